Source: an optimization exercise on an open RTL-to-GDS flow (aim: small area, a short achievable clock period and few clock cycles per item). Production flows keep margins and buffers that such runs may drop.
RTL that was checked went through simulation tests only; none was proved equivalent to the original.
Runs are listed by start time; runs that overlapped did not see each other's results, and the first one shown may already differ from the original design.
Some runs may be left out. An edit can pass the tests and still lose a function that they never use.
No functional check of the RTL was part of runs 2, 6 to 14, 16 to 20 and 22.
Power is estimated from default activity; no workload was simulated.

==> design.v <==
`timescale 1ns/100ps
module cache_controller(
    input [31:0] current_instruction,
    input clock,
    input reset,
    input [127:0] inst_readdata,
    input inst_BUSY,
    output reg inst_read,
    output [31:0] output_instr,
    output reg [5:0] inst_address,
    output reg BUSY
);
    reg cache_VALID [7:0];
    reg [2:0] cache_TAG [7:0];
    reg [127:0] cache_DATA [7:0];
    wire [9:0] address;
    wire VALID;
    wire [2:0] TAG;
    reg [127:0] DATA;
    wire compare;
    wire HIT;
    integer i;
    assign address = current_instruction[9:0];
    always @ (*) begin
        DATA = cache_DATA[address[6:4]];
    end
    assign VALID = cache_VALID[address[6:4]];
    assign TAG = cache_TAG[address[6:4]];
    assign compare = (TAG == address[9:7]) ? 1 : 0;
    assign HIT = compare && VALID;
    always @(posedge clock) begin  
        if ( (current_instruction == 32'd0) || (HIT) ) begin
            BUSY <= 1'b0;
        end 
        else begin
            BUSY <= 1'b1;
        end
    end
    assign output_instr = ((address[3:2] == 2'b01) && HIT) ? DATA[63:32] :
                          ((address[3:2] == 2'b10) && HIT) ? DATA[95:64] :
                          ((address[3:2] == 2'b11) && HIT) ? DATA[127:96] : DATA[31:0];
    parameter IDLE = 2'b00, MEM_READ = 2'b01, CACHE_UPDATE = 2'b10;
    reg [1:0] state, next_state;
    always @(*) begin
        case (state)
            IDLE:
                if ((current_instruction != 32'd0) && !HIT)
                    next_state = MEM_READ;
                else
                    next_state = IDLE;
            MEM_READ:
                if (inst_BUSY)
                    next_state = MEM_READ;
                else
                    next_state = CACHE_UPDATE;
            CACHE_UPDATE:
                next_state = IDLE;
            default:
                next_state = IDLE;
        endcase
    end
    always @(*) begin
        case(state)
            MEM_READ: begin
                inst_read = 1;
                inst_address = {address[9:4]};
            end
            default: begin
                inst_read = 0;
                inst_address = 6'd0;
            end
        endcase
    end
    always @(posedge clock or posedge reset) begin
        if (reset) begin
            for(i = 0; i < 8; i = i + 1) begin
                cache_VALID[i] <= 1'd0;
            end
        end
        else if (state == MEM_READ && !inst_BUSY) begin
            cache_VALID[address[6:4]] <= 1'b1;
        end
    end
    always @(posedge clock) begin
        if (state == MEM_READ && !inst_BUSY) begin
            cache_DATA[address[6:4]] <= inst_readdata;
            cache_TAG[address[6:4]] <= address[9:7];
        end
    end
always @(posedge clock or posedge reset) begin
    if (reset)
        state <= IDLE;
    else
        state <= next_state;
end
endmodule
==> run.sh <==
#!/bin/bash
# synth_recipe.tcl (not shown) runs the flow's synth.tcl, then flattens the netlist and writes it again
# the make line also repeats each setting of config.mk as NAME=value (left out here)
make -C /OpenROAD-flow-scripts/flow DESIGN_CONFIG=/design/flow/config.mk WORK_HOME=/design/flow/orfs CLKGATE_MAP_FILE= SYNTH_SCRIPT=/design/flow/synth_recipe.tcl finish
==> config.mk <==
export PLATFORM = sky130hd
export DESIGN_NAME = cache_controller
export DESIGN_NICKNAME = cache_controller
export VERILOG_FILES = /design/flow/design.v
export SDC_FILE = /design/flow/constraint.sdc
export NUM_CORES = 4
export LEC_CHECK = 0
export CAP_MARGIN = 20
export CORE_MARGIN = 2
export CORE_UTILIZATION = 40
export PLACE_DENSITY = 0.6
export SLEW_MARGIN = 20
==> constraint.sdc <==
create_clock -name core_clock -period 6.5 [get_ports {clock}]
set_input_delay 1.3000 -clock core_clock [delete_from_list [all_inputs] [get_ports {clock}]]
set_output_delay 1.3000 -clock core_clock [all_outputs]
set_load 0.01 [all_outputs]
==> impl_metrics.tcl, run 1 <==
set metrics [dict create \
    seq_area_mm2 0.0317 \
    fillerInstances 8353 \
    synth_top_cell_by_area "edfxtp_1" \
    slowest_delay_ns 0.64 \
    clk_latency_ns 0.68 \
    antenna_found_initial 23 \
    start_util_pct 40.4 \
    regToRegStartpoint "state[0]" \
    ys_types 60 \
    cts_made_buffers 102 \
    place_inst 3710 \
    place_worst_setup_slack_ns 0.334 \
    grt_max_degree 133 \
    syn_nets 2368 \
    synth-xor-area-share_pct 0.0647 \
    ctsHtreeMaxLevel 3 \
    ir_drop_mv 0.196 \
    fin_cells 3897 \
    hold_path_class "reg -> reg" \
    fin_crit_sh_pct 94.5 \
    critical_path_class "in -> out" \
    status "finished clean" \
    r2r_cells 5 \
    hold_depth 1 \
    postSynthAreaPerCell_um2 18.4 \
    overflow 0 \
    fp.dieH_um 323 \
    grt_pass1_wl_mm 168 \
    synth-simple-area-share_pct 2.82 \
    wirelength_mm 117 \
    drt-initial-drc-count 2590 \
    cp_slowest_cell "clkdlybuf4s50_1" \
    die_x_um 323 \
    cts_max_path_buffers 3 \
    post_cts_buffers 0 \
    p_per_area_mw_per_mm2 313 \
    die_area_mm2 0.104 \
    design_area_mm2 0.0481 \
    fmax_mhz 163 \
    num_io_pins 203 \
    crit_chain "buf_8, mux4_2, mux2i_1, xnor2_1, a2111oi_4, nand2_1, mux2_2, a21oi_1, clkdlybuf4s50_1" \
    ys_async_sr_fraction_pct 0.944 \
    fin_util_pct 47.9 \
    gp_congestion 0.782 \
    yosysWarnings 2 \
    nets 2620 \
    cts_tree "yes" \
    finClkSkew_ns 0.0294 \
    drv_slew 0 \
    core_area_mm2 0.100 \
    synth_top_family_by_area "compound AO/OA/AOI/OAI gates" \
    io_buffers 202 \
    critPathCaptureType "output port" \
    routedWlPerCell_um 30.1 \
    synth-compound-area-share_pct 8.71 \
    seq_area_frac_synth_pct 78.1 \
    reg2reg_to "cache_DATA[6][43]" \
    synth_edf_count 1048 \
    syn_inst 2205 \
    fin_ws_ns 0.356 \
    dr_total_vias 22900 \
    postCtsResizedCells 0 \
    area_delta_synth_final_pct 18.5 \
    grt_util_all_layers_pct 22.5 \
    holdPathEnd "state[0]" \
    vias_per_cell 5.88 \
    ys_seq_elements 1059 \
    crit_path_max_fanout 30 \
    synthMuxAreaShare_pct 8.62 \
    drt_first_pass_iters 5 \
    cap_violations 0 \
    synth_ff_type "edfxtp_1" \
    yosysTopAreaCellShare_pct 77.5 \
    timing.hold.ws_ns 0.439 \
    ctsRootBufferMaster "clkbuf_16" \
    rows 116 \
    hold_viol_final 0 \
    multi_input_area_mm2 0.00834 \
    setup_viol 0 \
    cts.sinks 1059 \
    start_kind "input pin" \
    crit_arrival_ns 4.84 \
    tightest_slew_ns 1.01 \
    synthTopCellsByArea "edfxtp_1, mux4_2, mux2i_1, a221oi_1, mux2_2" \
    placed_cell_area_mm2 0.0447 \
    hpwlAfterDp_mm 66.8 \
    drc 0 \
    power.leakage_uw 0.0154 \
    rsz0062_at_grt "no" \
    ant_nets 0 \
    drive_above_1_share_pct 16.7 \
    min_from "state[1]" \
    yosys.area_share.adder_pct 0 \
    cp.required_ns 5.20 \
    path_clk_slew_ns 0.06 \
    cts.hold.buffers_added 0 \
    synth_area_mm2 0.0406 \
    min_period_ns 6.14 \
    grt_pass1_vias 22636 \
    slew_headroom_pct 32.4 \
    rrSetupSlack_ns 2.49 \
]
[synthesized netlist by cell type, types with 17 or more instances]
library cell / count
mux2i_1: 118
nor2_1: 93
buf_2: 54
a22o_1: 32
o21ai_0: 45
a221oi_1: 122
mux2_2: 76
nor3_1: 19
nand2_1: 77
edfxtp_1: 1048
clkbuf_1: 76
mux4_2: 65
a221o_1: 39
o22ai_1: 17
a21oi_1: 102
a22oi_1: 63
[kinds of logic (layout without fill, tap and decap cells)]
group / Yosys count / count (layout)
AOI/OAI and AO/OA: 479 / 479
xor gates and xnor gates: 3 / 3
buffers and inverters: 153 / 485
DFF: 1059 / 1059
muxes: 259 / 259
other: 0 / 3
and+or+nand+nor: 252 / 252
[stage by stage]
stage / setup TNS (ns) / power, uW
4_1_cts: 0 / 15200
5_1_grt: 0 / 15500
2_1_floorplan: -1342.16 / 8560
6_report: 0 / 15100
3_3_place_gp: 0 / 9180
3_5_place_dp: 0 / 9210
[cell type report]
cell class | instances | share of cell area (%)
Tap cell | 1357 | 3.53
Inverter | 6 | 0.0468
Multi-Input combinational cell | 993 | 17.3
Sequential cell | 1059 | 66.0
Antenna cell | 3 | 0.0156
Clock inverter | 63 | 1.44
Clock buffer | 121 | 5.61
Timing Repair Buffer | 295 | 6.08
[sequential cells by signal (all words and copies together) (netlist names)]
name	count
cache_TAG	24
BUSY	1
state	2
cache_DATA	1024
cache_VALID	8
[worst max-delay path, delay by kind of cell]
kind | cells | cell delay (ns)
simple gates | 1 | 0.45
mux | 3 | 1.13
buf+inv | 2 | 0.87
xor+xnor | 1 | 0.14
compound gates | 2 | 0.94
[placed cells by master (no fill, tap or decap), types with 4 or more instances in the layout]
cell type and instances:
edfxtp_1 1048, clkdlybuf4s50_1 198, a221oi_1 122, mux2i_1 118, clkbuf_16 105, a21oi_1 102, nor2_1 89, nand2_1 77
buf_4 77, mux2_2 76, mux4_2 65, a22oi_1 63, o21ai_0 45, a221o_1 39, a22o_1 32, clkinv_1 21
clkinv_2 21, o22ai_1 17, buf_12 16, clkbuf_1 15, bufinv_16 15, a31oi_1 14, nor3_1 12, a211oi_1 11
or2_2 10, and2_1 10, dfrtp_1 10, o211ai_1 7, nand3_1 6, nor3_4 6, nor4_1 6, o221ai_1 5
nand4_1 5, nor2b_2 4, o22a_1 4, inv_1 4
[per-layer routing]
metal  up-vias  wire length [um]  share of wire, %  GRT usage [%]
met5         -               253              0.22              0
met4        38              2220               1.9           5.43
met3       188             10400               8.8           5.20
met2      1009             56500                48           36.1
met1     12059             48200                41           31.3
li1       9606                 -                 -              -
[worst max path at each step]
stage | slack (ns) | end | startpoint
finish | 0.36 | output_instr[12] | current_instruction[5]
global route | 0.30 | output_instr[12] | current_instruction[4]
CTS | 0.36 | output_instr[3] | current_instruction[4]
detailed placement | 0.33 | output_instr[3] | current_instruction[4]
global placement | 0.39 | output_instr[3] | current_instruction[4]
floorplan | -1.81 | cache_VALID[0] | current_instruction[6]
[power by group]
part | leakage [uW] | total [uW] | switching, uW | internal (uW)
Combinational | 0.00418 | 1240 | 781 | 461
Sequential | 0.00957 | 7820 | 54.6 | 7760
Clock | 0.00167 | 6030 | 2480 | 3540
Testbench counts, summed over its fixed seeds: cycles 18,253, requests 6,400.
==> run 2: changes to the inputs <==
==> design.v (replaced) <==
`timescale 1ns/100ps
module cache_controller(
    input [31:0] current_instruction,
    input clock,
    input reset,
    input [127:0] inst_readdata,
    input inst_BUSY,
    output reg inst_read,
    output [31:0] output_instr,
    output reg [5:0] inst_address,
    output reg BUSY
);
    reg         cache_VALID [7:0];
    reg [2:0]   cache_TAG   [7:0];
    reg [127:0] cache_DATA  [7:0];
    reg         done;
    reg [31:0]  out_q;
    wire [9:0] address = current_instruction[9:0];
    wire       fetch   = |current_instruction;
    wire       HIT     = cache_VALID[address[6:4]] && (cache_TAG[address[6:4]] == address[9:7]);
    wire       ready   = !inst_read && !done;
    reg [31:0] out_d;
    integer l, w;
    always @(*) begin
        out_d = 32'd0;
        for (l = 0; l < 8; l = l + 1)
            for (w = 0; w < 4; w = w + 1)
                out_d = out_d | ({32{!inst_read && address[6:4] == l && address[3:2] == w}}
                                 & cache_DATA[l][32*w +: 32]);
        for (w = 0; w < 4; w = w + 1)
            out_d = out_d | ({32{inst_read && address[3:2] == w}} & inst_readdata[32*w +: 32]);
    end
    wire read_d = inst_read ? inst_BUSY : (ready && fetch && !HIT);
    wire done_d = inst_read ? !inst_BUSY : (ready && fetch && HIT);
    always @(posedge clock or posedge reset) begin
        if (reset) begin
            inst_read <= 1'b0;
            done      <= 1'b0;
        end else begin
            inst_read <= read_d;
            done      <= done_d;
        end
    end
    always @(posedge clock) begin
        BUSY         <= !done_d;
        inst_address <= address[9:4];
        out_q        <= out_d;
    end
    assign output_instr = out_q;
    integer i;
    always @(posedge clock or posedge reset) begin
        if (reset) begin
            for (i = 0; i < 8; i = i + 1)
                cache_VALID[i] <= 1'b0;
        end else if (inst_read) begin
            cache_VALID[inst_address[2:0]] <= 1'b1;
        end
    end
    always @(posedge clock) begin
        if (inst_read) begin
            cache_DATA[inst_address[2:0]] <= inst_readdata;
            cache_TAG[inst_address[2:0]]  <= inst_address[5:3];
        end
    end
endmodule
--- a/config.mk
+++ b/config.mk
@@ -9,4 +9,5 @@
 export CORE_MARGIN = 2
 export CORE_UTILIZATION = 40
 export PLACE_DENSITY = 0.6
+export SETUP_SLACK_MARGIN = 3.8
 export SLEW_MARGIN = 20
==> run 2 against run 1 <==
Via count up 5.5%; sequential power increased by 8.6%; critical path depth down 7; utilization is 1.5 points higher; sequential cell count up 38; critical path type is now reg -> out; global-route usage increased by 2.5 points.
==> impl_metrics.tcl, run 2 <==
set metrics [dict create \
    status "finished clean" \
    area_delta_synth_final_pct 22.3 \
    cts_made_buffers 106 \
    regToRegStartpoint "inst_read" \
    rsz0062_at_grt "yes" \
    critPathCaptureType "output port" \
    fin_tns_setup_ns 0 \
    die_x_um 319 \
    path_clk_slew_ns 0.06 \
    antenna_found_initial 16 \
    ir_drop_mv 0.214 \
    ctsRootBufferMaster "clkbuf_16" \
    slew_headroom_pct 28.9 \
    finClkSkew_ns 0.0177 \
    synthTopCellsByArea "edfxtp_1, a22oi_1, mux4_2, dfxtp_1, nand4_1" \
    ys_types 41 \
    path_buf_inv 2 \
    syn_nets 2300 \
    crit_path_start "inst_read" \
    overflow 0 \
    grt_util_all_layers_pct 25.1 \
    dr_total_vias 24165 \
    largest_reg_flops 1024 \
    fin_cells 3877 \
    rrSetupSlack_ns 3.91 \
    power.leakage_uw 0.0157 \
    design_area_mm2 0.0486 \
    synth_area_mm2 0.0398 \
    wirelength_mm 130 \
    drv_slew 0 \
    grt_use_met3_pct 5.02 \
    routedWlPerCell_um 33.5 \
    seq_area_frac_synth_pct 81.7 \
    synth_ff_type "edfxtp_1" \
    grt_use_met2_pct 40.5 \
    crit_arrival_ns 1.44 \
    start_util_pct 40.4 \
    gr-max-usage-layer "met2" \
    crit_chain "buf_16, buf_6" \
    ys_seq_elements 1097 \
    cts.hold.buffers_added 0 \
    drt_first_pass_iters 7 \
    ys_top_cells_by_count "edfxtp_1, a22oi_1, nand2_1, nand4_1, buf_2" \
    nets 2654 \
    cp.required_ns 5.20 \
    cap_violations 0 \
    p_per_area_mw_per_mm2 332 \
    num_io_pins 203 \
    ys_async_sr_fraction_pct 0.912 \
    slowest_delay_ns 0.51 \
    cp_slowest_cell "dfrtp_4" \
    ctsHtreeMaxLevel 3 \
    min_period_ns 2.74 \
    use_met1_pct 33.7 \
    clk_latency_ns 0.67 \
    syn_inst 2137 \
    fp.dieH_um 319 \
    start_kind "flip-flop" \
    cts_max_path_buffers 3 \
    drt-initial-drc-count 3357 \
    cts_tree "yes" \
    yosysMostFrequentCell "edfxtp_1" \
    final_common_cell "edfxtp_1" \
    io_buffers 202 \
    synth_edf_count 1048 \
    critical_path_class "reg -> out" \
    crit_path_max_fanout 3 \
    grt_pass1_vias 23919 \
    tightest_slew_ns 1.07 \
    place_inst 3582 \
    hold_viol_final 0 \
    drive_above_1_share_pct 17.4 \
    synth_top_cell_by_area "edfxtp_1" \
    setup_viol 0 \
    placed_cell_area_mm2 0.0438 \
    yosysTopAreaCellShare_pct 79.1 \
    cts.sinks 1097 \
    layout_common_cells "edfxtp_1, a22oi_1, clkdlybuf4s50_1" \
    vias_per_cell 6.23 \
    core_area_mm2 0.0984 \
    place_worst_setup_slack_ns 1.61 \
    drc 0 \
    fmax_mhz 366 \
    rows 115 \
    min_from "cache_VALID[7]" \
    grt_max_degree 133 \
    hpwlAfterDp_mm 68.3 \
    ant_nets 0 \
    postSynthAreaPerCell_um2 18.6 \
    critPathTopFamily "flip-flops" \
    fin_ws_ns 3.76 \
    fin_crit_sh_pct 42.1 \
    yosysWarnings 2 \
    hold_path_class "reg -> reg" \
    gp_congestion 0.797 \
    die_area_mm2 0.102 \
    grt_pass1_wl_mm 182 \
]
-- run 2: cell types whose count changed after synthesis, moves of 42 or more --
cell | previous run | this run
a21oi_1 | 102 | 0
a221oi_1 | 122 | 0
a22oi_1 | 63 | 480
mux2_2 | 76 | 2
mux2i_1 | 118 | 4
nand4_1 | 5 | 93
o21ai_0 | 45 | 3
-- run 2: path summary, 6_finish.rpt --
kind                                endpoint  cells after the start
min in group asynchronous     cache_VALID[0]                      2
setup / recovery                   inst_read                      2
setup reg to reg           cache_DATA[5][19]                      6
max in group asynchronous          inst_read                      2
hold reg to reg               cache_VALID[7]                      1
hold / removal                cache_VALID[7]                      1
-- run 2: layer usage --
metal  routed length (um)  up-vias
met5                  105        -
met4                 4680       16
met2                61800     1659
li1                     -     9710
met1                48900    12476
met3                14200      304
-- run 2: cells by family after synthesis --
family | share of synthesized area, %
flip-flops | 81.7
AND/OR/NAND/NOR | 4.57
multiplexers | 2.20
AO/OA/AOI/OAI | 10.1
XOR/XNOR | 0.0441
buffers and inverters | 1.38
-- run 2: final cells by class --
cell class,count,area (um2)
multi-input cells,921,7110
clock buffers,158,3030
inverters,3,11.3
diodes,6,15.0
clock inverters,43,429
well taps,1287,1610
flip-flops and latches,1097,32500
fillers,7976,49800
repair buffers,362,3890
-- run 2: worst register-to-register path, delay by kind of cell (launching register included) --
family	cells	cell delay, ns
buffers and inverters	4	1.48
flip-flops	1	0.45
AND/OR/NAND/NOR	2	0.24
-- run 2: power by group --
part | internal [uW] | total [uW] | switching [uW] | leakage, uW
combinational | 542 | 1550 | 1010 | 0.00408
clock | 3510 | 6100 | 2590 | 0.00171
sequential | 8310 | 8490 | 175 | 0.00995
-- run 2: metrics by stage --
stage | util, % | hold slack, ns | total power [uW]
global route | 49.4 | 0.477 | 16500
floorplan | - | 0.428 | 9170
global placement | 44.4 | 0.443 | 10000
finish | 49.4 | 0.466 | 16100
detailed placement | 44.5 | 0.441 | 10100
CTS | 49.3 | 0.465 | 16200
-- run 2: timing repair --
action,4_1_cts,5_1_grt
cloned,5,0
setup endpoints to repair,1121,38
buffers inserted,83,0
gates resized for setup,142,19
pin swaps,32,13
==> run 3: changes to the inputs <==
==> design.v (replaced) <==
`timescale 1ns/100ps
module cache_controller(
    input [31:0] current_instruction,
    input clock,
    input reset,
    input [127:0] inst_readdata,
    input inst_BUSY,
    output reg inst_read,
    output [31:0] output_instr,
    output reg [5:0] inst_address,
    output reg BUSY
);
    reg         cache_VALID [7:0];
    reg [2:0]   cache_TAG   [7:0];
    reg [127:0] cache_DATA  [7:0];
    reg         idle_rd;         
    reg         done;            
    reg [7:0]   line_we;         
    reg [3:0]   word_rd;         
    reg [31:0]  out_q;
    wire [9:0] address = current_instruction[9:0];
    wire       fetch   = |current_instruction;
    wire       HIT     = cache_VALID[address[6:4]] && (cache_TAG[address[6:4]] == address[9:7]);
    wire       ready   = idle_rd && !done;
    wire read_d = idle_rd ? (ready && fetch && !HIT) : inst_BUSY;
    wire done_d = idle_rd ? (ready && fetch && HIT) : !inst_BUSY;
    reg [31:0] out_d;
    integer l, w;
    always @(*) begin
        out_d = 32'd0;
        for (l = 0; l < 8; l = l + 1)
            for (w = 0; w < 4; w = w + 1)
                out_d = out_d | ({32{idle_rd && address[6:4] == l && address[3:2] == w}}
                                 & cache_DATA[l][32*w +: 32]);
        for (w = 0; w < 4; w = w + 1)
            out_d = out_d | ({32{word_rd[w]}} & inst_readdata[32*w +: 32]);
    end
    integer i;
    always @(posedge clock or posedge reset) begin
        if (reset) begin
            idle_rd   <= 1'b1;
            done      <= 1'b0;
            inst_read <= 1'b0;
            line_we   <= 8'd0;
        end else begin
            idle_rd   <= !read_d;
            done      <= done_d;
            inst_read <= read_d;
            for (i = 0; i < 8; i = i + 1)
                line_we[i] <= read_d && address[6:4] == i;
        end
    end
    always @(posedge clock) begin
        for (i = 0; i < 4; i = i + 1)
            word_rd[i] <= read_d && address[3:2] == i;
        BUSY         <= !done_d;
        inst_address <= address[9:4];
        out_q        <= out_d;
    end
    assign output_instr = out_q;
    always @(posedge clock or posedge reset) begin
        if (reset) begin
            for (i = 0; i < 8; i = i + 1)
                cache_VALID[i] <= 1'b0;
        end else begin
            for (i = 0; i < 8; i = i + 1)
                if (line_we[i]) cache_VALID[i] <= 1'b1;
        end
    end
    always @(posedge clock) begin
        for (i = 0; i < 8; i = i + 1)
            if (line_we[i]) begin
                cache_DATA[i] <= inst_readdata;
                cache_TAG[i]  <= address[9:7];
            end
    end
endmodule
==> flow/run.sh (new file) <==
#!/bin/bash
# The standard layout, with plain buffers on the ports instead of the
# delay cells buffer_ports picks by default. make's output goes to
# make_finish.log; each ORFS step logs under orfs/logs/.
set -euo pipefail
bash standard.sh \
    BUFFER_PORTS_ARGS="-buffer_cell sky130_fd_sc_hd__buf_2" \
    finish > make_finish.log 2>&1
==> standard.sh (new file) <==
#!/bin/bash
# synth_recipe.tcl (not shown) runs the flow's synth.tcl, then flattens the netlist and writes it again
# the make line also repeats each setting of config.mk as NAME=value (left out here)
make -C /OpenROAD-flow-scripts/flow DESIGN_CONFIG=/design/flow/config.mk WORK_HOME=/design/flow/orfs CLKGATE_MAP_FILE= SYNTH_SCRIPT=/design/flow/synth_recipe.tcl "${@:-finish}"
--- a/config.mk
+++ b/config.mk
@@ -9,5 +9,5 @@
 export CORE_MARGIN = 2
 export CORE_UTILIZATION = 40
 export PLACE_DENSITY = 0.6
-export SETUP_SLACK_MARGIN = 3.8
+export SETUP_SLACK_MARGIN = 4.0
 export SLEW_MARGIN = 20
removed: run.sh
==> run 3 against run 2 <==
Still clean; critical path depth increased by 7; routed wire length rose by 5.2%; count of clock-buffer cells in the layout fell by 12; utilization is 0.54 points lower; cell count increased by 0.39%; synthesized cell count is 0.28% higher; setup slack better by 0.12 ns; register-to-register slack improved by 0.09 ns; via count increased by 3.6%.
==> impl_metrics.tcl, run 3 <==
set metrics [dict create \
    cpMostUsedCell "buf_4" \
    crit_path_max_fanout 12 \
    hold_viol_final 0 \
    drv_slew 0 \
    yosysTopAreaCellShare_pct 79.1 \
    yosysWarnings 4 \
    hold_depth 1 \
    hold_path_class "reg -> reg" \
    cp_slowest_cell "nor2_4" \
    crit_arrival_ns 3.23 \
    cts_max_path_buffers 3 \
    die_area_mm2 0.102 \
    min_period_ns 2.62 \
    tightest_slew_ns 1.16 \
    timing.hold.ws_ns 0.468 \
    clk_latency_ns 0.69 \
    gp_congestion 0.836 \
    synth_ff_type "edfxtp_1" \
    power_uw 16600 \
    reg2reg_to "out_q[5]" \
    largest_reg_flops 1024 \
    rows 115 \
    ctsRootBufferMaster "clkbuf_16" \
    nets 2669 \
    die_x_um 319 \
    fin_ws_ns 3.88 \
    rrSetupSlack_ns 4.00 \
    area_delta_synth_final_pct 21.0 \
    synth_edf_count 1048 \
    overflow 0 \
    slew_headroom_pct 22.5 \
    vias_per_cell 6.44 \
    core_area_mm2 0.0986 \
    critPathCaptureType "flip-flop" \
    wirelength_mm 136 \
    yosysMostFrequentCell "edfxtp_1" \
    fin_tns_setup_ns 0 \
    path_clk_slew_ns 0.06 \
    dr_total_vias 25046 \
    ys_types 51 \
    final_common_cell "edfxtp_1" \
    place_worst_setup_slack_ns 2.19 \
    slowest_delay_ns 0.64 \
    holdPathEnd "cache_VALID[6]" \
    crit_chain "buf_16, nand2b_4, buf_4, buf_4, nor2_4, a22oi_1, nand4_1, nor4_2, nand2_1" \
    ys_async_sr_fraction_pct 1.71 \
    drt_first_pass_iters 6 \
    min_from "cache_VALID[6]" \
    seq_area_frac_synth_pct 82.4 \
    layout_common_cells "edfxtp_1, a22oi_1, buf_2" \
    finClkSkew_ns 0.0371 \
    antenna_found_initial 23 \
    start_kind "input pin" \
    fmax_mhz 382 \
    p_per_area_mw_per_mm2 344 \
    r2r_cells 8 \
    cp.required_ns 7.11 \
    routedWlPerCell_um 35.1 \
    synth_top_cell_by_area "edfxtp_1" \
    fin_util_pct 48.9 \
    grt_pass1_vias 24835 \
    postSynthAreaPerCell_um2 18.6 \
    fp.dieH_um 319 \
    cap_violations 0 \
    grt_util_all_layers_pct 26.2 \
    drc 0 \
    status "finished clean" \
    ant_nets 0 \
    ctsHtreeMaxLevel 3 \
    synth_area_mm2 0.0398 \
    ys_top_cells_by_count "edfxtp_1, a22oi_1, nand4_1, nand2_1, clkbuf_1" \
    cts_tree "yes" \
    power.leakage_uw 0.0155 \
    drive_above_1_share_pct 26.3 \
    ys_seq_elements 1110 \
    setup_viol 0 \
    hpwlAfterDp_mm 70.6 \
    critical_path_class "in -> reg" \
    fin_crit_sh_pct 40.2 \
    syn_nets 2306 \
    syn_inst 2143 \
    num_io_pins 203 \
    synthTopCellsByArea "edfxtp_1, a22oi_1, dfxtp_1, nand4_1, dfrtp_1" \
    io_buffers 202 \
    rsz0062_at_grt "yes" \
    regToRegStartpoint "idle_rd" \
    ir_drop_mv 0.212 \
    grt_max_degree 88 \
    cts_made_buffers 110 \
    grt_pass1_wl_mm 190 \
    cts.hold.buffers_added 0 \
    cts.sinks 1110 \
    start_util_pct 40.4 \
    drt-initial-drc-count 3867 \
]
run 3: changes by cell type after synthesis, sizes merged, moves of 22 or more:
cell,before,now
mux4,36,0
nor3,30,5
a221oi,0,50
clkbuf,47,69
nand2,115,76
nor4,13,41
nor2,73,41
a22o,0,50
a22oi,480,404
nand3,0,28
run 3: stage by stage:
step	std cells	instance area [um2]
6_report	3892	48200
5_1_grt	3891	48200
4_1_cts	3867	47600
3_5_place_dp	3573	42700
3_3_place_gp	3570	42600
2_1_floorplan	2143	40100
run 3: power by group:
group | internal [uW] | switching [uW] | total, uW | leakage, uW
Clock | 3510 | 2720 | 6230 | 0.00172
Combinational | 526 | 981 | 1510 | 0.00372
Sequential | 8480 | 357 | 8830 | 0.0101
run 3: area by class of cell:
class,count,area (um2)
clock inverter,62,571
inverter,4,15.0
clock buffer,146,2980
antenna,3,7.51
fill,7946,50400
tap,1287,1610
multi-input combinational,912,7150
timing repair buffer,368,2960
sequential,1110,32900
run 3: cell families after synthesis:
family,Yosys count,share of synthesized area (%)
buf+inv,128,1.51
simple gates,330,4.47
flops,1110,82.4
xor+xnor,2,0.0629
compound gates,564,11.3
mux,9,0.226
run 3: critical path, delay by kind of cell:
kind            cells  cell delay, ns
simple gates        5            1.22
buf+inv             3            0.48
compound gates      1            0.18
run 3: worst max-delay path by stage:
stage | from | endpoint | slack (ns) | cells past startpoint
after floorplan | current_instruction[4] | line_we[2] | 3.56 | 10
after global placement | current_instruction[5] | out_q[7] | 2.23 | 9
after detailed placement | current_instruction[5] | out_q[17] | 2.19 | 8
after CTS | out_q[2] | output_instr[2] | 3.97 | 1
after global routing | current_instruction[5] | out_q[5] | 3.90 | 11
final | current_instruction[6] | out_q[5] | 3.88 | 9
run 3: repair_timing:
item	in CTS	in global routing
resized for setup	125	76
setup buffers	77	21
endpoints found under the setup margin	66	52
pin swaps	35	20
gates cloned	9	1
run 3: metal layers:
metal / vias to the layer above / part of all wire [%] / GRT usage (%)
li1: 9860 / - / -
met1: 12815 / 36 / 34.7
met2: 1978 / 47 / 41.7
met3: 369 / 12 / 6.64
met4: 24 / 3.9 / 9.87
met5: - / 0.11 / 0
Testbench counts for the RTL of run 3, summed over its fixed seeds: cycles 16,611, requests 6,400.
==> run 4: changes to the inputs <==
--- a/config.mk
+++ b/config.mk
@@ -7,7 +7,9 @@
 export LEC_CHECK = 0
 export CAP_MARGIN = 20
 export CORE_MARGIN = 2
-export CORE_UTILIZATION = 40
-export PLACE_DENSITY = 0.6
-export SETUP_SLACK_MARGIN = 4.0
+export CORE_UTILIZATION = 55
+export CTS_CLUSTER_DIAMETER = 80
+export CTS_CLUSTER_SIZE = 25
+export PLACE_DENSITY = 0.7
+export SETUP_SLACK_MARGIN = 4.4
 export SLEW_MARGIN = 20
==> run 4 against run 3 <==
Largest cell class unchanged; combinational power grew 19%; sequential cell count unchanged; hold slack improved by 0.0077 ns; cell count down 8.4%; clock power is 39% lower; critical path type unchanged; routed wire length increased by 2.9%; global-route usage up 11 points.
==> impl_metrics.tcl, run 4 <==
set metrics [dict create \
    status "finished clean" \
    cts_max_path_buffers 3 \
    cts_made_buffers 52 \
    layout_common_cells "edfxtp_1, a22oi_1, buf_2" \
    crit_path_max_fanout 5 \
    die_x_um 273 \
    synth_edf_count 1048 \
    fin_crit_sh_pct 39.7 \
    ir_drop_mv 0.244 \
    final_common_cell "edfxtp_1" \
    area_delta_synth_final_pct 22.9 \
    path_clk_slew_ns 0.11 \
    grt_util_all_layers_pct 36.9 \
    p_per_area_mw_per_mm2 295 \
    yosysMostFrequentCell "edfxtp_1" \
    slew_headroom_pct 26.5 \
    ys_async_sr_fraction_pct 1.71 \
    start_util_pct 55.6 \
    largest_reg_flops 1024 \
    cts.hold.buffers_added 0 \
    hold_path_class "reg -> reg" \
    drt_first_pass_iters 10 \
    multi_input_area_mm2 0.00789 \
    syn_nets 2306 \
    fp.dieH_um 273 \
    synth_area_mm2 0.0398 \
    yosysWarnings 4 \
    postSynthAreaPerCell_um2 18.6 \
    cts_tree "yes" \
    synthTopCellsByArea "edfxtp_1, a22oi_1, dfxtp_1, nand4_1, dfrtp_1" \
    wirelength_mm 140 \
    fin_ws_ns 3.92 \
    routedWlPerCell_um 39.4 \
    antenna_found_initial 20 \
    io_buffers 202 \
    gp_congestion 0.834 \
    fin_tns_setup_ns 0 \
    finClkSkew_ns 0.0314 \
    fmax_mhz 388 \
    die_area_mm2 0.0745 \
    drive_above_1_share_pct 32.5 \
    seq_area_frac_synth_pct 82.4 \
    core_area_mm2 0.0716 \
    fin_util_pct 68.3 \
    fillerInstances 4384 \
    min_period_ns 2.58 \
    grt_pass1_vias 25282 \
    grt_pass1_wl_mm 192 \
    yosysTopAreaCellShare_pct 79.1 \
    syn_inst 2143 \
    ant_nets 0 \
    setup_viol 0 \
    rows 98 \
    critical_path_class "in -> reg" \
    start_kind "input pin" \
    ctsRootBufferMaster "clkbuf_16" \
    cap_violations 0 \
    num_io_pins 203 \
    ys_top_cells_by_count "edfxtp_1, a22oi_1, nand4_1, nand2_1, clkbuf_1" \
    drv_slew 0 \
    cts.sinks 1110 \
    drt-initial-drc-count 4957 \
    critPathCaptureType "flip-flop" \
    vias_per_cell 7.39 \
    seq_area_mm2 0.0329 \
    ys_seq_elements 1110 \
    dr_total_vias 26354 \
    rsz0062_at_grt "yes" \
    clk_latency_ns 0.67 \
    ys_types 51 \
    hpwlAfterDp_mm 63.6 \
    drc 0 \
    synth_top_cell_by_area "edfxtp_1" \
    power.leakage_uw 0.0158 \
    nets 2723 \
    tightest_slew_ns 1.10 \
    hold_viol_final 0 \
    synth_ff_type "edfxtp_1" \
    crit_arrival_ns 3.10 \
    grt_max_degree 109 \
    place_worst_setup_slack_ns 1.98 \
    overflow 0 \
    ctsHtreeMaxLevel 2 \
    cp.required_ns 7.02 \
]
==> run 4: what timing repair did <==
item / CTS / global route
cloned: 34 / 4
buffers inserted: 174 / 19
gates resized for setup: 339 / 138
setup endpoints to repair: 354 / 88
pin swaps: 147 / 92
==> run 4: worst paths after layout <==
path                                       end  slack [ns]  cells past startpoint              startpoint
min in group asynchronous                 done        0.74                      2                   reset
max in group asynchronous           line_we[7]        5.22                      2                   reset
worst max register to register        out_q[7]        4.00                      9                 idle_rd
worst min-delay path            cache_VALID[3]        0.48                      1          cache_VALID[3]
worst min register to register  cache_VALID[3]        0.48                      1          cache_VALID[3]
worst max-delay path                  out_q[7]        3.92                     11  current_instruction[6]
==> run 4: cell type report <==
type	count	area share, %
clock buffers	84	2.99
diodes	13	0.0665
inverters	4	0.0358
well taps	950	2.43
flip-flops and latches	1110	67.3
multi-input cells	911	16.1
clock inverters	12	0.243
repair buffers	481	10.8
==> run 4: per-layer routing <==
metal	vias to the layer above	global-route usage [%]	part of all wire, %
li1	9925	-	-
met1	13107	49.3	32
met2	2661	55.8	45
met3	641	11.1	16
met4	20	18.3	6.7
met5	-	0	0.11
==> run 4: worst max-delay path, cell delays in order <==
cell and delay (ns):
buf_16 0.12, buf_12 0.13, nand2b_4 0.09, nor2_4 0.05
buf_12 0.15, buf_12 0.15, a22oi_2 0.20, nand4_1 0.14
a221o_1 0.31, nor4_2 0.26, nand2_1 0.16
==> run 4: logic make-up (layout without fill, tap and decap cells) <==
| group | count (synthesis) | in the layout | synth area share (%) |
|---|---|---|---|
| compound gates | 564 | 564 | 11.3 |
| other cells | 0 | 13 | 0 |
| buf+inv | 128 | 581 | 1.51 |
| flops | 1110 | 1110 | 82.4 |
| simple gates | 330 | 336 | 4.47 |
| xor+xnor | 2 | 2 | 0.0629 |
| mux | 9 | 9 | 0.226 |
==> run 4: metrics by stage <==
stage | cells | cell area, um2 | total power, uW | hold slack (ns)
floorplan | 2143 | 40300 | 9410 | 0.431
global placement | 3222 | 42200 | 10100 | 0.441
detailed placement | 3225 | 42300 | 10200 | 0.452
CTS | 3529 | 47900 | 14200 | 0.476
global route | 3555 | 48900 | 14700 | 0.497
finish | 3565 | 48900 | 14400 | 0.475
==> run 4: power breakdown <==
group	switching (uW)	internal, uW	total, uW
sequential	331	8470	8800
clock	2230	1590	3820
combinational	1090	703	1790
total	3650	10800	14400
==> run 5: changes to the inputs <==
--- a/config.mk
+++ b/config.mk
@@ -11,5 +11,5 @@
 export CTS_CLUSTER_DIAMETER = 80
 export CTS_CLUSTER_SIZE = 25
 export PLACE_DENSITY = 0.7
-export SETUP_SLACK_MARGIN = 4.4
+export SETUP_SLACK_MARGIN = 4.0
 export SLEW_MARGIN = 20
==> run 5 against run 4 <==
Still clean on timing, DRC and antenna; via count is 5.7% lower; sequential share of layout area increased by 3.6 points; clock skew is 0.0072 ns lower; first-iteration DRC count is 15% lower; global-route usage decreased by 3.3 points; hold slack worse by 0.0053 ns; setup slack gained 0.034 ns; sequential power shrank 0.7%; synthesized cell count unchanged; clock power is 5.8% lower; critical path type unchanged.
==> impl_metrics.tcl, run 5 <==
set metrics [dict create \
    status "finished clean" \
    drive_above_1_share_pct 24.8 \
    fin_cells 3483 \
    min_period_ns 2.55 \
    hpwlAfterDp_mm 64.4 \
    drc 0 \
    path_clk_slew_ns 0.10 \
    slew_headroom_pct 25.4 \
    cts.sinks 1110 \
    grt_util_all_layers_pct 33.7 \
    ys_types 51 \
    overflow 0 \
    area_delta_synth_final_pct 16.5 \
    synthTopCellsByArea "edfxtp_1, a22oi_1, dfxtp_1, nand4_1, dfrtp_1" \
    cap_violations 0 \
    crit_path_max_fanout 15 \
    start_util_pct 55.6 \
    postSynthAreaPerCell_um2 18.6 \
    grt_pass1_wl_mm 177 \
    yosysWarnings 4 \
    cts_tree "yes" \
    fmax_mhz 393 \
    ir_drop_mv 0.203 \
    yosysMostFrequentCell "edfxtp_1" \
    tightest_slew_ns 1.12 \
    ys_seq_elements 1110 \
    grt_pass1_vias 23887 \
    synth_edf_count 1048 \
    cts.hold.buffers_added 0 \
    crit_arrival_ns 3.13 \
    hold_path_class "reg -> reg" \
    drt-initial-drc-count 4197 \
    cp.required_ns 7.08 \
    critical_path_class "in -> reg" \
    ant_nets 0 \
    rrSetupSlack_ns 4.01 \
    cts_max_path_buffers 3 \
    rsz0062_at_grt "yes" \
    syn_inst 2143 \
    fin_crit_sh_pct 39.2 \
    die_area_mm2 0.0745 \
    wirelength_mm 129 \
    fp.dieH_um 273 \
    gp_congestion 0.824 \
    vias_per_cell 7.14 \
    cts_made_buffers 50 \
    start_kind "input pin" \
    num_io_pins 203 \
    power.leakage_uw 0.0149 \
    synth_area_mm2 0.0398 \
    clk_latency_ns 0.65 \
    place_inst 3231 \
    seq_area_frac_synth_pct 82.4 \
    grt_max_degree 67 \
    ctsHtreeMaxLevel 2 \
    layout_common_cells "edfxtp_1, a22oi_1, buf_2" \
    ys_top_cells_by_count "edfxtp_1, a22oi_1, nand4_1, nand2_1, clkbuf_1" \
    largest_reg_flops 1024 \
    routedWlPerCell_um 37.0 \
    ctsRootBufferMaster "clkbuf_16" \
    final_common_cell "edfxtp_1" \
    drt_first_pass_iters 8 \
    die_x_um 273 \
    rows 98 \
    fin_tns_setup_ns 0 \
    hold_viol_final 0 \
    critPathCaptureType "flip-flop" \
    drv_slew 0 \
    yosysTopAreaCellShare_pct 79.1 \
    syn_nets 2306 \
    p_per_area_mw_per_mm2 299 \
    ys_async_sr_fraction_pct 1.71 \
    setup_viol 0 \
    dr_total_vias 24864 \
    synth_ff_type "edfxtp_1" \
    core_area_mm2 0.0716 \
    synth_top_cell_by_area "edfxtp_1" \
    nets 2651 \
    io_buffers 202 \
    antenna_found_initial 19 \
    finClkSkew_ns 0.0241 \
]
-- run 5: cell counts after synthesis --
Identical to the previous run, type by type.
-- run 5: per-stage QoR --
step	utilization [%]	hold slack (ns)	setup WS [ns]	power (uW)	area, um2
global placement	58.9	0.451	2.24	10100	42200
floorplan	-	0.431	3.56	9420	40100
detailed placement	59.0	0.448	2.16	10100	42300
global route	64.7	0.493	3.94	14200	46400
CTS	63.2	0.469	4.00	13700	45200
finish	64.8	0.470	3.95	13900	46400
-- run 5: critical path, cell delays in order --
cell       delay (ns)
buf_16           0.13
or4b_4           0.63
nor2_4           0.30
clkbuf_16        0.34
a22oi_1          0.12
nand4_1          0.15
nor4_2           0.06
nand2_1          0.05
-- run 5: path summary, 6_finish.rpt --
kind / start / endpoint / cells after the start
setup / recovery: current_instruction[4] / out_q[10] / 8
hold / removal: cache_DATA[0][86] / out_q[22] / 2
setup reg to reg: idle_rd / out_q[10] / 7
hold reg to reg: cache_DATA[0][86] / out_q[22] / 2
max in group asynchronous: reset / line_we[0] / 2
min in group asynchronous: reset / inst_read / 2
-- run 5: cells by family (layout without fill, tap and decap cells) --
kind of cell / after synthesis / in the layout / share of synthesized area, %
DFF: 1110 / 1110 / 82.4
muxes: 9 / 9 / 0.226
and+or+nand+nor: 330 / 336 / 4.47
AOI/OAI and AO/OA: 564 / 564 / 11.3
xor gates and xnor gates: 2 / 2 / 0.0629
buffers and inverters: 128 / 499 / 1.51
other: 0 / 13 / 0
-- run 5: per-layer routing --
metal	vias to the layer above	wire [um]	GRT usage (%)	part of all wire [%]
li1	9750	-	-	-
met4	14	7680	18.1	6.0
met1	12381	42700	45.5	33
met2	2295	60200	52.4	47
met5	-	92	0	0.071
met3	424	18100	6.40	14
-- run 5: timing repair --
| item | 4_1_cts | 5_1_grt |
|---|---|---|
| gates cloned | 8 | 7 |
| setup endpoints to repair | 58 | 88 |
| pin swaps | 47 | 47 |
| gates resized for setup | 100 | 111 |
| setup buffers | 101 | 38 |
-- run 5: power by group --
| part | internal, uW | leakage [uW] | switching (uW) | total, uW |
|---|---|---|---|---|
| Combinational | 511 | 0.00408 | 1000 | 1510 |
| Clock | 1490 | 0.000683 | 2110 | 3600 |
| Sequential | 8450 | 0.0101 | 293 | 8740 |
| Total | 10400 | 0.0149 | 3400 | 13900 |
-- run 5: area by class of cell --
class,count,area (um2)
fillers,4753,25200
multi-input cells,911,7220
diodes,13,32.5
clock buffers,81,1400
clock inverters,3,22.5
inverters,4,15.0
flip-flops and latches,1110,32900
well taps,950,1190
repair buffers,411,3640
==> run 6: changes to the inputs <==
--- a/design.v
+++ b/design.v
@@ -24,16 +24,30 @@
     wire       ready   = idle_rd && !done;
     wire read_d = idle_rd ? (ready && fetch && !HIT) : inst_BUSY;
     wire done_d = idle_rd ? (ready && fetch && HIT) : !inst_BUSY;
+    wire [7:0] line_sel;
+    wire [3:0] word_sel;
+    genvar g;
+    generate
+        for (g = 0; g < 8; g = g + 1) begin : g_line
+            assign line_sel[g] = address[6:4] == g;
+        end
+        for (g = 0; g < 4; g = g + 1) begin : g_word
+            assign word_sel[g] = idle_rd && address[3:2] == g;
+        end
+    endgenerate
+    reg [31:0] pos_word [3:0];
     reg [31:0] out_d;
     integer l, w;
     always @(*) begin
+        for (w = 0; w < 4; w = w + 1) begin
+            pos_word[w] = 32'd0;
+            for (l = 0; l < 8; l = l + 1)
+                pos_word[w] = pos_word[w] | ({32{line_sel[l]}} & cache_DATA[l][32*w +: 32]);
+        end
         out_d = 32'd0;
-        for (l = 0; l < 8; l = l + 1)
-            for (w = 0; w < 4; w = w + 1)
-                out_d = out_d | ({32{idle_rd && address[6:4] == l && address[3:2] == w}}
-                                 & cache_DATA[l][32*w +: 32]);
         for (w = 0; w < 4; w = w + 1)
-            out_d = out_d | ({32{word_rd[w]}} & inst_readdata[32*w +: 32]);
+            out_d = out_d | ({32{word_sel[w]}} & pos_word[w])
+                          | ({32{word_rd[w]}} & inst_readdata[32*w +: 32]);
     end
     integer i;
     always @(posedge clock or posedge reset) begin
==> run 6 against run 5 <==
Still clean on timing, DRC and antenna; total power barely moved; critical path depth did not move; sequential power barely moved; via count down 3.9%; register-to-register slack improved by 0.13 ns; synthesized cell count fell by 0.56%; fmax shrank 7.6%; count of clock-buffer cells in the layout grew 4; highest routed layer unchanged.
==> impl_metrics.tcl, run 6 <==
set metrics [dict create \
    area_delta_synth_final_pct 14.0 \
    postSynthAreaPerCell_um2 18.8 \
    placed_cell_area_mm2 0.0422 \
    ctsHtreeMaxLevel 2 \
    place_worst_setup_slack_ns 2.44 \
    critical_path_class "in -> reg" \
    antenna_found_initial 25 \
    vias_per_cell 7.07 \
    io_buffers 202 \
    crit_arrival_ns 3.24 \
    synth_edf_count 1048 \
    slew_headroom_pct 27.1 \
    hold_path_class "reg -> reg" \
    ir_drop_mv 0.204 \
    fin_tns_setup_ns 0 \
    dr_total_vias 23887 \
    hpwlAfterDp_mm 49.6 \
    ant_nets 0 \
    start_util_pct 55.3 \
    fin_crit_sh_pct 42.4 \
    p_int_uw 10400 \
    yosysMostFrequentCell "edfxtp_1" \
    crit_chain "clkbuf_16, and3_4, buf_4, a22o_1, a221oi_2, a31oi_2, nor4_4, nand3_1" \
    ys_types 52 \
    synth_area_mm2 0.0401 \
    core_area_mm2 0.0726 \
    min_from "cache_VALID[2]" \
    critPathCaptureType "flip-flop" \
    design_area_mm2 0.0457 \
    reg2reg_to "cache_DATA[7][126]" \
    tightest_slew_ns 1.09 \
    cts_tree "yes" \
    power.leakage_uw 0.0142 \
    cp_slowest_cell "nor4_4" \
    die_x_um 274 \
    drt-initial-drc-count 3805 \
    netSwitchingPower_uw 3420 \
    slowest_delay_ns 0.46 \
    p_sw_share_pct 24.7 \
    die_area_mm2 0.0751 \
    path_clk_slew_ns 0.09 \
    regToRegStartpoint "line_we[7]" \
    ys_seq_elements 1110 \
    synth_ff_type "edfxtp_1" \
    holdPathEnd "cache_VALID[2]" \
    cap_violations 0 \
    pwr-share-clk_pct 25.9 \
    rsz0062_at_grt "yes" \
    start_kind "input pin" \
    power_frac_seq_pct 63.2 \
    overflow 0 \
    gp_congestion 0.819 \
    crit_path_max_fanout 7 \
    grt_pass1_wl_mm 161 \
    ys_top_cells_by_count "edfxtp_1, a22oi_1, a31oi_1, a22o_1, a221oi_1" \
    grt_pass1_vias 22826 \
    cts.hold.buffers_added 0 \
    clk_latency_ns 0.65 \
    ctsRootBufferMaster "clkbuf_16" \
    routedWlPerCell_um 35.1 \
    nets 2533 \
    num_io_pins 203 \
    rows 99 \
    min_period_ns 2.76 \
    largest_reg_flops 1024 \
    cp.required_ns 6.99 \
    r2r_cells 1 \
    rrSetupSlack_ns 4.14 \
    wirelength_mm 119 \
    seq_area_frac_synth_pct 81.8 \
    syn_inst 2131 \
    hold_viol_final 0 \
    cts.sinks 1110 \
    fin_ws_ns 3.74 \
    final_common_cell "edfxtp_1" \
    drt_first_pass_iters 5 \
    fmax_mhz 363 \
    p_per_area_mw_per_mm2 303 \
    finClkSkew_ns 0.0326 \
    yosysWarnings 5 \
    combinationalPowerShare_pct 10.9 \
    layout_common_cells "edfxtp_1, a22oi_1, buf_2" \
    cts_made_buffers 50 \
    ys_async_sr_fraction_pct 1.71 \
    synth_top_cell_by_area "edfxtp_1" \
    yosysTopAreaCellShare_pct 78.5 \
    drive_above_1_share_pct 20.9 \
    synthTopCellsByArea "edfxtp_1, a22oi_1, dfxtp_1, a22o_1, a221oi_1" \
    drc 0 \
    grt_max_degree 119 \
    setup_viol 0 \
    grt_util_all_layers_pct 30.1 \
    drv_slew 0 \
    fp.dieH_um 274 \
    syn_nets 2294 \
    cts_max_path_buffers 3 \
    status "finished clean" \
    hold_depth 1 \
]
-- run 6: cell types whose count changed after synthesis, moves of 7 or more --
cell,delta
nand4_1,-105
buf_1,+27
nor2_1,-28
nand2_1,-68
nand3_1,+7
a221oi_1,+31
a22o_1,+39
buf_2,+9
a31oi_1,+91
a41oi_1,+40
a221oi_2,+8
a221o_1,-8
clkbuf_1,-15
a222oi_1,-32
-- run 6: logic make-up after synthesis --
logic type | synth area share (%)
and+or+nand+nor | 1.83
buffers and inverters | 1.74
AOI/OAI and AO/OA | 14.5
muxes | 0.156
DFF | 81.8
-- run 6: worst max-delay path: cells and delay by family --
kind | cells | cell delay [ns]
AO/OA/AOI/OAI | 3 | 0.68
AND/OR/NAND/NOR | 3 | 0.90
buffers and inverters | 2 | 0.34
-- run 6: worst max-delay path by stage --
| stage | start | endpoint |
|---|---|---|
| finish | current_instruction[4] | out_q[13] |
| global route | current_instruction[5] | out_q[13] |
| CTS | current_instruction[6] | out_q[2] |
| detailed placement | current_instruction[4] | line_we[6] |
| global placement | current_instruction[4] | line_we[6] |
| floorplan | current_instruction[4] | line_we[0] |
-- run 6: per-stage QoR --
stage	hold slack [ns]	std cells	total power (uW)	util (%)
after floorplan	0.430	2131	9420	-
after global placement	0.451	3184	10100	58.2
after detailed placement	0.452	3184	10200	58.2
after CTS	0.474	3322	13700	61.7
after global routing	0.487	3372	14200	63.0
final	0.470	3380	13800	63.0
-- run 6: metal layers --
metal  vias up  share of wire [%]  track usage, %
li1       9621                  -               -
met3       272                 13            7.90
met5         -               0.14               0
met1     12198                 36            40.4
met4        26                3.5            10.2
met2      1770                 47            48.4
-- run 6: cell type report --
class | instances | area (um2)
tap | 959 | 1200
multi-input combinational | 879 | 7100
clock buffer | 85 | 1400
inverter | 3 | 23.8
sequential | 1110 | 32900
fill | 4951 | 26900
clock inverter | 4 | 30.0
timing repair buffer | 326 | 3080
antenna | 14 | 35.0
-- run 6: power by group through the flow --
| stage | clock network [uW] | registers, uW | logic (uW) |
|---|---|---|---|
| after floorplan | 0 | 8910 | 508 |
| after global placement | 0 | 8870 | 1240 |
| after detailed placement | 0 | 8890 | 1260 |
| after CTS | 3580 | 8740 | 1380 |
| after global routing | 3830 | 8790 | 1570 |
| final | 3580 | 8750 | 1510 |
-- run 6: repair_timing --
action | in CTS | in global routing
buffers inserted | 26 | 31
gates cloned | 23 | 13
pin swaps | 34 | 51
gates resized for setup | 72 | 65
setup endpoints to repair | 57 | 47
hold endpoints to repair | 0 | 0
==> run 7: changes to the inputs <==
==> design.v (replaced) <==
`timescale 1ns/100ps
module cache_controller(
    input [31:0] current_instruction,
    input clock,
    input reset,
    input [127:0] inst_readdata,
    input inst_BUSY,
    output reg inst_read,
    output [31:0] output_instr,
    output reg [5:0] inst_address,
    output reg BUSY
);
    reg         cache_VALID [7:0];
    reg [2:0]   cache_TAG   [7:0];
    reg [127:0] ring        [7:0];
    reg  [2:0]  ptr;             
    reg         pend;            
    reg  [2:0]  pend_line;       
    reg         idle_rd;         
    reg         done;            
    reg         waiting;         
    reg [3:0]   word_rd;         
    reg [31:0]  out_q;
    wire [9:0] address = current_instruction[9:0];
    wire [2:0] index   = address[6:4];
    wire       fetch   = |current_instruction;
    wire       HIT     = cache_VALID[index] && (cache_TAG[index] == address[9:7]);
    wire       ready   = idle_rd && !done && !waiting;
    wire       enter0 = pend && (pend_line == 3'd7 - ptr);
    wire       enter4 = pend && (pend_line == 3'd3 - ptr);
    wire       enter   = enter0 || enter4;
    wire       go      = !pend || enter || (pend_line == index);
    wire miss   = ready && fetch && !HIT;
    wire read_d = idle_rd ? ((miss || waiting) && go) : inst_BUSY;
    wire wait_d = (miss || waiting) && !go;
    wire done_d = idle_rd ? (ready && fetch && HIT) : !inst_BUSY;
    wire last   = !idle_rd && !inst_BUSY;    
    wire pend_d = last || (pend && !enter && !read_d);
    wire       pend_hit = pend && (pend_line == index);
    reg [31:0] out_d;
    integer s, w;
    always @(*) begin
        out_d = 32'd0;
        for (s = 0; s < 8; s = s + 1)
            for (w = 0; w < 4; w = w + 1)
                out_d = out_d | ({32{idle_rd && !(pend && pend_line == s[2:0] - ptr)
                                     && index == s[2:0] - ptr && address[3:2] == w}}
                                 & ring[s][32*w +: 32]);
        for (w = 0; w < 4; w = w + 1)
            out_d = out_d | ({32{word_rd[w] || (idle_rd && pend_hit && address[3:2] == w)}}
                             & inst_readdata[32*w +: 32]);
    end
    integer i;
    always @(posedge clock or posedge reset) begin
        if (reset) begin
            idle_rd   <= 1'b1;
            done      <= 1'b0;
            waiting   <= 1'b0;
            inst_read <= 1'b0;
            ptr       <= 3'd0;
            pend      <= 1'b0;
        end else begin
            idle_rd   <= !read_d;
            done      <= done_d;
            waiting   <= wait_d;
            inst_read <= read_d;
            ptr       <= ptr + 3'd1;
            pend      <= pend_d;
        end
    end
    always @(posedge clock) begin
        for (i = 0; i < 4; i = i + 1)
            word_rd[i] <= read_d && address[3:2] == i;
        BUSY         <= !done_d;
        inst_address <= address[9:4];
        out_q        <= out_d;
        if (last)
            pend_line <= index;
    end
    assign output_instr = out_q;
    always @(posedge clock or posedge reset) begin
        if (reset) begin
            for (i = 0; i < 8; i = i + 1)
                cache_VALID[i] <= 1'b0;
        end else if (last) begin
            cache_VALID[index] <= 1'b1;
        end
    end
    always @(posedge clock) begin
        if (last)
            cache_TAG[index] <= address[9:7];
    end
    always @(posedge clock) begin
        ring[0] <= enter0 ? inst_readdata : ring[7];
        ring[4] <= enter4 ? inst_readdata : ring[3];
        for (i = 1; i < 8; i = i + 1)
            if (i != 4) ring[i] <= ring[i-1];
    end
endmodule
==> run 7 against run 6 <==
Via count is 29% higher; non-clock buffer count is 283 higher; synthesized cell count grew 49%; total power increased by 33%; sequential power grew 33%; largest power group unchanged.
==> impl_metrics.tcl, run 7 <==
set metrics [dict create \
    status "finished clean" \
    ant_nets 0 \
    critPathCaptureType "flip-flop" \
    cts_max_path_buffers 3 \
    die_x_um 254 \
    crit_chain "buf_8, ha_4, xor3_2, o41ai_2, buf_4, or3_4, buf_4, nor2_4, a22oi_1, o2111ai_2, or4_1" \
    rows 91 \
    cp_slowest_cell "nor2_4" \
    tightest_slew_ns 1.06 \
    overflow 0 \
    crit_arrival_ns 3.98 \
    syn_nets 3334 \
    hpwlAfterDp_mm 78.2 \
    yosysTopAreaCellShare_pct 62.2 \
    placed_cell_area_mm2 0.0370 \
    cts.hold.buffers_added 0 \
    fp.dieH_um 254 \
    p_per_area_mw_per_mm2 418 \
    drc 0 \
    synth_top_cell_by_area "dfxtp_1" \
    grt_pass1_vias 29409 \
    nets 3805 \
    dr_total_vias 30766 \
    vias_per_cell 6.85 \
    hold_depth 0 \
    fin_tns_setup_ns 0 \
    synth_ff_type "dfxtp_1" \
    ys_seq_elements 1110 \
    yosysMostFrequentCell "dfxtp_1" \
    ys_top_cells_by_count "dfxtp_1, nand2_1, a22oi_1, clkbuf_1, a22o_1" \
    grt_util_all_layers_pct 43.8 \
    regToRegStartpoint "ptr[1]" \
    cpMostUsedCell "buf_4" \
    ys_async_sr_fraction_pct 1.44 \
    critPathTopFamily "simple AND/OR/NAND/NOR gates" \
    start_kind "flip-flop" \
    clk_latency_ns 0.69 \
    rsz0062_at_grt "yes" \
    r2r_cells 11 \
    postSynthAreaPerCell_um2 10.8 \
    hold_path_class "reg -> reg" \
    min_period_ns 3.35 \
    hold_viol_final 0 \
    largest_reg_flops 1024 \
    path_clk_slew_ns 0.11 \
    ctsRootBufferMaster "clkbuf_16" \
    fmax_mhz 298 \
    path_buf_inv 3 \
    routedWlPerCell_um 33.5 \
    grt_pass1_wl_mm 202 \
    synth_edf_count 27 \
    reg2reg_to "out_q[18]" \
    die_area_mm2 0.0644 \
    critical_path_class "reg -> reg" \
    gp_congestion 0.952 \
    synth_area_mm2 0.0343 \
    antenna_found_initial 8 \
    ctsHtreeMaxLevel 2 \
    drt_first_pass_iters 8 \
    io_buffers 202 \
    cap_violations 0 \
    final_common_cell "dfxtp_1" \
    setup_viol 0 \
    slew_headroom_pct 29.5 \
    wirelength_mm 150 \
    synthTopCellsByArea "dfxtp_1, nand2_1, a22oi_1, edfxtp_1, a22o_1" \
    crit_path_max_fanout 7 \
    seq_area_frac_synth_pct 65.8 \
    start_util_pct 55.6 \
    cts_tree "yes" \
    drive_above_1_share_pct 26.0 \
    finClkSkew_ns 0.0411 \
    grt_max_degree 69 \
    min_from "ring[6][69]" \
    cts.sinks 1110 \
    power.leakage_uw 0.0186 \
    layout_common_cells "dfxtp_1, nand2_1, a22oi_1" \
    fin_crit_sh_pct 51.5 \
    syn_inst 3169 \
    ys_types 79 \
    cp.required_ns 7.13 \
    slowest_delay_ns 0.49 \
    drt-initial-drc-count 5274 \
    cts_made_buffers 51 \
    yosysWarnings 3 \
    area_delta_synth_final_pct 28.3 \
    holdPathEnd "ring[7][69]" \
    num_io_pins 203 \
    rrSetupSlack_ns 3.15 \
    ir_drop_mv 0.295 \
    fillerInstances 4176 \
    core_area_mm2 0.0617 \
    design_area_mm2 0.0440 \
    drv_slew 0 \
]
run 7: layout make-up:
| class | instances | area [um2] | share of cell area, % |
|---|---|---|---|
| repair buffers | 609 | 6200 | 14.1 |
| clock inverters | 6 | 66.3 | 0.151 |
| inverters | 14 | 78.8 | 0.179 |
| diodes | 1 | 2.50 | 0.00568 |
| multi-input cells | 1853 | 12700 | 28.7 |
| clock buffers | 59 | 1370 | 3.11 |
| repair inverters | 1 | 16.3 | 0.0369 |
| flip-flops and latches | 1110 | 22600 | 51.3 |
| well taps | 837 | 1050 | 2.38 |
run 7: repair_timing:
action                                  in CTS  in global routing
endpoints found under the setup margin     252                170
gates resized for setup                    347                152
pin swaps                                  137                116
buffers inserted                           227                 72
gates cloned                                19                  5
run 7: worst max-delay path by stage:
stage	start	endpoint	depth (start not counted)
CTS	current_instruction[6]	out_q[21]	11
global placement	current_instruction[3]	out_q[10]	9
floorplan	current_instruction[5]	out_q[22]	9
finish	ptr[1]	out_q[18]	11
detailed placement	current_instruction[3]	out_q[10]	9
global route	ptr[1]	out_q[18]	11
run 7: through the flow:
step                      cells  utilization (%)  setup WS, ns  hold slack (ns)  power (uW)
after floorplan            3169                -          3.13            0.323       12200
after global placement     4099             59.9          1.48            0.330       13600
after detailed placement   4101             59.9          1.36            0.335       13700
after CTS                  4412             69.0          3.51            0.343       17700
after global routing       4489             71.3          3.19            0.352       18800
final                      4490             71.3          3.15            0.346       18400
run 7: routing by layer:
metal	track usage [%]	part of all wire [%]	wire length, um	up-vias
met5	0.618	0.10	152	-
met4	30.1	9.1	13700	16
met2	63.8	41	62000	2964
met3	16.1	16	23300	966
met1	54.0	34	51000	14621
li1	-	-	-	12199
run 7: report_power, final:
group          switching, uW  leakage [uW]  internal (uW)  total, uW
logic                   1780       0.00848           1320       3100
registers               1940       0.00939           9660      11600
clock network           2180      0.000702           1510       3700
run 7: cell families (layout without fill, tap and decap cells):
group / count (synthesis) / count (layout) / synth area share (%)
xor gates and xnor gates: 23 / 23 / 0.879
muxes: 60 / 60 / 1.99
AOI/OAI and AO/OA: 596 / 596 / 13.9
other: 0 / 1 / 0
buffers and inverters: 206 / 689 / 2.35
DFF: 1110 / 1110 / 65.8
and+or+nand+nor: 1172 / 1172 / 15.1
adders and majority gates: 2 / 2 / 0.0729
==> run 8: changes to the inputs <==
--- a/design.v
+++ b/design.v
@@ -13,7 +13,7 @@
     reg         cache_VALID [7:0];
     reg [2:0]   cache_TAG   [7:0];
     reg [127:0] ring        [7:0];
-    reg  [2:0]  ptr;             
+    reg  [2:0]  label       [7:0];   
     reg         pend;            
     reg  [2:0]  pend_line;       
     reg         idle_rd;         
@@ -26,8 +26,8 @@
     wire       fetch   = |current_instruction;
     wire       HIT     = cache_VALID[index] && (cache_TAG[index] == address[9:7]);
     wire       ready   = idle_rd && !done && !waiting;
-    wire       enter0 = pend && (pend_line == 3'd7 - ptr);
-    wire       enter4 = pend && (pend_line == 3'd3 - ptr);
+    wire       enter0 = pend && (pend_line == label[7]);
+    wire       enter4 = pend && (pend_line == label[3]);
     wire       enter   = enter0 || enter4;
     wire       go      = !pend || enter || (pend_line == index);
     wire miss   = ready && fetch && !HIT;
@@ -43,8 +43,8 @@
         out_d = 32'd0;
         for (s = 0; s < 8; s = s + 1)
             for (w = 0; w < 4; w = w + 1)
-                out_d = out_d | ({32{idle_rd && !(pend && pend_line == s[2:0] - ptr)
-                                     && index == s[2:0] - ptr && address[3:2] == w}}
+                out_d = out_d | ({32{idle_rd && !(pend && pend_line == label[s])
+                                     && index == label[s] && address[3:2] == w}}
                                  & ring[s][32*w +: 32]);
         for (w = 0; w < 4; w = w + 1)
             out_d = out_d | ({32{word_rd[w] || (idle_rd && pend_hit && address[3:2] == w)}}
@@ -57,14 +57,17 @@
             done      <= 1'b0;
             waiting   <= 1'b0;
             inst_read <= 1'b0;
-            ptr       <= 3'd0;
+            for (i = 0; i < 8; i = i + 1)
+                label[i] <= i;
             pend      <= 1'b0;
         end else begin
             idle_rd   <= !read_d;
             done      <= done_d;
             waiting   <= wait_d;
             inst_read <= read_d;
-            ptr       <= ptr + 3'd1;
+            label[0]  <= label[7];
+            for (i = 1; i < 8; i = i + 1)
+                label[i] <= label[i-1];
             pend      <= pend_d;
         end
     end
==> run 8 against run 7 <==
Critical endpoint is now out_q[0]; via count fell by 14%; fmax rose by 4.8%; register-to-register slack improved by 0.21 ns; still clean; largest cell class unchanged; design area fell by 9.0%; highest routed layer is now met4; clock power fell by 3%.
==> impl_metrics.tcl, run 8 <==
set metrics [dict create \
    num_io_pins 203 \
    final_common_cell "dfxtp_1" \
    postSynthAreaPerCell_um2 12.2 \
    design_area_mm2 0.0401 \
    yosysTopAreaCellShare_pct 63.6 \
    hold_viol_final 0 \
    status "finished clean" \
    fmax_mhz 313 \
    fin_ws_ns 3.30 \
    slew_headroom_pct 27.5 \
    netSwitchingPower_uw 5060 \
    dr_total_vias 26434 \
    tightest_slew_ns 1.09 \
    ant_nets 0 \
    p_sw_share_pct 29.4 \
    gp_congestion 0.928 \
    layout_common_cells "dfxtp_1, nand2_1, a22oi_1" \
    combinationalPowerShare_pct 12.2 \
    vias_per_cell 6.83 \
    ir_drop_mv 0.256 \
    power_frac_seq_pct 66.8 \
    die_x_um 251 \
    min_period_ns 3.20 \
    ys_top_cells_by_count "dfxtp_1, nand2_1, a22oi_1, mux2_2, clkbuf_1" \
    area_delta_synth_final_pct 19.3 \
    drc 0 \
    overflow 0 \
    syn_inst 2751 \
    yosysWarnings 4 \
    hpwlAfterDp_mm 67.2 \
    crit_path_max_fanout 11 \
    drt-initial-drc-count 4397 \
    place_inst 3642 \
    die_area_mm2 0.0631 \
    drv_slew 0 \
    place_worst_setup_slack_ns 1.89 \
    synth_top_cell_by_area "dfxtp_1" \
    cts.hold.buffers_added 0 \
    syn_nets 2914 \
    wirelength_mm 123 \
    fin_tns_setup_ns 0 \
    grt_pass1_vias 26109 \
    setup_viol 0 \
    start_util_pct 55.7 \
    io_buffers 202 \
    fin_util_pct 66.4 \
    antenna_found_initial 3 \
    cts_max_path_buffers 3 \
    synthTopCellsByArea "dfxtp_1, a22oi_1, nand2_1, mux2_2, a221oi_1" \
    clk_latency_ns 0.66 \
    nets 3241 \
    crit_arrival_ns 3.72 \
    cp.required_ns 7.02 \
    p_per_area_mw_per_mm2 429 \
    finClkSkew_ns 0.0210 \
    power.leakage_uw 0.0166 \
    cts_tree "yes" \
    rsz0062_at_grt "yes" \
    seq_area_frac_synth_pct 68.8 \
    grt_util_all_layers_pct 37.6 \
    critPathCaptureType "flip-flop" \
    path_clk_slew_ns 0.10 \
    critical_path_class "in -> reg" \
    synth_edf_count 27 \
    cap_violations 0 \
    cts.sinks 1131 \
    ys_types 50 \
    synth_area_mm2 0.0336 \
    grt_max_degree 74 \
    pwr-share-clk_pct 20.9 \
    rows 90 \
    p_int_uw 12200 \
    grt_pass1_wl_mm 174 \
    fp.dieH_um 251 \
    ys_seq_elements 1131 \
    start_kind "input pin" \
    core_area_mm2 0.0604 \
    fillerInstances 4332 \
    ctsHtreeMaxLevel 2 \
    synth_ff_type "dfxtp_1" \
    ys_async_sr_fraction_pct 3.27 \
    routedWlPerCell_um 31.7 \
    fin_crit_sh_pct 49.2 \
    fin_cells 3871 \
    ctsRootBufferMaster "clkbuf_16" \
    hold_path_class "reg -> reg" \
    cts_made_buffers 51 \
    largest_reg_flops 1024 \
    placed_cell_area_mm2 0.0358 \
    drt_first_pass_iters 7 \
    yosysMostFrequentCell "dfxtp_1" \
    drive_above_1_share_pct 25.8 \
]
## run 8: cell types whose count changed in the layout (fill, tap and decap cells not counted), sizes merged, moves of 25 or more
cell    before  now
a21oi       29    4
xnor2        8   39
mux2        25  135
nor2        55   21
buf        592  426
nand2      848  426
a221oi      65  114
nand4       48   75
mux2i       31    4
nor4        38    9
## run 8: final cells by class
class | instances | area [um2] | share of cell area, %
clock buffers | 57 | 1320 | 3.29
flip-flops and latches | 1131 | 23100 | 57.7
repair buffers | 437 | 3790 | 9.46
multi-input cells | 1450 | 10800 | 26.9
diodes | 2 | 5.00 | 0.0125
inverters | 7 | 26.3 | 0.0656
clock inverters | 5 | 53.8 | 0.134
well taps | 782 | 978 | 2.44
## run 8: logic make-up after synthesis
family	count (synthesis)	synth area share, %
flops	1131	68.8
simple gates	699	9.51
xor+xnor	42	1.09
buf+inv	174	2.06
mux	139	4.64
compound gates	566	13.9
## run 8: path summary, 6_finish.rpt
path,end,cells past startpoint,slack (ns),startpoint
min in group asynchronous,label[0][1],3,0.73,reset
hold / removal,ring[2][2],0,0.35,ring[1][2]
hold reg to reg,ring[2][2],0,0.35,ring[1][2]
setup reg to reg,out_q[0],13,3.36,pend_line[2]
max in group asynchronous,label[3][0],3,5.40,reset
setup / recovery,out_q[0],13,3.30,current_instruction[4]
## run 8: per-stage QoR
stage | hold WS [ns] | total power (uW)
global route | 0.347 | 17700
detailed placement | 0.336 | 13200
CTS | 0.351 | 16900
global placement | 0.333 | 13100
floorplan | 0.327 | 11900
finish | 0.346 | 17200
## run 8: timing repair
action	in CTS	in global routing
cloned	24	1
endpoints found under the setup margin	224	173
pin swaps	77	32
buffers inserted	120	20
gates resized for setup	212	56
## run 8: power groups by stage
stage	sequential, uW	combinational, uW	clock (uW)
after floorplan	10800	1140	0
after global placement	11300	1720	0
after detailed placement	11400	1770	0
after CTS	11300	1990	3580
after global routing	11700	2220	3820
final	11500	2110	3600
## run 8: per-layer routing
layer  vias to the layer above  share of wire (%)  track usage [%]
met5                         -                  0                0
met4                         0                6.7             21.3
met3                       537                 14             9.96
met2                      2349                 43             56.0
met1                     12810                 37             49.9
li1                      10738                  -                -
## run 8: worst max-delay path: stages
cell and delay, ns:
buf_16 0.13, xor2_4 0.16, nor4b_4 0.38, buf_4 0.18
buf_4 0.10, buf_6 0.12, buf_4 0.12, nor2_4 0.05
buf_12 0.17, a22oi_1 0.20, and3_1 0.22, nand4_1 0.11
or4_1 0.46
==> run 9: changes to the inputs <==
--- a/design.v
+++ b/design.v
@@ -13,7 +13,7 @@
     reg         cache_VALID [7:0];
     reg [2:0]   cache_TAG   [7:0];
     reg [127:0] ring        [7:0];
-    reg  [2:0]  label       [7:0];   
+    reg [2:0]   label       [7:0];   
     reg         pend;            
     reg  [2:0]  pend_line;       
     reg         idle_rd;         
@@ -26,8 +26,8 @@
     wire       fetch   = |current_instruction;
     wire       HIT     = cache_VALID[index] && (cache_TAG[index] == address[9:7]);
     wire       ready   = idle_rd && !done && !waiting;
-    wire       enter0 = pend && (pend_line == label[7]);
-    wire       enter4 = pend && (pend_line == label[3]);
+    wire       enter0  = pend && (pend_line == label[7]);
+    wire       enter4  = pend && (pend_line == label[3]);
     wire       enter   = enter0 || enter4;
     wire       go      = !pend || enter || (pend_line == index);
     wire miss   = ready && fetch && !HIT;
@@ -36,19 +36,33 @@
     wire done_d = idle_rd ? (ready && fetch && HIT) : !inst_BUSY;
     wire last   = !idle_rd && !inst_BUSY;    
     wire pend_d = last || (pend && !enter && !read_d);
-    wire       pend_hit = pend && (pend_line == index);
+    wire [23:0] labels;
+    wire [8:0]  slot_ok;
+    wire [31:0] sel;
+    wire [3:0]  fsel;
+    genvar g;
+    generate
+        for (g = 0; g < 8; g = g + 1) begin : g_slot
+            assign labels[3*g +: 3] = label[g];
+            assign slot_ok[g] = idle_rd && !(pend && pend_line == label[g]);
+        end
+    endgenerate
+    assign slot_ok[8] = idle_rd && pend;
+    cache_word_select u_select (
+        .index(index), .word(address[3:2]),
+        .labels({pend_line, labels}), .slot_ok(slot_ok),
+        .sel({fsel, sel})
+    );
+    wire [3:0] rsel = word_rd | fsel;
     reg [31:0] out_d;
     integer s, w;
     always @(*) begin
         out_d = 32'd0;
         for (s = 0; s < 8; s = s + 1)
             for (w = 0; w < 4; w = w + 1)
-                out_d = out_d | ({32{idle_rd && !(pend && pend_line == label[s])
-                                     && index == label[s] && address[3:2] == w}}
-                                 & ring[s][32*w +: 32]);
+                out_d = out_d | ({32{sel[4*s+w]}} & ring[s][32*w +: 32]);
         for (w = 0; w < 4; w = w + 1)
-            out_d = out_d | ({32{word_rd[w] || (idle_rd && pend_hit && address[3:2] == w)}}
-                             & inst_readdata[32*w +: 32]);
+            out_d = out_d | ({32{rsel[w]}} & inst_readdata[32*w +: 32]);
     end
     integer i;
     always @(posedge clock or posedge reset) begin
@@ -57,18 +71,18 @@
             done      <= 1'b0;
             waiting   <= 1'b0;
             inst_read <= 1'b0;
+            pend      <= 1'b0;
             for (i = 0; i < 8; i = i + 1)
                 label[i] <= i;
-            pend      <= 1'b0;
         end else begin
             idle_rd   <= !read_d;
             done      <= done_d;
             waiting   <= wait_d;
             inst_read <= read_d;
+            pend      <= pend_d;
             label[0]  <= label[7];
             for (i = 1; i < 8; i = i + 1)
                 label[i] <= label[i-1];
-            pend      <= pend_d;
         end
     end
     always @(posedge clock) begin
@@ -100,3 +114,20 @@
             if (i != 4) ring[i] <= ring[i-1];
     end
 endmodule
+module cache_word_select (
+    input  [2:0]  index,
+    input  [1:0]  word,
+    input  [26:0] labels,
+    input  [8:0]  slot_ok,
+    output [35:0] sel
+);
+    genvar s, w;
+    generate
+        for (s = 0; s < 9; s = s + 1) begin : g_s
+            wire hit = slot_ok[s] && index == labels[3*s +: 3];
+            for (w = 0; w < 4; w = w + 1) begin : g_w
+                assign sel[4*s+w] = hit && word == w;
+            end
+        end
+    endgenerate
+endmodule
--- a/config.mk
+++ b/config.mk
@@ -13,3 +13,5 @@
 export PLACE_DENSITY = 0.7
 export SETUP_SLACK_MARGIN = 4.0
 export SLEW_MARGIN = 20
+export SYNTH_HIERARCHICAL = 1
+export SYNTH_MINIMUM_KEEP_SIZE = 0
==> run 9 against run 8 <==
Total power down 0.27%; die area up 1.1%; global-route usage down 0.50 points; clock skew down 0.0020 ns; critical path type is now reg -> reg; utilization up 0.98 points; critical endpoint is now out_q[1]; cell count down 5.8%; fmax up 12%; setup slack better by 0.34 ns; clock power up 3%.
==> impl_metrics.tcl, run 9 <==
set metrics [dict create \
    power.leakage_uw 0.0159 \
    cts.sinks 1131 \
    area_delta_synth_final_pct 21.6 \
    cts_made_buffers 52 \
    seq_area_mm2 0.0231 \
    nets 3003 \
    die_area_mm2 0.0638 \
    multi_input_area_mm2 0.0122 \
    p_per_area_mw_per_mm2 415 \
    postSynthAreaPerCell_um2 13.3 \
    power_frac_seq_pct 65.3 \
    start_util_pct 55.4 \
    wirelength_mm 123 \
    syn_inst 2559 \
    die_x_um 253 \
    cp.required_ns 7.02 \
    synth_top_cell_by_area "dfxtp_1" \
    path_clk_slew_ns 0.10 \
    placed_cell_area_mm2 0.0369 \
    fin_cells 3646 \
    core_area_mm2 0.0614 \
    cts_tree "yes" \
    hpwlAfterDp_mm 59.2 \
    drt-initial-drc-count 3556 \
    fp.dieH_um 253 \
    grt_pass1_vias 24778 \
    slew_headroom_pct 47.0 \
    grt_util_all_layers_pct 37.1 \
    gp_congestion 0.870 \
    pwr-share-clk_pct 21.5 \
    p_int_uw 12200 \
    synth_area_mm2 0.0340 \
    critical_path_class "reg -> reg" \
    yosysMostFrequentCell "dfxtp_1" \
    ant_nets 0 \
    io_buffers 202 \
    p_sw_share_pct 28.8 \
    ys_seq_elements 1131 \
    synthTopCellsByArea "dfxtp_1, a22oi_1, mux2_2, nand4_1, edfxtp_1" \
    ctsRootBufferMaster "clkbuf_16" \
    hold_viol_final 0 \
    hold_path_class "reg -> reg" \
    num_io_pins 203 \
    place_inst 3440 \
    start_kind "flip-flop" \
    antenna_found_initial 10 \
    finClkSkew_ns 0.0190 \
    syn_nets 2722 \
    synth_edf_count 27 \
    cap_violations 0 \
    fin_tns_setup_ns 0 \
    vias_per_cell 6.84 \
    drv_slew 0 \
    status "finished clean" \
    ctsHtreeMaxLevel 2 \
    combinationalPowerShare_pct 13.2 \
    cts.hold.buffers_added 0 \
    dr_total_vias 24952 \
    design_area_mm2 0.0414 \
    grt_max_degree 83 \
    ys_top_cells_by_count "dfxtp_1, a22oi_1, mux2_2, nand4_1, clkbuf_1" \
    drive_above_1_share_pct 34.2 \
    rows 91 \
    fillerInstances 4174 \
    yosysTopAreaCellShare_pct 62.8 \
    seq_area_frac_synth_pct 68.0 \
    min_period_ns 2.85 \
    clk_latency_ns 0.65 \
    netSwitchingPower_uw 4950 \
    crit_arrival_ns 3.37 \
    crit_path_max_fanout 16 \
    rsz0062_at_grt "yes" \
    drt_first_pass_iters 8 \
    drc 0 \
    grt_pass1_wl_mm 171 \
    fin_crit_sh_pct 43.9 \
    critPathCaptureType "flip-flop" \
    yosysWarnings 10 \
    fmax_mhz 350 \
    ys_async_sr_fraction_pct 3.27 \
    routedWlPerCell_um 33.6 \
    overflow 0 \
    ir_drop_mv 0.270 \
    ys_types 48 \
    layout_common_cells "dfxtp_1, a22oi_1, mux2_2" \
    largest_reg_flops 1024 \
    synth_ff_type "dfxtp_1" \
    setup_viol 0 \
    cts_max_path_buffers 3 \
    final_common_cell "dfxtp_1" \
    tightest_slew_ns 0.789 \
]
## run 9: layer usage
layer | GRT usage, % | share of wire, % | up-vias
met5 | 0 | 0.073 | -
met4 | 19.1 | 5.9 | 14
met3 | 10.4 | 12 | 470
met2 | 56.4 | 44 | 1820
met1 | 48.5 | 38 | 12410
li1 | - | - | 10238
## run 9: critical path, stage by stage (launching register included)
cell	delay (ns)
edfxtp_1	0.44
buf_4	0.17
buf_6	0.14
xnor2_1	0.20
a41oi_2	0.18
or3b_2	0.26
nor4_4	0.04
buf_4	0.19
buf_16	0.20
a22oi_1	0.22
nand4_1	0.21
nor4_2	0.36
nand3_1	0.13
## run 9: metrics by stage
| stage | worst slack [ns] | hold slack [ns] | power (uW) | utilization (%) |
|---|---|---|---|---|
| CTS | 3.89 | 0.347 | 16900 | 66.4 |
| finish | 3.65 | 0.347 | 17200 | 67.4 |
| global placement | 2.30 | 0.334 | 12900 | 60.1 |
| global route | 3.59 | 0.354 | 17600 | 67.4 |
| detailed placement | 2.31 | 0.336 | 13000 | 60.1 |
| floorplan | 3.66 | 0.331 | 11800 | - |
## run 9: layout make-up
| cell class | instances | area share [%] |
|---|---|---|
| Multi-Input combinational cell | 1268 | 29.4 |
| Clock buffer | 57 | 3.24 |
| Sequential cell | 1131 | 55.9 |
| Antenna cell | 7 | 0.0424 |
| Tap cell | 790 | 2.39 |
| Timing Repair Buffer | 382 | 8.71 |
| Clock inverter | 6 | 0.233 |
| Inverter | 5 | 0.0454 |
## run 9: path summary, 6_finish.rpt
kind	slack (ns)	to	startpoint	depth (start not counted)
worst max-delay path	3.65	out_q[1]	pend_line[2]	12
worst min-delay path	0.35	ring[3][64]	ring[2][64]	0
worst max register to register	3.65	out_q[1]	pend_line[2]	12
worst min register to register	0.35	ring[3][64]	ring[2][64]	0
max in group asynchronous	5.37	label[5][0]	reset	3
min in group asynchronous	0.76	inst_read	reset	3
## run 9: cells by family after synthesis
| family | after synthesis | synth area share [%] |
|---|---|---|
| simple gates | 330 | 6.05 |
| compound gates | 608 | 13.5 |
| buf+inv | 164 | 2.09 |
| xor+xnor | 57 | 1.47 |
| mux | 269 | 8.91 |
| flops | 1131 | 68.0 |
## run 9: what timing repair did
| action | 4_1_cts | 5_1_grt |
|---|---|---|
| setup endpoints to repair | 332 | 125 |
| gates resized for setup | 235 | 60 |
| pin swaps | 83 | 28 |
| cloned | 30 | 4 |
| buffers inserted | 77 | 25 |
## run 9: modules after synthesis (local to each module, per instance)
module | cells inside | flops+latches
cache_controller | 2451 | 1131
cache_word_select | 108 | 0
## run 9: power groups by stage
| stage | clock [uW] | sequential, uW | combinational [uW] |
|---|---|---|---|
| 2_1_floorplan | 0 | 10600 | 1230 |
| 3_3_place_gp | 0 | 11100 | 1790 |
| 3_5_place_dp | 0 | 11100 | 1830 |
| 4_1_cts | 3670 | 11100 | 2140 |
| 5_1_grt | 3910 | 11400 | 2370 |
| 6_report | 3690 | 11200 | 2270 |
==> run 10: changes to the inputs <==
==> design.v (replaced) <==
`timescale 1ns/100ps
module cache_controller(
    input [31:0] current_instruction,
    input clock,
    input reset,
    input [127:0] inst_readdata,
    input inst_BUSY,
    output reg inst_read,
    output [31:0] output_instr,
    output reg [5:0] inst_address,
    output reg BUSY
);
    reg         cache_VALID [7:0];
    reg [2:0]   cache_TAG   [7:0];
    reg [127:0] cache_DATA  [7:0];
    reg         idle_rd;         
    reg         done;            
    reg [7:0]   line_we;         
    reg [3:0]   word_rd;         
    reg [31:0]  out_q;
    wire [9:0] address = current_instruction[9:0];
    wire       fetch   = |current_instruction;
    wire       HIT     = cache_VALID[address[6:4]] && (cache_TAG[address[6:4]] == address[9:7]);
    wire       ready   = idle_rd && !done;
    wire read_d = idle_rd ? (ready && fetch && !HIT) : inst_BUSY;
    wire done_d = idle_rd ? (ready && fetch && HIT) : !inst_BUSY;
    wire [31:0] sel;
    cache_word_select u_select (
        .index(address[6:4]), .word(address[3:2]), .enable(idle_rd),
        .sel(sel)
    );
    reg [31:0] out_d;
    integer l, w;
    always @(*) begin
        out_d = 32'd0;
        for (l = 0; l < 8; l = l + 1)
            for (w = 0; w < 4; w = w + 1)
                out_d = out_d | ({32{sel[4*l+w]}} & cache_DATA[l][32*w +: 32]);
        for (w = 0; w < 4; w = w + 1)
            out_d = out_d | ({32{word_rd[w]}} & inst_readdata[32*w +: 32]);
    end
    integer i;
    always @(posedge clock or posedge reset) begin
        if (reset) begin
            idle_rd   <= 1'b1;
            done      <= 1'b0;
            inst_read <= 1'b0;
            line_we   <= 8'd0;
        end else begin
            idle_rd   <= !read_d;
            done      <= done_d;
            inst_read <= read_d;
            for (i = 0; i < 8; i = i + 1)
                line_we[i] <= read_d && address[6:4] == i;
        end
    end
    always @(posedge clock) begin
        for (i = 0; i < 4; i = i + 1)
            word_rd[i] <= read_d && address[3:2] == i;
        BUSY         <= !done_d;
        inst_address <= address[9:4];
        out_q        <= out_d;
    end
    assign output_instr = out_q;
    always @(posedge clock or posedge reset) begin
        if (reset) begin
            for (i = 0; i < 8; i = i + 1)
                cache_VALID[i] <= 1'b0;
        end else begin
            for (i = 0; i < 8; i = i + 1)
                if (line_we[i]) cache_VALID[i] <= 1'b1;
        end
    end
    always @(posedge clock) begin
        for (i = 0; i < 8; i = i + 1)
            if (line_we[i]) begin
                cache_DATA[i] <= inst_readdata;
                cache_TAG[i]  <= address[9:7];
            end
    end
endmodule
module cache_word_select (
    input  [2:0]  index,
    input  [1:0]  word,
    input         enable,
    output [31:0] sel
);
    genvar l, w;
    generate
        for (l = 0; l < 8; l = l + 1) begin : g_l
            for (w = 0; w < 4; w = w + 1) begin : g_w
                assign sel[4*l+w] = enable && index == l && word == w;
            end
        end
    endgenerate
endmodule
==> run 10 against run 9 <==
Non-clock buffer count grew 8; via count grew 0.41%; clock power is 3% higher; setup slack better by 0.34 ns; count of clock-buffer cells in the layout grew 30; clock skew increased by 0.0081 ns; synthesized cell count fell by 18%; cell count fell by 5.6%; highest routed layer unchanged; die area rose by 17%; critical endpoint is now out_q[3]; design area grew 12%; total power fell by 18%; fmax up 14%; still clean.
==> impl_metrics.tcl, run 10 <==
set metrics [dict create \
    yosysMostFrequentCell "edfxtp_1" \
    grt_util_all_layers_pct 34.1 \
    dr_total_vias 25054 \
    crit_arrival_ns 3.10 \
    clk_latency_ns 0.68 \
    p_sw_share_pct 24.9 \
    routedWlPerCell_um 37.4 \
    status "finished clean" \
    ant_nets 0 \
    synth_area_mm2 0.0397 \
    hold_path_class "reg -> reg" \
    hpwlAfterDp_mm 66.0 \
    tightest_slew_ns 1.15 \
    fp.dieH_um 273 \
    grt_pass1_vias 24347 \
    ys_seq_elements 1110 \
    drt_first_pass_iters 6 \
    cts.sinks 1110 \
    postSynthAreaPerCell_um2 18.8 \
    drv_slew 0 \
    finClkSkew_ns 0.0270 \
    syn_nets 2272 \
    fin_crit_sh_pct 38.6 \
    ys_types 50 \
    cts_made_buffers 52 \
    regToRegStartpoint "line_we[4]" \
    largest_reg_flops 1024 \
    p_int_uw 10500 \
    netSwitchingPower_uw 3500 \
    area_delta_synth_final_pct 16.7 \
    yosysWarnings 10 \
    hold_viol_final 0 \
    drive_above_1_share_pct 26.5 \
    io_buffers 202 \
    start_util_pct 55.6 \
    synth_top_cell_by_area "edfxtp_1" \
    num_io_pins 203 \
    drc 0 \
    ys_async_sr_fraction_pct 1.71 \
    critPathCaptureType "flip-flop" \
    core_area_mm2 0.0715 \
    pwr-share-clk_pct 27.1 \
    antenna_found_initial 9 \
    cts_tree "yes" \
    cap_violations 0 \
    wirelength_mm 129 \
    yosysTopAreaCellShare_pct 79.2 \
    cts_max_path_buffers 3 \
    setup_viol 0 \
    fmax_mhz 398 \
    combinationalPowerShare_pct 10.3 \
    ir_drop_mv 0.230 \
    synth_edf_count 1048 \
    crit_path_start "current_instruction[6]" \
    grt_pass1_wl_mm 179 \
    vias_per_cell 7.28 \
    ys_top_cells_by_count "edfxtp_1, a22oi_1, nand4_1, clkbuf_1, a221oi_1" \
    final_common_cell "edfxtp_1" \
    rows 98 \
    min_from "cache_VALID[1]" \
    power_frac_seq_pct 62.6 \
    die_area_mm2 0.0744 \
    rsz0062_at_grt "yes" \
    start_kind "input pin" \
    synth_ff_type "edfxtp_1" \
    fin_tns_setup_ns 0 \
    ctsRootBufferMaster "clkbuf_16" \
    grt_max_degree 92 \
    p_per_area_mw_per_mm2 303 \
    syn_inst 2109 \
    critical_path_class "in -> reg" \
    ctsHtreeMaxLevel 2 \
    slew_headroom_pct 23.6 \
    cts.hold.buffers_added 0 \
    crit_path_max_fanout 17 \
    nets 2605 \
    drt-initial-drc-count 4130 \
    min_period_ns 2.51 \
    synthTopCellsByArea "edfxtp_1, a22oi_1, dfxtp_1, a221oi_1, a22o_1" \
    cp.required_ns 7.09 \
    gp_congestion 0.841 \
    fin_util_pct 64.9 \
    die_x_um 273 \
    overflow 0 \
    seq_area_frac_synth_pct 82.5 \
    power.leakage_uw 0.0146 \
    layout_common_cells "edfxtp_1, a22oi_1, buf_2" \
    path_clk_slew_ns 0.09 \
]
run 10: final cells by class:
| cell class | count | area, um2 |
|---|---|---|
| inverters | 4 | 15.0 |
| repair buffers | 390 | 3230 |
| clock inverters | 8 | 150 |
| clock buffers | 87 | 1430 |
| flip-flops and latches | 1110 | 32900 |
| multi-input cells | 884 | 7470 |
| well taps | 950 | 1190 |
| fillers | 4705 | 25100 |
| diodes | 9 | 22.5 |
run 10: power groups by stage:
stage          Sequential, uW  Clock (uW)  Combinational (uW)
2_1_floorplan            8940           0                 470
4_1_cts                  8780        3790                1340
5_1_grt                  8810        4030                1500
3_3_place_gp             8900           0                1200
6_report                 8780        3800                1450
3_5_place_dp             8920           0                1230
run 10: logic make-up after synthesis:
| family | synth area share [%] |
|---|---|
| AO/OA/AOI/OAI | 12.3 |
| buffers and inverters | 1.23 |
| flip-flops | 82.5 |
| multiplexers | 0.186 |
| AND/OR/NAND/NOR | 3.70 |
run 10: layer usage:
metal  routed length [um]  track usage (%)  vias to the layer above
met3                18200             8.19                      414
li1                     -                -                     9716
met2                60000             52.6                     2298
met4                 6970             16.4                        2
met1                43500             46.3                    12624
met5                   13                0                        -
run 10: path summary, 6_finish.rpt:
check                                    end  slack (ns)  depth (start not counted)
max                                 out_q[3]        3.99                          8
min                           cache_VALID[1]        0.48                          1
max reg2reg                cache_DATA[4][52]        3.99                          1
min reg2reg                   cache_VALID[1]        0.48                          1
max in group asynchronous         line_we[4]        5.09                          2
min in group asynchronous         line_we[0]        0.80                          2
run 10: repair_timing:
| action | in CTS | in global routing |
|---|---|---|
| setup buffers | 90 | 32 |
| hold endpoints to repair | 0 | 0 |
| pin swaps | 40 | 29 |
| gates resized for setup | 105 | 69 |
| cloned | 9 | 3 |
| endpoints found under the setup margin | 61 | 52 |
run 10: through the flow:
step / hold slack (ns) / area (um2) / worst slack (ns) / total power, uW / std cells
after floorplan: 0.439 / 40900 / 3.61 / 9410 / 2109
after global placement: 0.452 / 42600 / 2.07 / 10100 / 3200
after detailed placement: 0.454 / 42600 / 2.11 / 10100 / 3203
after CTS: 0.478 / 45600 / 3.95 / 13900 / 3397
after global routing: 0.508 / 46400 / 3.96 / 14400 / 3440
final: 0.476 / 46400 / 3.99 / 14000 / 3442
run 10: worst max-delay path, stage by stage:
cell and delay (ns):
buf_16 0.13, or4b_4 0.64, nor2_4 0.26, buf_8 0.29, a22oi_1 0.13, nand4_1 0.17
nor3_2 0.07, nand4_1 0.09
run 10: modules after synthesis (local to each module, per instance):
module / area (um2) / flip-flops and latches
cache_controller: 39500 / 1110
cache_word_select: 234 / 0
==> run 11: changes to the inputs <==
--- a/design.v
+++ b/design.v
@@ -85,12 +85,26 @@
     input         enable,
     output [31:0] sel
 );
+    wire [3:0] pa, pq;
+    wire [1:0] pb;
+    sel_dec2 u_pa (.a(index[1:0]), .y(pa));
+    sel_dec2 u_pq (.a(word), .y(pq));
+    sel_dec1 u_pb (.a(index[2]), .en(enable), .y(pb));
     genvar l, w;
     generate
         for (l = 0; l < 8; l = l + 1) begin : g_l
             for (w = 0; w < 4; w = w + 1) begin : g_w
-                assign sel[4*l+w] = enable && index == l && word == w;
+                sel_and3 u_and (.a(pa[l % 4]), .b(pb[l / 4]), .c(pq[w]), .y(sel[4*l+w]));
             end
         end
     endgenerate
 endmodule
+module sel_dec2 (input [1:0] a, output [3:0] y);
+    assign y = {a[1] & a[0], a[1] & !a[0], !a[1] & a[0], !a[1] & !a[0]};
+endmodule
+module sel_dec1 (input a, input en, output [1:0] y);
+    assign y = {en & a, en & !a};
+endmodule
+module sel_and3 (input a, input b, input c, output y);
+    assign y = a & b & c;
+endmodule
==> run 11 against run 10 <==
Synthesized cell count decreased by 0.24%; count of clock-buffer cells in the layout decreased by 1; highest routed layer unchanged; cell count increased by 1.1%; combinational power increased by 9.7%; sequential share of layout area decreased by 0.87 points; still clean; utilization increased by 0.65 points; routed wire length increased by 8.8%.
==> impl_metrics.tcl, run 11 <==
set metrics [dict create \
    rrSetupSlack_ns 4.12 \
    fin_tns_setup_ns 0 \
    yosysMostFrequentCell "edfxtp_1" \
    grt_pass1_wl_mm 188 \
    drt_first_pass_iters 8 \
    layout_common_cells "edfxtp_1, a22oi_1, buf_2" \
    grt_pass1_vias 24428 \
    hpwlAfterDp_mm 56.1 \
    combinationalPowerShare_pct 11.3 \
    synth_ff_type "edfxtp_1" \
    syn_nets 2267 \
    dr.max_layer_used "met5" \
    rows 98 \
    largest_reg_flops 1024 \
    fillerInstances 4728 \
    crit_chain "buf_12, nor2_4, and3_4, a22oi_1, nand4_1, nor3_2, nand4_1" \
    p_sw_share_pct 25.0 \
    cp.required_ns 7.08 \
    r2r_cells 6 \
    nets 2650 \
    power_frac_seq_pct 62.1 \
    wirelength_mm 140 \
    grt_util_all_layers_pct 36.5 \
    fin_crit_sh_pct 40.5 \
    cts_made_buffers 51 \
    drt-initial-drc-count 5002 \
    drv_slew 0 \
    seq_area_frac_synth_pct 82.5 \
    ctsHtreeMaxLevel 2 \
    clk_latency_ns 0.65 \
    cp.depth 7 \
    cts.sinks 1110 \
    ys_top_cells_by_count "edfxtp_1, a22oi_1, nand4_1, a221oi_1, clkbuf_1" \
    min_period_ns 2.63 \
    cap_violations 0 \
    cp_slowest_cell "and3_4" \
    slew_headroom_pct 24.7 \
    critPathCaptureType "flip-flop" \
    grt_max_degree 108 \
    start_util_pct 55.6 \
    core_area_mm2 0.0716 \
    ys_seq_elements 1110 \
    antenna_found_initial 15 \
    synth_top_cell_by_area "edfxtp_1" \
    cpMostUsedCell "nand4_1" \
    syn_inst 2104 \
    drc 0 \
    wl_met3_mm 23.8 \
    fin_util_pct 65.5 \
    critPathTopFamily "simple AND/OR/NAND/NOR gates" \
    routedWlPerCell_um 40.2 \
    overflow 0 \
    drive_above_1_share_pct 28.6 \
    regToRegStartpoint "idle_rd" \
    path_clk_slew_ns 0.10 \
    setup_viol 0 \
    yosysWarnings 10 \
    pwr-share-clk_pct 26.6 \
    finClkSkew_ns 0.0217 \
    holdPathEnd "cache_VALID[1]" \
    wl_met1_mm 45.2 \
    crit_path_max_fanout 23 \
    p_int_uw 10500 \
    postSynthAreaPerCell_um2 18.9 \
    ctsRootBufferMaster "clkbuf_16" \
    num_io_pins 203 \
    ys_async_sr_fraction_pct 1.71 \
    die_area_mm2 0.0745 \
    netSwitchingPower_uw 3510 \
    reg2reg_to "out_q[7]" \
    ir_drop_mv 0.214 \
    met2_length_mm 61.9 \
    hold_depth 1 \
    cts_max_path_buffers 3 \
    hold_viol_final 0 \
    dr_total_vias 26097 \
    path_buf_inv 1 \
    vias_per_cell 7.50 \
    tightest_slew_ns 1.13 \
    ys_types 48 \
    synth_edf_count 1048 \
    min_from "cache_VALID[1]" \
    gp_congestion 0.808 \
    synthTopCellsByArea "edfxtp_1, a22oi_1, dfxtp_1, a221oi_1, a22o_1" \
    die_x_um 273 \
    power.leakage_uw 0.0150 \
    crit_arrival_ns 3.21 \
    io_buffers 202 \
    synth_area_mm2 0.0398 \
    fmax_mhz 380 \
    rsz0062_at_grt "yes" \
    final_common_cell "edfxtp_1" \
    cts_tree "yes" \
    p_per_area_mw_per_mm2 300 \
    fp.dieH_um 273 \
    area_delta_synth_final_pct 17.9 \
    start_kind "input pin" \
    status "finished clean" \
    critical_path_class "in -> reg" \
    slowest_delay_ns 0.67 \
    yosysTopAreaCellShare_pct 79.1 \
    hold_path_class "reg -> reg" \
    ant_nets 0 \
]
-- run 11: area by class of cell --
class                      instances  area, um2  area share, %
clock buffer                      86       1450           3.09
inverter                           4       15.0         0.0320
tap                              950       1190           2.53
multi-input combinational        914       7840           16.7
timing repair buffer             406       3490           7.44
sequential                      1110      32900           70.0
clock inverter                     5       70.1          0.149
antenna                            5       12.5         0.0267
-- run 11: how the worst max path moves through the flow --
stage	slack (ns)	to	from
after floorplan	3.59	line_we[1]	current_instruction[4]
after global routing	3.93	out_q[7]	current_instruction[6]
after CTS	3.94	out_q[12]	current_instruction[4]
final	3.87	out_q[7]	current_instruction[4]
after detailed placement	2.59	out_q[14]	current_instruction[6]
after global placement	2.56	out_q[14]	current_instruction[6]
-- run 11: power by group through the flow --
stage	sequential (uW)	combinational (uW)	clock, uW
after floorplan	8930	486	0
after global placement	8840	1230	0
after detailed placement	8860	1250	0
after CTS	8710	1420	3710
after global routing	8760	1630	3950
final	8720	1590	3740
-- run 11: routing by layer --
layer,vias up,GRT usage (%)
met5,-,0
met4,22,17.9
met3,560,12.2
met2,2618,54.4
met1,13037,48.6
li1,9860,-
-- run 11: modules after synthesis, one instance, submodules excluded, excerpt --
module | cells | area [um2] | copies in the design | flops+latches
sel_and3 | 1 | 6.26 | 32 | 0
sel_dec1 | 2 | 16.3 | 1 | 0
cache_controller | 2062 | 39500 | 1 | 1110
sel_dec2 | 4 | 26.3 | 2 | 0
-- run 11: logic make-up after synthesis --
logic type             after synthesis  synth area share [%]
flip-flops                        1110                  82.5
AO/OA/AOI/OAI                      618                  12.3
buffers and inverters              119                  1.20
AND/OR/NAND/NOR                    250                  3.81
multiplexers                         7                 0.186
-- run 11: through the flow --
step | total power, uW | hold WS [ns] | worst slack [ns] | cells | cell area (um2)
2_1_floorplan | 9420 | 0.439 | 3.59 | 2104 | 40900
3_3_place_gp | 10100 | 0.449 | 2.56 | 3166 | 42400
3_5_place_dp | 10100 | 0.454 | 2.59 | 3166 | 42400
4_1_cts | 13800 | 0.485 | 3.94 | 3410 | 45900
5_1_grt | 14300 | 0.503 | 3.93 | 3477 | 46900
6_report | 14100 | 0.481 | 3.87 | 3480 | 46900
-- run 11: repair_timing --
| action | CTS | global route |
|---|---|---|
| hold endpoints to repair | 0 | 0 |
| hold buffers | 0 | 0 |
| cloned | 37 | 9 |
| resized for setup | 82 | 64 |
| setup buffers | 116 | 56 |
| endpoints found under the setup margin | 53 | 48 |
| pin swaps | 12 | 37 |
==> run 12: changes to the inputs <==
==> design.v (replaced) <==
`timescale 1ns/100ps
module cache_controller(
    input [31:0] current_instruction,
    input clock,
    input reset,
    input [127:0] inst_readdata,
    input inst_BUSY,
    output reg inst_read,
    output [31:0] output_instr,
    output reg [5:0] inst_address,
    output reg BUSY
);
    reg         cache_VALID [7:0];
    reg [2:0]   cache_TAG   [7:0];
    reg [127:0] ring        [7:0];
    reg [2:0]   label       [7:0];   
    reg         pend;            
    reg  [2:0]  pend_line;       
    reg         idle_rd;         
    reg         done;            
    reg         waiting;         
    reg [3:0]   word_rd;         
    reg [31:0]  out_q;
    wire [9:0] address = current_instruction[9:0];
    wire [2:0] index   = address[6:4];
    wire       fetch   = |current_instruction;
    wire       HIT     = cache_VALID[index] && (cache_TAG[index] == address[9:7]);
    wire       ready   = idle_rd && !done && !waiting;
    wire       enter0  = pend && (pend_line == label[7]);
    wire       enter4  = pend && (pend_line == label[3]);
    wire       enter   = enter0 || enter4;
    wire       go      = !pend || enter || (pend_line == index);
    wire miss   = ready && fetch && !HIT;
    wire read_d = idle_rd ? ((miss || waiting) && go) : inst_BUSY;
    wire wait_d = (miss || waiting) && !go;
    wire done_d = idle_rd ? (ready && fetch && HIT) : !inst_BUSY;
    wire last   = !idle_rd && !inst_BUSY;    
    wire pend_d = last || (pend && !enter && !read_d);
    wire [23:0] labels;
    wire [8:0]  slot_ok;
    genvar g;
    generate
        for (g = 0; g < 8; g = g + 1) begin : g_slot
            assign labels[3*g +: 3] = label[g];
            assign slot_ok[g] = idle_rd && !(pend && pend_line == label[g]);
        end
    endgenerate
    assign slot_ok[8] = idle_rd && pend;
    wire [35:0] sel_g [3:0];
    genvar q;
    generate
        for (q = 0; q < 4; q = q + 1) begin : g_sel
            cache_word_select u_select (
                .index(index), .word(address[3:2]),
                .labels({pend_line, labels}), .slot_ok(slot_ok),
                .sel(sel_g[q])
            );
        end
    endgenerate
    reg [31:0] out_d;
    integer s, w, b;
    always @(*) begin
        out_d = 32'd0;
        for (b = 0; b < 32; b = b + 1) begin
            for (s = 0; s < 8; s = s + 1)
                for (w = 0; w < 4; w = w + 1)
                    out_d[b] = out_d[b] | (sel_g[b/8][4*s+w] & ring[s][32*w+b]);
            for (w = 0; w < 4; w = w + 1)
                out_d[b] = out_d[b] | ((word_rd[w] | sel_g[b/8][32+w]) & inst_readdata[32*w+b]);
        end
    end
    integer i;
    always @(posedge clock or posedge reset) begin
        if (reset) begin
            idle_rd   <= 1'b1;
            done      <= 1'b0;
            waiting   <= 1'b0;
            inst_read <= 1'b0;
            pend      <= 1'b0;
            for (i = 0; i < 8; i = i + 1)
                label[i] <= i;
        end else begin
            idle_rd   <= !read_d;
            done      <= done_d;
            waiting   <= wait_d;
            inst_read <= read_d;
            pend      <= pend_d;
            label[0]  <= label[7];
            for (i = 1; i < 8; i = i + 1)
                label[i] <= label[i-1];
        end
    end
    always @(posedge clock) begin
        for (i = 0; i < 4; i = i + 1)
            word_rd[i] <= read_d && address[3:2] == i;
        BUSY         <= !done_d;
        inst_address <= address[9:4];
        out_q        <= out_d;
        if (last)
            pend_line <= index;
    end
    assign output_instr = out_q;
    always @(posedge clock or posedge reset) begin
        if (reset) begin
            for (i = 0; i < 8; i = i + 1)
                cache_VALID[i] <= 1'b0;
        end else if (last) begin
            cache_VALID[index] <= 1'b1;
        end
    end
    always @(posedge clock) begin
        if (last)
            cache_TAG[index] <= address[9:7];
    end
    always @(posedge clock) begin
        ring[0] <= enter0 ? inst_readdata : ring[7];
        ring[4] <= enter4 ? inst_readdata : ring[3];
        for (i = 1; i < 8; i = i + 1)
            if (i != 4) ring[i] <= ring[i-1];
    end
endmodule
module cache_word_select (
    input  [2:0]  index,
    input  [1:0]  word,
    input  [26:0] labels,
    input  [8:0]  slot_ok,
    output [35:0] sel
);
    wire [3:0] pq;
    wire [8:0] hit;
    sel_dec2 u_pq (.a(word), .y(pq));
    genvar s, w;
    generate
        for (s = 0; s < 9; s = s + 1) begin : g_s
            sel_match u_match (.a(index), .b(labels[3*s +: 3]), .en(slot_ok[s]), .y(hit[s]));
            for (w = 0; w < 4; w = w + 1) begin : g_w
                sel_and2 u_and (.a(hit[s]), .b(pq[w]), .y(sel[4*s+w]));
            end
        end
    endgenerate
endmodule
module sel_dec2 (input [1:0] a, output [3:0] y);
    assign y = {a[1] & a[0], a[1] & !a[0], !a[1] & a[0], !a[1] & !a[0]};
endmodule
module sel_match (input [2:0] a, input [2:0] b, input en, output y);
    assign y = en && a == b;
endmodule
module sel_and2 (input a, input b, output y);
    assign y = a & b;
endmodule
==> run 12 against run 11 <==
Critical endpoint is now out_q[20]; critical path depth up 3; via count down 4.2%; largest power group unchanged; cell count up 9.7%; synthesized cell count up 33%; sequential cell count up 21; still clean on timing, DRC and antenna; total power up 23%; count of clock-buffer cells in the layout down 24; sequential power up 31%; sequential share of layout area down 14 points; largest cell class unchanged.
==> impl_metrics.tcl, run 12 <==
set metrics [dict create \
    design_area_mm2 0.0416 \
    synth-xor-area-share_pct 3.37 \
    syn_nets 2966 \
    finClkSkew_ns 0.0202 \
    fin_crit_sh_pct 41.7 \
    yosys.area_share.adder_pct 0 \
    synth-compound-area-share_pct 12.8 \
    slew_headroom_pct 56.0 \
    cts_max_path_buffers 3 \
    drt_first_pass_iters 6 \
    critPathCaptureType "flip-flop" \
    min_from "ring[6][11]" \
    ctsRootBufferMaster "clkbuf_16" \
    wl_met3_mm 10.2 \
    combinationalPowerShare_pct 12.8 \
    ir_drop_mv 0.273 \
    grt_util_all_layers_pct 33.0 \
    dr_total_vias 24991 \
    hold_path_class "reg -> reg" \
    cts.sinks 1131 \
    clk_latency_ns 0.64 \
    drv_slew 0 \
    die_area_mm2 0.0668 \
    met2_length_mm 53.0 \
    cts_made_buffers 52 \
    drt-initial-drc-count 2368 \
    hpwlAfterDp_mm 70.9 \
    rsz0062_at_grt "yes" \
    routedWlPerCell_um 29.8 \
    synthMuxAreaShare_pct 8.45 \
    crit_path_start "pend_line[0]" \
    p_sw_share_pct 29.0 \
    crit_path_max_fanout 8 \
    synth_ff_type "dfxtp_1" \
    seq_area_frac_synth_pct 64.9 \
    path_clk_slew_ns 0.10 \
    synth_edf_count 27 \
    ctsHtreeMaxLevel 2 \
    yosysTopAreaCellShare_pct 60.0 \
    synth-simple-area-share_pct 8.34 \
    io_buffers 202 \
    hold_viol_final 0 \
    slowest_delay_ns 0.48 \
    ys_types 48 \
    place_inst 3686 \
    path_buf_inv 2 \
    gp_congestion 0.957 \
    die_x_um 258 \
    wl_met1_mm 45.3 \
    final_common_cell "dfxtp_1" \
    rows 93 \
    critical_path_class "reg -> reg" \
    placed_cell_area_mm2 0.0381 \
    vias_per_cell 6.54 \
    min_period_ns 2.71 \
    power_frac_seq_pct 66.0 \
    postSynthAreaPerCell_um2 12.7 \
    area_delta_synth_final_pct 16.8 \
    power.leakage_uw 0.0159 \
    grt_pass1_wl_mm 165 \
    core_area_mm2 0.0642 \
    status "finished clean" \
    fmax_mhz 369 \
    yosysWarnings 13 \
    cts_tree "yes" \
    start_kind "flip-flop" \
    setup_viol 0 \
    drive_above_1_share_pct 37.9 \
    netSwitchingPower_uw 5010 \
    nets 3112 \
    yosysMostFrequentCell "dfxtp_1" \
    num_io_pins 203 \
    grt_pass1_vias 25663 \
    ys_async_sr_fraction_pct 3.27 \
    tightest_slew_ns 0.658 \
    start_util_pct 55.4 \
    pwr-share-clk_pct 21.2 \
    grt_max_degree 54 \
    ys_seq_elements 1131 \
    synth_top_family_by_area "compound AO/OA/AOI/OAI gates" \
    synth_top_cell_by_area "dfxtp_1" \
    power_uw 17300 \
    overflow 0 \
    synth_area_mm2 0.0356 \
    ant_nets 0 \
    largest_reg_flops 1024 \
    cap_violations 0 \
    wirelength_mm 114 \
    p_int_uw 12300 \
    fillerInstances 4857 \
    critPathTopFamily "simple AND/OR/NAND/NOR gates" \
    rrSetupSlack_ns 3.79 \
    syn_inst 2803 \
    ys_top_cells_by_count "dfxtp_1, a22oi_1, mux2_2, and2_1, clkbuf_1" \
    crit_arrival_ns 3.22 \
    fin_tns_setup_ns 0 \
    fin_cells 3819 \
    drc 0 \
    regToRegStartpoint "pend_line[0]" \
    dr.max_layer_used "met4" \
    p_per_area_mw_per_mm2 416 \
    cp.required_ns 7.01 \
    layout_common_cells "dfxtp_1, a22oi_1, mux2_2" \
    crit_chain "buf_6, buf_12, xnor2_2, a41oi_4, and4_4, and2_4, a22oi_1, nand4_1, nor4_2, nand3_1" \
    fp.dieH_um 258 \
    antenna_found_initial 0 \
    cp_slowest_cell "edfxtp_1" \
    synthTopCellsByArea "dfxtp_1, a22oi_1, mux2_2, xnor2_1, and2_1" \
]
-- run 12: changes by cell type in the layout (fill, tap and decap cells not counted), sizes merged, moves of 26 or more --
cell    delta
dfxtp   +1024
edfxtp  -1021
mux2     +254
a22oi    +196
and2     +145
buf      -131
xnor2    +128
a221oi    -97
a22o      -96
and3      -66
and4      +36
nand3     +34
nor4      +33
clkbuf    -26
-- run 12: path summary, 6_finish.rpt --
| kind | to | cells after the start |
|---|---|---|
| min in group asynchronous | cache_VALID[2] | 3 |
| max reg2reg | out_q[20] | 10 |
| max | out_q[20] | 10 |
| max in group asynchronous | pend | 3 |
| min reg2reg | ring[7][11] | 0 |
| min | ring[7][11] | 0 |
-- run 12: power by group through the flow --
stage	clock (uW)	combinational, uW	sequential [uW]
after floorplan	0	1260	10800
after global placement	0	1790	11400
after detailed placement	0	1840	11400
after CTS	3710	2050	11300
after global routing	3960	2330	11600
final	3670	2210	11400
-- run 12: what timing repair did --
| action | 4_1_cts | 5_1_grt |
|---|---|---|
| resized for setup | 400 | 72 |
| setup endpoints to repair | 325 | 210 |
| pin swaps | 45 | 65 |
| hold buffers | 0 | 0 |
| cloned | 4 | 2 |
| buffers inserted | 29 | 29 |
-- run 12: Yosys stat by module, one instance, submodules excluded, excerpt --
module            flip-flops and latches  area [um2]  times used  cells
cache_controller                    1131       33300           1   2499
sel_match                              0        35.0          36      4
sel_dec2                               0        26.3           4      4
sel_and2                               0        6.26         144      1
-- run 12: final cells by class --
class	instances	area (um2)	area share [%]
Antenna cell	1	2.50	0.00602
Inverter	6	26.3	0.0632
Clock buffer	62	1380	3.32
Timing Repair Buffer	273	1930	4.64
Clock inverter	6	77.6	0.187
Multi-Input combinational cell	1485	14000	33.6
Sequential cell	1131	23100	55.6
Tap cell	855	1070	2.57
-- run 12: kinds of logic after synthesis --
family                 Yosys count
AO/OA/AOI/OAI                  606
XOR/XNOR                       137
buffers and inverters          188
flip-flops                    1131
multiplexers                   268
AND/OR/NAND/NOR                473
-- run 12: per-layer routing --
metal	track usage, %	vias to the layer above
met3	6.64	392
met1	43.0	12465
li1	-	10635
met2	52.9	1499
met4	16.0	0
met5	0.712	-
-- run 12: metrics by stage --
step | utilization, % | worst slack (ns) | hold WS, ns
2_1_floorplan | - | 3.71 | 0.331
3_3_place_gp | 59.3 | 2.08 | 0.333
3_5_place_dp | 59.3 | 2.05 | 0.337
4_1_cts | 63.7 | 3.85 | 0.343
5_1_grt | 64.7 | 3.73 | 0.357
6_report | 64.7 | 3.79 | 0.349
==> run 13: changes to the inputs <==
--- a/design.v
+++ b/design.v
@@ -20,6 +20,7 @@
     reg         done;            
     reg         waiting;         
     reg [3:0]   word_rd;         
+    reg [8:0]   slot_ok;         
     reg [31:0]  out_q;
     wire [9:0] address = current_instruction[9:0];
     wire [2:0] index   = address[6:4];
@@ -36,38 +37,32 @@
     wire done_d = idle_rd ? (ready && fetch && HIT) : !inst_BUSY;
     wire last   = !idle_rd && !inst_BUSY;    
     wire pend_d = last || (pend && !enter && !read_d);
+    wire       pend_x    = last || (pend && !enter);
+    wire [2:0] pend_next = last ? index : pend_line;
     wire [23:0] labels;
-    wire [8:0]  slot_ok;
+    wire [31:0] sel;
+    wire [3:0]  fsel;
     genvar g;
     generate
         for (g = 0; g < 8; g = g + 1) begin : g_slot
             assign labels[3*g +: 3] = label[g];
-            assign slot_ok[g] = idle_rd && !(pend && pend_line == label[g]);
         end
     endgenerate
-    assign slot_ok[8] = idle_rd && pend;
-    wire [35:0] sel_g [3:0];
-    genvar q;
-    generate
-        for (q = 0; q < 4; q = q + 1) begin : g_sel
-            cache_word_select u_select (
-                .index(index), .word(address[3:2]),
-                .labels({pend_line, labels}), .slot_ok(slot_ok),
-                .sel(sel_g[q])
-            );
-        end
-    endgenerate
+    cache_word_select u_select (
+        .index(index), .word(address[3:2]), .enable(idle_rd),
+        .labels({pend_line, labels}), .slot_ok(slot_ok),
+        .sel({fsel, sel})
+    );
+    wire [3:0] rsel = word_rd | fsel;
     reg [31:0] out_d;
-    integer s, w, b;
+    integer s, w;
     always @(*) begin
         out_d = 32'd0;
-        for (b = 0; b < 32; b = b + 1) begin
-            for (s = 0; s < 8; s = s + 1)
-                for (w = 0; w < 4; w = w + 1)
-                    out_d[b] = out_d[b] | (sel_g[b/8][4*s+w] & ring[s][32*w+b]);
+        for (s = 0; s < 8; s = s + 1)
             for (w = 0; w < 4; w = w + 1)
-                out_d[b] = out_d[b] | ((word_rd[w] | sel_g[b/8][32+w]) & inst_readdata[32*w+b]);
-        end
+                out_d = out_d | ({32{sel[4*s+w]}} & ring[s][32*w +: 32]);
+        for (w = 0; w < 4; w = w + 1)
+            out_d = out_d | ({32{rsel[w]}} & inst_readdata[32*w +: 32]);
     end
     integer i;
     always @(posedge clock or posedge reset) begin
@@ -77,6 +72,7 @@
             waiting   <= 1'b0;
             inst_read <= 1'b0;
             pend      <= 1'b0;
+            slot_ok   <= 9'h0ff;
             for (i = 0; i < 8; i = i + 1)
                 label[i] <= i;
         end else begin
@@ -85,6 +81,10 @@
             waiting   <= wait_d;
             inst_read <= read_d;
             pend      <= pend_d;
+            slot_ok[0] <= !(pend_x && pend_next == label[7]);
+            for (i = 1; i < 8; i = i + 1)
+                slot_ok[i] <= !(pend_x && pend_next == label[i-1]);
+            slot_ok[8] <= pend_x;
             label[0]  <= label[7];
             for (i = 1; i < 8; i = i + 1)
                 label[i] <= label[i-1];
@@ -122,13 +122,14 @@
 module cache_word_select (
     input  [2:0]  index,
     input  [1:0]  word,
+    input         enable,
     input  [26:0] labels,
     input  [8:0]  slot_ok,
     output [35:0] sel
 );
     wire [3:0] pq;
     wire [8:0] hit;
-    sel_dec2 u_pq (.a(word), .y(pq));
+    sel_dec2 u_pq (.a(word), .en(enable), .y(pq));
     genvar s, w;
     generate
         for (s = 0; s < 9; s = s + 1) begin : g_s
@@ -139,8 +140,8 @@
         end
     endgenerate
 endmodule
-module sel_dec2 (input [1:0] a, output [3:0] y);
-    assign y = {a[1] & a[0], a[1] & !a[0], !a[1] & a[0], !a[1] & !a[0]};
+module sel_dec2 (input [1:0] a, input en, output [3:0] y);
+    assign y = {4{en}} & {a[1] & a[0], a[1] & !a[0], !a[1] & a[0], !a[1] & !a[0]};
 endmodule
 module sel_match (input [2:0] a, input [2:0] b, input en, output y);
     assign y = en && a == b;
==> run 13 against run 12 <==
Still clean on timing, DRC and antenna; register-to-register slack worse by 0.11 ns; combinational power about the same; die area fell by 4.7%; clock skew increased by 0.0048 ns; routed wire length shrank 4.7%; count of clock-buffer cells in the layout down 5; clock power decreased by 3%; critical path type is now in -> reg; critical endpoint is now out_q[0]; largest power group unchanged.
==> impl_metrics.tcl, run 13 <==
set metrics [dict create \
    hold_viol_final 0 \
    status "finished clean" \
    ir_drop_mv 0.263 \
    ant_nets 0 \
    drive_above_1_share_pct 30.7 \
    grt_max_degree 117 \
    netSwitchingPower_uw 5360 \
    rows 91 \
    final_common_cell "dfxtp_1" \
    ctsRootBufferMaster "clkbuf_16" \
    yosysMostFrequentCell "dfxtp_1" \
    yosysWarnings 10 \
    seq_area_frac_synth_pct 68.8 \
    crit_arrival_ns 3.59 \
    ys_seq_elements 1140 \
    critPathCaptureType "flip-flop" \
    hold_path_class "reg -> reg" \
    drc 0 \
    grt_pass1_vias 23526 \
    grt_util_all_layers_pct 33.5 \
    p_sw_share_pct 29.4 \
    slowest_delay_ns 0.86 \
    wl_met1_mm 43.7 \
    ys_types 53 \
    cap_violations 0 \
    drv_slew 0 \
    met2_length_mm 47.7 \
    setup_viol 0 \
    start_kind "input pin" \
    gp_congestion 0.880 \
    tightest_slew_ns 0.978 \
    core_area_mm2 0.0614 \
    largest_reg_flops 1024 \
    die_area_mm2 0.0637 \
    cts_made_buffers 51 \
    wirelength_mm 109 \
    yosysTopAreaCellShare_pct 63.2 \
    drt_first_pass_iters 6 \
    rsz0062_at_grt "yes" \
    ys_async_sr_fraction_pct 4.04 \
    nets 2833 \
    synth_area_mm2 0.0339 \
    dr.max_layer_used "met4" \
    p_int_uw 12900 \
    combinationalPowerShare_pct 12.1 \
    synth_edf_count 24 \
    start_util_pct 55.2 \
    critical_path_class "in -> reg" \
    min_period_ns 3.03 \
    p_per_area_mw_per_mm2 475 \
    wl_met3_mm 12.0 \
    slew_headroom_pct 34.8 \
    synthTopCellsByArea "dfxtp_1, a22oi_1, mux2_2, nand4_1, edfxtp_1" \
    syn_inst 2531 \
    syn_nets 2694 \
    ys_top_cells_by_count "dfxtp_1, a22oi_1, mux2_2, clkbuf_1, nand4_1" \
    fin_tns_setup_ns 0 \
    cp.required_ns 7.07 \
    fin_crit_sh_pct 46.5 \
    area_delta_synth_final_pct 13.2 \
    crit_chain "buf_2, and3b_1, and2_4, a22oi_1, nand4_1, nor4_1, nand3_1" \
    grt_pass1_wl_mm 156 \
    rrSetupSlack_ns 3.68 \
    routedWlPerCell_um 31.3 \
    ctsHtreeMaxLevel 2 \
    crit_path_max_fanout 32 \
    cts_tree "yes" \
    fmax_mhz 331 \
    drt-initial-drc-count 2733 \
    die_x_um 252 \
    critPathTopFamily "simple AND/OR/NAND/NOR gates" \
    layout_common_cells "dfxtp_1, a22oi_1, mux2_2" \
    dr_total_vias 22828 \
    postSynthAreaPerCell_um2 13.4 \
    path_buf_inv 1 \
    finClkSkew_ns 0.0251 \
    cts.sinks 1140 \
    antenna_found_initial 2 \
    hpwlAfterDp_mm 57.0 \
    cts_max_path_buffers 3 \
    fp.dieH_um 252 \
    overflow 0 \
    synth_ff_type "dfxtp_1" \
    fillerInstances 4651 \
    num_io_pins 203 \
    io_buffers 202 \
    pwr-share-clk_pct 19.5 \
    power_frac_seq_pct 68.4 \
    vias_per_cell 6.58 \
    path_clk_slew_ns 0.10 \
    clk_latency_ns 0.65 \
    power.leakage_uw 0.0148 \
    synth_top_cell_by_area "dfxtp_1" \
    fin_util_pct 62.5 \
    cp_slowest_cell "and2_4" \
]
run 13: cell count changes in the layout (fill, tap and decap cells not counted), sizes merged, moves of 12 or more:
cell	previous run	this run
and2	152	43
and4	36	10
buf	269	222
or2	27	15
xnor2	128	28
xor2	9	34
run 13: per-module statistics from Yosys, one instance, submodules excluded, a selection:
module            flip-flops and latches  copies in the design  cells inside  area (um2)
sel_and2                               0                    36             1        6.26
sel_match                              0                     9             4        35.0
cache_controller                    1140                     1          2455       33300
sel_dec2                               0                     1             4        37.5
run 13: power groups by stage:
stage,Sequential [uW],Combinational (uW),Clock [uW]
floorplan,11700,1490,0
global placement,12400,2010,0
detailed placement,12500,2060,0
CTS,12400,2180,3570
global route,12700,2350,3820
finish,12500,2210,3550
run 13: worst paths after layout:
path,startpoint,to,cells after the start
max in group asynchronous,reset,slot_ok[0],3
min in group asynchronous,reset,slot_ok[8],3
setup reg to reg,idle_rd,out_q[0],6
setup / recovery,current_instruction[2],out_q[0],7
hold / removal,ring[4][32],ring[5][32],0
hold reg to reg,ring[4][32],ring[5][32],0
run 13: kinds of logic after synthesis:
| group | synth area share (%) |
|---|---|
| AO/OA/AOI/OAI | 13.3 |
| flip-flops | 68.8 |
| buffers and inverters | 1.74 |
| XOR/XNOR | 1.60 |
| AND/OR/NAND/NOR | 5.60 |
| multiplexers | 9.01 |
run 13: through the flow:
stage	std cells	hold slack [ns]	total power, uW	worst slack, ns	area (um2)
after floorplan	2531	0.331	13200	3.57	36400
after global placement	3382	0.332	14500	2.73	36600
after detailed placement	3382	0.336	14500	2.60	36600
after CTS	3460	0.345	18100	3.63	38200
after global routing	3470	0.354	18900	3.50	38400
final	3470	0.335	18200	3.47	38400
run 13: repair_timing:
action	4_1_cts	5_1_grt
setup buffers	7	8
cloned	9	1
pin swaps	8	5
hold buffers	0	0
resized for setup	25	18
setup endpoints to repair	127	154
run 13: final cells by class:
cell class | instances | area [um2] | share of cell area [%]
antenna | 1 | 2.50 | 0.00652
clock buffer | 57 | 1300 | 3.38
clock inverter | 5 | 40.0 | 0.104
inverter | 7 | 26.3 | 0.0685
multi-input combinational | 1247 | 11400 | 29.6
sequential | 1140 | 23300 | 60.8
tap | 790 | 988 | 2.58
timing repair buffer | 223 | 1330 | 3.46
run 13: per-layer routing:
layer / track usage [%] / vias to the layer above
li1: - / 9762
met1: 45.4 / 11226
met2: 51.8 / 1493
met3: 7.64 / 347
met4: 14.3 / 0
met5: 0 / -
==> run 14: changes to the inputs <==
--- a/design.v
+++ b/design.v
@@ -40,30 +40,43 @@
     wire       pend_x    = last || (pend && !enter);
     wire [2:0] pend_next = last ? index : pend_line;
     wire [23:0] labels;
-    wire [31:0] sel;
-    wire [3:0]  fsel;
     genvar g;
     generate
         for (g = 0; g < 8; g = g + 1) begin : g_slot
             assign labels[3*g +: 3] = label[g];
         end
     endgenerate
-    cache_word_select u_select (
-        .index(index), .word(address[3:2]), .enable(idle_rd),
-        .labels({pend_line, labels}), .slot_ok(slot_ok),
-        .sel({fsel, sel})
-    );
-    wire [3:0] rsel = word_rd | fsel;
-    reg [31:0] out_d;
-    integer s, w;
-    always @(*) begin
-        out_d = 32'd0;
-        for (s = 0; s < 8; s = s + 1)
-            for (w = 0; w < 4; w = w + 1)
-                out_d = out_d | ({32{sel[4*s+w]}} & ring[s][32*w +: 32]);
-        for (w = 0; w < 4; w = w + 1)
-            out_d = out_d | ({32{rsel[w]}} & inst_readdata[32*w +: 32]);
-    end
+    wire [35:0] sel_g [3:0];
+    genvar q;
+    generate
+        for (q = 0; q < 4; q = q + 1) begin : g_sel
+            cache_word_select u_select (
+                .index(index), .word(address[3:2]), .enable(idle_rd),
+                .labels({pend_line, labels}), .slot_ok(slot_ok),
+                .sel(sel_g[q])
+            );
+        end
+    endgenerate
+    wire [31:0] out_d;
+    genvar b, k;
+    generate
+        for (b = 0; b < 32; b = b + 1) begin : g_bit
+            wire [35:0] term_s, term_d;
+            wire [8:0]  grp;
+            for (k = 0; k < 32; k = k + 1) begin : g_k
+                assign term_s[k] = sel_g[b/8][k];
+                assign term_d[k] = ring[k/4][32*(k%4)+b];
+            end
+            for (k = 0; k < 4; k = k + 1) begin : g_r
+                assign term_s[32+k] = word_rd[k] | sel_g[b/8][32+k];
+                assign term_d[32+k] = inst_readdata[32*k+b];
+            end
+            for (k = 0; k < 9; k = k + 1) begin : g_grp
+                sel_ao4 u_ao (.s(term_s[4*k +: 4]), .d(term_d[4*k +: 4]), .y(grp[k]));
+            end
+            sel_or9 u_or (.a(grp), .y(out_d[b]));
+        end
+    endgenerate
     integer i;
     always @(posedge clock or posedge reset) begin
         if (reset) begin
@@ -149,3 +162,19 @@
 module sel_and2 (input a, input b, output y);
     assign y = a & b;
 endmodule
+module sel_ao4 (input [3:0] s, input [3:0] d, output y);
+    assign y = |(s & d);
+endmodule
+module sel_or9 (input [8:0] a, output y);
+    wire [2:0] n;
+    sel_nor3 u_n0 (.a(a[2:0]), .y(n[0]));
+    sel_nor3 u_n1 (.a(a[5:3]), .y(n[1]));
+    sel_nor3 u_n2 (.a(a[8:6]), .y(n[2]));
+    sel_nand3 u_o (.a(n), .y(y));
+endmodule
+module sel_nor3 (input [2:0] a, output y);
+    assign y = !(|a);
+endmodule
+module sel_nand3 (input [2:0] a, output y);
+    assign y = !(&a);
+endmodule
==> run 14 against run 13 <==
Setup slack improved by 0.40 ns; via count increased by 7.7%; synthesized area increased by 7.1%; sequential share of layout area decreased by 3.9 points; sequential power decreased by 7%.
==> impl_metrics.tcl, run 14 <==
set metrics [dict create \
    fp.dieH_um 261 \
    timing.hold.ws_ns 0.344 \
    vias_per_cell 6.12 \
    synth_area_mm2 0.0363 \
    grt_pass1_wl_mm 153 \
    cts_max_path_buffers 3 \
    cpMostUsedCell "buf_16" \
    setup_viol 0 \
    ys_top_cells_by_count "dfxtp_1, a22oi_1, nand2_1, mux2_2, and2_1" \
    place_inst 3921 \
    layout_common_cells "dfxtp_1, a22oi_1, nand2_1" \
    tightest_slew_ns 0.791 \
    ir_drop_mv 0.277 \
    fin_crit_sh_pct 40.3 \
    rows 94 \
    synth_top_cell_by_area "dfxtp_1" \
    power_uw 17700 \
    critPathTopFamily "simple AND/OR/NAND/NOR gates" \
    overflow 0 \
    nets 3303 \
    crit_path_max_fanout 6 \
    ys_async_sr_fraction_pct 4.04 \
    r2r_cells 5 \
    cp_slowest_cell "or2_4" \
    largest_reg_flops 1024 \
    wirelength_mm 106 \
    crit_path_start "current_instruction[6]" \
    cts_tree "yes" \
    fmax_mhz 382 \
    synthTopCellsByArea "dfxtp_1, a22oi_1, mux2_2, nand2_1, nor3_2" \
    critPathCaptureType "flip-flop" \
    seq_area_frac_synth_pct 64.2 \
    syn_nets 3043 \
    io_buffers 202 \
    fin_cells 4017 \
    hold_path_class "reg -> reg" \
    antenna_found_initial 0 \
    grt_util_all_layers_pct 30.3 \
    min_from "ring[1][5]" \
    netSwitchingPower_uw 4980 \
    power_frac_seq_pct 65.2 \
    num_io_pins 203 \
    die_x_um 261 \
    design_area_mm2 0.0410 \
    slowest_delay_ns 0.28 \
    cts_made_buffers 51 \
    fin_tns_setup_ns 0 \
    ant_nets 0 \
    clk_latency_ns 0.64 \
    antenna_cells 0 \
    yosysTopAreaCellShare_pct 59.0 \
    status "finished clean" \
    postSynthAreaPerCell_um2 12.6 \
    grt_max_degree 71 \
    finClkSkew_ns 0.0151 \
    pwr-share-clk_pct 20.3 \
    slew_headroom_pct 46.3 \
    dr_total_vias 24578 \
    synth_ff_type "dfxtp_1" \
    placed_cell_area_mm2 0.0384 \
    drive_above_1_share_pct 29.2 \
    grt_pass1_vias 24937 \
    start_util_pct 55.4 \
    combinationalPowerShare_pct 14.5 \
    hpwlAfterDp_mm 67.7 \
    p_sw_share_pct 28.1 \
    path_clk_slew_ns 0.10 \
    yosysMostFrequentCell "dfxtp_1" \
    crit_chain "buf_16, buf_16, xnor2_1, and4_1, and2_1, or2_4, buf_12, a22oi_1, nand2_1, nor3_2, nand3_1" \
    critical_path_class "in -> reg" \
    drv_slew 0 \
    crit_arrival_ns 3.13 \
    start_kind "input pin" \
    ctsHtreeMaxLevel 2 \
    ys_types 43 \
    min_period_ns 2.62 \
    drt-initial-drc-count 2256 \
    core_area_mm2 0.0655 \
    regToRegStartpoint "pend_line[1]" \
    p_per_area_mw_per_mm2 432 \
    die_area_mm2 0.0681 \
    synth_edf_count 24 \
    cts.sinks 1140 \
    hold_depth 0 \
    rsz0062_at_grt "yes" \
    ys_seq_elements 1140 \
    rrSetupSlack_ns 3.97 \
    cap_violations 0 \
    power.leakage_uw 0.0172 \
    holdPathEnd "ring[2][5]" \
    path_buf_inv 3 \
    final_common_cell "dfxtp_1" \
    drc 0 \
    syn_inst 2880 \
    hold_viol_final 0 \
    ctsRootBufferMaster "clkbuf_16" \
    routedWlPerCell_um 26.3 \
    reg2reg_to "ring[0][119]" \
    yosysWarnings 13 \
    drt_first_pass_iters 6 \
    gp_congestion 0.884 \
    cp.required_ns 7.01 \
    area_delta_synth_final_pct 13.0 \
    p_int_uw 12800 \
]
[run 14: kinds of logic (layout without fill, tap and decap cells)]
kind of cell / Yosys count / after routing / synth area share, %
AOI/OAI and AO/OA: 591 / 591 / 12.3
xor gates and xnor gates: 144 / 144 / 3.47
buffers and inverters: 41 / 312 / 0.479
DFF: 1140 / 1140 / 64.2
muxes: 269 / 269 / 8.46
and+or+nand+nor: 695 / 697 / 11.1
[run 14: worst max-delay path by stage]
stage / slack [ns] / cells after the start / end
2_1_floorplan: 3.60 / 7 / pend
3_3_place_gp: 2.56 / 9 / out_q[12]
3_5_place_dp: 2.48 / 9 / out_q[20]
4_1_cts: 3.95 / 9 / out_q[25]
5_1_grt: 3.85 / 8 / pend
6_report: 3.88 / 11 / out_q[21]
[run 14: stage by stage]
stage	setup slack (ns)	utilization, %
2_1_floorplan	3.60	-
3_3_place_gp	2.56	58.6
3_5_place_dp	2.48	58.6
4_1_cts	3.95	61.8
5_1_grt	3.85	62.7
6_report	3.88	62.7
[run 14: layout make-up]
| cell class | count | area [um2] |
|---|---|---|
| Clock inverter | 1 | 5.00 |
| Clock buffer | 65 | 1400 |
| Fill cell | 5103 | 24500 |
| Timing Repair Buffer | 238 | 1690 |
| Inverter | 8 | 30.0 |
| Tap cell | 864 | 1080 |
| Sequential cell | 1140 | 23300 |
| Multi-Input combinational cell | 1701 | 13500 |
[run 14: Yosys stat by module (local to each module, per instance), a selection]
| module | cells inside | copies in the design |
|---|---|---|
| cache_controller | 1584 | 1 |
| sel_dec2 | 4 | 4 |
| sel_match | 4 | 36 |
| sel_ao4 | 3 | 288 |
| sel_nor3 | 1 | 96 |
| sel_and2 | 1 | 144 |
| sel_nand3 | 1 | 32 |
[run 14: power by group through the flow]
stage	registers [uW]	logic (uW)	clock network [uW]
final	11600	2580	3590
after detailed placement	11600	2300	0
after CTS	11500	2440	3640
after global placement	11500	2250	0
after global routing	11800	2750	3880
after floorplan	11000	1590	0
[run 14: repair_timing]
| item | CTS | global route |
|---|---|---|
| hold buffers | 0 | 0 |
| cloned | 8 | 2 |
| setup endpoints to repair | 305 | 107 |
| setup buffers | 9 | 11 |
| resized for setup | 185 | 132 |
| pin swaps | 11 | 19 |
[run 14: layer usage]
metal | track usage, % | part of all wire, % | up-vias
li1 | - | - | 11026
met1 | 39.3 | 40 | 12123
met2 | 50.2 | 48 | 1139
met3 | 4.48 | 7.9 | 290
met4 | 13.9 | 4.6 | 0
met5 | 0 | 0 | -
==> run 15: changes to the inputs <==
--- a/design.v
+++ b/design.v
@@ -57,26 +57,18 @@
             );
         end
     endgenerate
-    wire [31:0] out_d;
-    genvar b, k;
-    generate
-        for (b = 0; b < 32; b = b + 1) begin : g_bit
-            wire [35:0] term_s, term_d;
-            wire [8:0]  grp;
-            for (k = 0; k < 32; k = k + 1) begin : g_k
-                assign term_s[k] = sel_g[b/8][k];
-                assign term_d[k] = ring[k/4][32*(k%4)+b];
-            end
-            for (k = 0; k < 4; k = k + 1) begin : g_r
-                assign term_s[32+k] = word_rd[k] | sel_g[b/8][32+k];
-                assign term_d[32+k] = inst_readdata[32*k+b];
-            end
-            for (k = 0; k < 9; k = k + 1) begin : g_grp
-                sel_ao4 u_ao (.s(term_s[4*k +: 4]), .d(term_d[4*k +: 4]), .y(grp[k]));
-            end
-            sel_or9 u_or (.a(grp), .y(out_d[b]));
+    reg [31:0] out_d;
+    integer s, w, b;
+    always @(*) begin
+        out_d = 32'd0;
+        for (b = 0; b < 32; b = b + 1) begin
+            for (s = 0; s < 8; s = s + 1)
+                for (w = 0; w < 4; w = w + 1)
+                    out_d[b] = out_d[b] | (sel_g[b/8][4*s+w] & ring[s][32*w+b]);
+            for (w = 0; w < 4; w = w + 1)
+                out_d[b] = out_d[b] | ((word_rd[w] | sel_g[b/8][32+w]) & inst_readdata[32*w+b]);
         end
-    endgenerate
+    end
     integer i;
     always @(posedge clock or posedge reset) begin
         if (reset) begin
@@ -162,19 +154,3 @@
 module sel_and2 (input a, input b, output y);
     assign y = a & b;
 endmodule
-module sel_ao4 (input [3:0] s, input [3:0] d, output y);
-    assign y = |(s & d);
-endmodule
-module sel_or9 (input [8:0] a, output y);
-    wire [2:0] n;
-    sel_nor3 u_n0 (.a(a[2:0]), .y(n[0]));
-    sel_nor3 u_n1 (.a(a[5:3]), .y(n[1]));
-    sel_nor3 u_n2 (.a(a[8:6]), .y(n[2]));
-    sel_nand3 u_o (.a(n), .y(y));
-endmodule
-module sel_nor3 (input [2:0] a, output y);
-    assign y = !(|a);
-endmodule
-module sel_nand3 (input [2:0] a, output y);
-    assign y = !(&a);
-endmodule
==> run 15 against run 14 <==
Routed wire length grew 7.1%; sequential cell count is the same; first-iteration DRC count grew 11%; synthesized cell count shrank 2.8%; via count grew 1.1%; sequential power grew 4%; clock skew grew 0.0021 ns; clock power grew 1%; sequential share of layout area shrank 0.71 points; critical endpoint unchanged.
==> impl_metrics.tcl, run 15 <==
set metrics [dict create \
    status "finished clean" \
    io_buffers 202 \
    layout_common_cells "dfxtp_1, a22oi_1, a22oi_2" \
    crit_path_max_fanout 8 \
    ctsHtreeMaxLevel 2 \
    grt_pass1_wl_mm 164 \
    die_area_mm2 0.0672 \
    path_clk_slew_ns 0.10 \
    postSynthAreaPerCell_um2 12.8 \
    ys_top_cells_by_count "dfxtp_1, a22oi_1, mux2_2, and2_1, clkbuf_1" \
    overflow 0 \
    largest_reg_flops 1024 \
    power.leakage_uw 0.0160 \
    yosysMostFrequentCell "dfxtp_1" \
    seq_area_frac_synth_pct 65.1 \
    grt_pass1_vias 25321 \
    finClkSkew_ns 0.0173 \
    synthTopCellsByArea "dfxtp_1, a22oi_1, mux2_2, xnor2_1, and2_1" \
    ys_async_sr_fraction_pct 4.04 \
    synth_top_cell_by_area "dfxtp_1" \
    dr_total_vias 24858 \
    cp.required_ns 7.01 \
    syn_nets 2963 \
    tightest_slew_ns 0.782 \
    cts_tree "yes" \
    r2r_cells 5 \
    fmax_mhz 388 \
    hpwlAfterDp_mm 72.0 \
    wirelength_mm 113 \
    yosysWarnings 13 \
    num_io_pins 203 \
    final_common_cell "dfxtp_1" \
    antenna_found_initial 0 \
    reg2reg_to "ring[0][113]" \
    ant_nets 0 \
    cts.sinks 1140 \
    grt_util_all_layers_pct 32.6 \
    core_area_mm2 0.0645 \
    nets 3098 \
    drc 0 \
    crit_end "out_q[21]" \
    synth_edf_count 24 \
    ir_drop_mv 0.268 \
    synth_ff_type "dfxtp_1" \
    ys_types 43 \
    rows 93 \
    ctsRootBufferMaster "clkbuf_16" \
    vias_per_cell 6.54 \
    cts.hold.buffers_added 0 \
    cap_violations 0 \
    grt_max_degree 62 \
    drv_slew 0 \
    fin_tns_setup_ns 0 \
    cts_made_buffers 52 \
    start_kind "input pin" \
    drive_above_1_share_pct 37.9 \
    design_area_mm2 0.0416 \
    drt_first_pass_iters 9 \
    min_period_ns 2.58 \
    crit_arrival_ns 3.08 \
    rrSetupSlack_ns 4.07 \
    hold_viol_final 0 \
    routedWlPerCell_um 29.8 \
    fp.dieH_um 259 \
    syn_inst 2800 \
    crit_path_start "current_instruction[4]" \
    multi_input_area_mm2 0.0138 \
    drt-initial-drc-count 2495 \
    ys_seq_elements 1140 \
    p_per_area_mw_per_mm2 437 \
    synth_area_mm2 0.0358 \
    fillerInstances 4827 \
    cts_max_path_buffers 3 \
    slew_headroom_pct 47.9 \
    yosysTopAreaCellShare_pct 59.8 \
    antenna_cells 0 \
    rsz0062_at_grt "yes" \
    gp_congestion 0.976 \
    clk_latency_ns 0.65 \
    placed_cell_area_mm2 0.0384 \
    seq_area_mm2 0.0233 \
    fin_crit_sh_pct 39.6 \
    start_util_pct 55.6 \
    regToRegStartpoint "label[7][1]" \
    power_uw 18100 \
    die_x_um 259 \
    setup_viol 0 \
    hold_path_class "reg -> reg" \
    critPathCaptureType "flip-flop" \
    critical_path_class "in -> reg" \
    area_delta_synth_final_pct 16.0 \
]
-- run 15: layer usage --
metal | GRT usage, % | vias to the layer above | part of all wire (%)
li1 | - | 10610 | -
met4 | 13.9 | 0 | 4.8
met1 | 43.1 | 12195 | 40
met3 | 8.42 | 424 | 10
met5 | 0.285 | - | 0
met2 | 51.0 | 1629 | 45
-- run 15: cell families after synthesis --
| group | share of synthesized area [%] |
|---|---|
| flip-flops | 65.1 |
| multiplexers | 8.57 |
| XOR/XNOR | 3.52 |
| buffers and inverters | 2.01 |
| AO/OA/AOI/OAI | 12.5 |
| AND/OR/NAND/NOR | 8.34 |
-- run 15: what timing repair did --
action | in CTS | in global routing
endpoints found under the hold margin | 0 | 0
pin swaps | 28 | 63
endpoints found under the setup margin | 296 | 128
cloned | 7 | 2
resized for setup | 340 | 124
buffers inserted | 14 | 24
-- run 15: worst max-delay path: stages --
cell and delay, ns:
buf_16 0.12, buf_12 0.12, buf_12 0.14, buf_6 0.12, xnor2_1 0.12, and4_4 0.17, and2_4 0.21, a22oi_2 0.18
nand4_1 0.12, nor4_2 0.36, nand3_1 0.12
-- run 15: modules after synthesis, one instance, submodules excluded, a selection --
module / flip-flops and latches / cells
cache_controller: 1140 / 2496
sel_and2: 0 / 1
sel_dec2: 0 / 4
sel_match: 0 / 4
-- run 15: worst min path at each step --
stage	from	endpoint	cells after the start
final	ring[1][65]	ring[2][65]	0
after global routing	ring[2][33]	ring[3][33]	0
after CTS	ring[2][61]	ring[3][61]	0
after detailed placement	ring[5][31]	ring[6][31]	0
after global placement	ring[5][70]	ring[6][70]	0
after floorplan	ring[0][0]	ring[1][0]	0
-- run 15: cell type report --
cell class / instances / share of cell area (%)
sequential: 1140 / 56.1
multi-input combinational: 1475 / 33.3
timing repair buffer: 258 / 4.53
clock buffer: 61 / 3.31
tap: 855 / 2.57
clock inverter: 5 / 0.0933
inverter: 8 / 0.0783
-- run 15: power by group --
| group | internal [uW] | total [uW] | switching, uW |
|---|---|---|---|
| logic | 1250 | 2430 | 1180 |
| registers | 9930 | 12100 | 2150 |
| clock network | 1510 | 3640 | 2130 |
| total | 12700 | 18100 | 5460 |
-- run 15: metrics by stage --
step	worst slack (ns)	util, %	hold slack (ns)	cells
2_1_floorplan	3.60	-	0.331	2800
3_3_place_gp	2.25	59.6	0.334	3689
3_5_place_dp	2.21	59.6	0.336	3689
4_1_cts	3.95	63.4	0.351	3776
5_1_grt	3.86	64.5	0.356	3802
6_report	3.92	64.5	0.349	3802
Testbench counts for the RTL of run 15, summed over its fixed seeds: cycles 16,889, requests 6,400.
==> run 16: changes to the inputs <==
--- a/design.v
+++ b/design.v
@@ -46,13 +46,17 @@
             assign labels[3*g +: 3] = label[g];
         end
     endgenerate
+    wire [8:0]  hit;
     wire [35:0] sel_g [3:0];
+    cache_slot_match u_match (
+        .index(index), .labels({pend_line, labels}), .slot_ok(slot_ok),
+        .hit(hit)
+    );
     genvar q;
     generate
         for (q = 0; q < 4; q = q + 1) begin : g_sel
             cache_word_select u_select (
-                .index(index), .word(address[3:2]), .enable(idle_rd),
-                .labels({pend_line, labels}), .slot_ok(slot_ok),
+                .hit(hit), .word(address[3:2]), .enable(idle_rd),
                 .sel(sel_g[q])
             );
         end
@@ -75,7 +79,6 @@
             idle_rd   <= 1'b1;
             done      <= 1'b0;
             waiting   <= 1'b0;
-            inst_read <= 1'b0;
             pend      <= 1'b0;
             slot_ok   <= 9'h0ff;
             for (i = 0; i < 8; i = i + 1)
@@ -84,7 +87,6 @@
             idle_rd   <= !read_d;
             done      <= done_d;
             waiting   <= wait_d;
-            inst_read <= read_d;
             pend      <= pend_d;
             slot_ok[0] <= !(pend_x && pend_next == label[7]);
             for (i = 1; i < 8; i = i + 1)
@@ -96,6 +98,7 @@
         end
     end
     always @(posedge clock) begin
+        inst_read    <= read_d;
         for (i = 0; i < 4; i = i + 1)
             word_rd[i] <= read_d && address[3:2] == i;
         BUSY         <= !done_d;
@@ -124,21 +127,30 @@
             if (i != 4) ring[i] <= ring[i-1];
     end
 endmodule
+module cache_slot_match (
+    input  [2:0]  index,
+    input  [26:0] labels,
+    input  [8:0]  slot_ok,
+    output [8:0]  hit
+);
+    genvar s;
+    generate
+        for (s = 0; s < 9; s = s + 1) begin : g_s
+            sel_match u_match (.a(index), .b(labels[3*s +: 3]), .en(slot_ok[s]), .y(hit[s]));
+        end
+    endgenerate
+endmodule
 module cache_word_select (
-    input  [2:0]  index,
+    input  [8:0]  hit,
     input  [1:0]  word,
     input         enable,
-    input  [26:0] labels,
-    input  [8:0]  slot_ok,
     output [35:0] sel
 );
     wire [3:0] pq;
-    wire [8:0] hit;
     sel_dec2 u_pq (.a(word), .en(enable), .y(pq));
     genvar s, w;
     generate
         for (s = 0; s < 9; s = s + 1) begin : g_s
-            sel_match u_match (.a(index), .b(labels[3*s +: 3]), .en(slot_ok[s]), .y(hit[s]));
             for (w = 0; w < 4; w = w + 1) begin : g_w
                 sel_and2 u_and (.a(hit[s]), .b(pq[w]), .y(sel[4*s+w]));
             end
--- a/config.mk
+++ b/config.mk
@@ -11,7 +11,7 @@
 export CTS_CLUSTER_DIAMETER = 80
 export CTS_CLUSTER_SIZE = 25
 export PLACE_DENSITY = 0.7
-export SETUP_SLACK_MARGIN = 4.0
+export SETUP_SLACK_MARGIN = 4.15
 export SLEW_MARGIN = 20
 export SYNTH_HIERARCHICAL = 1
 export SYNTH_MINIMUM_KEEP_SIZE = 0
==> run 16 against run 15 <==
Die area is 2.6% lower; clock power hardly changed; via count is 3.9% lower; largest power group unchanged.
==> impl_metrics.tcl, run 16 <==
set metrics [dict create \
    holdPathEnd "ring[2][101]" \
    area_delta_synth_final_pct 18.6 \
    p_per_area_mw_per_mm2 438 \
    cts_tree "yes" \
    hold_depth 0 \
    yosysWarnings 13 \
    wl_met3_mm 9.84 \
    die_x_um 256 \
    largest_reg_flops 1024 \
    hold_path_class "reg -> reg" \
    fin_cells 3706 \
    drc 0 \
    cts_max_path_buffers 3 \
    core_area_mm2 0.0629 \
    gp_congestion 0.935 \
    critical_path_class "in -> reg" \
    syn_nets 2855 \
    io_buffers 202 \
    slowest_delay_ns 0.42 \
    synth_area_mm2 0.0349 \
    cts_made_buffers 51 \
    fmax_mhz 397 \
    start_util_pct 55.5 \
    antenna_found_initial 1 \
    layout_common_cells "dfxtp_1, a22oi_2, a22oi_1" \
    grt_max_degree 71 \
    setup_viol 0 \
    cp_slowest_cell "and4_4" \
    critPathCaptureType "flip-flop" \
    cap_violations 0 \
    synth_edf_count 24 \
    tightest_slew_ns 0.616 \
    yosysTopAreaCellShare_pct 61.5 \
    ctsRootBufferMaster "clkbuf_16" \
    routedWlPerCell_um 30.0 \
    ys_top_cells_by_count "dfxtp_1, a22oi_1, mux2_2, and2_1, clkbuf_1" \
    ys_types 43 \
    drt_first_pass_iters 5 \
    grt_pass1_wl_mm 160 \
    nets 3011 \
    grt_util_all_layers_pct 32.7 \
    cp.required_ns 7.08 \
    crit_chain "buf_12, xnor2_1, and4_4, and2_4, buf_6, buf_4, a22oi_2, nand4_1, nor4_2, nand3_1" \
    slew_headroom_pct 58.8 \
    syn_inst 2692 \
    antenna_cells 0 \
    path_clk_slew_ns 0.10 \
    status "finished clean" \
    die_area_mm2 0.0654 \
    reg2reg_to "out_q[6]" \
    vias_per_cell 6.45 \
    ir_drop_mv 0.337 \
    min_period_ns 2.52 \
    rows 92 \
    wirelength_mm 111 \
    cts.hold.buffers_added 0 \
    wl_met1_mm 45.8 \
    ctsHtreeMaxLevel 2 \
    postSynthAreaPerCell_um2 13.0 \
    overflow 0 \
    place_inst 3568 \
    min_from "ring[1][101]" \
    fin_crit_sh_pct 38.8 \
    crit_arrival_ns 3.10 \
    rrSetupSlack_ns 4.12 \
    finClkSkew_ns 0.0204 \
    dr_total_vias 23895 \
    fp.dieH_um 256 \
    num_io_pins 203 \
    fin_tns_setup_ns 0 \
    r2r_cells 5 \
    final_common_cell "dfxtp_1" \
    ant_nets 0 \
    dr.max_layer_used "met5" \
    met2_length_mm 50.5 \
    ys_seq_elements 1140 \
    clk_latency_ns 0.64 \
    placed_cell_area_mm2 0.0377 \
    drive_above_1_share_pct 42.2 \
    design_area_mm2 0.0414 \
    cts.sinks 1140 \
    synth_top_cell_by_area "dfxtp_1" \
    hpwlAfterDp_mm 67.3 \
    power.leakage_uw 0.0159 \
    start_kind "input pin" \
    crit_path_max_fanout 21 \
    drt-initial-drc-count 2303 \
    hold_viol_final 0 \
    regToRegStartpoint "idle_rd" \
    drv_slew 0 \
    ys_async_sr_fraction_pct 3.95 \
    synthTopCellsByArea "dfxtp_1, a22oi_1, mux2_2, and2_1, nand4_1" \
    seq_area_frac_synth_pct 66.9 \
    rsz0062_at_grt "yes" \
    grt_pass1_vias 24384 \
    yosysMostFrequentCell "dfxtp_1" \
    synth_ff_type "dfxtp_1" \
]
run 16: power breakdown:
part	internal, uW	total [uW]	switching [uW]
Combinational	1300	2520	1220
Sequential	9940	11900	1990
Clock	1560	3670	2110
run 16: Yosys stat by module (local to each module, per instance), excerpt:
module	flops+latches	copies in the design
sel_and2	0	144
cache_controller	1140	1
sel_dec2	0	4
sel_match	0	9
run 16: kinds of logic after synthesis:
kind of cell           Yosys count  share of synthesized area (%)
buffers and inverters          185                           2.06
AND/OR/NAND/NOR                444                           7.89
multiplexers                   269                           8.81
flip-flops                    1140                           66.9
XOR/XNOR                        63                           1.58
AO/OA/AOI/OAI                  591                           12.8
run 16: worst max-delay path by stage:
stage                                 from          to  slack [ns]
CTS                 current_instruction[5]  word_rd[0]        4.02
global route        current_instruction[5]    out_q[5]        3.97
global placement    current_instruction[5]    out_q[2]        2.79
finish              current_instruction[6]    out_q[0]        3.98
detailed placement  current_instruction[5]   out_q[30]        2.75
floorplan           current_instruction[5]        pend        3.60
run 16: layer usage:
metal / track usage [%] / vias up
met3: 7.09 / 336
met2: 51.6 / 1383
met4: 14.4 / 2
li1: - / 10282
met5: 0 / -
met1: 43.6 / 11892
run 16: cell type report:
| type | count | area, um2 |
|---|---|---|
| Clock inverter | 1 | 30.0 |
| Multi-Input combinational cell | 1375 | 13400 |
| Timing Repair Buffer | 272 | 2060 |
| Clock buffer | 64 | 1400 |
| Sequential cell | 1140 | 23300 |
| Fill cell | 4643 | 21500 |
| Tap cell | 846 | 1060 |
| Inverter | 8 | 30.0 |
run 16: timing repair:
item / CTS / global route
pin swaps: 68 / 96
endpoints found under the setup margin: 324 / 258
gates cloned: 10 / 3
setup buffers: 17 / 43
resized for setup: 254 / 99
run 16: metrics by stage:
stage          power [uW]  setup slack (ns)  utilization [%]  hold WS [ns]
3_5_place_dp        14000              2.75             60.0         0.337
5_1_grt             18700              3.97             65.8         0.353
3_3_place_gp        13900              2.79             60.0         0.332
2_1_floorplan       12700              3.60                -         0.331
6_report            18100              3.98             65.8         0.344
4_1_cts             17900              4.02             64.2         0.349
run 16: worst max-delay path: cells and delay by family:
family / cells / cell delay [ns]
simple gates: 5 / 0.90
xor+xnor: 1 / 0.37
compound gates: 1 / 0.06
buf+inv: 3 / 0.44
==> run 17: changes to the inputs <==
--- a/config.mk
+++ b/config.mk
@@ -7,10 +7,10 @@
 export LEC_CHECK = 0
 export CAP_MARGIN = 20
 export CORE_MARGIN = 2
-export CORE_UTILIZATION = 55
+export CORE_UTILIZATION = 65
 export CTS_CLUSTER_DIAMETER = 80
 export CTS_CLUSTER_SIZE = 25
-export PLACE_DENSITY = 0.7
+export PLACE_DENSITY = 0.78
 export SETUP_SLACK_MARGIN = 4.15
 export SLEW_MARGIN = 20
 export SYNTH_HIERARCHICAL = 1
==> run 17 against run 16 <==
Combinational power about the same; via count increased by 2.0%; critical path type unchanged; synthesized area is the same; hold slack gained 0.00091 ns.
==> impl_metrics.tcl, run 17 <==
set metrics [dict create \
    status "finished clean" \
    grt_pass1_vias 24973 \
    hpwlAfterDp_mm 66.1 \
    finClkSkew_ns 0.0257 \
    fp.dieH_um 236 \
    critPathCaptureType "flip-flop" \
    start_util_pct 66.1 \
    seq_area_frac_synth_pct 66.9 \
    ys_seq_elements 1140 \
    layout_common_cells "dfxtp_1, a22oi_2, a22oi_1" \
    core_area_mm2 0.0528 \
    cts_made_buffers 51 \
    ctsHtreeMaxLevel 2 \
    fin_ws_ns 3.92 \
    die_area_mm2 0.0555 \
    crit_arrival_ns 3.09 \
    fin_crit_sh_pct 39.7 \
    drt-initial-drc-count 2630 \
    io_buffers 202 \
    synth_edf_count 24 \
    min_period_ns 2.58 \
    critical_path_class "in -> reg" \
    cts_max_path_buffers 3 \
    nets 3005 \
    fin_cells 3541 \
    drc 0 \
    yosysMostFrequentCell "dfxtp_1" \
    crit_path_max_fanout 22 \
    grt_use_met2_pct 60.2 \
    grt_max_degree 59 \
    postSynthAreaPerCell_um2 13.0 \
    grt_pass1_wl_mm 160 \
    cts.sinks 1140 \
    drv_slew 0 \
    fin_tns_setup_ns 0 \
    clk_latency_ns 0.65 \
    fmax_mhz 387 \
    gp_congestion 0.970 \
    yosysTopAreaCellShare_pct 61.5 \
    num_io_pins 203 \
    slew_headroom_pct 34.6 \
    area_delta_synth_final_pct 17.0 \
    antenna_cells 0 \
    cts_tree "yes" \
    synth_area_mm2 0.0349 \
    ir_drop_mv 0.311 \
    largest_reg_flops 1024 \
    drive_above_1_share_pct 40.7 \
    cp.required_ns 7.01 \
    synthTopCellsByArea "dfxtp_1, a22oi_1, mux2_2, and2_1, nand4_1" \
    grt_use_met3_pct 8.61 \
    place_worst_setup_slack_ns 2.61 \
    ys_async_sr_fraction_pct 3.95 \
    dr_total_vias 24380 \
    cap_violations 0 \
    place_inst 3411 \
    power.leakage_uw 0.0158 \
    yosysWarnings 13 \
    start_kind "input pin" \
    die_x_um 236 \
    path_clk_slew_ns 0.09 \
    timing.hold.ws_ns 0.344 \
    overflow 0 \
    ctsRootBufferMaster "clkbuf_16" \
    rsz0062_at_grt "yes" \
    ys_top_cells_by_count "dfxtp_1, a22oi_1, mux2_2, and2_1, clkbuf_1" \
    synth_top_cell_by_area "dfxtp_1" \
    drt_first_pass_iters 5 \
    gr-max-usage-layer "met2" \
    ant_nets 0 \
    hold_path_class "reg -> reg" \
    grt_util_all_layers_pct 38.4 \
    use_met1_pct 49.8 \
    p_per_area_mw_per_mm2 442 \
    tightest_slew_ns 0.981 \
    ys_types 43 \
    synth_ff_type "dfxtp_1" \
    final_common_cell "dfxtp_1" \
    hold_viol_final 0 \
    syn_inst 2692 \
    vias_per_cell 6.89 \
    syn_nets 2855 \
    routedWlPerCell_um 30.9 \
    setup_viol 0 \
    wirelength_mm 109 \
    antenna_found_initial 0 \
    rows 84 \
]
## run 17: cell types whose count changed in the layout (fill, tap and decap cells not counted), sizes merged
| cell | delta |
|---|---|
| buf | -2 |
| clkinv | -1 |
| clkbuf | -4 |
| and4 | -1 |
| bufinv | -1 |
| inv | +2 |
## run 17: per-module statistics from Yosys, one instance, submodules excluded, a selection
module            cells inside  flip-flops and latches
cache_controller          2496                    1140
sel_match                    4                       0
sel_dec2                     4                       0
sel_and2                     1                       0
## run 17: logic make-up after synthesis
family | Yosys count | synth area share [%]
flops | 1140 | 66.9
mux | 269 | 8.81
buf+inv | 185 | 2.06
simple gates | 444 | 7.89
xor+xnor | 63 | 1.58
compound gates | 591 | 12.8
## run 17: path summary, 6_finish.rpt
check	to	cells past startpoint	slack, ns	start
max in group asynchronous	label[5][1]	2	4.98	reset
min in group asynchronous	cache_VALID[7]	2	0.89	reset
min reg2reg	ring[2][68]	0	0.34	ring[1][68]
max reg2reg	out_q[2]	9	4.20	label[7][1]
min	ring[2][68]	0	0.34	ring[1][68]
max	out_q[1]	9	3.92	current_instruction[4]
## run 17: area by class of cell
class | count | area [um2]
Multi-Input combinational cell | 1374 | 13200
Timing Repair Buffer | 267 | 1960
Inverter | 8 | 30.0
Sequential cell | 1140 | 23300
Tap cell | 688 | 861
Fill cell | 3272 | 12000
Clock inverter | 1 | 11.3
Clock buffer | 63 | 1360
## run 17: per-stage QoR
step / instance area [um2] / total power, uW / util [%]
floorplan: 37300 / 12700 / -
global placement: 37500 / 13800 / 71.1
detailed placement: 37500 / 14000 / 71.1
CTS: 40200 / 17800 / 76.2
global route: 40800 / 18600 / 77.3
finish: 40800 / 18000 / 77.3
## run 17: routing by layer
layer | wire [um] | part of all wire [%]
met1 | 42900 | 39
met2 | 49900 | 46
met3 | 10700 | 9.8
met4 | 5790 | 5.3
met5 | 0 | 0
## run 17: what timing repair did
item | CTS | global route
pin swaps | 68 | 50
gates cloned | 11 | 1
setup buffers | 20 | 34
gates resized for setup | 256 | 63
hold buffers | 0 | 0
endpoints found under the setup margin | 319 | 270
## run 17: power by group
part	leakage, uW	internal (uW)	switching [uW]
clock network	0.000671	1480	2110
registers	0.00968	9940	2000
logic	0.00547	1290	1200
## run 17: worst max-delay path: stages
cell and delay (ns):
buf_12 0.14, xnor2_1 0.18, and4_4 0.25, and2_4 0.22
buf_6 0.13, a22oi_2 0.18, nand4_1 0.14, nor4_2 0.35
nand3_1 0.14
==> run 18: changes to the inputs <==
--- a/design.v
+++ b/design.v
@@ -13,7 +13,8 @@
     reg         cache_VALID [7:0];
     reg [2:0]   cache_TAG   [7:0];
     reg [127:0] ring        [7:0];
-    reg [2:0]   label       [7:0];   
+    reg [2:0]   ptr;
+    wire [2:0]  label       [7:0];   
     reg         pend;            
     reg  [2:0]  pend_line;       
     reg         idle_rd;         
@@ -43,6 +44,7 @@
     genvar g;
     generate
         for (g = 0; g < 8; g = g + 1) begin : g_slot
+            assign label[g] = g - ptr;
             assign labels[3*g +: 3] = label[g];
         end
     endgenerate
@@ -81,8 +83,7 @@
             waiting   <= 1'b0;
             pend      <= 1'b0;
             slot_ok   <= 9'h0ff;
-            for (i = 0; i < 8; i = i + 1)
-                label[i] <= i;
+            ptr       <= 3'd0;
         end else begin
             idle_rd   <= !read_d;
             done      <= done_d;
@@ -92,9 +93,7 @@
             for (i = 1; i < 8; i = i + 1)
                 slot_ok[i] <= !(pend_x && pend_next == label[i-1]);
             slot_ok[8] <= pend_x;
-            label[0]  <= label[7];
-            for (i = 1; i < 8; i = i + 1)
-                label[i] <= label[i-1];
+            ptr       <= ptr + 3'd1;
         end
     end
     always @(posedge clock) begin
--- a/flow/run.sh
+++ b/flow/run.sh
@@ -4,5 +4,5 @@
 # make_finish.log; each ORFS step logs under orfs/logs/.
 set -euo pipefail
 bash standard.sh \
-    BUFFER_PORTS_ARGS="-buffer_cell sky130_fd_sc_hd__buf_2" \
+    BUFFER_PORTS_ARGS="-buffer_cell sky130_fd_sc_hd__buf_1" \
     finish > make_finish.log 2>&1
--- a/config.mk
+++ b/config.mk
@@ -7,10 +7,10 @@
 export LEC_CHECK = 0
 export CAP_MARGIN = 20
 export CORE_MARGIN = 2
-export CORE_UTILIZATION = 65
+export CORE_UTILIZATION = 55
 export CTS_CLUSTER_DIAMETER = 80
 export CTS_CLUSTER_SIZE = 25
-export PLACE_DENSITY = 0.78
+export PLACE_DENSITY = 0.7
 export SETUP_SLACK_MARGIN = 4.15
 export SLEW_MARGIN = 20
 export SYNTH_HIERARCHICAL = 1
==> run 18 against run 17 <==
Register-to-register slack got worse by 0.33 ns; critical path depth up 2; largest power group unchanged; still clean; clock skew fell by 0.0059 ns; first-iteration DRC count increased by 0.76%; critical endpoint is now out_q[11]; routed wire length up 2.0%.
==> impl_metrics.tcl, run 18 <==
set metrics [dict create \
    status "finished clean" \
    ir_drop_mv 0.254 \
    cap_violations 0 \
    fillerInstances 4497 \
    die_area_mm2 0.0644 \
    path_clk_slew_ns 0.10 \
    fmax_mhz 373 \
    postSynthAreaPerCell_um2 12.8 \
    pwr-share-clk_pct 20.4 \
    ant_nets 0 \
    cts_max_path_buffers 3 \
    core_area_mm2 0.0617 \
    gp_congestion 0.926 \
    cts_tree "yes" \
    fin_tns_setup_ns 0 \
    ctsHtreeMaxLevel 2 \
    num_io_pins 203 \
    antenna_found_initial 2 \
    crit_arrival_ns 3.20 \
    area_delta_synth_final_pct 19.8 \
    grt_util_all_layers_pct 33.6 \
    cts.hold.buffers_added 0 \
    min_period_ns 2.68 \
    power_frac_seq_pct 66.2 \
    layout_common_cells "dfxtp_1, a22oi_2, a22oi_1" \
    drive_above_1_share_pct 37.7 \
    seq_area_frac_synth_pct 66.4 \
    tightest_slew_ns 0.976 \
    combinationalPowerShare_pct 13.5 \
    p_int_uw 12400 \
    clk_latency_ns 0.65 \
    final_common_cell "dfxtp_1" \
    setup_viol 0 \
    ys_top_cells_by_count "dfxtp_1, a22oi_1, mux2_2, and2_1, clkbuf_1" \
    synth_top_cell_by_area "dfxtp_1" \
    grt_pass1_vias 24782 \
    drv_slew 0 \
    die_x_um 254 \
    routedWlPerCell_um 29.7 \
    synth_edf_count 24 \
    io_buffers 202 \
    grt_pass1_wl_mm 160 \
    p_per_area_mw_per_mm2 424 \
    cp.required_ns 7.02 \
    cts_made_buffers 50 \
    wirelength_mm 111 \
    critical_path_class "in -> reg" \
    vias_per_cell 6.50 \
    largest_reg_flops 1024 \
    start_util_pct 55.6 \
    grt_max_degree 57 \
    hold_path_class "reg -> reg" \
    synth_ff_type "dfxtp_1" \
    synthTopCellsByArea "dfxtp_1, a22oi_1, mux2_2, and2_1, nand4_1" \
    yosysMostFrequentCell "dfxtp_1" \
    hpwlAfterDp_mm 65.6 \
    drt_first_pass_iters 6 \
    overflow 0 \
    fin_crit_sh_pct 41.2 \
    yosysTopAreaCellShare_pct 62.5 \
    ys_async_sr_fraction_pct 2.14 \
    p_sw_share_pct 29.0 \
    rsz0062_at_grt "yes" \
    ys_seq_elements 1119 \
    drc 0 \
    crit_path_max_fanout 8 \
    finClkSkew_ns 0.0198 \
    yosysWarnings 11 \
    power.leakage_uw 0.0155 \
    fp.dieH_um 254 \
    dr_total_vias 24384 \
    cts.sinks 1119 \
    nets 3068 \
    slew_headroom_pct 34.5 \
    netSwitchingPower_uw 5060 \
    syn_nets 2848 \
    ys_types 54 \
    ctsRootBufferMaster "clkbuf_16" \
    rows 91 \
    start_kind "input pin" \
    critPathCaptureType "flip-flop" \
    syn_inst 2683 \
    hold_viol_final 0 \
    synth_area_mm2 0.0343 \
    power_uw 17400 \
    drt-initial-drc-count 2650 \
]
==> run 18: final timing paths <==
kind	slack, ns	cells after the start	from	to
min in group asynchronous	0.72	2	reset	cache_VALID[7]
max in group asynchronous	5.25	2	reset	ptr[2]
hold reg to reg	0.35	0	ring[0][15]	ring[1][15]
hold / removal	0.35	0	ring[0][15]	ring[1][15]
setup reg to reg	3.87	12	ptr[0]	out_q[11]
setup / recovery	3.82	11	current_instruction[4]	out_q[11]
==> run 18: timing repair <==
| action | 4_1_cts | 5_1_grt |
|---|---|---|
| buffers inserted | 57 | 65 |
| gates cloned | 11 | 4 |
| endpoints found under the setup margin | 304 | 118 |
| gates resized for setup | 324 | 90 |
| pin swaps | 110 | 98 |
==> run 18: area by class of cell <==
cell class                      count  area (um2)  share of cell area (%)
Multi-Input combinational cell   1379       13400                    32.5
Clock buffer                       62        1360                    3.31
Antenna cell                        2        5.00                  0.0122
Clock inverter                      1        7.51                  0.0183
Inverter                           14        60.1                   0.146
Timing Repair Buffer              339        2440                    5.95
Sequential cell                  1119       22800                    55.5
Tap cell                          837        1050                    2.55
==> run 18: critical path, stage by stage <==
cell and delay, ns:
buf_8 0.10, buf_12 0.14, buf_6 0.13, xnor2_2 0.13, and4_4 0.25, and2_4 0.24
buf_4 0.16, a22oi_2 0.15, nand4_1 0.14, nor4_2 0.35, nand3_1 0.10
==> run 18: power by group through the flow <==
| stage | Clock [uW] | Combinational [uW] | Sequential, uW |
|---|---|---|---|
| global placement | 0 | 1900 | 11400 |
| global route | 3810 | 2480 | 11800 |
| CTS | 3570 | 2220 | 11400 |
| floorplan | 0 | 1400 | 10900 |
| finish | 3550 | 2350 | 11500 |
| detailed placement | 0 | 1950 | 11500 |
==> run 18: through the flow <==
stage | utilization (%) | setup WS, ns | instance area [um2] | hold slack (ns) | instances
after floorplan | - | 3.52 | 36900 | 0.331 | 2683
after global placement | 59.8 | 2.63 | 36900 | 0.334 | 3551
after detailed placement | 59.8 | 2.58 | 36900 | 0.336 | 3551
after CTS | 64.9 | 3.91 | 40100 | 0.349 | 3682
after global routing | 66.6 | 3.80 | 41100 | 0.357 | 3753
final | 66.6 | 3.82 | 41100 | 0.350 | 3753
==> run 18: metal layers <==
| layer | GRT usage (%) | up-vias | part of all wire, % |
|---|---|---|---|
| met5 | 0 | - | 0 |
| met4 | 16.2 | 0 | 4.8 |
| met3 | 8.95 | 381 | 10 |
| met2 | 50.7 | 1537 | 44 |
| met1 | 44.9 | 12101 | 41 |
| li1 | - | 10365 | - |
==> run 18: kinds of logic (layout without fill, tap and decap cells) <==
group / after synthesis / after routing / synth area share [%]
flip-flops: 1119 / 1119 / 66.4
AO/OA/AOI/OAI: 601 / 601 / 13.1
AND/OR/NAND/NOR: 453 / 461 / 8.13
multiplexers: 268 / 268 / 8.93
buffers and inverters: 193 / 416 / 2.21
XOR/XNOR: 47 / 47 / 1.20
adder cells (fa/ha/maj): 2 / 2 / 0.0729
other: 0 / 2 / 0
==> run 18: Yosys stat by module (local to each module, per instance), excerpt <==
module	times used	area, um2
sel_and2	144	6.26
sel_dec2	4	37.5
cache_controller	1	32900
sel_match	9	35.0
==> run 19: changes to the inputs <==
--- a/flow/run.sh
+++ b/flow/run.sh
@@ -4,5 +4,5 @@
 # make_finish.log; each ORFS step logs under orfs/logs/.
 set -euo pipefail
 bash standard.sh \
-    BUFFER_PORTS_ARGS="-buffer_cell sky130_fd_sc_hd__buf_1" \
+    BUFFER_PORTS_ARGS="-buffer_cell sky130_fd_sc_hd__buf_2" \
     finish > make_finish.log 2>&1
==> run 19 against run 18 <==
Critical path depth grew 1; count of clock-buffer cells in the layout grew 2; cell count shrank 1.5%; first-iteration DRC count shrank 8.4%; die area is the same; critical endpoint is now out_q[4]; largest cell class unchanged; largest power group unchanged.
==> impl_metrics.tcl, run 19 <==
set metrics [dict create \
    fin_util_pct 65.7 \
    cap_violations 0 \
    fin_tns_setup_ns 0 \
    seq_area_frac_synth_pct 66.4 \
    fp.dieH_um 254 \
    ys_async_sr_fraction_pct 2.14 \
    ys_types 54 \
    critical_path_class "reg -> reg" \
    power.leakage_uw 0.0156 \
    tightest_slew_ns 0.960 \
    routedWlPerCell_um 29.6 \
    cts.sinks 1119 \
    dr_total_vias 23757 \
    finClkSkew_ns 0.0288 \
    drive_above_1_share_pct 40.7 \
    syn_inst 2683 \
    drt-initial-drc-count 2427 \
    ctsRootBufferMaster "clkbuf_16" \
    ant_nets 0 \
    fmax_mhz 383 \
    synth_top_cell_by_area "dfxtp_1" \
    min_from "ring[2][1]" \
    min_period_ns 2.61 \
    nets 3010 \
    grt_pass1_vias 24291 \
    synth_area_mm2 0.0343 \
    vias_per_cell 6.43 \
    ys_seq_elements 1119 \
    slew_headroom_pct 35.6 \
    fin_crit_sh_pct 40.1 \
    setup_viol 0 \
    grt_util_all_layers_pct 33.3 \
    rsz0062_at_grt "yes" \
    design_area_mm2 0.0405 \
    yosysMostFrequentCell "dfxtp_1" \
    num_io_pins 203 \
    antenna_found_initial 1 \
    final_common_cell "dfxtp_1" \
    gp_congestion 0.913 \
    synth_ff_type "dfxtp_1" \
    yosysWarnings 11 \
    cts_max_path_buffers 3 \
    wirelength_mm 109 \
    crit_path_start "ptr[1]" \
    start_kind "flip-flop" \
    ir_drop_mv 0.256 \
    clk_latency_ns 0.64 \
    cts_tree "yes" \
    start_util_pct 55.6 \
    grt_max_degree 43 \
    hpwlAfterDp_mm 65.3 \
    ys_top_cells_by_count "dfxtp_1, a22oi_1, mux2_2, and2_1, clkbuf_1" \
    hold_path_class "reg -> reg" \
    overflow 0 \
    status "finished clean" \
    layout_common_cells "dfxtp_1, a22oi_2, a22oi_1" \
    critPathCaptureType "flip-flop" \
    drt_first_pass_iters 5 \
    synthTopCellsByArea "dfxtp_1, a22oi_1, mux2_2, and2_1, nand4_1" \
    die_x_um 254 \
    synth_edf_count 24 \
    crit_arrival_ns 3.12 \
    regToRegStartpoint "ptr[1]" \
    p_per_area_mw_per_mm2 429 \
    io_buffers 202 \
    drv_slew 0 \
    cp.required_ns 7.01 \
    drc 0 \
    cts.hold.buffers_added 0 \
    yosysTopAreaCellShare_pct 62.5 \
    area_delta_synth_final_pct 18.1 \
    core_area_mm2 0.0617 \
    cts_made_buffers 50 \
    rows 91 \
    placed_cell_area_mm2 0.0372 \
    largest_reg_flops 1024 \
    hold_viol_final 0 \
    ctsHtreeMaxLevel 2 \
    path_clk_slew_ns 0.10 \
    fillerInstances 4548 \
    syn_nets 2848 \
    grt_pass1_wl_mm 158 \
    crit_path_max_fanout 8 \
    postSynthAreaPerCell_um2 12.8 \
    die_area_mm2 0.0644 \
]
## run 19: cell counts after synthesis
No cell type changed its count.
## run 19: path summary, 6_finish.rpt
check	endpoint	slack, ns	cells after the start
setup / recovery	out_q[4]	3.89	12
hold / removal	ring[3][1]	0.34	0
setup reg to reg	out_q[4]	3.89	12
hold reg to reg	ring[3][1]	0.34	0
max in group asynchronous	ptr[0]	5.26	2
min in group asynchronous	cache_VALID[4]	0.74	2
## run 19: cell type report
| class | instances | area, um2 | area share, % |
|---|---|---|---|
| inverter | 14 | 57.6 | 0.142 |
| antenna | 1 | 2.50 | 0.00617 |
| multi-input combinational | 1376 | 13100 | 32.4 |
| tap | 837 | 1050 | 2.58 |
| sequential | 1119 | 22800 | 56.3 |
| clock buffer | 64 | 1400 | 3.45 |
| timing repair buffer | 284 | 2100 | 5.18 |
## run 19: cells by family (layout without fill, tap and decap cells)
| logic type | Yosys count | after routing | synth area share [%] |
|---|---|---|---|
| flops | 1119 | 1119 | 66.4 |
| compound gates | 601 | 601 | 13.1 |
| simple gates | 453 | 458 | 8.13 |
| mux | 268 | 268 | 8.93 |
| buf+inv | 193 | 362 | 2.21 |
| xor+xnor | 47 | 47 | 1.20 |
| fa+ha+maj | 2 | 2 | 0.0729 |
| other cells | 0 | 1 | 0 |
## run 19: through the flow
step | hold slack (ns) | total power [uW] | instances | worst slack [ns]
2_1_floorplan | 0.331 | 12300 | 2683 | 3.52
3_3_place_gp | 0.335 | 13300 | 3549 | 2.70
3_5_place_dp | 0.337 | 13400 | 3549 | 2.64
4_1_cts | 0.342 | 17200 | 3644 | 3.93
5_1_grt | 0.356 | 18000 | 3695 | 3.80
6_report | 0.343 | 17400 | 3695 | 3.89
## run 19: per-layer routing
| metal | GRT usage [%] | routed length, um | part of all wire, % | vias up |
|---|---|---|---|---|
| met5 | 0 | 0 | 0 | - |
| met4 | 14.8 | 4970 | 4.6 | 0 |
| met3 | 7.94 | 10700 | 9.8 | 347 |
| met2 | 50.4 | 48500 | 44 | 1442 |
| met1 | 45.4 | 45000 | 41 | 11711 |
| li1 | - | - | - | 10257 |
## run 19: critical path, stage by stage (launching register included)
cell	delay, ns
dfrtp_2	0.49
buf_6	0.15
ha_4	0.17
xor2_4	0.14
inv_2	0.07
xnor2_2	0.15
and4_4	0.26
and2_4	0.22
buf_12	0.14
a22oi_1	0.16
nand4_1	0.13
nor4_2	0.29
nand3_1	0.10
## run 19: report_power, final
| group | switching (uW) | internal (uW) |
|---|---|---|
| registers | 1850 | 9650 |
| clock network | 2070 | 1510 |
| logic | 1090 | 1220 |
| total | 5000 | 12400 |
## run 19: what timing repair did
action,4_1_cts,5_1_grt
gates cloned,9,1
gates resized for setup,191,115
buffers inserted,22,49
setup endpoints to repair,305,159
pin swaps,31,137
## run 19: modules after synthesis, one instance, submodules excluded, a selection
module / copies in the design / cells inside
sel_match: 9 / 4
cache_controller: 1 / 2487
sel_dec2: 4 / 4
sel_and2: 144 / 1
==> run 20: changes to the inputs <==
--- a/design.v
+++ b/design.v
@@ -13,8 +13,7 @@
     reg         cache_VALID [7:0];
     reg [2:0]   cache_TAG   [7:0];
     reg [127:0] ring        [7:0];
-    reg [2:0]   ptr;
-    wire [2:0]  label       [7:0];   
+    reg [2:0]   label       [7:0];   
     reg         pend;            
     reg  [2:0]  pend_line;       
     reg         idle_rd;         
@@ -28,23 +27,25 @@
     wire       fetch   = |current_instruction;
     wire       HIT     = cache_VALID[index] && (cache_TAG[index] == address[9:7]);
     wire       ready   = idle_rd && !done && !waiting;
-    wire       enter0  = pend && (pend_line == label[7]);
-    wire       enter4  = pend && (pend_line == label[3]);
+    wire       last    = !idle_rd && !inst_BUSY;
+    wire       pend_e  = pend || last;
+    wire [2:0] pline_e = last ? index : pend_line;
+    wire       enter0, enter4;
+    sel_match u_enter0 (.a(pline_e), .b(label[7]), .en(pend_e), .y(enter0));
+    sel_match u_enter4 (.a(pline_e), .b(label[3]), .en(pend_e), .y(enter4));
     wire       enter   = enter0 || enter4;
     wire       go      = !pend || enter || (pend_line == index);
     wire miss   = ready && fetch && !HIT;
     wire read_d = idle_rd ? ((miss || waiting) && go) : inst_BUSY;
     wire wait_d = (miss || waiting) && !go;
     wire done_d = idle_rd ? (ready && fetch && HIT) : !inst_BUSY;
-    wire last   = !idle_rd && !inst_BUSY;    
-    wire pend_d = last || (pend && !enter && !read_d);
-    wire       pend_x    = last || (pend && !enter);
-    wire [2:0] pend_next = last ? index : pend_line;
+    wire pend_d = pend_e && !enter && !read_d;
+    wire       pend_x    = pend_e && !enter;
+    wire [2:0] pend_next = pline_e;
     wire [23:0] labels;
     genvar g;
     generate
         for (g = 0; g < 8; g = g + 1) begin : g_slot
-            assign label[g] = g - ptr;
             assign labels[3*g +: 3] = label[g];
         end
     endgenerate
@@ -81,23 +82,27 @@
             idle_rd   <= 1'b1;
             done      <= 1'b0;
             waiting   <= 1'b0;
+            inst_read <= 1'b0;
             pend      <= 1'b0;
             slot_ok   <= 9'h0ff;
-            ptr       <= 3'd0;
+            for (i = 0; i < 8; i = i + 1)
+                label[i] <= i;
         end else begin
             idle_rd   <= !read_d;
             done      <= done_d;
             waiting   <= wait_d;
+            inst_read <= read_d;
             pend      <= pend_d;
             slot_ok[0] <= !(pend_x && pend_next == label[7]);
             for (i = 1; i < 8; i = i + 1)
                 slot_ok[i] <= !(pend_x && pend_next == label[i-1]);
             slot_ok[8] <= pend_x;
-            ptr       <= ptr + 3'd1;
+            label[0]  <= label[7];
+            for (i = 1; i < 8; i = i + 1)
+                label[i] <= label[i-1];
         end
     end
     always @(posedge clock) begin
-        inst_read    <= read_d;
         for (i = 0; i < 4; i = i + 1)
             word_rd[i] <= read_d && address[3:2] == i;
         BUSY         <= !done_d;
==> run 20 against run 19 <==
Clock power is 3% higher; design area grew 4.9%; via count up 3.4%; synthesized cell count increased by 0.26%; fmax is 6.3% lower; first-iteration DRC count up 1.2%; global-route usage increased by 1.8 points; critical path depth fell by 1; non-clock buffer count is 21 higher; critical endpoint is now ring[0][33]; largest cell class unchanged; highest routed layer is now met5.
==> impl_metrics.tcl, run 20 <==
set metrics [dict create \
    min_period_ns 2.79 \
    ir_drop_mv 0.285 \
    placed_cell_area_mm2 0.0378 \
    ys_top_cells_by_count "dfxtp_1, a22oi_1, mux2_2, clkbuf_1, and2_1" \
    seq_area_frac_synth_pct 66.9 \
    yosysMostFrequentCell "dfxtp_1" \
    cp.required_ns 7.04 \
    area_delta_synth_final_pct 22.0 \
    antenna_found_initial 4 \
    tightest_slew_ns 0.987 \
    place_inst 3565 \
    path_clk_slew_ns 0.10 \
    dr_total_vias 24569 \
    slew_headroom_pct 34.0 \
    crit_path_start "inst_BUSY" \
    yosysWarnings 13 \
    largest_reg_flops 1024 \
    drt_first_pass_iters 5 \
    cts_max_path_buffers 3 \
    wl_met1_mm 47.8 \
    rsz0062_at_grt "yes" \
    grt_max_degree 47 \
    drive_above_1_share_pct 39.5 \
    routedWlPerCell_um 31.8 \
    nets 3042 \
    crit_arrival_ns 3.33 \
    regToRegStartpoint "idle_rd" \
    holdPathEnd "ring[5][65]" \
    ctsHtreeMaxLevel 2 \
    ctsRootBufferMaster "clkbuf_16" \
    reg2reg_to "ring[0][33]" \
    start_kind "input pin" \
    grt_pass1_vias 25577 \
    yosysTopAreaCellShare_pct 61.4 \
    fin_tns_setup_ns 0 \
    hold_depth 0 \
    wirelength_mm 119 \
    fp.dieH_um 256 \
    clk_latency_ns 0.66 \
    r2r_cells 10 \
    io_buffers 202 \
    num_io_pins 203 \
    postSynthAreaPerCell_um2 13.0 \
    fin_cells 3740 \
    overflow 0 \
    cts.sinks 1140 \
    core_area_mm2 0.0629 \
    hpwlAfterDp_mm 67.7 \
    final_common_cell "dfxtp_1" \
    syn_inst 2690 \
    power.leakage_uw 0.0164 \
    hold_path_class "reg -> reg" \
    critical_path_class "in -> reg" \
    cap_violations 0 \
    p_per_area_mw_per_mm2 466 \
    hold_viol_final 0 \
    drc 0 \
    die_area_mm2 0.0654 \
    drv_slew 0 \
    design_area_mm2 0.0425 \
    wl_met3_mm 10.8 \
    power_uw 19800 \
    grt_pass1_wl_mm 171 \
    vias_per_cell 6.57 \
    status "finished clean" \
    synth_area_mm2 0.0349 \
    synth_edf_count 24 \
    met2_length_mm 53.4 \
    fmax_mhz 359 \
    ys_seq_elements 1140 \
    cts_tree "yes" \
    start_util_pct 55.5 \
    drt-initial-drc-count 2455 \
    ys_async_sr_fraction_pct 4.04 \
    layout_common_cells "dfxtp_1, a22oi_1, a22oi_2" \
    ant_nets 0 \
    synth_top_cell_by_area "dfxtp_1" \
    dr.max_layer_used "met5" \
    rrSetupSlack_ns 3.82 \
    setup_viol 0 \
    die_x_um 256 \
    cts_made_buffers 51 \
    crit_path_max_fanout 7 \
    syn_nets 2853 \
    critPathCaptureType "flip-flop" \
    fin_crit_sh_pct 42.9 \
    finClkSkew_ns 0.0239 \
    rows 92 \
    gp_congestion 0.886 \
    ys_types 48 \
    synth_ff_type "dfxtp_1" \
    min_from "ring[4][65]" \
    grt_util_all_layers_pct 35.1 \
    synthTopCellsByArea "dfxtp_1, a22oi_1, mux2_2, and2_1, nand4_1" \
]
run 20: changes by cell type in the layout (fill, tap and decap cells not counted), moves of 10 or more:
cell     delta
buf_4      -23
buf_16     +16
xnor2_1    -10
dfstp_2    +11
dfrtp_1    +13
nand2_1    -13
buf_12     +24
xor2_1     +21
a22oi_2    -61
mux2_2    -185
a22oi_1    +60
mux2_4    +185
run 20: through the flow:
stage	setup slack [ns]	util, %	hold WS, ns
finish	3.71	67.7	0.344
global route	3.67	67.7	0.351
CTS	3.81	66.5	0.332
detailed placement	1.95	60.2	0.337
global placement	2.01	60.2	0.334
floorplan	3.23	-	0.331
run 20: report_power, final:
| group | internal, uW | switching, uW | total (uW) |
|---|---|---|---|
| clock | 1550 | 2130 | 3680 |
| sequential | 10200 | 2060 | 12200 |
| combinational | 2230 | 1700 | 3930 |
| total | 13900 | 5890 | 19800 |
run 20: layout make-up:
| type | instances | area (um2) |
|---|---|---|
| sequential | 1140 | 23300 |
| fill | 4445 | 20300 |
| multi-input combinational | 1376 | 13700 |
| timing repair buffer | 305 | 2930 |
| clock buffer | 61 | 1370 |
| tap | 846 | 1060 |
| clock inverter | 3 | 52.6 |
| inverter | 5 | 30.0 |
| antenna | 4 | 10.0 |
run 20: per-module statistics from Yosys (local to each module, per instance), a selection:
| module | flip-flops and latches | times used | area [um2] | cells inside |
|---|---|---|---|---|
| sel_and2 | 0 | 144 | 6.26 | 1 |
| cache_controller | 1140 | 1 | 33400 | 2486 |
| sel_dec2 | 0 | 4 | 37.5 | 4 |
| sel_match | 0 | 11 | 35.0 | 4 |
run 20: worst max path at each step:
stage              endpoint  slack [ns]  depth (start not counted)
3_5_place_dp   ring[4][103]        1.95                          8
6_report        ring[0][33]        3.71                         11
5_1_grt                pend        3.67                         13
2_1_floorplan  ring[0][100]        3.23                          8
4_1_cts         ring[4][36]        3.81                         12
3_3_place_gp    ring[4][35]        2.01                          8
run 20: cell families (layout without fill, tap and decap cells):
family                 Yosys count  after routing  synth area share [%]
AO/OA/AOI/OAI                  594            594                  12.8
XOR/XNOR                        62             62                  1.56
buffers and inverters          183            374                  2.01
flip-flops                    1140           1140                  66.9
multiplexers                   270            270                  8.82
other                            0              4                     0
AND/OR/NAND/NOR                441            450                  7.94
run 20: what timing repair did:
item / in CTS / in global routing
pin swaps: 69 / 19
endpoints found under the setup margin: 347 / 347
buffers inserted: 64 / 9
hold buffers: 0 / 0
gates resized for setup: 308 / 123
cloned: 27 / 7
run 20: metal layers:
layer	global-route usage [%]	vias to the layer above
met5	0	-
met2	54.6	1433
li1	-	10347
met4	18.9	2
met1	45.9	12373
met3	7.62	414
run 20: worst max-delay path: stages:
cell	delay, ns
buf_8	0.10
nor2_4	0.09
buf_12	0.14
mux2i_4	0.28
inv_4	0.10
xnor2_4	0.19
and4_4	0.33
buf_12	0.19
buf_12	0.12
buf_16	0.15
mux2_4	0.31
==> run 21: changes to the inputs <==
--- a/design.v
+++ b/design.v
@@ -27,21 +27,18 @@
     wire       fetch   = |current_instruction;
     wire       HIT     = cache_VALID[index] && (cache_TAG[index] == address[9:7]);
     wire       ready   = idle_rd && !done && !waiting;
-    wire       last    = !idle_rd && !inst_BUSY;
-    wire       pend_e  = pend || last;
-    wire [2:0] pline_e = last ? index : pend_line;
-    wire       enter0, enter4;
-    sel_match u_enter0 (.a(pline_e), .b(label[7]), .en(pend_e), .y(enter0));
-    sel_match u_enter4 (.a(pline_e), .b(label[3]), .en(pend_e), .y(enter4));
+    wire       enter0  = pend && (pend_line == label[7]);
+    wire       enter4  = pend && (pend_line == label[3]);
     wire       enter   = enter0 || enter4;
     wire       go      = !pend || enter || (pend_line == index);
     wire miss   = ready && fetch && !HIT;
     wire read_d = idle_rd ? ((miss || waiting) && go) : inst_BUSY;
     wire wait_d = (miss || waiting) && !go;
     wire done_d = idle_rd ? (ready && fetch && HIT) : !inst_BUSY;
-    wire pend_d = pend_e && !enter && !read_d;
-    wire       pend_x    = pend_e && !enter;
-    wire [2:0] pend_next = pline_e;
+    wire last   = !idle_rd && !inst_BUSY;    
+    wire pend_d = last || (pend && !enter && !read_d);
+    wire       pend_x    = last || (pend && !enter);
+    wire [2:0] pend_next = last ? index : pend_line;
     wire [23:0] labels;
     genvar g;
     generate
==> run 21 against run 20 <==
Still clean; total power down 8.7%; clock skew shrank 0.0019 ns; non-clock buffer count fell by 26; global-route usage is 2.6 points lower; largest power group unchanged; highest routed layer unchanged.
==> impl_metrics.tcl, run 21 <==
set metrics [dict create \
    drive_above_1_share_pct 42.5 \
    grt_pass1_wl_mm 160 \
    yosysWarnings 13 \
    drt-initial-drc-count 2255 \
    start_kind "flip-flop" \
    ir_drop_mv 0.233 \
    synth_top_cell_by_area "dfxtp_1" \
    clk_latency_ns 0.64 \
    ctsRootBufferMaster "clkbuf_16" \
    ys_types 43 \
    power.leakage_uw 0.0160 \
    slew_headroom_pct 55.0 \
    r2r_cells 5 \
    overflow 0 \
    die_x_um 256 \
    cts_made_buffers 51 \
    fin_tns_setup_ns 0 \
    min_from "ring[5][61]" \
    grt_util_all_layers_pct 32.5 \
    syn_inst 2692 \
    synth_ff_type "dfxtp_1" \
    slowest_delay_ns 0.43 \
    drt_first_pass_iters 5 \
    cp_slowest_cell "dfrtp_1" \
    hpwlAfterDp_mm 67.6 \
    antenna_found_initial 3 \
    grt_pass1_vias 24623 \
    drc 0 \
    rsz0062_at_grt "yes" \
    ys_top_cells_by_count "dfxtp_1, a22oi_1, mux2_2, and2_1, clkbuf_1" \
    cts_tree "yes" \
    ys_async_sr_fraction_pct 4.04 \
    routedWlPerCell_um 30.2 \
    cap_violations 0 \
    gp_congestion 0.908 \
    antenna_cells 0 \
    area_delta_synth_final_pct 19.3 \
    layout_common_cells "dfxtp_1, a22oi_2, a22oi_1" \
    p_per_area_mw_per_mm2 435 \
    drv_slew 0 \
    finClkSkew_ns 0.0220 \
    rrSetupSlack_ns 4.17 \
    path_clk_slew_ns 0.10 \
    hold_depth 0 \
    postSynthAreaPerCell_um2 13.0 \
    io_buffers 202 \
    setup_viol 0 \
    crit_chain "buf_2" \
    wirelength_mm 112 \
    path_buf_inv 1 \
    nets 3020 \
    fin_crit_sh_pct 38.8 \
    ys_seq_elements 1140 \
    num_io_pins 203 \
    largest_reg_flops 1024 \
    crit_arrival_ns 1.22 \
    critPathTopFamily "flip-flops" \
    reg2reg_to "ring[0][54]" \
    cp.required_ns 5.20 \
    cts.sinks 1140 \
    rows 92 \
    min_period_ns 2.52 \
    synthTopCellsByArea "dfxtp_1, a22oi_1, mux2_2, and2_1, nand4_1" \
    die_area_mm2 0.0654 \
    ant_nets 0 \
    timing.hold.ws_ns 0.351 \
    dr_total_vias 24274 \
    core_area_mm2 0.0629 \
    crit_path_max_fanout 1 \
    cts.hold.buffers_added 0 \
    critPathCaptureType "output port" \
    fmax_mhz 397 \
    hold_viol_final 0 \
    grt_max_degree 63 \
    tightest_slew_ns 0.676 \
    fin_util_pct 66.2 \
    synth_edf_count 24 \
    holdPathEnd "ring[6][61]" \
    placed_cell_area_mm2 0.0377 \
    final_common_cell "dfxtp_1" \
    seq_area_frac_synth_pct 66.9 \
    yosysTopAreaCellShare_pct 61.4 \
    fp.dieH_um 256 \
    ctsHtreeMaxLevel 2 \
    design_area_mm2 0.0416 \
    hold_path_class "reg -> reg" \
    critical_path_class "reg -> out" \
    start_util_pct 55.5 \
    syn_nets 2855 \
    fillerInstances 4543 \
    vias_per_cell 6.54 \
    yosysMostFrequentCell "dfxtp_1" \
    cts_max_path_buffers 3 \
    status "finished clean" \
    synth_area_mm2 0.0349 \
    regToRegStartpoint "label[7][0]" \
]
## run 21: cell types whose count changed after synthesis, moves of 4 or more
cell | previous run | this run
clkbuf_1 | 152 | 140
xor2_1 | 27 | 36
xnor2_1 | 35 | 27
buf_2 | 3 | 10
a21oi_1 | 6 | 0
mux2_2 | 256 | 262
nand2_1 | 6 | 11
mux2i_1 | 7 | 3
## run 21: metal layers
| layer | vias up | track usage (%) | wire [um] |
|---|---|---|---|
| met5 | - | 0 | 71 |
| met4 | 6 | 13.7 | 5170 |
| met3 | 368 | 6.96 | 10200 |
| met2 | 1454 | 51.1 | 51000 |
| met1 | 12121 | 43.5 | 45700 |
| li1 | 10325 | - | - |
## run 21: report_power, final
| group | switching (uW) | leakage (uW) | internal, uW |
|---|---|---|---|
| Sequential | 2010 | 0.00969 | 9950 |
| Combinational | 1220 | 0.00566 | 1330 |
| Clock | 2090 | 0.000674 | 1490 |
| Total | 5330 | 0.0160 | 12800 |
## run 21: how the worst max path moves through the flow
stage | slack, ns | cells past startpoint | endpoint | start
final | 3.98 | 1 | inst_read | inst_read
after global routing | 3.94 | 1 | inst_read | inst_read
after CTS | 3.96 | 1 | inst_read | inst_read
after detailed placement | 2.74 | 8 | out_q[7] | current_instruction[5]
after global placement | 2.75 | 8 | out_q[7] | current_instruction[5]
after floorplan | 3.60 | 7 | pend | current_instruction[5]
## run 21: final cells by class
type	count	area (um2)	share of cell area, %
sequential	1140	23400	56.2
clock buffer	62	1370	3.29
inverter	8	33.8	0.0812
timing repair buffer	279	2250	5.41
multi-input combinational	1377	13500	32.5
clock inverter	1	8.76	0.0211
tap	846	1060	2.55
## run 21: cells by family after synthesis
group,share of synthesized area (%)
xor gates and xnor gates,1.58
AOI/OAI and AO/OA,12.8
DFF,66.9
and+or+nand+nor,7.89
muxes,8.81
buffers and inverters,2.06
## run 21: metrics by stage
stage | std cells | setup WS, ns | power (uW)
6_report | 3713 | 3.98 | 18100
5_1_grt | 3713 | 3.94 | 18700
4_1_cts | 3645 | 3.96 | 17800
3_5_place_dp | 3568 | 2.74 | 14000
3_3_place_gp | 3568 | 2.75 | 13900
2_1_floorplan | 2692 | 3.60 | 12700
## run 21: Yosys stat by module (local to each module, per instance), excerpt
module / cells / times used
sel_dec2: 4 / 4
cache_controller: 2496 / 1
sel_and2: 1 / 144
sel_match: 4 / 9
## run 21: timing repair
action	CTS	global route
gates cloned	8	9
buffers inserted	6	58
pin swaps	28	112
resized for setup	218	166
endpoints found under the hold margin	0	0
setup endpoints to repair	291	269
Testbench counts for the RTL of run 21, summed over its fixed seeds: cycles 16,889, requests 6,400.
==> run 22: changes to the inputs <==
--- a/design.v
+++ b/design.v
@@ -47,14 +47,14 @@
         end
     endgenerate
     wire [8:0]  hit;
-    wire [35:0] sel_g [3:0];
+    wire [35:0] sel_g [1:0];
     cache_slot_match u_match (
         .index(index), .labels({pend_line, labels}), .slot_ok(slot_ok),
         .hit(hit)
     );
     genvar q;
     generate
-        for (q = 0; q < 4; q = q + 1) begin : g_sel
+        for (q = 0; q < 2; q = q + 1) begin : g_sel
             cache_word_select u_select (
                 .hit(hit), .word(address[3:2]), .enable(idle_rd),
                 .sel(sel_g[q])
@@ -68,9 +68,9 @@
         for (b = 0; b < 32; b = b + 1) begin
             for (s = 0; s < 8; s = s + 1)
                 for (w = 0; w < 4; w = w + 1)
-                    out_d[b] = out_d[b] | (sel_g[b/8][4*s+w] & ring[s][32*w+b]);
+                    out_d[b] = out_d[b] | (sel_g[b/16][4*s+w] & ring[s][32*w+b]);
             for (w = 0; w < 4; w = w + 1)
-                out_d[b] = out_d[b] | ((word_rd[w] | sel_g[b/8][32+w]) & inst_readdata[32*w+b]);
+                out_d[b] = out_d[b] | ((word_rd[w] | sel_g[b/16][32+w]) & inst_readdata[32*w+b]);
         end
     end
     integer i;
==> run 22 against run 21 <==
Global-route usage rose by 2.3 points; combinational power decreased by 11%; register-to-register slack got worse by 0.10 ns; utilization is 1.8 points higher; sequential power decreased by 9%; fmax fell by 3.4%; sequential cell count unchanged; clock power increased by 5.6%; critical path depth rose by 9; via count rose by 4.7%.
==> impl_metrics.tcl, run 22 <==
set metrics [dict create \
    hold_viol_final 0 \
    synth_edf_count 24 \
    ys_top_cells_by_count "dfxtp_1, a22oi_1, mux2_2, clkbuf_1, nand4_1" \
    tightest_slew_ns 0.999 \
    seq_area_frac_synth_pct 67.8 \
    grt_max_degree 59 \
    cap_violations 0 \
    area_delta_synth_final_pct 22.1 \
    drv_slew 0 \
    start_kind "input pin" \
    fin_ws_ns 3.89 \
    drt_first_pass_iters 6 \
    crit_path_start "current_instruction[4]" \
    use_met1_pct 48.9 \
    path_clk_slew_ns 0.10 \
    layout_common_cells "dfxtp_1, a22oi_1, a22oi_2" \
    cts_tree "yes" \
    final_common_cell "dfxtp_1" \
    min_period_ns 2.61 \
    regToRegStartpoint "idle_rd" \
    ys_types 51 \
    slew_headroom_pct 33.2 \
    ys_seq_elements 1140 \
    drc 0 \
    num_io_pins 203 \
    postSynthAreaPerCell_um2 13.2 \
    core_area_mm2 0.0617 \
    antenna_found_initial 6 \
    synth_ff_type "dfxtp_1" \
    rows 91 \
    synth_area_mm2 0.0344 \
    gp_congestion 0.912 \
    syn_nets 2770 \
    syn_inst 2607 \
    dr_total_vias 25409 \
    cts_max_path_buffers 3 \
    rsz0062_at_grt "yes" \
    grt_pass1_wl_mm 163 \
    r2r_cells 6 \
    drt-initial-drc-count 3513 \
    status "finished clean" \
    finClkSkew_ns 0.0291 \
    hpwlAfterDp_mm 62.8 \
    routedWlPerCell_um 32.8 \
    place_worst_setup_slack_ns 2.71 \
    ctsHtreeMaxLevel 2 \
    critical_path_class "in -> reg" \
    cts.sinks 1140 \
    timing.hold.ws_ns 0.331 \
    drive_above_1_share_pct 39.9 \
    rrSetupSlack_ns 4.07 \
    fmax_mhz 383 \
    grt_util_all_layers_pct 34.8 \
    crit_end "out_q[1]" \
    grt_pass1_vias 24412 \
    fillerInstances 4319 \
    cp.required_ns 7.03 \
    crit_path_max_fanout 10 \
    synthTopCellsByArea "dfxtp_1, a22oi_1, mux2_2, nand4_1, edfxtp_1" \
    critPathCaptureType "flip-flop" \
    fp.dieH_um 254 \
    synth_top_cell_by_area "dfxtp_1" \
    gr-max-usage-layer "met2" \
    start_util_pct 55.7 \
    grt_use_met2_pct 51.4 \
    power.leakage_uw 0.0165 \
    grt_use_met3_pct 8.68 \
    cts_made_buffers 53 \
    yosysMostFrequentCell "dfxtp_1" \
    io_buffers 202 \
    reg2reg_to "out_q[1]" \
    ir_drop_mv 0.307 \
    yosysTopAreaCellShare_pct 62.3 \
    ys_async_sr_fraction_pct 4.04 \
    crit_arrival_ns 3.14 \
    vias_per_cell 6.76 \
    hold_path_class "reg -> reg" \
    overflow 0 \
    die_area_mm2 0.0645 \
    fin_tns_setup_ns 0 \
    ctsRootBufferMaster "clkbuf_16" \
    nets 3069 \
    yosysWarnings 13 \
    fin_crit_sh_pct 40.1 \
    clk_latency_ns 0.66 \
    p_per_area_mw_per_mm2 403 \
    ant_nets 0 \
    die_x_um 254 \
    largest_reg_flops 1024 \
    wirelength_mm 123 \
    setup_viol 0 \
]
## run 22: layout make-up
| cell class | instances | area [um2] | area share, % |
|---|---|---|---|
| multi-input cells | 1319 | 12500 | 29.9 |
| clock buffers | 57 | 1410 | 3.35 |
| inverters | 7 | 30.0 | 0.0715 |
| flip-flops and latches | 1140 | 23400 | 55.7 |
| repair buffers | 385 | 3500 | 8.34 |
| clock inverters | 8 | 82.6 | 0.197 |
| diodes | 5 | 12.5 | 0.0298 |
| well taps | 837 | 1050 | 2.49 |
## run 22: what timing repair did
item	CTS	global route
endpoints found under the setup margin	275	226
resized for setup	194	151
hold buffers	0	0
pin swaps	32	119
setup buffers	35	117
gates cloned	25	22
hold endpoints to repair	0	0
## run 22: worst min-delay path by stage
stage	start	end	cells past startpoint	slack, ns
finish	ring[2][16]	ring[3][16]	0	0.33
global route	ring[1][86]	ring[2][86]	0	0.34
CTS	ring[2][16]	ring[3][16]	0	0.33
detailed placement	ring[0][62]	ring[1][62]	0	0.34
global placement	ring[1][80]	ring[2][80]	0	0.33
floorplan	ring[0][121]	ring[1][121]	0	0.33
## run 22: worst max-delay path, cell delays in order
cell,delay [ns]
buf_16,0.13
xnor2_2,0.12
and4_4,0.24
buf_4,0.15
and2_4,0.25
buf_12,0.18
a22oi_2,0.11
nand4_1,0.18
nor4_2,0.35
nand3_1,0.11
## run 22: metal layers
metal	share of wire, %	up-vias
met5	0.023	-
met4	4.5	4
met3	13	368
met2	43	1972
met1	40	12718
li1	-	10347
## run 22: logic make-up (layout without fill, tap and decap cells)
| kind of cell | after synthesis | count (layout) | synth area share [%] |
|---|---|---|---|
| compound gates | 595 | 595 | 13.0 |
| xor+xnor | 63 | 63 | 1.61 |
| buf+inv | 185 | 457 | 2.20 |
| flops | 1140 | 1140 | 67.8 |
| mux | 271 | 271 | 9.01 |
| other cells | 0 | 5 | 0 |
| simple gates | 353 | 390 | 6.37 |
## run 22: per-module statistics from Yosys (local to each module, per instance), excerpt
| module | area [um2] | cells inside | flip-flops and latches | times used |
|---|---|---|---|---|
| cache_controller | 33500 | 2491 | 1140 | 1 |
| sel_match | 35.0 | 4 | 0 | 9 |
| sel_and2 | 6.26 | 1 | 0 | 72 |
| sel_dec2 | 37.5 | 4 | 0 | 2 |
## run 22: through the flow
stage	instances	total power (uW)	util [%]	cell area (um2)
after floorplan	2607	11600	-	36900
after global placement	3487	12400	59.8	36900
after detailed placement	3489	12500	59.8	36900
after CTS	3614	16500	64.6	39800
after global routing	3755	17400	68.0	42000
final	3758	16900	68.0	42000
## run 22: where the power goes
| group | total (uW) | internal, uW | switching, uW |
|---|---|---|---|
| logic | 2290 | 1130 | 1160 |
| registers | 10900 | 9330 | 1530 |
| clock network | 3780 | 1570 | 2220 |
| total | 16900 | 12000 | 4900 |
==> run 23: changes to the inputs <==
--- a/design.v
+++ b/design.v
@@ -47,14 +47,14 @@
         end
     endgenerate
     wire [8:0]  hit;
-    wire [35:0] sel_g [1:0];
+    wire [35:0] sel_g [3:0];
     cache_slot_match u_match (
         .index(index), .labels({pend_line, labels}), .slot_ok(slot_ok),
         .hit(hit)
     );
     genvar q;
     generate
-        for (q = 0; q < 2; q = q + 1) begin : g_sel
+        for (q = 0; q < 4; q = q + 1) begin : g_sel
             cache_word_select u_select (
                 .hit(hit), .word(address[3:2]), .enable(idle_rd),
                 .sel(sel_g[q])
@@ -68,9 +68,9 @@
         for (b = 0; b < 32; b = b + 1) begin
             for (s = 0; s < 8; s = s + 1)
                 for (w = 0; w < 4; w = w + 1)
-                    out_d[b] = out_d[b] | (sel_g[b/16][4*s+w] & ring[s][32*w+b]);
+                    out_d[b] = out_d[b] | (sel_g[b/8][4*s+w] & ring[s][32*w+b]);
             for (w = 0; w < 4; w = w + 1)
-                out_d[b] = out_d[b] | ((word_rd[w] | sel_g[b/16][32+w]) & inst_readdata[32*w+b]);
+                out_d[b] = out_d[b] | ((word_rd[w] | sel_g[b/8][32+w]) & inst_readdata[32*w+b]);
         end
     end
     integer i;
--- a/config.mk
+++ b/config.mk
@@ -8,8 +8,8 @@
 export CAP_MARGIN = 20
 export CORE_MARGIN = 2
 export CORE_UTILIZATION = 55
-export CTS_CLUSTER_DIAMETER = 80
-export CTS_CLUSTER_SIZE = 25
+export CTS_CLUSTER_DIAMETER = 70
+export CTS_CLUSTER_SIZE = 32
 export PLACE_DENSITY = 0.7
 export SETUP_SLACK_MARGIN = 4.15
 export SLEW_MARGIN = 20
==> run 23 against run 22 <==
Total power increased by 8.1%; largest cell class unchanged; hold slack improved by 0.016 ns; highest routed layer unchanged; design area decreased by 1.5%; sequential share of layout area increased by 0.80 points; critical path type unchanged; via count decreased by 4.9%; first-iteration DRC count decreased by 33%; largest power group unchanged; utilization decreased by 2.2 points; clock skew decreased by 0.0048 ns.
==> impl_metrics.tcl, run 23 <==
set metrics [dict create \
    status "finished clean" \
    yosysWarnings 13 \
    cp_slowest_cell "and4_4" \
    path_clk_slew_ns 0.12 \
    crit_chain "buf_16, buf_4, xnor2_4, and4_4, and2_4, buf_4, a22oi_1, nand4_1, nor4_2, nand3_1" \
    start_util_pct 55.5 \
    cts.hold.buffers_added 0 \
    ctsRootBufferMaster "clkbuf_16" \
    num_io_pins 203 \
    core_area_mm2 0.0629 \
    pwr-share-clk_pct 21.1 \
    p_int_uw 12800 \
    power_frac_seq_pct 65.1 \
    synth_top_cell_by_area "dfxtp_1" \
    place_worst_setup_slack_ns 2.74 \
    rrSetupSlack_ns 4.17 \
    yosysTopAreaCellShare_pct 61.4 \
    crit_arrival_ns 3.04 \
    seq_area_frac_synth_pct 66.9 \
    min_period_ns 2.55 \
    ctsHtreeMaxLevel 2 \
    gp_congestion 0.908 \
    cts_made_buffers 48 \
    routedWlPerCell_um 30.0 \
    fillerInstances 4570 \
    rows 92 \
    ir_drop_mv 0.308 \
    nets 2994 \
    grt_util_all_layers_pct 32.2 \
    finClkSkew_ns 0.0243 \
    p_per_area_mw_per_mm2 443 \
    cpMostUsedCell "buf_4" \
    vias_per_cell 6.51 \
    synth_ff_type "dfxtp_1" \
    crit_end "out_q[7]" \
    largest_reg_flops 1024 \
    final_common_cell "dfxtp_1" \
    cts.sinks 1140 \
    postSynthAreaPerCell_um2 13.0 \
    dr_total_vias 24152 \
    crit_path_start "current_instruction[5]" \
    wirelength_mm 111 \
    setup_viol 0 \
    r2r_cells 5 \
    synth_edf_count 24 \
    grt_pass1_vias 24340 \
    reg2reg_to "ring[0][22]" \
    fin_ws_ns 3.95 \
    fin_crit_sh_pct 39.2 \
    rsz0062_at_grt "yes" \
    ys_async_sr_fraction_pct 4.04 \
    p_sw_share_pct 30.0 \
    synth_area_mm2 0.0349 \
    cap_violations 0 \
    area_delta_synth_final_pct 18.6 \
    tightest_slew_ns 0.624 \
    ant_nets 0 \
    crit_path_max_fanout 8 \
    drt_first_pass_iters 5 \
    synthTopCellsByArea "dfxtp_1, a22oi_1, mux2_2, and2_1, nand4_1" \
    design_area_mm2 0.0414 \
    netSwitchingPower_uw 5490 \
    antenna_found_initial 3 \
    power_uw 18300 \
    grt_pass1_wl_mm 159 \
    regToRegStartpoint "label[7][0]" \
    drt-initial-drc-count 2351 \
    yosysMostFrequentCell "dfxtp_1" \
    hold_path_class "reg -> reg" \
    ys_types 43 \
    clk_latency_ns 0.65 \
    fmax_mhz 392 \
    fin_tns_setup_ns 0 \
    io_buffers 202 \
    combinationalPowerShare_pct 13.8 \
    syn_inst 2692 \
    critical_path_class "in -> reg" \
    ys_top_cells_by_count "dfxtp_1, a22oi_1, mux2_2, and2_1, clkbuf_1" \
    cts_max_path_buffers 3 \
    fp.dieH_um 256 \
    die_area_mm2 0.0654 \
    slowest_delay_ns 0.24 \
    drv_slew 0 \
    die_x_um 256 \
    critPathCaptureType "flip-flop" \
    syn_nets 2855 \
    overflow 0 \
    ys_seq_elements 1140 \
    hold_viol_final 0 \
    hpwlAfterDp_mm 67.6 \
    start_kind "input pin" \
    cts_tree "yes" \
    drc 0 \
    slew_headroom_pct 58.4 \
    min_from "ring[1][80]" \
    drive_above_1_share_pct 41.9 \
    cp.required_ns 6.99 \
    power.leakage_uw 0.0160 \
    grt_max_degree 63 \
    placed_cell_area_mm2 0.0377 \
    layout_common_cells "dfxtp_1, a22oi_2, a22oi_1" \
]
[run 23: changes by cell type after synthesis, sizes merged, moves of 3 or more]
| cell | before | now |
|---|---|---|
| and2 | 73 | 145 |
| or2 | 17 | 27 |
| a21oi | 7 | 0 |
| mux2i | 10 | 3 |
| mux2 | 257 | 262 |
| and3b | 4 | 8 |
| clkbuf | 147 | 143 |
| buf | 31 | 34 |
| nand2 | 8 | 11 |
| o32ai | 0 | 3 |
[run 23: routing by layer]
layer,GRT usage (%),wire length (um),up-vias
met1,43.2,45400,12060
met2,50.4,50600,1446
met3,6.71,10300,360
li1,-,-,10282
met5,0,98,-
met4,14.4,4880,4
[run 23: power groups by stage]
stage	Combinational, uW	Sequential (uW)	Clock [uW]
5_1_grt	2670	12100	4120
4_1_cts	2340	11800	3890
3_5_place_dp	2160	11900	0
3_3_place_gp	2100	11800	0
6_report	2520	11900	3860
2_1_floorplan	1520	11200	0
[run 23: layout make-up]
type	instances	area [um2]	share of cell area [%]
clock buffers	52	1260	3.04
well taps	846	1060	2.56
diodes	2	5.00	0.0121
repair buffers	256	1940	4.70
clock inverters	27	340	0.823
inverters	8	33.8	0.0817
multi-input cells	1377	13400	32.3
flip-flops and latches	1140	23400	56.5
[run 23: what timing repair did]
item                                    4_1_cts  5_1_grt
gates cloned                                  6        9
hold endpoints to repair                      0        0
pin swaps                                    17      120
endpoints found under the setup margin      291      248
resized for setup                           204      144
setup buffers                                 3       40
[run 23: Yosys stat by module, one instance, submodules excluded, a selection]
module / times used / cell area, um2
sel_dec2: 4 / 37.5
sel_match: 9 / 35.0
sel_and2: 144 / 6.26
cache_controller: 1 / 33500
[run 23: cells by family after synthesis]
family	count (synthesis)	synth area share, %
muxes	269	8.81
buffers and inverters	185	2.06
DFF	1140	66.9
and+or+nand+nor	444	7.89
xor gates and xnor gates	63	1.58
AOI/OAI and AO/OA	591	12.8
[run 23: worst max-delay path: cells and delay by family]
family / cells / cell delay, ns
AOI/OAI and AO/OA: 1 / 0.18
buffers and inverters: 3 / 0.43
and+or+nand+nor: 5 / 0.99
xor gates and xnor gates: 1 / 0.13
[run 23: per-stage QoR]
stage / utilization (%) / hold slack, ns / cells
2_1_floorplan: - / 0.331 / 2692
3_3_place_gp: 60.0 / 0.333 / 3568
3_5_place_dp: 60.0 / 0.336 / 3568
4_1_cts: 63.8 / 0.351 / 3656
5_1_grt: 65.8 / 0.354 / 3707
6_report: 65.8 / 0.347 / 3708
[run 23: how the worst min path moves through the flow]
stage	end	slack, ns	cells after the start
CTS	ring[3][112]	0.35	0
global placement	ring[7][79]	0.33	0
global route	ring[5][114]	0.35	0
finish	ring[2][80]	0.35	0
detailed placement	ring[5][116]	0.34	0
floorplan	ring[1][0]	0.33	0
Testbench counts for the RTL of run 23, summed over its fixed seeds: cycles 16,889, requests 6,400.

[what the ideal ports hide]
How much do the figures lean on ideal ports? The routed layouts below were timed once more, with nothing changed but the port constraints.
Step 1 assumes that a clkbuf_16 drives the clock port and a buf_2 every other input.
Step 2 times the ports against the registers' clock, not the clock port: input delays grow and output delays shrink by t, the midpoint of the rising clock arrivals with the driver on.
Slacks: no drivers / after step 1 / after step 2; pairs: no drivers / after step 1.
run | t, ns | setup WS [ns] | worst hold slack (ns)
run 1 | 0.740 | 0.356 / 0.293 / 0.293 | 0.439 / 0.439 / 0.439
run 2 | 0.735 | 3.764 / 3.697 / 2.976 | 0.466 / 0.466 / 0.466
run 3 | 0.750 | 3.885 / 3.828 / 3.078 | 0.468 / 0.468 / 0.468
run 4 | 0.724 | 3.920 / 3.739 / 3.015 | 0.475 / 0.475 / 0.475
run 5 | 0.706 | 3.954 / 3.848 / 3.142 | 0.470 / 0.470 / 0.470
run 6 | 0.702 | 3.743 / 3.584 / 2.882 | 0.470 / 0.470 / 0.470
run 7 | 0.734 | 3.149 / 3.149 / 2.436 | 0.346 / 0.346 / 0.346
run 8 | 0.714 | 3.302 / 3.274 / 2.560 | 0.346 / 0.346 / 0.346
run 9 | 0.701 | 3.646 / 3.637 / 2.936 | 0.347 / 0.347 / 0.347
run 10 | 0.731 | 3.990 / 3.927 / 3.196 | 0.476 / 0.476 / 0.476
run 11 | 0.704 | 3.868 / 3.816 / 3.112 | 0.481 / 0.481 / 0.481
run 12 | 0.695 | 3.791 / 3.791 / 3.174 | 0.349 / 0.349 / 0.349
run 13 | 0.701 | 3.475 / 3.512 / 2.811 | 0.335 / 0.335 / 0.335
run 14 | 0.694 | 3.879 / 3.815 / 3.122 | 0.344 / 0.344 / 0.344
run 15 | 0.705 | 3.925 / 3.839 / 3.134 | 0.349 / 0.349 / 0.349
run 16 | 0.702 | 3.980 / 3.856 / 3.155 | 0.344 / 0.344 / 0.344
run 17 | 0.697 | 3.917 / 3.717 / 3.021 | 0.344 / 0.344 / 0.344
run 18 | 0.697 | 3.821 / 3.845 / 3.149 | 0.350 / 0.350 / 0.350
run 19 | 0.699 | 3.891 / 3.884 / 3.186 | 0.343 / 0.343 / 0.343
run 20 | 0.712 | 3.714 / 3.673 / 2.962 | 0.344 / 0.344 / 0.344
run 21 | 0.698 | 3.980 / 3.884 / 3.186 | 0.351 / 0.351 / 0.351
run 22 | 0.708 | 3.892 / 3.830 / 3.121 | 0.331 / 0.331 / 0.331
run 23 | 0.703 | 3.950 / 3.860 / 3.157 | 0.347 / 0.347 / 0.347
After both steps every run listed still meets setup and hold. The setup slack of run 4, which loses most, moves by -0.181 ns with the drivers and by -0.905 ns with both steps.
